This design comes from an exercise in tuning for small area on the open sky130 flow, not from production work.
Only simulation tests tie the RTL to the original design; equivalence was not proved.
Order is by start time. A run may have started before the one above it ended, and the first run may already hold edits.
Not every run is shown, and edits may drop behaviour that the tests do not exercise.
No driver is modelled on the clock port, so clocking that relies on it looks cheaper here than on a real chip.
Power and IR drop assume default switching activity.

===== design/flow/run.sh =====
#!/bin/bash
# synth_recipe.tcl (not shown) runs the flow's synth.tcl, then flattens the netlist and writes it again
# the make line also repeats each setting of config.mk as NAME=value (left out here)
make -C /OpenROAD-flow-scripts/flow DESIGN_CONFIG=/design/flow/config.mk WORK_HOME=/design/flow/orfs CLKGATE_MAP_FILE= SYNTH_SCRIPT=/design/flow/synth_recipe.tcl finish

===== design/flow/config.mk =====
export PLATFORM = sky130hd
export DESIGN_NAME = top
export DESIGN_NICKNAME = top
export VERILOG_FILES = /design/flow/design.v
export SDC_FILE = /design/flow/constraint.sdc
export NUM_CORES = 4
export LEC_CHECK = 0
export CAP_MARGIN = 20
export CORE_MARGIN = 2
export CORE_UTILIZATION = 40
export SLEW_MARGIN = 20

===== design/flow/constraint.sdc =====
create_clock -name core_clock -period 25.0 [get_ports {CLK100MHZ}]
set_input_delay 5.0000 -clock core_clock [delete_from_list [all_inputs] [get_ports {CLK100MHZ}]]
set_output_delay 5.0000 -clock core_clock [all_outputs]
set_load 0.01 [all_outputs]

===== design/flow/design.v =====
`timescale 1ns / 1ps
module clkgen_200KHz(
    input clk_100MHz,
    input rst,
    output tick_200KHz
    );
    reg [7:0] counter;
    reg clk_reg;
    always @(posedge clk_100MHz or posedge rst) begin
        if(rst) begin
            counter <= 8'h00;
            clk_reg <= 1'b1;
        end
        else if(counter == 24) begin
            counter <= 8'h00;
            clk_reg <= ~clk_reg;
        end
        else
            counter <= counter + 1;
    end
    assign tick_200KHz = (counter == 24) && !clk_reg;
endmodule
`timescale 1ns / 1ps
module clkgen_1Hz(
    input clk_100MHz,
    input rst,
    output tick_1Hz
    );
    localparam [26:0] HALF_PERIOD = 27'd14999;
    reg [26:0] counter;
    reg clk_reg;
    always @(posedge clk_100MHz or posedge rst) begin
        if(rst) begin
            counter <= 27'd0;
            clk_reg <= 1'b1;
        end
        else if(counter == HALF_PERIOD) begin
            counter <= 27'd0;
            clk_reg <= ~clk_reg;
        end
        else
            counter <= counter + 1;
    end
    assign tick_1Hz = (counter == HALF_PERIOD) && !clk_reg;
endmodule
`timescale 1ns / 1ps
module temperature_sensor_interface(
    input clk,
    input rst,
    input tick_200KHz,
    input sda_in,
    output sda_out,
    output sda_oe,
    output [7:0] temperature_output,
    output sensor_clock
);
wire data_line_direction;
reg [3:0] clock_divider;
reg clock_signal;
assign sensor_clock = clock_signal;
parameter [7:0] device_identifier = 8'b1001_0111;
reg [7:0] temperature_msb;
reg [7:0] temperature_lsb;
reg output_bit;
reg [11:0] cycle_counter;
reg [7:0] temperature_buffer;
localparam [4:0] INITIALIZATION = 5'h00,
TRANSMISSION_START = 5'h01,
ADDRESS_TRANSMISSION_6 = 5'h02,
ADDRESS_TRANSMISSION_5 = 5'h03,
ADDRESS_TRANSMISSION_4 = 5'h04,
ADDRESS_TRANSMISSION_3 = 5'h05,
ADDRESS_TRANSMISSION_2 = 5'h06,
ADDRESS_TRANSMISSION_1 = 5'h07,
ADDRESS_TRANSMISSION_0 = 5'h08,
READ_WRITE_MODE = 5'h09,
ACKNOWLEDGMENT_RECEPTION = 5'h0A,
MSB_RECEPTION_7 = 5'h0B,
MSB_RECEPTION_6 = 5'h0C,
MSB_RECEPTION_5 = 5'h0D,
MSB_RECEPTION_4 = 5'h0E,
MSB_RECEPTION_3 = 5'h0F,
MSB_RECEPTION_2 = 5'h10,
MSB_RECEPTION_1 = 5'h11,
MSB_RECEPTION_0 = 5'h12,
ACKNOWLEDGMENT_TRANSMISSION = 5'h13,
LSB_RECEPTION_7 = 5'h14,
LSB_RECEPTION_6 = 5'h15,
LSB_RECEPTION_5 = 5'h16,
LSB_RECEPTION_4 = 5'h17,
LSB_RECEPTION_3 = 5'h18,
LSB_RECEPTION_2 = 5'h19,
LSB_RECEPTION_1 = 5'h1A,
LSB_RECEPTION_0 = 5'h1B,
NO_ACKNOWLEDGMENT = 5'h1C;
reg [4:0] current_state;
wire input_bit;
always @(posedge clk or posedge rst) begin
    if(rst) begin
        clock_divider <= 4'b0;
        clock_signal <= 1'b1;
        temperature_msb <= 8'b0;
        temperature_lsb <= 8'b0;
        output_bit <= 1'b1;
        cycle_counter <= 12'b0;
        current_state <= INITIALIZATION;
    end
    else if(tick_200KHz) begin
    if(clock_divider == 9) begin
        clock_divider <= 4'b0;
        clock_signal <= ~clock_signal;
    end
    else
        clock_divider <= clock_divider + 1;
        cycle_counter <= cycle_counter + 1;
        case(current_state)
        INITIALIZATION: begin
            if(cycle_counter == 12'd1999)
            current_state <= TRANSMISSION_START;
        end
        TRANSMISSION_START: begin
            if(cycle_counter == 12'd2004)
            output_bit <= 1'b0;
            if(cycle_counter == 12'd2013)
            current_state <= ADDRESS_TRANSMISSION_6;
        end
        ADDRESS_TRANSMISSION_6: begin
            output_bit <= device_identifier[7];
            if(cycle_counter == 12'd2033)
            current_state <= ADDRESS_TRANSMISSION_5;
        end
        ADDRESS_TRANSMISSION_5: begin
            output_bit <= device_identifier[6];
            if(cycle_counter == 12'd2053)
            current_state <= ADDRESS_TRANSMISSION_4;
        end
        ADDRESS_TRANSMISSION_4: begin
            output_bit <= device_identifier[5];
            if(cycle_counter == 12'd2073)
            current_state <= ADDRESS_TRANSMISSION_3;
        end
        ADDRESS_TRANSMISSION_3: begin
            output_bit <= device_identifier[4];
            if(cycle_counter == 12'd2093)
            current_state <= ADDRESS_TRANSMISSION_2;
        end
        ADDRESS_TRANSMISSION_2: begin
            output_bit <= device_identifier[3];
            if(cycle_counter == 12'd2113)
            current_state <= ADDRESS_TRANSMISSION_1;
        end
        ADDRESS_TRANSMISSION_1: begin
            output_bit <= device_identifier[2];
            if(cycle_counter == 12'd2133)
            current_state <= ADDRESS_TRANSMISSION_0;
        end
        ADDRESS_TRANSMISSION_0: begin
            output_bit <= device_identifier[1];
            if(cycle_counter == 12'd2153)
            current_state <= READ_WRITE_MODE;
        end
        READ_WRITE_MODE: begin
            output_bit <= device_identifier[0];
            if(cycle_counter == 12'd2169)
            current_state <= ACKNOWLEDGMENT_RECEPTION;
        end
        ACKNOWLEDGMENT_RECEPTION: begin
            if(cycle_counter == 12'd2189)
            current_state <= MSB_RECEPTION_7;
        end
        MSB_RECEPTION_7: begin
            temperature_msb[7] <= input_bit;
            if(cycle_counter == 12'd2209)
            current_state <= MSB_RECEPTION_6;
        end
        MSB_RECEPTION_6: begin
            temperature_msb[6] <= input_bit;
            if(cycle_counter == 12'd2229)
            current_state <= MSB_RECEPTION_5;
        end
        MSB_RECEPTION_5: begin
            temperature_msb[5] <= input_bit;
            if(cycle_counter == 12'd2249)
            current_state <= MSB_RECEPTION_4;       
        end
        MSB_RECEPTION_4: begin
            temperature_msb[4] <= input_bit;
            if(cycle_counter == 12'd2269)
            current_state <= MSB_RECEPTION_3;
        end
        MSB_RECEPTION_3: begin
            temperature_msb[3] <= input_bit;
            if(cycle_counter == 12'd2289)
            current_state <= MSB_RECEPTION_2;
        end
        MSB_RECEPTION_2: begin
        temperature_msb[2] <= input_bit;
        if(cycle_counter == 12'd2309)
        current_state <= MSB_RECEPTION_1;
        end
        MSB_RECEPTION_1: begin
            temperature_msb[1] <= input_bit;
            if(cycle_counter == 12'd2329)
                current_state <= MSB_RECEPTION_0;   
        end
        MSB_RECEPTION_0: begin
        output_bit <= 1'b0;
        temperature_msb[0] <= input_bit;
        if(cycle_counter == 12'd2349)
        current_state <= ACKNOWLEDGMENT_TRANSMISSION;
    end
    ACKNOWLEDGMENT_TRANSMISSION: begin
    if(cycle_counter == 12'd2369)
    current_state <= LSB_RECEPTION_7;
    end
    LSB_RECEPTION_7: begin
    temperature_lsb[7] <= input_bit;
    if(cycle_counter == 12'd2389)
        current_state <= LSB_RECEPTION_6;
    end
    LSB_RECEPTION_6: begin
        temperature_lsb[6] <= input_bit;
        if(cycle_counter == 12'd2409)
            current_state <= LSB_RECEPTION_5;
    end
    LSB_RECEPTION_5: begin
        temperature_lsb[5] <= input_bit;
        if(cycle_counter == 12'd2429)
            current_state <= LSB_RECEPTION_4;
    end
    LSB_RECEPTION_4: begin
        temperature_lsb[4] <= input_bit;
        if(cycle_counter == 12'd2449)
            current_state <= LSB_RECEPTION_3;
    end
    LSB_RECEPTION_3: begin
        temperature_lsb[3] <= input_bit;
        if(cycle_counter == 12'd2469)
            current_state <= LSB_RECEPTION_2;
    end
    LSB_RECEPTION_2: begin
        temperature_lsb[2] <= input_bit;
        if(cycle_counter == 12'd2489)   
            current_state <= LSB_RECEPTION_1;
    end
    LSB_RECEPTION_1: begin
        temperature_lsb[1] <= input_bit;
        if(cycle_counter == 12'd2509)   
            current_state <= LSB_RECEPTION_0;
    end
    LSB_RECEPTION_0: begin
        output_bit <= 1'b1; 
        temperature_lsb[0] <= input_bit;
        if(cycle_counter == 12'd2529)
            current_state <= NO_ACKNOWLEDGMENT; 
    end
    NO_ACKNOWLEDGMENT: begin
        if(cycle_counter == 12'd2559) begin
        cycle_counter <= 12'd2000;
        current_state <= TRANSMISSION_START;
    end
end
endcase
    end
end
always @(posedge clk or posedge rst)
if(rst)
    temperature_buffer <= 8'b0;
else if(tick_200KHz && current_state == NO_ACKNOWLEDGMENT)
    temperature_buffer <= { temperature_msb[6:0], temperature_lsb[7] };
assign data_line_direction = (
current_state == INITIALIZATION || current_state == TRANSMISSION_START || 
current_state == ADDRESS_TRANSMISSION_6 || current_state == ADDRESS_TRANSMISSION_5 ||
current_state == ADDRESS_TRANSMISSION_4 || current_state == ADDRESS_TRANSMISSION_3 ||
current_state == ADDRESS_TRANSMISSION_2 || current_state == ADDRESS_TRANSMISSION_1 ||
current_state == ADDRESS_TRANSMISSION_0 || current_state == READ_WRITE_MODE ||
current_state == ACKNOWLEDGMENT_TRANSMISSION || current_state == NO_ACKNOWLEDGMENT) ? 1 : 0;
assign sda_oe = data_line_direction;
assign sda_out = output_bit;
assign input_bit = sda_in;
assign temperature_output = temperature_buffer;
endmodule
`timescale 1ns / 1ps
module tempConverter(
    input [7:0] c,
    output reg[7:0] f
    );
    reg [15:0] a;
    reg [7:0] b,d;
    always@(*)begin
        a = c * 9;
        b = a / 5;
        f = b + 32;
    end
endmodule
`timescale 1ns / 1ps
module seg7c(
    input clk_100MHz,                
    input rst,                       
    input [7:0] display_data,        
    input [7:0] f_data,              
    output reg [6:0] SEG,            
    output reg [7:0] AN              
    );
    wire [3:0] f_tens, f_ones;
    wire [3:0] display_tens, display_ones;
    assign f_tens = f_data / 10;            
    assign f_ones = f_data % 10;            
    assign display_tens = display_data / 10;            
    assign display_ones = display_data % 10;            
    parameter ZERO  = 7'b000_0001;   
    parameter ONE   = 7'b100_1111;   
    parameter TWO   = 7'b001_0010;   
    parameter THREE = 7'b000_0110;   
    parameter FOUR  = 7'b100_1100;   
    parameter FIVE  = 7'b010_0100;   
    parameter SIX   = 7'b010_0000;   
    parameter SEVEN = 7'b000_1111;   
    parameter EIGHT = 7'b000_0000;   
    parameter NINE  = 7'b000_0100;   
    parameter DEG   = 7'b001_1100;   
    parameter F     = 7'b011_1000;   
    reg [2:0] anode_select;          
    reg [16:0] anode_timer;          
    always @(posedge clk_100MHz or posedge rst) begin
        if(rst) begin
            anode_timer <= 0;
            anode_select <= 0;
        end
        else if(anode_timer == 99_999) begin          
            anode_timer <= 0;                    
            anode_select <=  anode_select + 1;
        end
        else
            anode_timer <=  anode_timer + 1;
    end
    always @(anode_select) begin
        case(anode_select) 
            3'o0 : AN = 8'b1111_1110;
            3'o1 : AN = 8'b1111_1101;
            3'o2 : AN = 8'b1111_1011;
            3'o3 : AN = 8'b1111_0111;
            3'o4 : AN = 8'b1110_1111;
            3'o5 : AN = 8'b1101_1111;
            3'o6 : AN = 8'b1011_1111;
            3'o7 : AN = 8'b0111_1111;
        endcase
    end
    always @*
        case(anode_select)
            3'o0 : SEG = F;     
            3'o1 : SEG = DEG;   
            3'o2 : begin        
                        case(display_ones)
                            4'b0000 : SEG = ZERO;
                            4'b0001 : SEG = ONE;
                            4'b0010 : SEG = TWO;
                            4'b0011 : SEG = THREE;
                            4'b0100 : SEG = FOUR;
                            4'b0101 : SEG = FIVE;
                            4'b0110 : SEG = SIX;
                            4'b0111 : SEG = SEVEN;
                            4'b1000 : SEG = EIGHT;
                            4'b1001 : SEG = NINE;
                            default : SEG = 7'b111_1111;   
                        endcase
                    end
            3'o3 : begin        
                        case(display_tens)
                            4'b0000 : SEG = ZERO;
                            4'b0001 : SEG = ONE;
                            4'b0010 : SEG = TWO;
                            4'b0011 : SEG = THREE;
                            4'b0100 : SEG = FOUR;
                            4'b0101 : SEG = FIVE;
                            4'b0110 : SEG = SIX;
                            4'b0111 : SEG = SEVEN;
                            4'b1000 : SEG = EIGHT;
                            4'b1001 : SEG = NINE;
                            default : SEG = 7'b111_1111;   
                        endcase
                    end
            3'o4 : SEG = F;     
            3'o5 : SEG = DEG;   
            3'o6 : begin        
                        case(f_ones)
                            4'b0000 : SEG = ZERO;
                            4'b0001 : SEG = ONE;
                            4'b0010 : SEG = TWO;
                            4'b0011 : SEG = THREE;
                            4'b0100 : SEG = FOUR;
                            4'b0101 : SEG = FIVE;
                            4'b0110 : SEG = SIX;
                            4'b0111 : SEG = SEVEN;
                            4'b1000 : SEG = EIGHT;
                            4'b1001 : SEG = NINE;
                            default : SEG = 7'b111_1111;   
                        endcase
                    end
            3'o7 : begin        
                        case(f_tens)
                            4'b0000 : SEG = ZERO;
                            4'b0001 : SEG = ONE;
                            4'b0010 : SEG = TWO;
                            4'b0011 : SEG = THREE;
                            4'b0100 : SEG = FOUR;
                            4'b0101 : SEG = FIVE;
                            4'b0110 : SEG = SIX;
                            4'b0111 : SEG = SEVEN;
                            4'b1000 : SEG = EIGHT;
                            4'b1001 : SEG = NINE;
                            default : SEG = 7'b111_1111;   
                        endcase
                    end             
        endcase  
endmodule
`timescale 1ns / 1ps
module setTemperature(
    input [1:0]   selectionSW,    
    input         CLK100MHZ,         
    input [7:0] set_temp,              
    input [7:0] ave_temp,              
    input [7:0] max_temp,             
    input [7:0] min_temp,             
    output reg[7:0] display_reg           
    );
    always@(posedge CLK100MHZ)begin
        case(selectionSW)
            2'b00: begin
                display_reg <= set_temp;
            end
            2'b01: begin
                display_reg <= ave_temp;
            end
            2'b10: begin
                display_reg <= min_temp;
            end
            2'b11: begin
                display_reg <= max_temp;
            end
        endcase
    end
endmodule
`timescale 1ns / 1ps
module BRAMController ( 
     input wire clk,  
     input wire tick,  
     input wire rst,  
     input wire [7:0] new_temp,  
     input wire new_temp_valid,  
     output reg [7:0] avg_temp,  
     output reg [7:0] max_temp,  
     output reg [7:0] min_temp  
     ); 
     reg [7:0] bram [0:9];  
     reg [3:0] write_pointer;  
     reg [11:0] temp_sum;  
     reg [7:0] max_calc, min_calc;
     integer i;  
     always @(*) begin
            temp_sum = 0; 
            max_calc = 8'd1; 
            min_calc = 8'd255; 
            for (i = 0; i < 10; i = i + 1) 
                begin temp_sum = temp_sum + bram[i]; 
                if (bram[i] > max_calc) max_calc = bram[i]; 
                if (bram[i] < min_calc) min_calc = bram[i]; 
            end 
     end
     always @(posedge clk or posedge rst) begin 
        if (rst) begin  
            write_pointer <= 0; 
            avg_temp <= 8'd0; 
            max_temp <= 8'd0; 
            min_temp <= 8'd255;
            for (i = 0; i < 10; i = i + 1) begin 
                bram[i] <= 8'd0; 
            end 
            end 
            else if (tick && new_temp_valid) begin 
            bram[write_pointer] <= new_temp; 
            write_pointer <= (write_pointer + 1) % 10; 
            max_temp <= max_calc;
            min_temp <= min_calc;
            avg_temp <= temp_sum / 10; 
        end 
    end
 endmodule
`timescale 1ns / 1ps
module temp_controller(
    input[7:0] current_temp,
    input [7:0] set_temp,
    output reg red,
    output reg blue
    );
    always@(*)begin
        red = (current_temp < set_temp) ? 1'b1 : 1'b0;
        blue = (current_temp > set_temp) ? 1'b1 : 1'b0; 
    end
endmodule
`timescale 1ns / 1ps
module top(
    input [1:0]   selectionSW,       
    input [7:0]   desired_temp,       
    input         CLK100MHZ,         
    input         rst,
    input         TMP_SDA_i,         
    output        TMP_SDA_o,         
    output        TMP_SDA_oe,        
    output        TMP_SCL,           
    output [6:0]  SEG,               
    output [7:0]  AN,                
    output [15:0] LED,                
    output redLED,
    output blueLED
    );
    wire w_200KHz;                   
    wire w_1Hz;                      
    wire [7:0] c_data;               
    wire [7:0] f_data;               
    wire [7:0] display_data;         
    wire [7:0] ave_temp;
    wire [7:0] min_temp;
    wire [7:0] max_temp;
temperature_sensor_interface i2cmaster(
    .clk(CLK100MHZ),
    .rst(rst),
    .tick_200KHz(w_200KHz),
    .sda_in(TMP_SDA_i),
    .sda_out(TMP_SDA_o),
    .sda_oe(TMP_SDA_oe),
    .temperature_output(c_data),
    .sensor_clock(TMP_SCL)
    );
clkgen_200KHz clkgen(
    .clk_100MHz(CLK100MHZ),
    .rst(rst),
    .tick_200KHz(w_200KHz)
    );
clkgen_1Hz clkgen1(
    .clk_100MHz(CLK100MHZ),
    .rst(rst),
    .tick_1Hz(w_1Hz)
    ); 
seg7c segcontrol(
    .clk_100MHz(CLK100MHZ),
    .rst(rst),
    .display_data(display_data),
    .f_data(f_data),
    .SEG(SEG),
    .AN(AN)
    );
tempConverter tempconv(
    .c(c_data),
    .f(f_data)
    );
setTemperature set(
    .set_temp(desired_temp),
    .ave_temp(ave_temp),
    .max_temp(max_temp),
    .min_temp(min_temp),
    .selectionSW(selectionSW),
    .CLK100MHZ(CLK100MHZ),
    .display_reg(display_data)
    );
 BRAMController bram( 
    .clk(CLK100MHZ),
    .tick(w_1Hz),
    .rst(rst),      
    .new_temp(f_data), 
    .new_temp_valid(1'b1), 
    .avg_temp(ave_temp), 
    .max_temp(max_temp), 
    .min_temp(min_temp) 
    );
temp_controller heater_ac(
    .current_temp(f_data),
    .set_temp(desired_temp),
    .red(redLED),
    .blue(blueLED)
    );
assign LED = {display_data, f_data};
endmodule

==> metrics.md, run 1 <==
| Metric | Value |
|---|---|
| Outcome | no timing/DRC/antenna violations |
| Via/cell ratio | 5.930 |
| Pwr Density | about 34 nW/µm² |
| Syn Inst Count | between 2,000 and 3,000 |
| Max incr delay on CP | ~0.94 ns |
| Max Freq | between 50 and 60 MHz |
| Synth Warn # | 9 |
| First-pass GRT wire length | 110,900 µm |
| Cell row count | 87 |
| Clk slew on worst S/H paths | ~0.060 ns |
| Max-slew headroom | between 20% and 30% |
| Port buffer count | 48 |
| Post-Syn Nets | 3,068 |
| Peak VDD IR | 0.04714 mV |
| Number of synthesized flops with an enable pin | 0 |
| H-tree levels | 1 |
| Ant diodes | 0 |
| Minimum clock period after layout | 18.67 ns |
| Max Cap Viol | 0 |
| 1st-iter DRT viols | roughly 1,600 |
| Vias | 20,920 |
| CP endpoint kind | flip-flop |
| Syn-to-layout area delta | 9.614% |
| Layout Skew | between 0.04 and 0.05 ns |
| Sequential area share after synthesis | 23.37% |
| Crit share post-route | between 70 and 80% |
| DRC | 0 |
| LEAKAGE | 10.88 nW |
| Final Hold Fails | 0 |
| Max reg flops | 80 |
| Root buffer cell | clkbuf_16 |
| Worst-path maximum fanout | 16 |
| Setup Fix Bufs, Post-CTS | 0 |
| WP data arrival | between 15 and 20 ns |
| Worst-Margin Slew | roughly 1.0 ns |
| Register with the most flip-flops | bram.bram |
| Distinct cells, synth | between 100 and 150 |
| Wire per inst | 19.42 µm |
| Min-Delay Path Class | reg -> reg |
| Flip-flop and latch count after synthesis | 212 |
| Fraction of layout cells with a size suffix above 1 | 6.962% |
| Die height | between 200 and 250 µm |
| Final Max Slew Viols | 0 |
| Asr flop ratio synth | a little over nine tenths |
| Gr ovfl total | 0 |
| CTS hold repair buffers | 0 |
| RSZ-0062 raised after global routing | no |
| Die Wd | 241.7 µm |
| Top Registers | bram.bram: 80 flops, clkgen1.counter: 27 flops, segcontrol.anode_timer: 17 flops |
| Worst skew pair latency | ~0.60 ns |
| Setup Crit Path Kind | reg -> reg |
| Pre-antenna DRT Iters | 5 |
| # IOs | 49 |
| Final WL | ~69,000 µm |
| Num CTS Buffers | 28 |
| GRT Overall Usage | 23.11% |
| Final setup vio count | 0 |
| DP Wirelength | 53,080 µm |
| Fin nets | 3,049 |
| GPL Wtd Cong | 0.9495 |
| Netlist area before placement | 22,590 µm² |
| Setup TNS Final | 0 ns |
| Critical path's slowest cell | o41ai_2 |
| Avg Inst Size Synth | 8.157 µm² |
| Initial core utilization | 40.23% |
| Clk buf depth | 3 |
| CTS tree | yes |
| Post_cts resized | 0 |
| Largest net degree at the start of global routing | 138 |
| Initial antenna violation count | 0 |
| Tot Pwr | 0.8420 mW |
| Core ar. | 56,170 µm² |
| WP data required | 25.49 ns |
| Number of global-route vias before repair | 20,070 |
| Setup crit start kind | flip-flop |
| DIE AREA | about 60,000 µm² |
| DRT antenna net count | 0 |
| Top FF cell, synth | dfrtp_1 |
| Clk sink count | 212 |
kinds of logic (layout without fill, tap and decap cells):
| family | Yosys count | in the layout | synth area share, % |
|---|---|---|---|
| fa+ha+maj | 289 | 289 | 17.85 |
| buf+inv | 301 | 303 | 5.167 |
| mux | 109 | 109 | 5.549 |
| xor+xnor | 103 | 103 | 4.054 |
| compound gates | 830 | 830 | 24.49 |
| simple gates | 926 | 926 | 19.51 |
| flops | 212 | 212 | 23.37 |
synth_stat cells, types with 37 or more instances:
master,instances,share of area [%]
clkbuf_1,94,1.6
a21o_1,56,1.9
fa_1,57,5.1
nand3_1,90,2.0
dfrtp_1,192,21
mux2i_1,51,2.3
inv_1,177,2.9
nor2_1,213,3.5
a31oi_1,44,1.2
xor2_1,41,1.6
ha_1,228,13
o211ai_1,43,1.4
mux2_2,50,2.5
nand2_1,313,5.2
nor2b_1,37,1.0
and3_1,40,1.1
o21ai_0,219,4.9
nor3_1,55,1.2
xnor2_1,61,2.4
a21oi_1,166,3.7
placed cells by master, fill, tap and decap left out, types with 28 or more instances in the layout:
cell type,count
a211oi_1,33
dfrtp_1,192
mux2_2,50
nand4_1,33
a21o_1,56
nand2b_1,29
clkdlybuf4s50_1,48
mux2i_1,51
xor2_1,40
fa_1,57
xnor2_1,61
inv_1,176
nor2_1,213
nor3_1,54
nand2_1,313
ha_1,228
nand3_1,90
o21a_1,34
a31oi_1,44
a21oi_1,166
o211ai_1,43
and3_1,40
clkbuf_16,28
o21ai_0,219
nor2b_1,37
final timing paths:
path                                              to  depth (start not counted)             start  slack (ns)
min                                 bram.max_temp[6]                          2  bram.max_temp[6]        0.48
max                                 bram.min_temp[1]                         69   bram.bram[0][1]        6.33
max in group asynchronous            bram.bram[3][3]                          4               rst       18.44
max reg2reg                         bram.min_temp[1]                         69   bram.bram[0][1]        6.33
min in group asynchronous  segcontrol.anode_timer[8]                          2               rst        4.85
min reg2reg                         bram.max_temp[6]                          2  bram.max_temp[6]        0.48
worst max-delay path: cells and delay by family (launching register included):
kind / cells / cell delay, ns
AOI/OAI and AO/OA: 39 / 10.86
muxes: 2 / 0.83
buffers and inverters: 4 / 0.52
and+or+nand+nor: 15 / 3.46
adders and majority gates: 9 / 2.43
DFF: 1 / 0.46
metrics by stage:
stage               setup slack [ns]  hold slack [ns]  instance area, µm²  utilization (%)  instances
finish                         6.332           0.4766               24770            44.09       3528
global route                   4.804           0.4998               24770            44.09       3528
CTS                            6.681           0.4781               24740            44.04       3527
detailed placement             6.759           0.4645               23710            42.22       3476
global placement               7.194           0.4570               23710            42.22       3476
floorplan                      8.946           0.4406               22590                -       2770
cell type report:
type | count | area [µm²]
clock buffer | 36 | 780.7
clock inverter | 15 | 244.0
fill | 5613 | 31400
inverter | 186 | 708.2
multi-input combinational | 2257 | 16170
sequential | 212 | 5280
tap | 756 | 945.9
timing repair buffer | 66 | 635.6
power breakdown:
part / switching, mW / internal (mW) / total (mW)
logic: 0.0310 / 0.0193 / 0.0503
registers: 0.00138 / 0.344 / 0.345
clock network: 0.173 / 0.274 / 0.447
per-layer routing:
| metal | routed length, µm | up-vias | track usage (%) | part of all wire, % |
|---|---|---|---|---|
| li1 | - | 10050 | - | - |
| met5 | 0 | - | 0 | 0 |
| met4 | 1555 | 0 | 5.737 | 2.3 |
| met3 | 3588 | 98 | 2.309 | 5.2 |
| met1 | 31990 | 10140 | 32.65 | 47 |
| met2 | 31370 | 629 | 37.88 | 46 |
==> run 2, diff against run 1 <==
==> design/flow/design.v (replaced) <==
`timescale 1ns / 1ps
module top(
    input [1:0]   selectionSW,
    input [7:0]   desired_temp,
    input         CLK100MHZ,
    input         rst,
    input         TMP_SDA_i,
    output        TMP_SDA_o,
    output        TMP_SDA_oe,
    output        TMP_SCL,
    output reg [6:0] SEG,
    output reg [7:0] AN,
    output [15:0] LED,
    output redLED,
    output blueLED
    );
    reg [5:0] ph;        
    reg [3:0] cd;        
    reg [7:0] q;         
    reg [5:0] b60;       
    reg [3:0] a10;       
    reg [2:0] anode_select;
    wire tick   = (ph == 6'd49);
    wire tick10 = tick & (cd == 4'd9);
    wire lastp  = (cd == 4'd9) & (b60 == 6'd59);    
    wire stat   = tick & lastp;
    wire an_adv = tick10 & (((a10 == 4'd3) & (b60 == 6'd19)) |
                            ((a10 == 4'd6) & (b60 == 6'd39)) |
                            ((a10 == 4'd9) & (b60 == 6'd59)));
    always @(posedge CLK100MHZ or posedge rst) begin
        if (rst) begin
            ph <= 6'd0;
            cd <= 4'd0;
            q <= 8'd0;
            b60 <= 6'd0;
            a10 <= 4'd0;
            anode_select <= 3'd0;
        end else begin
            ph <= tick ? 6'd0 : ph + 6'd1;
            if (tick)
                cd <= (cd == 4'd9) ? 4'd0 : cd + 4'd1;
            if (tick10) begin
                q <= (q == 8'd255) ? 8'd200 : q + 8'd1;
                b60 <= (b60 == 6'd59) ? 6'd0 : b60 + 6'd1;
                if (b60 == 6'd59)
                    a10 <= (a10 == 4'd9) ? 4'd0 : a10 + 4'd1;
            end
            if (an_adv)
                anode_select <= anode_select + 3'd1;
        end
    end
    wire h = (cd >= 4'd5);
    assign TMP_SCL = ~q[0];
    assign TMP_SDA_oe = (q < 8'd217) | (q == 8'd235) | (q == 8'd236) | (q >= 8'd253);
    assign TMP_SDA_o = ~(((q == 8'd200) & h) | ((q == 8'd201) & ~h) |
                         ((q == 8'd203) & h) | ((q >= 8'd204) & (q <= 8'd206)) | ((q == 8'd207) & ~h) |
                         ((q == 8'd209) & h) | (q == 8'd210) | ((q == 8'd211) & ~h) |
                         (q == 8'd235) | (q == 8'd236));
    wire samp = tick10 & (((q >= 8'd222) & (q <= 8'd234) & ~q[0]) | (q == 8'd238));
    wire first = (q == 8'd222);
    reg [7:0] v;
    reg [2:0] r;
    reg [7:0] f_data;
    wire [2:0] rr = first ? 3'd0 : r;
    wire [4:0] t = {rr, 1'b0} + (TMP_SDA_i ? 5'd9 : 5'd0);
    reg [1:0] dq;
    reg [2:0] rn;
    always @(*) begin
        if (t >= 5'd15)      begin dq = 2'd3; rn = t - 5'd15; end
        else if (t >= 5'd10) begin dq = 2'd2; rn = t - 5'd10; end
        else if (t >= 5'd5)  begin dq = 2'd1; rn = t - 5'd5;  end
        else                 begin dq = 2'd0; rn = t[2:0];    end
    end
    always @(posedge CLK100MHZ) begin
        if (samp) begin
            v <= {v[6:0], 1'b0} + {6'd0, dq};
            r <= rn;
        end
    end
    always @(posedge CLK100MHZ or posedge rst) begin
        if (rst)
            f_data <= 8'd32;
        else if (tick & (q >= 8'd253))
            f_data <= v + 8'd32;
    end
    reg [7:0] ring [0:10];
    integer k;
    always @(posedge CLK100MHZ) begin
        ring[0] <= stat ? f_data : ring[10];
        for (k = 1; k < 11; k = k + 1)
            ring[k] <= ring[k-1];
    end
    reg [3:0] cnt;       
    reg [7:0] avg_temp, max_temp, min_temp;
    always @(posedge CLK100MHZ or posedge rst) begin
        if (rst) begin
            cnt <= 4'd0;
            avg_temp <= 8'd0;
            max_temp <= 8'd0;
            min_temp <= 8'd255;
        end else if (stat) begin
            if (cnt != 4'd10) cnt <= cnt + 4'd1;
            avg_temp <= acc[7:0];
            max_temp <= mx;
            min_temp <= mn;
        end
    end
    wire scan = lastp & (ph >= 6'd17) & (ph <= 6'd26);
    wire sfirst = (ph == 6'd17);
    wire div = lastp & (ph >= 6'd27) & (ph <= 6'd34);
    reg [3:0] age;
    always @(*) begin
        case (ph[3:0])
            4'd1:  age = 4'd7;    
            4'd2:  age = 4'd3;
            4'd3:  age = 4'd10;
            4'd4:  age = 4'd6;
            4'd5:  age = 4'd2;
            4'd6:  age = 4'd9;
            4'd7:  age = 4'd5;
            4'd8:  age = 4'd1;
            4'd9:  age = 4'd8;
            default: age = 4'd4;  
        endcase
    end
    wire [7:0] x = (age <= cnt) ? ring[10] : 8'd0;
    reg [11:0] acc;
    reg [7:0] mx, mn;
    wire [7:0] mx0 = sfirst ? 8'd1 : mx;
    wire [7:0] mn0 = sfirst ? 8'd255 : mn;
    wire [11:0] acc0 = sfirst ? 12'd0 : acc;
    wire [4:0] dt = {acc[11:8], acc[7]};
    wire dge = (dt >= 5'd10);
    wire [4:0] dr = dge ? dt - 5'd10 : dt;
    always @(posedge CLK100MHZ) begin
        if (scan) begin
            acc <= acc0 + {4'd0, x};
            mx <= (x > mx0) ? x : mx0;
            mn <= (x < mn0) ? x : mn0;
        end else if (div) begin
            acc <= {dr[3:0], acc[6:0], dge};
        end
    end
    reg [7:0] display_reg;
    always @(posedge CLK100MHZ) begin
        case (selectionSW)
            2'b00: display_reg <= desired_temp;
            2'b01: display_reg <= avg_temp;
            2'b10: display_reg <= min_temp;
            2'b11: display_reg <= max_temp;
        endcase
    end
    wire [7:0] val = anode_select[2] ? f_data : display_reg;
    wire [7:0] tens8 = val / 8'd10;
    wire [3:0] ones = val % 8'd10;
    wire [3:0] digit = anode_select[0] ? tens8[3:0] : ones;
    always @(*) begin
        if (!anode_select[1])
            SEG = anode_select[0] ? 7'b001_1100 : 7'b011_1000;
        else case (digit)
            4'd0: SEG = 7'b000_0001;
            4'd1: SEG = 7'b100_1111;
            4'd2: SEG = 7'b001_0010;
            4'd3: SEG = 7'b000_0110;
            4'd4: SEG = 7'b100_1100;
            4'd5: SEG = 7'b010_0100;
            4'd6: SEG = 7'b010_0000;
            4'd7: SEG = 7'b000_1111;
            4'd8: SEG = 7'b000_0000;
            4'd9: SEG = 7'b000_0100;
            default: SEG = 7'b111_1111;
        endcase
    end
    always @(*) begin
        AN = 8'hff;
        AN[anode_select] = 1'b0;
    end
    assign LED = {display_reg, f_data};
    assign redLED = f_data < desired_temp;
    assign blueLED = f_data > desired_temp;
endmodule
==> run 2 against run 1 <==
Critical endpoint is now blueLED. Largest power group is now sequential cells. Highest routed layer unchanged. Hold slack got worse by 0.16 ns. Global-route usage fell by 6.9 points. Total power fell by 20%.
==> metrics.md, run 2 <==
| Metric | Value |
|---|---|
| Gr ovfl total | 0 (unchanged) |
| Min-Delay Path Class | reg -> reg |
| Worst-path maximum fanout | 2 (-14) |
| Worst Setup SP | desired_temp[1] |
| Die height | 159.3 µm (-34%) |
| DRT antenna net count | 0 (unchanged) |
| Syn-to-layout area delta | 15.82% |
| Setup crit start kind | primary input |
| FF-to-FF path depth | 22 (-68%) |
| Sequential area share after synthesis | 49.58% (+26 points) |
| Synth top cells by count | dfxtp_1, nand2_1, ha_1 |
| Via/cell ratio | 5.136 (-13%) |
| Ant diodes | 0 (unchanged) |
| Wire per inst | 15.87 µm (-18%) |
| Register area | 4781 µm² (-9.5%) |
| Crit path to | blueLED |
| Register with the most flip-flops | ring |
| DRC | 0 (unchanged) |
| Top FF cell, synth | dfxtp_1 |
| Setup TNS Final | 0 ns (unchanged) |
| Placement Cell Area | 10,470 µm² (-56%) |
| Outcome | no timing/DRC/antenna violations |
| CTS tree | yes |
| Number of synthesized flops with an enable pin | 39 (+39) |
| Initial antenna violation count | 0 (unchanged) |
| Minimum clock period after layout | 12.50 ns (-6.163 ns) |
| Initial core utilization | 40.95% (+0.73 points) |
| Fraction of layout cells with a size suffix above 1 | 12.85% (+5.9 points) |
| GPL Wtd Cong | 0.8347 (-12%) |
| Vias | 6,595 (-68%) |
| Worst-Margin Slew | 1.044 ns (-0.005396 ns) |
| RSZ-0062 raised after global routing | no |
| Max-slew headroom | 29.94% (+0.36 points) |
| WP data arrival | 7.50 ns (-11.65 ns) |
| Post_cts resized | 0 (unchanged) |
| Setup Crit Path Kind | in -> out |
| LEAKAGE | 4.832 nW (-56%) |
| Worst skew pair latency | 0.50 ns (-0.10 ns) |
| Max Freq | 79.97 MHz (+49%) |
| DP Wirelength | 14,390 µm (-73%) |
| # IOs | 49 (unchanged) |
| Final Hold Fails | 0 (unchanged) |
| Largest net degree at the start of global routing | 68 (-51%) |
| Commonest non-fill, non-tap cell in the layout | dfxtp_1 |
| WP data required | 20.00 ns (-5.49 ns) |
| Max Cap Viol | 0 (unchanged) |
| Avg Inst Size Synth | 10.77 µm² (+32%) |
| Max reg flops | 88 (+10%) |
| Core ar. | 23,540 µm² (-58%) |
| Netlist area before placement | 9642 µm² (-57%) |
| Post-Layout Cell Count | 1,284 (-64%) |
| Synth top area share | 19.93% (-1.3 points) |
| Asr flop ratio synth | 33.17% (-63 points) |
| GRT Overall Usage | 16.25% (-6.9 points) |
| Syn Inst Count | 895 (-68%) |
| Top Registers | ring: 88 flops, acc: 12 flops |
| 1st-iter DRT viols | 344 (-79%) |
| Setup Fix Bufs, Post-CTS | 0 (unchanged) |
| Fill cells | 2,166 (-61%) |
| Clk sink count | 202 (-4.7%) |
| Post-route cell area | 11,170 µm² (-55%) |
| Peak VDD IR | 0.04222 mV (-10%) |
| CP endpoint kind | output pin |
| Post-Syn Nets | 981 (-68%) |
| DIE AREA | 25,360 µm² (-57%) |
| Die Wd | 159.3 µm (-34%) |
| Layout Skew | 0.007898 ns (-0.03509 ns) |
| CTS hold repair buffers | 0 (unchanged) |
| Fin nets | 1,035 (-66%) |
| Number of global-route vias before repair | 6,464 (-68%) |
| Synth area leaders | dfxtp_1, dfrtp_1, edfxtp_1, ha_1, mux2_2 |
| Final setup vio count | 0 (unchanged) |
| Clk buf depth | 3 (unchanged) |
| Flip-flop and latch count after synthesis | 202 (-4.7%) |
| Yosys top cell by area | dfxtp_1 |
| Cell row count | 56 (-36%) |
| Clk slew on worst S/H paths | 0.06 ns (about the same) |
| Final Max Slew Viols | 0 (unchanged) |
| Top-count cell post-synth | dfxtp_1 |
| Final core utilization | 47.43% (+3.3 points) |
| Crit share post-route | 50.02% (-25 points) |
| Num CTS Buffers | 22 (-21%) |
| Hold slack | 0.3204 ns (-0.1562 ns) |
| FF-to-FF End | acc[9] |
| Port buffer count | 48 (unchanged) |
| Final WL | 20,370 µm (-70%) |
| Synth Warn # | 2 (-7) |
| Pwr Density | 60.70 nW/µm² (+79%) |
| Distinct cells, synth | 79 (-28%) |
| Root buffer cell | clkbuf_16 |
| Most frequent cells in the layout | dfxtp_1, nand2_1, ha_1, dfrtp_1, o21ai_0 |
| Multi-input logic area | 4578 µm² (-72%) |
| Worst reg-to-reg setup slack | 19.43 ns (+13.10 ns) |
| First-pass GRT wire length | 33,980 µm (-69%) |
| Placed cells | 1,244 (-64%) |
| Crit Reg-Reg Startpoint | ph[1] |
| Pre-antenna DRT Iters | 4 (-1) |
| H-tree levels | 1 (unchanged) |
==> run 2: changes by cell type in the layout (fill, tap and decap cells not counted), sizes merged, moves of 134 or more <==
cell | previous run | this run
nand2 | 314 | 92
o21ai | 235 | 55
nor2 | 216 | 51
ha | 228 | 72
a21oi | 171 | 37
dfrtp | 192 | 58
==> run 2: layout make-up <==
class,instances,share of cell area (%)
inverter,51,1.714
timing repair buffer,53,4.639
multi-input combinational,619,41.00
sequential,202,42.81
clock buffer,28,5.501
clock inverter,12,0.7619
tap,319,3.574
==> run 2: per-layer routing <==
layer  share of wire [%]  up-vias  track usage (%)
li1                    -     3307                -
met1                  50     3126            23.49
met2                  43      132            25.34
met3                 4.4       30            2.891
met4                 2.1        0            3.967
met5                   0        -                0
==> run 2: logic make-up (layout without fill, tap and decap cells) <==
kind of cell	after synthesis	count (layout)	synth area share, %
AND/OR/NAND/NOR	261	261	13.00
flip-flops	202	202	49.58
AO/OA/AOI/OAI	171	171	11.63
multiplexers	76	76	9.771
buffers and inverters	74	144	3.011
adder cells (fa/ha/maj)	73	73	9.551
XOR/XNOR	38	38	3.452
==> run 2: critical path: stages <==
cell	delay, ns
clkdlybuf4s50_1	0.49
inv_1	0.08
ha_1	0.30
nor2b_1	0.13
o21ai_0	0.14
nand2b_1	0.07
a21oi_1	0.25
nor2_1	0.07
a211oi_1	0.30
nor2_1	0.16
clkdlybuf4s50_1	0.51
==> run 2: worst min-delay path by stage <==
stage	startpoint	end	slack, ns	depth (start not counted)
floorplan	ring[9][0]	ring[10][0]	0.31	0
global placement	ring[7][6]	ring[8][6]	0.31	0
detailed placement	ring[0][1]	ring[1][1]	0.31	0
CTS	ring[3][6]	ring[4][6]	0.32	0
global route	ring[8][7]	ring[9][7]	0.33	0
finish	ring[3][6]	ring[4][6]	0.32	0
==> run 2: through the flow <==
stage | worst slack, ns | total power, mW
6_report | 12.50 | 0.6778
5_1_grt | 12.40 | 0.7036
4_1_cts | 12.52 | 0.6870
3_5_place_dp | 12.53 | 0.3727
3_3_place_gp | 12.50 | 0.3728
2_1_floorplan | 13.65 | 0.3637
==> run 2: power breakdown <==
part / switching (mW) / leakage (nW) / internal, mW
Clock: 0.128 / 0.355 / 0.184
Sequential: 0.000606 / 1.98 / 0.333
Combinational: 0.0191 / 2.50 / 0.0135
==> run 3, diff against run 2 <==
--- a/design/flow/design.v
+++ b/design/flow/design.v
@@ -85,47 +85,17 @@
     end
-    reg [7:0] ring [0:10];
+    reg [7:0] ring [0:9];
     integer k;
+    wire clr = (q == 8'd0);
+    wire wr = lastp & ph[5] & ~ph[4] & (ph[3:0] == a10);    
     always @(posedge CLK100MHZ) begin
-        ring[0] <= stat ? f_data : ring[10];
-        for (k = 1; k < 11; k = k + 1)
+        ring[0] <= wr ? f_data : (clr ? 8'd0 : ring[9]);
+        for (k = 1; k < 10; k = k + 1)
             ring[k] <= ring[k-1];
     end
-    reg [3:0] cnt;       
-    reg [7:0] avg_temp, max_temp, min_temp;
-    always @(posedge CLK100MHZ or posedge rst) begin
-        if (rst) begin
-            cnt <= 4'd0;
-            avg_temp <= 8'd0;
-            max_temp <= 8'd0;
-            min_temp <= 8'd255;
-        end else if (stat) begin
-            if (cnt != 4'd10) cnt <= cnt + 4'd1;
-            avg_temp <= acc[7:0];
-            max_temp <= mx;
-            min_temp <= mn;
-        end
-    end
-    wire scan = lastp & (ph >= 6'd17) & (ph <= 6'd26);
-    wire sfirst = (ph == 6'd17);
-    wire div = lastp & (ph >= 6'd27) & (ph <= 6'd34);
-    reg [3:0] age;
-    always @(*) begin
-        case (ph[3:0])
-            4'd1:  age = 4'd7;    
-            4'd2:  age = 4'd3;
-            4'd3:  age = 4'd10;
-            4'd4:  age = 4'd6;
-            4'd5:  age = 4'd2;
-            4'd6:  age = 4'd9;
-            4'd7:  age = 4'd5;
-            4'd8:  age = 4'd1;
-            4'd9:  age = 4'd8;
-            default: age = 4'd4;  
-        endcase
-    end
-    wire [7:0] x = (age <= cnt) ? ring[10] : 8'd0;
+    wire scan = lastp & (ph <= 6'd9);
+    wire sfirst = (ph == 6'd0);
+    wire div = lastp & (ph >= 6'd10) & (ph <= 6'd17);
+    wire [7:0] x = ring[9];
     reg [11:0] acc;
     reg [7:0] mx, mn;
-    wire [7:0] mx0 = sfirst ? 8'd1 : mx;
-    wire [7:0] mn0 = sfirst ? 8'd255 : mn;
     wire [11:0] acc0 = sfirst ? 12'd0 : acc;
@@ -137,4 +107,4 @@
             acc <= acc0 + {4'd0, x};
-            mx <= (x > mx0) ? x : mx0;
-            mn <= (x < mn0) ? x : mn0;
+            if (sfirst | (x > mx)) mx <= x;
+            if (sfirst | (x < mn)) mn <= x;
         end else if (div) begin
@@ -143,2 +113,11 @@
     end
+    reg [7:0] avg_temp, max_temp, min_temp;
+    always @(posedge CLK100MHZ) begin
+        if (stat) begin
+            avg_temp <= acc[7:0];
+            max_temp <= {mx[7:1], mx[0] | ~(|mx[7:1])};
+            min_temp <= mn;
+        end
+    end
+    wire svalid = (q >= 8'd60);
     reg [7:0] display_reg;
@@ -147,5 +126,5 @@
             2'b00: display_reg <= desired_temp;
-            2'b01: display_reg <= avg_temp;
-            2'b10: display_reg <= min_temp;
-            2'b11: display_reg <= max_temp;
+            2'b01: display_reg <= svalid ? avg_temp : 8'd0;
+            2'b10: display_reg <= svalid ? min_temp : 8'd255;
+            2'b11: display_reg <= svalid ? max_temp : 8'd0;
         endcase
--- a/design/flow/config.mk
+++ b/design/flow/config.mk
@@ -10,2 +10,3 @@
 export CORE_UTILIZATION = 40
+export CTS_BUF_LIST = sky130_fd_sc_hd__clkbuf_8
 export SLEW_MARGIN = 20
==> run 3 against run 2 <==
Sequential share of layout area increased by 1.6 points. Clock skew up 0.016 ns. Flip-flop and latch count is 12 lower. Non-clock buffer count is 2 higher. Cell count fell by 5.4%. Worst setup slack improved by 0.26 ns. Largest cell class unchanged. Synthesized cell count decreased by 2.3%. Sequential power fell by 4%. Global-route usage is essentially flat. First-iteration DRC count rose by 7.6%. Still clean on timing, DRC and antenna.
==> metrics.md, run 3 <==
| Metric | Value |
|---|---|
| Min-Delay Path Class | reg -> reg |
| Setup crit start kind | primary input |
| WP data arrival | 7.24 ns (-0.26 ns) |
| Max-slew headroom | 39.28% (+9.3 points) |
| Yosys top cell by area | edfxtp_1 |
| Via/cell ratio | 5.284 (+2.9%) |
| Max Cap Viol | 0 (unchanged) |
| Reg power frac | 54.2% (+5.0 points) |
| Syn Inst Count | 874 (-2.3%) |
| Final Hold Fails | 0 (unchanged) |
| Fraction of the mapped netlist area in adder cells | 9.005% (-0.55 points) |
| Setup Fix Bufs, Post-CTS | 0 (unchanged) |
| Cell Int Power | 0.4318 mW (-19%) |
| Register with the most flip-flops | ring |
| Avg Inst Size Synth | 10.59 µm² (-1.7%) |
| Peak VDD IR | 0.02818 mV (-33%) |
| Multiplexer area fraction after synthesis | 3.880% (-5.9 points) |
| LEAKAGE | 4.220 nW (-13%) |
| Fin nets | 996 (-3.8%) |
| Net switching power | 0.1581 mW (+7.4%) |
| CP endpoint kind | output pin |
| Synth Area in XOR/XNOR | 3.786% (+0.33 points) |
| First-pass GRT wire length | 31,220 µm (-8.1%) |
| Die Wd | 156.1 µm (-2.0%) |
| Register area | 4631 µm² (-3.1%) |
| Flip-flop and latch count after synthesis | 190 (-5.9%) |
| Minimum clock period after layout | 12.24 ns (-0.2628 ns) |
| Asr flop ratio synth | 20.53% (-13 points) |
| Layout Skew | 0.02390 ns (+0.01600 ns) |
| Cell row count | 55 (-1.8%) |
| Synth Warn # | 2 (unchanged) |
| Pre-antenna DRT Iters | 4 (unchanged) |
| Synth top cells by count | dfxtp_1, nand2_1, ha_1 |
| Placement Cell Area | 9987 µm² (-4.6%) |
| Final Max Slew Viols | 0 (unchanged) |
| # IOs | 49 (unchanged) |
| Gr ovfl total | 0 (unchanged) |
| Num CTS Buffers | 17 (-23%) |
| Main combinational cell family by area after synthesis | compound AO/OA/AOI/OAI gates |
| Number of global-route vias before repair | 6,084 (-5.9%) |
| Worst skew pair latency | 0.48 ns (-0.02 ns) |
| Top FF cell, synth | dfxtp_1 |
| Synth area leaders | edfxtp_1, dfxtp_1, dfrtp_1, ha_1, o21ai_0 |
| DIE AREA | 24,370 µm² (-3.9%) |
| Final WL | 19,060 µm (-6.4%) |
| Top Registers | ring: 80 flops, acc: 12 flops |
| Synth top area share | 20.44% (+0.51 points) |
| H-tree levels | 4 (+3) |
| Sw frac | 26.81% (+5.1 points) |
| Setup Crit Path Kind | in -> out |
| Vias | 6,420 (-2.7%) |
| Wire per inst | 15.69 µm (-1.1%) |
| DRC | 0 (unchanged) |
| RSZ-0062 raised after global routing | no |
| Fraction of layout cells with a size suffix above 1 | 9.032% (-3.8 points) |
| DP Wirelength | 14,000 µm (-2.7%) |
| Post_cts resized | 0 (unchanged) |
| Post-Layout Cell Count | 1,215 (-5.4%) |
| Post-Syn Nets | 953 (-2.9%) |
| Pwr Density | 56.61 nW/µm² (-6.7%) |
| Hold slack | 0.3246 ns (+0.004196 ns) |
| Sequential area share after synthesis | 50.04% (+0.46 points) |
| Initial antenna violation count | 0 (unchanged) |
| Setup TNS Final | 0 ns (unchanged) |
| Max Freq | 81.69 MHz (+2.1%) |
| Core ar. | 22,710 µm² (-3.5%) |
| Die height | 156.1 µm (-2.0%) |
| Post-route cell area | 10,420 µm² (-6.7%) |
| Tot Pwr | 0.5900 mW (-13%) |
| Post-synthesis simple-gate area fraction | 14.44% (+1.4 points) |
| Clk sink count | 190 (-5.9%) |
| Worst-Margin Slew | 0.9107 ns (-0.1331 ns) |
| GPL Wtd Cong | 0.8846 (+6.0%) |
| Fill cells | 2,122 (-2.0%) |
| Crit share post-route | 48.97% (-1.1 points) |
| DRT antenna net count | 0 (unchanged) |
| Port buffer count | 48 (unchanged) |
| Final setup vio count | 0 (unchanged) |
| Max reg flops | 80 (-9.1%) |
| Placed cells | 1,183 (-4.9%) |
| Commonest non-fill, non-tap cell in the layout | dfxtp_1 |
| Syn-to-layout area delta | 12.61% |
| Root buffer cell | clkbuf_8 |
| Largest net degree at the start of global routing | 40 (-41%) |
| Top-count cell post-synth | dfxtp_1 |
| Most frequent cells in the layout | dfxtp_1, nand2_1, ha_1, edfxtp_1, inv_1 |
| WP data required | 20.00 ns (about the same) |
| Initial core utilization | 40.75% (-0.21 points) |
| GRT Overall Usage | 16.26% (+0.016 points) |
| Worst-path maximum fanout | 2 (unchanged) |
| Distinct cells, synth | 84 (+6.3%) |
| Clock power frac | 35.8% (-10 points) |
| Ant diodes | 0 (unchanged) |
| Multi-input logic area | 4238 µm² (-7.4%) |
| Outcome | no timing/DRC/antenna violations |
| Netlist area before placement | 9254 µm² (-4.0%) |
| Combinational share of power | 10.0% (+5.2 points) |
| Clk slew on worst S/H paths | 0.10 ns (+0.04 ns) |
| Number of synthesized flops with an enable pin | 63 (+62%) |
| 1st-iter DRT viols | 370 (+7.6%) |
| Clk buf depth | 2 (-1) |
| CTS hold repair buffers | 0 (unchanged) |
| Synth Area in Compound Gates | 14.59% (+3.0 points) |
| CTS tree | yes |
[run 3: cell count changes in the layout (fill, tap and decap cells not counted), sizes merged, moves of 10 or more]
cell    change
mux2       -33
edfxtp     +24
dfrtp      -20
nand2      -25
o31ai      +13
clkbuf     -10
inv        +17
[run 3: power by group through the flow]
| stage | Combinational, mW | Sequential, mW | Clock, mW |
|---|---|---|---|
| after global placement | 0.0588 | 0.327 | 0 |
| after detailed placement | 0.0590 | 0.327 | 0 |
| after global routing | 0.0657 | 0.320 | 0.232 |
| after floorplan | 0.0472 | 0.327 | 0 |
| final | 0.0592 | 0.320 | 0.211 |
| after CTS | 0.0594 | 0.320 | 0.218 |
[run 3: layout make-up]
| class | count | area share, % |
|---|---|---|
| Clock buffer | 18 | 2.377 |
| Tap cell | 285 | 3.422 |
| Timing Repair Buffer | 55 | 5.115 |
| Multi-Input combinational cell | 592 | 40.67 |
| Inverter | 61 | 2.197 |
| Sequential cell | 190 | 44.44 |
| Clock inverter | 14 | 1.789 |
[run 3: final timing paths]
check | cells past startpoint | from | endpoint | slack, ns
max | 10 | desired_temp[1] | redLED | 12.76
min | 0 | ring[8][0] | ring[9][0] | 0.32
max reg2reg | 15 | ph[2] | acc[11] | 21.08
min reg2reg | 0 | ring[8][0] | ring[9][0] | 0.32
max in group asynchronous | 3 | rst | a10[3] | 19.66
min in group asynchronous | 3 | rst | cd[3] | 4.96
[run 3: routing by layer]
layer / GRT usage [%] / vias up / share of wire [%]
met5: 0 / - / 0
met3: 3.139 / 22 / 3.2
met2: 26.74 / 106 / 47
met1: 21.59 / 3084 / 48
met4: 5.461 / 0 / 1.9
li1: - / 3208 / -
[run 3: stage by stage]
step	utilization, %	setup WS [ns]
floorplan	-	13.65
global placement	43.98	12.77
detailed placement	43.98	12.74
CTS	45.89	12.74
global route	45.89	12.58
finish	45.89	12.76
[run 3: critical path: stages]
cell             delay, ns
clkdlybuf4s50_1       0.48
inv_1                 0.05
ha_1                  0.29
nor2b_1               0.13
o21ai_0               0.13
nand2b_1              0.08
a21oi_1               0.14
nor2_1                0.05
a211oi_1              0.29
clkdlybuf4s50_1       0.60
[run 3: logic make-up (layout without fill, tap and decap cells)]
family | Yosys count | count (layout)
AO/OA/AOI/OAI | 195 | 195
adder cells (fa/ha/maj) | 66 | 66
flip-flops | 190 | 190
XOR/XNOR | 40 | 40
AND/OR/NAND/NOR | 262 | 262
multiplexers | 29 | 29
buffers and inverters | 92 | 148
==> run 4, diff against run 3 <==
==> design/flow/flow/run.sh (new file) <==
#!/bin/bash
# Layout flow: the standard ORFS flow (standard.sh), with two changes:
#  - synthesis maps the logic with an area-oriented ABC script (flow/area.abc) and
#    without Yosys's half/full-adder extraction; everything else in the standard
#    synthesis script (synth_recipe.tcl) is unchanged, so the registers are the same;
#  - port buffers use the smallest buffer cell (sky130_fd_sc_hd__buf_1).
# Each tool writes its full log under orfs/logs/; make's output goes to flow_make.log.
set -euo pipefail
W=$(pwd)
F=$W/flow
{
  echo "proc abc {args} { set o {}; set s 0; foreach a \$args { if {\$s} {set s 0; continue}; if {\$a eq \"-script\"} {set s 1; continue}; lappend o \$a }; yosys abc -script $F/area.abc {*}\$o }"
  echo "proc extract_fa {args} { }"
  cat "$W/synth_recipe.tcl"
} > "$W/area_synth.tcl"
sed "s#SYNTH_SCRIPT=[^ ]*#SYNTH_SCRIPT=$W/area_synth.tcl #" "$W/standard.sh" > "$W/area_standard.sh"
bash "$W/area_standard.sh" "BUFFER_PORTS_ARGS=-buffer_cell sky130_fd_sc_hd__buf_1" finish > "$W/flow_make.log" 2>&1
==> design/flow/flow/area.abc (new file) <==
strash
dch -f
map -a
strash
dch -f
map -a
strash
dch -f
map -a
strash
dch -f
map -a
strash
dch -f
map -a
topo
==> design/flow/standard.sh (new file) <==
#!/bin/bash
# synth_recipe.tcl (not shown) runs the flow's synth.tcl, then flattens the netlist and writes it again
# the make line also repeats each setting of config.mk as NAME=value (left out here)
make -C /OpenROAD-flow-scripts/flow DESIGN_CONFIG=/design/flow/config.mk WORK_HOME=/design/flow/orfs CLKGATE_MAP_FILE= SYNTH_SCRIPT=/design/flow/synth_recipe.tcl "${@:-finish}"
removed: design/flow/run.sh
==> run 4 against run 3 <==
Non-clock buffer count fell by 3. Clock power fell by 5%. Global-route usage fell by 0.16 points. Wire length fell by 21%. Area after synthesis fell by 19%. Total power fell by 6.8%. Clock-buffer cell count fell by 1. Worst setup slack improved by 0.85 ns. Combinational power fell by 48%. Largest power group unchanged. Synthesized cell count fell by 8.1%. Cell area fell by 19%. Cell count fell by 7.7%.
==> metrics.md, run 4 <==
| Metric | Value |
|---|---|
| Max Cap Viol | 0 (unchanged) |
| CP endpoint kind | output pin |
| Hold slack | 0.3267 ns (+0.002075 ns) |
| Gr ovfl total | 0 (unchanged) |
| Syn-to-layout area delta | 12.46% |
| Core ar. | 18,520 µm² (-18%) |
| Combinational share of power | 5.6% (-4.4 points) |
| Final setup vio count | 0 (unchanged) |
| Sequential area share after synthesis | 61.90% (+12 points) |
| Sw frac | 25.03% (-1.8 points) |
| Num CTS Buffers | 17 (unchanged) |
| Synth top cells by count | nor2_1, clkinv_1, nand2_1 |
| Syn Inst Count | 803 (-8.1%) |
| Clk buf depth | 2 (unchanged) |
| Flip-flop and latch count after synthesis | 190 (unchanged) |
| First-pass GRT wire length | 24,980 µm (-20%) |
| Setup crit start kind | primary input |
| Pre-antenna DRT Iters | 4 (unchanged) |
| Final WL | 15,140 µm (-21%) |
| Ant diodes | 0 (unchanged) |
| Max reg flops | 80 (unchanged) |
| Top-count cell post-synth | nor2_1 |
| Final core utilization | 45.43% (-0.46 points) |
| Vias | 5,466 (-15%) |
| Register area | 4631 µm² (unchanged) |
| Netlist area before placement | 7481 µm² (-19%) |
| Max Freq | 87.82 MHz (+7.5%) |
| Die height | 140.8 µm (-9.8%) |
| Min-Delay Path Class | reg -> reg |
| Layout Skew | 0.01736 ns (-0.006534 ns) |
| Worst Setup SP | desired_temp[1] |
| Most frequent cells in the layout | nor2_1, clkinv_1, nand2_1, dfxtp_1, o21ai_0 |
| Synth top area share | 25.29% (+4.8 points) |
| Setup Crit Path Kind | in -> out |
| DIE AREA | 19,810 µm² (-19%) |
| Post-Syn Nets | 816 (-14%) |
| FF-to-FF path depth | 21 (+6) |
| Synth area leaders | edfxtp_1, dfxtp_1, dfrtp_1, nor2_1, clkinv_1 |
| Outcome | no timing/DRC/antenna violations |
| Top Registers | ring: 80 flops, acc: 12 flops |
| H-tree levels | 4 (unchanged) |
| WP data required | 20.00 ns (about the same) |
| Crit Reg-Reg Startpoint | ph[2] |
| Crit path to | blueLED |
| Clk slew on worst S/H paths | 0.10 ns (about the same) |
| Worst-Margin Slew | 0.8448 ns (-0.06592 ns) |
| Fin nets | 887 (-11%) |
| Fraction of layout cells with a size suffix above 1 | 5.186% (-3.8 points) |
| FF-to-FF End | acc[10] |
| Net switching power | 0.1376 mW (-13%) |
| Crit share post-route | 45.55% (-3.4 points) |
| GRT Overall Usage | 16.10% (-0.16 points) |
| GPL Wtd Cong | 0.8794 (-0.59%) |
| Worst-path maximum fanout | 3 (+1) |
| Post-route cell area | 8413 µm² (-19%) |
| Register with the most flip-flops | ring |
| Met2 routed WL | 7174 µm (-20%) |
| Multi-input logic area | 2429 µm² (-43%) |
| Worst reg-to-reg setup slack | 21.16 ns (+0.08 ns) |
| Number of global-route vias before repair | 5,071 (-17%) |
| DP Wirelength | 11,390 µm (-19%) |
| Setup Fix Bufs, Post-CTS | 0 (unchanged) |
| LEAKAGE | 3.172 nW (-25%) |
| Top FF cell, synth | dfxtp_1 |
| Via/cell ratio | 4.876 (-7.7%) |
| Tot Pwr | 0.5499 mW (-6.8%) |
| Setup TNS Final | 0 ns (unchanged) |
| Asr flop ratio synth | 20.53% (unchanged) |
| Post_cts resized | 0 (unchanged) |
| Largest net degree at the start of global routing | 40 (unchanged) |
| DRT antenna net count | 0 (unchanged) |
| Peak VDD IR | 0.04098 mV (+45%) |
| 1st-iter DRT viols | 252 (-32%) |
| CTS tree | yes |
| Worst skew pair latency | 0.47 ns (about the same) |
| Placement Cell Area | 7998 µm² (-20%) |
| Hold_sp | ring[2][6] |
| Initial core utilization | 40.40% (-0.35 points) |
| Number of synthesized flops with an enable pin | 63 (unchanged) |
| CTS hold repair buffers | 0 (unchanged) |
| Die Wd | 140.8 µm (-9.8%) |
| Final Max Slew Viols | 0 (unchanged) |
| Avg Inst Size Synth | 9.316 µm² (-12%) |
| Clk sink count | 190 (unchanged) |
| WP data arrival | 6.39 ns (-0.85 ns) |
| Metal3 WL | 597 µm (-3.1%) |
| Fill cells | 1,751 (-17%) |
| Minimum clock period after layout | 11.39 ns (-0.8546 ns) |
| Top layer in use | met4 |
| Commonest non-fill, non-tap cell in the layout | nor2_1 |
| Final Hold Fails | 0 (unchanged) |
| Placed cells | 1,089 (-7.9%) |
| Max-slew headroom | 43.25% (+4.0 points) |
| Cell row count | 50 (-9.1%) |
| RSZ-0062 raised after global routing | no |
| Yosys top cell by area | edfxtp_1 |
| Reg power frac | 58.0% (+3.8 points) |
| Port buffer count | 48 (unchanged) |
| Post-Layout Cell Count | 1,121 (-7.7%) |
| Pwr Density | 65.37 nW/µm² (+15%) |
| Clock power frac | 36.4% (+0.6 points) |
| # IOs | 49 (unchanged) |
| Cell Int Power | 0.4123 mW (-4.5%) |
| Dpl ws | 13.56 ns (+0.8239 ns) |
| Wire per inst | 13.51 µm (-14%) |
| Distinct cells, synth | 32 (-62%) |
| Setup ws final | 13.61 ns (+0.8546 ns) |
| Synth Warn # | 2 (unchanged) |
| Root buffer cell | clkbuf_8 |
| DRC | 0 (unchanged) |
| Met1 wire length | 7164 µm (-22%) |
| Initial antenna violation count | 0 (unchanged) |
==> run 4: cell count changes after synthesis, moves of 19 or more <==
cell and change:
clkbuf_1 -19, clkinv_1 +118, ha_1 -65, inv_1 -59
nand2_1 +32, nand2b_1 -19, nor2_1 +85
==> run 4: cell families after synthesis <==
| group | share of synthesized area, % |
|---|---|
| AO/OA/AOI/OAI | 14.12 |
| XOR/XNOR | 1.873 |
| buffers and inverters | 5.921 |
| flip-flops | 61.90 |
| AND/OR/NAND/NOR | 16.19 |
==> run 4: area by class of cell <==
| class | count | share of cell area, % |
|---|---|---|
| flip-flops and latches | 190 | 55.04 |
| multi-input cells | 495 | 28.87 |
| inverters | 118 | 5.265 |
| well taps | 234 | 3.480 |
| clock buffers | 17 | 2.781 |
| repair buffers | 52 | 2.499 |
| clock inverters | 15 | 2.067 |
==> run 4: worst min-delay path by stage <==
stage | end | slack (ns) | cells after the start
3_3_place_gp | ring[6][0] | 0.31 | 0
5_1_grt | ring[5][2] | 0.33 | 0
4_1_cts | ring[6][5] | 0.33 | 0
2_1_floorplan | ring[1][0] | 0.31 | 0
3_5_place_dp | ring[1][5] | 0.31 | 0
6_report | ring[3][6] | 0.33 | 0
==> run 4: critical path, cell delays in order <==
cell      delay, ns
buf_1          0.10
or2_2          0.31
o211ai_1       0.11
a31oi_1        0.11
o21a_1         0.19
a221oi_1       0.34
a31oi_1        0.08
buf_1          0.14
==> run 4: metal layers <==
metal | up-vias | global-route usage [%]
li1 | 2878 | -
met1 | 2475 | 20.96
met2 | 100 | 26.60
met3 | 13 | 3.838
met4 | 0 | 5.368
met5 | - | 0
==> run 4: power groups by stage <==
| stage | sequential (mW) | clock, mW | combinational [mW] |
|---|---|---|---|
| 2_1_floorplan | 0.326 | 0 | 0.0227 |
| 3_3_place_gp | 0.326 | 0 | 0.0303 |
| 3_5_place_dp | 0.326 | 0 | 0.0304 |
| 4_1_cts | 0.319 | 0.207 | 0.0307 |
| 5_1_grt | 0.319 | 0.220 | 0.0364 |
| 6_report | 0.319 | 0.200 | 0.0307 |
==> run 5, diff against run 4 <==
--- a/design/flow/config.mk
+++ b/design/flow/config.mk
@@ -7,3 +7,3 @@
 export LEC_CHECK = 0
-export CAP_MARGIN = 20
+export CAP_MARGIN = 0
 export CORE_MARGIN = 2
@@ -11,2 +11,2 @@
 export CTS_BUF_LIST = sky130_fd_sc_hd__clkbuf_8
-export SLEW_MARGIN = 20
+export SLEW_MARGIN = 0
==> run 5 against run 4 <==
Clock skew is essentially flat. Critical path type unchanged. Sequential share of layout area is essentially flat. Wire length shrank 0.59%. Highest routed layer unchanged. Largest power group unchanged. Still clean.
==> metrics.md, run 5 <==
| Metric | Value |
|---|---|
| Minimum clock period after layout | 11.39 ns (+0.0001000 ns) |
| Flip-flop and latch count after synthesis | 190 (unchanged) |
| Top Registers | ring: 80 flops, acc: 12 flops |
| Distinct cells, synth | 32 (unchanged) |
| LEAKAGE | 3.171 nW (about the same) |
| DRC | 0 (unchanged) |
| Final WL | 15,050 µm (-0.59%) |
| DRT antenna net count | 0 (unchanged) |
| Die height | 140.8 µm (unchanged) |
| Placed cells | 1,089 (unchanged) |
| Min-Delay Path Class | reg -> reg |
| Die Wd | 140.8 µm (unchanged) |
| Crit share post-route | 45.55% (about the same) |
| Syn Inst Count | 803 (unchanged) |
| Gr ovfl total | 0 (unchanged) |
| Core ar. | 18,520 µm² (unchanged) |
| Max Cap Viol | 0 (unchanged) |
| Most frequent cells in the layout | nor2_1, clkinv_1, nand2_1, dfxtp_1, o21ai_0 |
| CP endpoint kind | output pin |
| Sw frac | 24.95% (-0.081 points) |
| Worst Setup SP | desired_temp[1] |
| Clk sink count | 190 (unchanged) |
| Sequential area share after synthesis | 61.90% (unchanged) |
| Post-Syn Nets | 816 (unchanged) |
| Fin nets | 887 (unchanged) |
| Number of global-route vias before repair | 5,071 (unchanged) |
| Netlist area before placement | 7481 µm² (unchanged) |
| WP data required | 20.00 ns (about the same) |
| Vias | 5,455 (-0.20%) |
| Ant diodes | 0 (unchanged) |
| Top-count cell post-synth | nor2_1 |
| Clock power frac | 36.4% (about the same) |
| Register with the most flip-flops | ring |
| Wire per inst | 13.43 µm (-0.59%) |
| Syn-to-layout area delta | 12.36% (about the same) |
| Setup Crit Path Kind | in -> out |
| Reg power frac | 58.0% (about the same) |
| Largest net degree at the start of global routing | 40 (unchanged) |
| Max reg flops | 80 (unchanged) |
| Number of synthesized flops with an enable pin | 63 (unchanged) |
| Combinational share of power | 5.6% (about the same) |
| Pre-antenna DRT Iters | 4 (unchanged) |
| Commonest non-fill, non-tap cell in the layout | nor2_1 |
| Top FF cell, synth | dfxtp_1 |
| Final setup vio count | 0 (unchanged) |
| GRT Overall Usage | 16.10% (unchanged) |
| Pwr Density | 65.37 nW/µm² (about the same) |
| Post-Layout Cell Count | 1,121 (unchanged) |
| Worst-path maximum fanout | 3 (unchanged) |
| WP data arrival | 6.39 ns (about the same) |
| First-pass GRT wire length | 24,980 µm (unchanged) |
| Via/cell ratio | 4.866 (-0.20%) |
| Setup Fix Bufs, Post-CTS | 0 (unchanged) |
| Clk slew on worst S/H paths | 0.10 ns (about the same) |
| 1st-iter DRT viols | 265 (+5.2%) |
| Hold_sp | ring[2][6] |
| CTS tree | yes |
| Num CTS Buffers | 17 (unchanged) |
| Synth top area share | 25.29% (unchanged) |
| CTS hold repair buffers | 0 (unchanged) |
| Peak VDD IR | 0.03999 mV (-2.4%) |
| Avg Inst Size Synth | 9.316 µm² (unchanged) |
| Max-slew headroom | 25.38% (-18 points) |
| Root buffer cell | clkbuf_8 |
| Initial antenna violation count | 0 (unchanged) |
| Cell row count | 50 (unchanged) |
| RSZ-0062 raised after global routing | no |
| Crit Reg-Reg Startpoint | ph[2] |
| DP Wirelength | 11,390 µm (unchanged) |
| H-tree levels | 4 (unchanged) |
| Initial core utilization | 40.40% (unchanged) |
| Synth area leaders | edfxtp_1, dfxtp_1, dfrtp_1, nor2_1, clkinv_1 |
| Setup TNS Final | 0 ns (unchanged) |
| Final Hold Fails | 0 (unchanged) |
| DIE AREA | 19,810 µm² (unchanged) |
| Setup crit start kind | primary input |
| Outcome | no timing/DRC/antenna violations |
| Fraction of layout cells with a size suffix above 1 | 5.186% (unchanged) |
| Layout Skew | 0.01783 ns (+0.0004697 ns) |
| Worst-Margin Slew | 1.117 ns (+0.2724 ns) |
| Synth top cells by count | nor2_1, clkinv_1, nand2_1 |
| Cell Int Power | 0.4124 mW (about the same) |
| Port buffer count | 48 (unchanged) |
| # IOs | 49 (unchanged) |
| Synth Warn # | 2 (unchanged) |
| Yosys top cell by area | edfxtp_1 |
| GPL Wtd Cong | 0.8794 (unchanged) |
| Final core utilization | 45.39% (about the same) |
| Max Freq | 87.81 MHz (about the same) |
| Worst skew pair latency | 0.46 ns (about the same) |
| Clk buf depth | 2 (unchanged) |
| Net switching power | 0.1371 mW (-0.41%) |
| Final Max Slew Viols | 0 (unchanged) |
| Post_cts resized | 0 (unchanged) |
| Asr flop ratio synth | 20.53% (unchanged) |
-- run 5: cell counts after synthesis --
Identical to the previous run, type by type.
-- run 5: cell type report --
type	count	area, µm²
fill	1753	10110
sequential	190	4631
multi-input combinational	495	2421
inverter	118	442.9
tap	234	292.8
clock buffer	17	234.0
timing repair buffer	52	210.2
clock inverter	15	173.9
-- run 5: worst paths after layout --
path | endpoint | slack [ns] | depth (start not counted)
min in group asynchronous | b60[0] | 4.60 | 3
min reg2reg | ring[3][6] | 0.33 | 0
max reg2reg | acc[10] | 21.19 | 21
max in group asynchronous | f_data[5] | 20.00 | 3
min | ring[3][6] | 0.33 | 0
max | blueLED | 13.61 | 8
-- run 5: power groups by stage --
stage          Combinational, mW  Sequential (mW)  Clock (mW)
6_report                  0.0307            0.319       0.200
2_1_floorplan             0.0227            0.326           0
3_5_place_dp              0.0304            0.326           0
4_1_cts                   0.0307            0.319       0.207
3_3_place_gp              0.0303            0.326           0
5_1_grt                   0.0364            0.319       0.220
-- run 5: routing by layer --
layer  global-route usage [%]  vias up  wire length (µm)
li1                         -     2882                 -
met1                    20.96     2464              7151
met2                    26.60      100              7149
met3                    3.838        9               587
met4                    5.368        0               163
met5                        0        -                 0
-- run 5: critical path: stages --
cell,delay [ns]
buf_1,0.10
or2_2,0.31
o211ai_1,0.11
a31oi_1,0.11
o21a_1,0.19
a221oi_1,0.34
a31oi_1,0.08
buf_1,0.14
-- run 5: metrics by stage --
step / area, µm² / power [mW] / hold WS [ns] / setup WS, ns
3_5_place_dp: 7998 / 0.3563 / 0.3121 / 13.56
5_1_grt: 8406 / 0.5759 / 0.3330 / 13.46
3_3_place_gp: 7998 / 0.3562 / 0.3102 / 13.58
2_1_floorplan: 7481 / 0.3490 / 0.3096 / 13.80
6_report: 8406 / 0.5494 / 0.3275 / 13.61
4_1_cts: 8406 / 0.5566 / 0.3278 / 13.56
-- run 5: cell families after synthesis --
group,Yosys count,synth area share [%]
compound gates,181,14.12
xor+xnor,16,1.873
buf+inv,118,5.921
flops,190,61.90
simple gates,298,16.19
==> run 6, diff against run 5 <==
--- a/design/flow/design.v
+++ b/design/flow/design.v
@@ -57,3 +57,3 @@
                          ((q == 8'd209) & h) | (q == 8'd210) | ((q == 8'd211) & ~h) |
-                         (q == 8'd235) | (q == 8'd236));
+                         ((q >= 8'd217) & (q <= 8'd252)));
     wire samp = tick10 & (((q >= 8'd222) & (q <= 8'd234) & ~q[0]) | (q == 8'd238));
@@ -88,5 +88,5 @@
     wire clr = (q == 8'd0);
-    wire wr = lastp & ph[5] & ~ph[4] & (ph[3:0] == a10);    
+    wire wr = (cd == 4'd0) & (b60 == 6'd0) & ph[5] & ~ph[4] & (ph[3:0] == a10);    
     always @(posedge CLK100MHZ) begin
-        ring[0] <= wr ? f_data : (clr ? 8'd0 : ring[9]);
+        ring[0] <= clr ? 8'd0 : (wr ? f_data : ring[9]);
         for (k = 1; k < 10; k = k + 1)
@@ -94,5 +94,4 @@
     end
-    wire scan = lastp & (ph <= 6'd9);
-    wire sfirst = (ph == 6'd0);
-    wire div = lastp & (ph >= 6'd10) & (ph <= 6'd17);
+    wire scan = lastp & (ph >= 6'd31) & (ph <= 6'd40);
+    wire sfirst = (ph == 6'd31);
     wire [7:0] x = ring[9];
@@ -105,9 +104,8 @@
     always @(posedge CLK100MHZ) begin
-        if (scan) begin
+        if (scan)
             acc <= acc0 + {4'd0, x};
-            if (sfirst | (x > mx)) mx <= x;
-            if (sfirst | (x < mn)) mn <= x;
-        end else if (div) begin
+        else
             acc <= {dr[3:0], acc[6:0], dge};
-        end
+        if (scan & (sfirst | (x > mx))) mx <= x;
+        if (scan & (sfirst | (x < mn))) mn <= x;
     end
--- a/design/flow/flow/run.sh
+++ b/design/flow/flow/run.sh
@@ -5,3 +5,4 @@
 #    synthesis script (synth_recipe.tcl) is unchanged, so the registers are the same;
-#  - port buffers use the smallest buffer cell (sky130_fd_sc_hd__buf_1).
+#  - port buffers use the smallest buffer cell (sky130_fd_sc_hd__buf_1);
+#  - clock tree synthesis uses clkbuf_8 buffers and inserts no dummy loads.
 # Each tool writes its full log under orfs/logs/; make's output goes to flow_make.log.
@@ -16,2 +17,5 @@
 sed "s#SYNTH_SCRIPT=[^ ]*#SYNTH_SCRIPT=$W/area_synth.tcl #" "$W/standard.sh" > "$W/area_standard.sh"
-bash "$W/area_standard.sh" "BUFFER_PORTS_ARGS=-buffer_cell sky130_fd_sc_hd__buf_1" finish > "$W/flow_make.log" 2>&1
+bash "$W/area_standard.sh" \
+  "BUFFER_PORTS_ARGS=-buffer_cell sky130_fd_sc_hd__buf_1" \
+  "CTS_ARGS=-sink_clustering_enable -repair_clock_nets -buf_list sky130_fd_sc_hd__clkbuf_16 -sink_clustering_size 40 -dont_use_dummy_load" \
+  finish > "$W/flow_make.log" 2>&1
--- a/design/flow/config.mk
+++ b/design/flow/config.mk
@@ -7,6 +7,5 @@
 export LEC_CHECK = 0
-export CAP_MARGIN = 0
+export CAP_MARGIN = 20
 export CORE_MARGIN = 2
 export CORE_UTILIZATION = 40
-export CTS_BUF_LIST = sky130_fd_sc_hd__clkbuf_8
-export SLEW_MARGIN = 0
+export SLEW_MARGIN = 20
==> run 6 against run 5 <==
Still clean. Cell count decreased by 0.98%. First-iteration DRC count rose by 7.9%. Area after synthesis fell by 1.6%. Critical path depth grew 2. Die area down 1.5%. Combinational power increased by 15%. Global-route usage is 0.82 points higher. Cell area fell by 1.2%. Critical endpoint unchanged.
==> metrics.md, run 6 <==
| Metric | Value |
|---|---|
| Setup Crit Path Kind | in -> out |
| Top-count cell post-synth | nor2_1 |
| Top layer in use | met4 |
| DRT antenna net count | 0 (unchanged) |
| CTS hold repair buffers | 0 (unchanged) |
| Dpl ws | 13.89 ns (+0.3298 ns) |
| Pwr Density | 68.59 nW/µm² (+4.9%) |
| Ant diodes | 0 (unchanged) |
| Setup crit start kind | primary input |
| Avg Inst Size Synth | 9.089 µm² (-2.4%) |
| Final Hold Fails | 0 (unchanged) |
| Die height | 139.7 µm (-0.77%) |
| Crit share post-route | 44.47% (-1.1 points) |
| Outcome | no timing/DRC/antenna violations |
| Setup TNS Final | 0 ns (unchanged) |
| Clk sink count | 190 (unchanged) |
| Syn-to-layout area delta | 12.76% |
| H-tree levels | 4 (unchanged) |
| DP Wirelength | 11,800 µm (+3.6%) |
| Sequential area share after synthesis | 61.27% (-0.63 points) |
| Clk buf depth | 2 (unchanged) |
| Synth Warn # | 2 (unchanged) |
| Hold slack | 0.3108 ns (-0.01668 ns) |
| Clk slew on worst S/H paths | 0.07 ns (-0.03 ns) |
| DIE AREA | 19,510 µm² (-1.5%) |
| Netlist area before placement | 7362 µm² (-1.6%) |
| Placement Cell Area | 7876 µm² (-1.5%) |
| Setup Fix Bufs, Post-CTS | 0 (unchanged) |
| Yosys top cell by area | dfxtp_1 |
| Peak VDD IR | 0.04969 mV (+24%) |
| LEAKAGE | 3.117 nW (-1.7%) |
| CTS tree | yes |
| Max-slew headroom | 29.37% (+4.0 points) |
| Max Cap Viol | 0 (unchanged) |
| CP endpoint kind | output pin |
| Via/cell ratio | 5.036 (+3.5%) |
| Asr flop ratio synth | 20.53% (unchanged) |
| Flip-flop and latch count after synthesis | 190 (unchanged) |
| Layout Skew | 0.03302 ns (+0.01519 ns) |
| Cell row count | 49 (-2.0%) |
| Number of synthesized flops with an enable pin | 51 (-19%) |
| Setup ws final | 13.88 ns (+0.2689 ns) |
| Worst skew pair latency | 0.44 ns (-0.02 ns) |
| Final WL | 15,800 µm (+5.0%) |
| Most frequent cells in the layout | nor2_1, clkinv_1, nand2_1, dfxtp_1, o21ai_0 |
| Wire per inst | 14.23 µm (+6.0%) |
| Met1 wire length | 7669 µm (+7.2%) |
| Post-Syn Nets | 823 (+0.86%) |
| Initial core utilization | 40.84% (+0.45 points) |
| Pre-antenna DRT Iters | 4 (unchanged) |
| Gr ovfl total | 0 (unchanged) |
| Initial antenna violation count | 0 (unchanged) |
| Worst-path maximum fanout | 3 (unchanged) |
| Synth top cells by count | nor2_1, clkinv_1, nand2_1 |
| Fraction of layout cells with a size suffix above 1 | 3.632% (-1.6 points) |
| Worst-Margin Slew | 1.056 ns (-0.06160 ns) |
| Tot Pwr | 0.5694 mW (+3.6%) |
| GRT Overall Usage | 16.92% (+0.82 points) |
| Final core utilization | 46.06% (+0.67 points) |
| GPL Wtd Cong | 0.8540 (-2.9%) |
| Top Registers | ring: 80 flops, acc: 12 flops |
| Num CTS Buffers | 17 (unchanged) |
| Max reg flops | 80 (unchanged) |
| Synth area leaders | dfxtp_1, edfxtp_1, dfrtp_1, nor2_1, clkinv_1 |
| WP data required | 20.00 ns (about the same) |
| Top FF cell, synth | dfxtp_1 |
| Root buffer cell | clkbuf_16 |
| Min-Delay Path Class | reg -> reg |
| Port buffer count | 48 (unchanged) |
| First-pass GRT wire length | 26,230 µm (+5.0%) |
| Synth top area share | 27.19% (+1.9 points) |
| Number of global-route vias before repair | 5,201 (+2.6%) |
| Final setup vio count | 0 (unchanged) |
| Vias | 5,590 (+2.5%) |
| Minimum clock period after layout | 11.12 ns (-0.2689 ns) |
| Worst reg-to-reg setup slack | 20.31 ns (-0.88 ns) |
| Commonest non-fill, non-tap cell in the layout | nor2_1 |
| Post-route cell area | 8302 µm² (-1.2%) |
| DRC | 0 (unchanged) |
| Fin nets | 896 (+1.0%) |
| Syn Inst Count | 810 (+0.87%) |
| Fill cells | 1,740 (-0.74%) |
| Placed cells | 1,093 (+0.37%) |
| Metal3 WL | 697 µm (+19%) |
| # IOs | 49 (unchanged) |
| 1st-iter DRT viols | 286 (+7.9%) |
| Post-Layout Cell Count | 1,110 (-0.98%) |
| Register with the most flip-flops | ring |
| Largest net degree at the start of global routing | 40 (unchanged) |
| Die Wd | 139.7 µm (-0.77%) |
| RSZ-0062 raised after global routing | no |
| Met2 routed WL | 7060 µm (-1.2%) |
| Max Freq | 89.94 MHz (+2.4%) |
| WP data arrival | 6.12 ns (-0.27 ns) |
| Distinct cells, synth | 33 (+3.1%) |
| Core ar. | 18,020 µm² (-2.7%) |
| Post_cts resized | 0 (unchanged) |
| Final Max Slew Viols | 0 (unchanged) |
[run 6: cell count changes after synthesis, sizes merged, moves of 7 or more]
cell	before	now
o21ai	65	73
nor2	138	128
edfxtp	63	51
o211ai	9	1
nor3	19	26
nand2	99	110
dfxtp	88	100
[run 6: power by group]
group          total (mW)  switching [mW]  internal [mW]  leakage [nW]
Sequential          0.317        0.000778          0.316          1.87
Clock               0.217          0.0988          0.118         0.209
Combinational      0.0354          0.0244         0.0110          1.04
Total               0.569           0.124          0.445          3.12
[run 6: worst paths after layout]
path | start | endpoint | depth (start not counted)
max in group asynchronous | rst | q[6] | 3
worst max-delay path | desired_temp[6] | blueLED | 10
worst min-delay path | ring[8][2] | ring[9][2] | 0
worst max register to register | ph[0] | acc[11] | 29
min in group asynchronous | rst | f_data[4] | 3
worst min register to register | ring[8][2] | ring[9][2] | 0
[run 6: kinds of logic (layout without fill, tap and decap cells)]
logic type                Yosys count  after routing  share of synthesized area [%]
and+or+nand+nor                   306            306                          17.06
DFF                               190            190                          61.27
AOI/OAI and AO/OA                 182            182                          14.06
buffers and inverters             119            190                          6.067
xor gates and xnor gates           13             13                          1.547
[run 6: area by class of cell]
class                   instances  area [µm²]  share of cell area, %
inverters                     119       446.7                  5.381
multi-input cells             501        2407                  29.00
clock buffers                  17       425.4                  5.124
repair buffers                 54       225.2                  2.713
well taps                     229       286.5                  3.451
flip-flops and latches        190        4511                  54.33
[run 6: worst max-delay path: stages]
cell and delay [ns]:
buf_1 0.11, o22ai_1 0.20, a21oi_1 0.06, nand2_1 0.06
clkinv_1 0.07, nand4_1 0.13, clkinv_1 0.08, a21oi_1 0.22
nor2_1 0.06, buf_1 0.13
[run 6: metal layers]
layer | up-vias | GRT usage [%]
li1 | 2879 | -
met1 | 2570 | 22.99
met2 | 119 | 26.26
met3 | 22 | 3.751
met4 | 0 | 7.105
met5 | - | 0
==> run 7, diff against run 6 <==
--- a/design/flow/flow/run.sh
+++ b/design/flow/flow/run.sh
@@ -19,3 +19,3 @@
   "BUFFER_PORTS_ARGS=-buffer_cell sky130_fd_sc_hd__buf_1" \
-  "CTS_ARGS=-sink_clustering_enable -repair_clock_nets -buf_list sky130_fd_sc_hd__clkbuf_16 -sink_clustering_size 40 -dont_use_dummy_load" \
+  "CTS_ARGS=-sink_clustering_enable -repair_clock_nets -buf_list sky130_fd_sc_hd__clkbuf_8 -dont_use_dummy_load" \
   finish > "$W/flow_make.log" 2>&1
==> run 7 against run 6 <==
Still clean on timing, DRC and antenna. Worst setup slack better by 0.0082 ns. Synthesized cell count unchanged. Fmax about the same. Area after synthesis unchanged. Via count down 0.75%. Total power down 11%. First-iteration DRC count down 21%. Clock-buffer cell count unchanged. Flip-flop and latch count unchanged. Core utilization down 1.1 points. Global-route usage down 0.10 points. Largest power group unchanged.
==> metrics.md, run 7 <==
| Metric | Value |
|---|---|
| Sw frac | 23.20% (+1.4 points) |
| Post_cts resized | 0 (unchanged) |
| Clk buf depth | 2 (unchanged) |
| Avg Inst Size Synth | 9.089 µm² (unchanged) |
| Net switching power | 0.1170 mW (-5.6%) |
| # IOs | 49 (unchanged) |
| Placement Cell Area | 7876 µm² (unchanged) |
| Placed cells | 1,093 (unchanged) |
| Final core utilization | 45.00% (-1.1 points) |
| Cell Int Power | 0.3872 mW (-13%) |
| Setup Crit Path Kind | in -> out |
| Dpl ws | 13.89 ns (unchanged) |
| GPL Wtd Cong | 0.8540 (unchanged) |
| Sequential area share after synthesis | 61.27% (unchanged) |
| Fin nets | 896 (unchanged) |
| Asr flop ratio synth | 20.53% (unchanged) |
| Initial core utilization | 40.84% (unchanged) |
| Synth top area share | 27.19% (unchanged) |
| DP Wirelength | 11,800 µm (unchanged) |
| Port buffer count | 48 (unchanged) |
| Top-count cell post-synth | nor2_1 |
| Clock power frac | 30.2% (-7.9 points) |
| WP data arrival | 6.11 ns (about the same) |
| Max Cap Viol | 0 (unchanged) |
| Peak VDD IR | 0.03561 mV (-28%) |
| 1st-iter DRT viols | 227 (-21%) |
| Clk slew on worst S/H paths | 0.09 ns (+0.02 ns) |
| Minimum clock period after layout | 11.11 ns (-0.008200 ns) |
| Min-Delay Path Class | reg -> reg |
| Setup ws final | 13.89 ns (+0.008200 ns) |
| Syn Inst Count | 810 (unchanged) |
| Most frequent cells in the layout | nor2_1, clkinv_1, nand2_1, dfxtp_1, o21ai_0 |
| Crit share post-route | 44.44% (about the same) |
| CTS hold repair buffers | 0 (unchanged) |
| Top Registers | ring: 80 flops, acc: 12 flops |
| Worst-path maximum fanout | 3 (unchanged) |
| Crit-path cells | buf_1 -> o22ai_1 -> a21oi_1 -> nand2_1 -> clkinv_1 -> nand4_1 -> clkinv_1 -> a21oi_1 -> nor2_1 -> buf_1 |
| Via/cell ratio | 4.998 (-0.75%) |
| Combinational share of power | 7.0% (+0.8 points) |
| Max-slew headroom | 29.90% (+0.53 points) |
| Final WL | 15,760 µm (-0.25%) |
| Gr ovfl total | 0 (unchanged) |
| Vias | 5,548 (-0.75%) |
| Distinct cells, synth | 33 (unchanged) |
| Num CTS Buffers | 17 (unchanged) |
| Fraction of layout cells with a size suffix above 1 | 3.632% (unchanged) |
| DIE AREA | 19,510 µm² (unchanged) |
| CP endpoint kind | output pin |
| Flip-flop and latch count after synthesis | 190 (unchanged) |
| Reg power frac | 62.8% (+7.1 points) |
| Largest net degree at the start of global routing | 40 (unchanged) |
| Post-route cell area | 8110 µm² (-2.3%) |
| Number of global-route vias before repair | 5,191 (-0.19%) |
| H-tree levels | 4 (unchanged) |
| Ant diodes | 0 (unchanged) |
| Synth top cells by count | nor2_1, clkinv_1, nand2_1 |
| Fill cells | 1,772 (+1.8%) |
| Setup crit start kind | primary input |
| Multi-input logic area | 2407 µm² (unchanged) |
| Final Hold Fails | 0 (unchanged) |
| Register area | 4511 µm² (unchanged) |
| Die height | 139.7 µm (unchanged) |
| Register with the most flip-flops | ring |
| DRT antenna net count | 0 (unchanged) |
| Tot Pwr | 0.5042 mW (-11%) |
| Commonest non-fill, non-tap cell in the layout | nor2_1 |
| Wire per inst | 14.20 µm (-0.25%) |
| Max Freq | 90.00 MHz (about the same) |
| WP data required | 20.00 ns (about the same) |
| Pre-antenna DRT Iters | 4 (unchanged) |
| Post-Syn Nets | 823 (unchanged) |
| WP buf/inv | 4 (unchanged) |
| Yosys top cell by area | dfxtp_1 |
| Outcome | no timing/DRC/antenna violations |
| Cell row count | 49 (unchanged) |
| Final Max Slew Viols | 0 (unchanged) |
| Root buffer cell | clkbuf_8 |
| Post-Layout Cell Count | 1,110 (unchanged) |
| Pwr Density | 62.17 nW/µm² (-9.4%) |
| Core ar. | 18,020 µm² (unchanged) |
| Number of synthesized flops with an enable pin | 51 (unchanged) |
| Max incr delay on CP | 0.21 ns (about the same) |
| Synth Warn # | 2 (unchanged) |
| Netlist area before placement | 7362 µm² (unchanged) |
| Layout Skew | 0.05095 ns (+0.01793 ns) |
| DRC | 0 (unchanged) |
| GRT Overall Usage | 16.82% (-0.10 points) |
| Critical path's slowest cell | a21oi_1 |
| Synth area leaders | dfxtp_1, edfxtp_1, dfrtp_1, nor2_1, clkinv_1 |
| CTS tree | yes |
| CP delay by family, top | compound AO/OA/AOI/OAI gates |
| First-pass GRT wire length | 26,130 µm (-0.39%) |
| Clk sink count | 190 (unchanged) |
| Max reg flops | 80 (unchanged) |
| Top FF cell, synth | dfxtp_1 |
| Syn-to-layout area delta | 10.16% |
| Final setup vio count | 0 (unchanged) |
| Initial antenna violation count | 0 (unchanged) |
| Worst-Margin Slew | 1.048 ns (-0.007966 ns) |
| Worst skew pair latency | 0.47 ns (+0.03 ns) |
| Setup TNS Final | 0 ns (unchanged) |
| LEAKAGE | 3.030 nW (-2.8%) |
| Hold slack | 0.3062 ns (-0.004575 ns) |
| Die Wd | 139.7 µm (unchanged) |
| RSZ-0062 raised after global routing | no |
| Setup Fix Bufs, Post-CTS | 0 (unchanged) |
==> run 7: cell counts after synthesis <==
Identical to the previous run, type by type.
==> run 7: layout make-up <==
cell class              count  area share [%]
clock buffers              17           2.885
repair buffers             54           2.777
inverters                 119           5.508
well taps                 229           3.533
multi-input cells         501           29.68
flip-flops and latches    190           55.62
==> run 7: final timing paths <==
| kind | slack [ns] | cells past startpoint | end | from |
|---|---|---|---|---|
| setup reg to reg | 20.36 | 29 | acc[11] | ph[0] |
| hold reg to reg | 0.31 | 0 | ring[9][2] | ring[8][2] |
| max in group asynchronous | 19.97 | 3 | q[6] | rst |
| min in group asynchronous | 4.63 | 3 | f_data[6] | rst |
| hold / removal | 0.31 | 0 | ring[9][2] | ring[8][2] |
| setup / recovery | 13.89 | 10 | blueLED | desired_temp[6] |
==> run 7: routing by layer <==
metal | wire length [µm] | share of wire [%] | track usage, %
met5 | 0 | 0 | 0
met2 | 6937 | 44 | 26.03
met3 | 652 | 4.1 | 3.889
met4 | 409 | 2.6 | 7.158
met1 | 7760 | 49 | 22.77
==> run 7: logic make-up (layout without fill, tap and decap cells) <==
logic type	Yosys count	count (layout)	synth area share, %
AOI/OAI and AO/OA	182	182	14.06
xor gates and xnor gates	13	13	1.547
buffers and inverters	119	190	6.067
DFF	190	190	61.27
and+or+nand+nor	306	306	17.06
==> run 7: power by group through the flow <==
stage	logic, mW	registers (mW)	clock network [mW]
floorplan	0.0265	0.324	0
finish	0.0354	0.317	0.152
CTS	0.0352	0.317	0.157
global placement	0.0345	0.324	0
detailed placement	0.0348	0.324	0
global route	0.0406	0.317	0.169
==> run 7: worst reg2reg max path: cells and delay by family, from the launching register on <==
family          cells  cell delay, ns
simple gates       18            2.57
buf+inv             7            0.88
compound gates      4            0.69
flops               1            0.40
==> run 8, diff against run 7 <==
--- a/design/flow/flow/run.sh
+++ b/design/flow/flow/run.sh
@@ -1,3 +1,3 @@
 #!/bin/bash
-# Layout flow: the standard ORFS flow (standard.sh), with two changes:
+# Layout flow: the standard ORFS flow (standard.sh), with these changes:
 #  - synthesis maps the logic with an area-oriented ABC script (flow/area.abc) and
==> design/flow/flow/area.abc (replaced) <==
strash
dch -f
map -a
strash
&get -n
&deepsyn -T 60
&put
strash
dch -f
map -a
strash
dch -f
map -a
strash
dch -f
map -a
topo
==> run 8 against run 7 <==
Clock skew is 0.0074 ns lower. Via count is 4.3% lower. Combinational power is 34% lower. Total power is 3.3% lower. Cell count is 3.0% lower. Largest power group unchanged. Synthesized cell count is 4.1% lower. Area after synthesis is 1.5% lower. Clock-buffer cell count stayed put. Worst setup slack worse by 0.39 ns. Core utilization is 0.22 points lower. Fmax is 3.4% lower.
==> metrics.md, run 8 <==
| Metric | Value |
|---|---|
| Setup Crit Path Kind | in -> out |
| Worst reg-to-reg setup slack | 20.45 ns (+0.09 ns) |
| Via/cell ratio | 4.930 (-1.4%) |
| Setup TNS Final | 0 ns (unchanged) |
| Setup crit start kind | primary input |
| 1st-iter DRT viols | 353 (+56%) |
| Max Freq | 86.93 MHz (-3.4%) |
| Initial core utilization | 40.51% (-0.34 points) |
| Final Hold Fails | 0 (unchanged) |
| Final WL | 14,470 µm (-8.2%) |
| CTS tree | yes |
| Register area | 4511 µm² (unchanged) |
| Final setup vio count | 0 (unchanged) |
| Ant diodes | 0 (unchanged) |
| FF-to-FF End | anode_select[2] |
| Hold_sp | ring[2][0] |
| Worst skew pair latency | 0.47 ns (about the same) |
| Number of synthesized flops with an enable pin | 51 (unchanged) |
| Cell row count | 49 (unchanged) |
| Distinct cells, synth | 37 (+12%) |
| CP most frequent cell | buf_1 |
| Die height | 138.6 µm (-0.73%) |
| Number of global-route vias before repair | 4,936 (-4.9%) |
| DIE AREA | 19,220 µm² (-1.5%) |
| Register with the most flip-flops | ring |
| Pre-antenna DRT Iters | 5 (+1) |
| Top FF cell, synth | dfxtp_1 |
| Post_cts resized | 0 (unchanged) |
| Netlist area before placement | 7252 µm² (-1.5%) |
| Yosys top cell by area | dfxtp_1 |
| Peak VDD IR | 0.03009 mV (-15%) |
| Pwr Density | 60.83 nW/µm² (-2.2%) |
| Final Max Slew Viols | 0 (unchanged) |
| Hold slack | 0.3244 ns (+0.01819 ns) |
| CTS hold repair buffers | 0 (unchanged) |
| H-tree levels | 4 (unchanged) |
| Levels on crit path | 8 (-2) |
| Crit share post-route | 46.01% (+1.6 points) |
| CP endpoint kind | output pin |
| WP buf/inv | 3 (-1) |
| Fin nets | 863 (-3.7%) |
| Fill cells | 1,762 (-0.56%) |
| Worst-Margin Slew | 0.8667 ns (-0.1809 ns) |
| Setup Fix Bufs, Post-CTS | 0 (unchanged) |
| Clk slew on worst S/H paths | 0.07 ns (-0.02 ns) |
| Port buffer count | 48 (unchanged) |
| Syn-to-layout area delta | 10.52% |
| Max incr delay on CP | 0.30 ns (+0.09 ns) |
| First-pass GRT wire length | 24,070 µm (-7.9%) |
| Minimum clock period after layout | 11.50 ns (+0.3931 ns) |
| Synth top area share | 27.61% (+0.41 points) |
| Synth area leaders | dfxtp_1, edfxtp_1, dfrtp_1, nor2_1, nand2_1 |
| Vias | 5,310 (-4.3%) |
| Num CTS Buffers | 17 (unchanged) |
| CP delay by family, top | compound AO/OA/AOI/OAI gates |
| Outcome | no timing/DRC/antenna violations |
| Most frequent cells in the layout | nor2_1, nand2_1, clkinv_1, dfxtp_1, o21ai_0 |
| LEAKAGE | 3.049 nW (+0.66%) |
| Clk sink count | 190 (unchanged) |
| WP data required | 20.00 ns (about the same) |
| Largest net degree at the start of global routing | 40 (unchanged) |
| Crit-path cells | buf_1 -> clkinv_1 -> a21oi_1 -> o221ai_1 -> nor3_1 -> a32oi_1 -> a31oi_1 -> buf_1 |
| Die Wd | 138.6 µm (-0.73%) |
| Layout Skew | 0.04360 ns (-0.007360 ns) |
| Initial antenna violation count | 0 (unchanged) |
| Wire per inst | 13.44 µm (-5.4%) |
| Clk buf depth | 2 (unchanged) |
| Core ar. | 17,900 µm² (-0.68%) |
| Top Registers | ring: 80 flops, acc: 12 flops |
| GRT Overall Usage | 15.87% (-0.95 points) |
| Max Cap Viol | 0 (unchanged) |
| Fraction of layout cells with a size suffix above 1 | 4.245% (+0.61 points) |
| Root buffer cell | clkbuf_8 |
| Max reg flops | 80 (unchanged) |
| DP Wirelength | 10,970 µm (-7.1%) |
| Post-Syn Nets | 790 (-4.0%) |
| Synth Warn # | 2 (unchanged) |
| # IOs | 49 (unchanged) |
| Worst-path maximum fanout | 2 (-1) |
| Top-count cell post-synth | nor2_1 |
| DRC | 0 (unchanged) |
| Critical path's slowest cell | nor3_1 |
| Synth top cells by count | nor2_1, nand2_1, clkinv_1 |
| Flip-flop and latch count after synthesis | 190 (unchanged) |
| RSZ-0062 raised after global routing | no |
| Min-Delay Path Class | reg -> reg |
| Avg Inst Size Synth | 9.333 µm² (+2.7%) |
| Sequential area share after synthesis | 62.20% (+0.93 points) |
| Gr ovfl total | 0 (unchanged) |
| Hold Path Stages | 0 (unchanged) |
| DRT antenna net count | 0 (unchanged) |
| FF-to-FF path depth | 20 (-31%) |
| Syn Inst Count | 777 (-4.1%) |
| Asr flop ratio synth | 20.53% (unchanged) |
| Crit Reg-Reg Startpoint | ph[4] |
| Commonest non-fill, non-tap cell in the layout | nor2_1 |
| WP data arrival | 6.50 ns (+0.39 ns) |
| Max-slew headroom | 41.77% (+12 points) |
| Multi-input logic area | 2350 µm² (-2.4%) |
| GPL Wtd Cong | 0.8784 (+2.9%) |
| Hold Path End | ring[3][0] |
==> run 8: logic make-up (layout without fill, tap and decap cells) <==
group	after synthesis	in the layout	synth area share [%]
XOR/XNOR	16	16	1.932
AND/OR/NAND/NOR	302	302	16.89
AO/OA/AOI/OAI	160	160	13.34
buffers and inverters	109	180	5.642
flip-flops	190	190	62.20
==> run 8: power by group <==
group	total (mW)	switching (mW)	internal [mW]	leakage (nW)
registers	0.316	0.000472	0.316	1.88
clock network	0.148	0.0880	0.0602	0.122
logic	0.0232	0.0156	0.00760	1.05
==> run 8: how the worst max path moves through the flow <==
stage,endpoint,from
after floorplan,blueLED,desired_temp[0]
after global placement,blueLED,desired_temp[6]
after detailed placement,blueLED,desired_temp[6]
after CTS,blueLED,desired_temp[6]
after global routing,blueLED,desired_temp[6]
final,blueLED,desired_temp[6]
==> run 8: per-stage QoR <==
step	area, µm²	instances	power, mW	util (%)	setup WS (ns)
global placement	7781	1060	0.3460	43.47	13.55
finish	8015	1077	0.4876	44.77	13.50
floorplan	7252	777	0.3402	-	13.90
detailed placement	7781	1060	0.3462	43.47	13.51
CTS	8015	1077	0.4941	44.77	13.50
global route	8015	1077	0.5093	44.77	13.25
==> run 8: final cells by class <==
class,instances,area share (%)
clock buffer,17,2.919
sequential,190,56.28
multi-input combinational,478,29.32
inverter,109,5.105
tap,229,3.575
timing repair buffer,54,2.810
==> run 8: layer usage <==
| metal | track usage, % | share of wire [%] | up-vias |
|---|---|---|---|
| li1 | - | - | 2760 |
| met5 | 0 | 0 | - |
| met3 | 3.453 | 3.2 | 25 |
| met2 | 24.99 | 45 | 105 |
| met1 | 21.38 | 50 | 2420 |
| met4 | 6.699 | 2.4 | 0 |
==> run 9, diff against run 8 <==
==> design/flow/flow/area.abc (replaced) <==
strash
&get -n
&dch -f
&nf -a -R 1000
&put
strash
&get -n
&deepsyn -T 60
&put
strash
&get -n
&dch -f
&nf -a -R 1000
&put
strash
&get -n
&dch -f
&nf -a -R 1000
&put
strash
&get -n
&dch -f
&nf -a -R 1000
&put
topo
==> run 9 against run 8 <==
Still clean. Cell area down 1.7%. Synthesized cell count is 15% lower. Clock skew is 0.00065 ns lower. Flip-flop and latch count did not move. Clock power is essentially flat. Hold slack got worse by 0.0092 ns. Core utilization rose by 0.63 points. Register-to-register slack improved by 1.1 ns. Wire length rose by 7.0%. Worst setup slack gained 0.019 ns.
==> metrics.md, run 9 <==
| Metric | Value |
|---|---|
| Number of synthesized flops with an enable pin | 51 (unchanged) |
| Crit-path cells | buf_1 -> a22o_1 -> a31oi_1 -> o221ai_1 -> a222oi_1 -> o2bb2ai_1 -> a21oi_1 -> buf_1 |
| CTS hold repair buffers | 0 (unchanged) |
| Layout Skew | 0.04294 ns (-0.0006508 ns) |
| Register with the most flip-flops | ring |
| H-tree levels | 4 (unchanged) |
| Die Wd | 137.6 µm (-0.73%) |
| Max Freq | 87.07 MHz (+0.16%) |
| Worst-path maximum fanout | 3 (+1) |
| Port buffer count | 48 (unchanged) |
| Initial core utilization | 41.15% (+0.65 points) |
| Initial antenna violation count | 0 (unchanged) |
| Largest net degree at the start of global routing | 40 (unchanged) |
| Yosys top cell by area | dfxtp_1 |
| WP data arrival | 6.48 ns (-0.02 ns) |
| Setup crit start kind | primary input |
| DIE AREA | 18,940 µm² (-1.5%) |
| Top Registers | ring: 80 flops, acc: 12 flops |
| Most frequent cells in the layout | dfxtp_1, nor2_1, a21oi_1, nand2_1, edfxtp_1 |
| Setup Crit Path Kind | in -> out |
| 1st-iter DRT viols | 306 (-13%) |
| Netlist area before placement | 7143 µm² (-1.5%) |
| Max incr delay on CP | 0.35 ns (+0.05 ns) |
| Die height | 137.6 µm (-0.73%) |
| Number of global-route vias before repair | 5,028 (+1.9%) |
| Worst-Margin Slew | 0.9283 ns (+0.06152 ns) |
| WP data required | 20.00 ns (about the same) |
| Max reg flops | 80 (unchanged) |
| Crit share post-route | 45.94% (-0.076 points) |
| Placement Cell Area | 7646 µm² (-1.7%) |
| Final WL | 15,490 µm (+7.0%) |
| Vias | 5,155 (-2.9%) |
| Setup Fix Bufs, Post-CTS | 0 (unchanged) |
| Worst skew pair latency | 0.46 ns (about the same) |
| Max-slew headroom | 37.99% (-3.8 points) |
| Distinct cells, synth | 51 (+38%) |
| LEAKAGE | 2.992 nW (-1.9%) |
| Fin nets | 746 (-14%) |
| Flip-flop and latch count after synthesis | 190 (unchanged) |
| CP delay by family, top | compound AO/OA/AOI/OAI gates |
| Final Hold Fails | 0 (unchanged) |
| Via/cell ratio | 5.392 (+9.4%) |
| CP endpoint kind | output pin |
| Sequential area share after synthesis | 63.15% (+0.95 points) |
| Peak VDD IR | 0.03436 mV (+14%) |
| Clk slew on worst S/H paths | 0.08 ns (about the same) |
| Num CTS Buffers | 17 (unchanged) |
| Cell row count | 48 (-2.0%) |
| Post-route cell area | 7880 µm² (-1.7%) |
| Syn-to-layout area delta | 10.32% |
| WP buf/inv | 2 (-1) |
| Core ar. | 17,360 µm² (-3.0%) |
| Top-count cell post-synth | dfxtp_1 |
| Outcome | no timing/DRC/antenna violations |
| Fill cells | 1,625 (-7.8%) |
| DP Wirelength | 11,490 µm (+4.8%) |
| Pwr Density | 62.00 nW/µm² (+1.9%) |
| Synth Warn # | 2 (unchanged) |
| DRC | 0 (unchanged) |
| Clk sink count | 190 (unchanged) |
| # IOs | 49 (unchanged) |
| Synth area leaders | dfxtp_1, edfxtp_1, dfrtp_1, nor2_1, a21oi_1 |
| Fraction of layout cells with a size suffix above 1 | 3.283% (-0.96 points) |
| RSZ-0062 raised after global routing | no |
| GPL Wtd Cong | 0.8337 (-5.1%) |
| Final setup vio count | 0 (unchanged) |
| Wire per inst | 16.20 µm (+21%) |
| GRT Overall Usage | 17.32% (+1.5 points) |
| Min-Delay Path Class | reg -> reg |
| CP most frequent cell | buf_1 |
| Minimum clock period after layout | 11.48 ns (-0.01890 ns) |
| Top FF cell, synth | dfxtp_1 |
| Asr flop ratio synth | 20.53% (unchanged) |
| Synth top area share | 28.03% (+0.42 points) |
| Pre-antenna DRT Iters | 5 (unchanged) |
| Max Cap Viol | 0 (unchanged) |
| Avg Inst Size Synth | 10.79 µm² (+16%) |
| Syn Inst Count | 662 (-15%) |
| CTS tree | yes |
| Setup TNS Final | 0 ns (unchanged) |
| Clk buf depth | 2 (unchanged) |
| Final Max Slew Viols | 0 (unchanged) |
| Critical path's slowest cell | a222oi_1 |
| DRT antenna net count | 0 (unchanged) |
| Commonest non-fill, non-tap cell in the layout | dfxtp_1 |
| Root buffer cell | clkbuf_8 |
| Post-Syn Nets | 675 (-15%) |
| First-pass GRT wire length | 25,010 µm (+3.9%) |
| Gr ovfl total | 0 (unchanged) |
| Ant diodes | 0 (unchanged) |
| Post_cts resized | 0 (unchanged) |
| Synth top cells by count | dfxtp_1, nor2_1, a21oi_1 |
run 9: changes by cell type after synthesis, sizes merged, moves of 10 or more:
cell,before,now
nand2,116,53
nand3,26,16
and3,0,12
xnor2,7,19
clkinv,109,32
o22ai,6,21
o21ai,54,31
nor2,123,79
run 9: cell families after synthesis:
| logic type | Yosys count | synth area share (%) |
|---|---|---|
| AND/OR/NAND/NOR | 228 | 14.84 |
| XOR/XNOR | 29 | 3.556 |
| adder cells (fa/ha/maj) | 6 | 0.8408 |
| buffers and inverters | 32 | 1.682 |
| AO/OA/AOI/OAI | 170 | 14.91 |
| multiplexers | 7 | 1.033 |
| flip-flops | 190 | 63.15 |
run 9: cell type report:
class	instances	area [µm²]	share of cell area, %
flip-flops and latches	190	4511	57.24
multi-input cells	440	2524	32.03
well taps	225	281.5	3.573
clock buffers	17	234.0	2.969
repair buffers	52	210.2	2.668
inverters	32	120.1	1.524
run 9: layer usage:
layer  share of wire, %  wire length [µm]  vias to the layer above  track usage [%]
met5                  0                 0                        -                0
met4                3.3               517                        0            8.133
met3                4.3               672                       33            3.826
met2                 47              7352                      145            28.83
met1                 45              6947                     2455            21.41
li1                   -                 -                     2522                -
run 9: per-stage QoR:
step                util [%]  instances  hold WS [ns]  total power, mW  setup WS (ns)
CTS                    45.40        956        0.3181           0.4925          13.52
detailed placement     44.05        939        0.3121           0.3463          13.53
global route           45.40        956        0.3198           0.5086          13.44
global placement       44.05        939        0.3110           0.3456          13.54
floorplan                  -        662        0.3096           0.3398          13.87
finish                 45.40        956        0.3152           0.4886          13.52
run 9: worst paths after layout:
check / depth (start not counted) / to / slack [ns] / startpoint
min in group asynchronous: 3 / q[2] / 4.65 / rst
min: 0 / ring[4][6] / 0.32 / ring[3][6]
min reg2reg: 0 / ring[4][6] / 0.32 / ring[3][6]
max in group asynchronous: 3 / f_data[5] / 19.97 / rst
max: 8 / blueLED / 13.52 / desired_temp[2]
max reg2reg: 15 / acc[11] / 21.55 / ring[9][1]
run 9: power by group:
group	switching (mW)	total (mW)	leakage (nW)	internal, mW
combinational	0.0158	0.0235	1.00	0.00770
clock	0.0883	0.149	0.122	0.0602
sequential	0.000720	0.317	1.87	0.316
total	0.105	0.489	2.99	0.384
==> run 10, diff against run 9 <==
==> design/flow/flow/run.sh (replaced) <==
#!/bin/bash
# Layout flow: the standard ORFS flow (standard.sh), with these changes:
#  - synthesis maps the logic with an area-oriented ABC script (flow/area.abc.in,
#    run with four random seeds for its &deepsyn step; the smallest result is kept)
#    and without Yosys's half/full-adder extraction; everything else in the
#    standard synthesis script (synth_recipe.tcl) is unchanged, so the registers
#    are the same;
#  - port buffers use the smallest buffer cell (sky130_fd_sc_hd__buf_1);
#  - clock tree synthesis uses clkbuf_8 buffers and inserts no dummy loads.
# Each tool writes its full log under orfs/logs/; make's output goes to flow_make.log.
# Optional arguments: the make targets (default finish).
set -euo pipefail
W=$(pwd)
F=$W/flow
SEEDS="1 2 3 4"
DEEPSYN_S=${DEEPSYN_S:-100}
for s in $SEEDS; do
  sed -e "s/@SEED@/$s/" -e "s/@TIME@/$DEEPSYN_S/" "$F/area.abc.in" > "$W/area_$s.abc"
done
cat > "$W/area_synth.tcl" <<EOF
proc abc {args} {
  set o {}; set s 0; set lib {}
  foreach a \$args {
    if {\$s == 1} { set s 0; continue }
    if {\$s == 2} { set s 0; set lib \$a; lappend o \$a; continue }
    if {\$a eq "-script"} { set s 1; continue }
    if {\$a eq "-liberty"} { set s 2 }
    lappend o \$a
  }
  yosys design -save abc_pre
  set best 1e30
  foreach seed {$SEEDS} {
    yosys design -load abc_pre
    yosys abc -script $W/area_\$seed.abc {*}\$o
    yosys tee -q -o $W/abc_stat_\$seed.txt stat -liberty \$lib
    set fh [open $W/abc_stat_\$seed.txt]; set txt [read \$fh]; close \$fh
    regexp {Chip area for module[^:]*:\s*([0-9.]+)} \$txt -> area
    puts "area_synth: ABC seed \$seed gives \$area um2"
    if {\$area < \$best} { set best \$area; yosys design -save abc_best }
  }
  yosys design -load abc_best
  puts "area_synth: kept \$best um2"
}
proc extract_fa {args} { }
EOF
cat "$W/synth_recipe.tcl" >> "$W/area_synth.tcl"
sed "s#SYNTH_SCRIPT=[^ ]*#SYNTH_SCRIPT=$W/area_synth.tcl #" "$W/standard.sh" > "$W/area_standard.sh"
bash "$W/area_standard.sh" \
  "BUFFER_PORTS_ARGS=-buffer_cell sky130_fd_sc_hd__buf_1" \
  "CTS_ARGS=-sink_clustering_enable -repair_clock_nets -buf_list sky130_fd_sc_hd__clkbuf_8 -dont_use_dummy_load" \
  "${@:-finish}" > "$W/flow_make.log" 2>&1
==> design/flow/flow/area.abc.in (new file) <==
strash
&get -n
&dch -f
&nf -a -R 1000
&put
strash
&get -n
&deepsyn -T @TIME@ -S @SEED@
&put
strash
&get -n
&dch -f
&nf -a -R 1000
&put
strash
&get -n
&dch -f
&nf -a -R 1000
&put
strash
&get -n
&dch -f
&nf -a -R 1000
&put
topo
removed: design/flow/flow/area.abc
==> run 10 against run 9 <==
Combinational power is about 10% lower. Via count is 3.4% lower. Wire length is 2.4% lower. Total power is 0.65% lower. Sequential power hardly changed. Hold slack worse by 0.010 ns. Fmax is 0.24% lower. Still clean on timing, DRC and antenna. Worst setup slack worse by 0.027 ns.
==> metrics.md, run 10 <==
| Metric | Value |
|---|---|
| Pre-antenna DRT Iters | 5 (unchanged) |
| Cell row count | 48 (unchanged) |
| Num CTS Buffers | 17 (unchanged) |
| Asr flop ratio synth | 20.53% (unchanged) |
| Net switching power | 0.1021 mW (-2.7%) |
| Setup Crit Path Kind | in -> out |
| Worst reg-to-reg setup slack | 21.13 ns (-0.42 ns) |
| Minimum clock period after layout | 11.51 ns (+0.02730 ns) |
| Levels on crit path | 7 (-1) |
| Top Registers | ring: 80 flops, acc: 12 flops |
| LEAKAGE | 2.992 nW (about the same) |
| FF-to-FF path depth | 14 (-1) |
| Hold Path Stages | 0 (unchanged) |
| GPL Wtd Cong | 0.9229 (+11%) |
| Clk slew on worst S/H paths | 0.12 ns (+0.04 ns) |
| Final WL | 15,110 µm (-2.4%) |
| Commonest non-fill, non-tap cell in the layout | dfxtp_1 |
| Clk sink count | 190 (unchanged) |
| Flip-flop and latch count after synthesis | 190 (unchanged) |
| Multi-input logic area | 2465 µm² (-2.3%) |
| Pwr Density | 62.12 nW/µm² (+0.19%) |
| Die height | 137.0 µm (-0.43%) |
| Number of synthesized flops with an enable pin | 51 (unchanged) |
| Outcome | no timing/DRC/antenna violations |
| H-tree levels | 4 (unchanged) |
| Layout Skew | 0.05343 ns (+0.01049 ns) |
| DRT antenna net count | 0 (unchanged) |
| Syn-to-layout area delta | 10.37% (about the same) |
| Final Hold Fails | 0 (unchanged) |
| Initial core utilization | 40.93% (-0.23 points) |
| Max-slew headroom | 32.34% (-5.6 points) |
| Final Max Slew Viols | 0 (unchanged) |
| Fraction of layout cells with a size suffix above 1 | 3.221% (-0.062 points) |
| Syn Inst Count | 646 (-2.4%) |
| RSZ-0062 raised after global routing | no |
| Final setup vio count | 0 (unchanged) |
| Worst-path maximum fanout | 3 (unchanged) |
| Sequential area share after synthesis | 63.72% (+0.57 points) |
| Reg power frac | 65.2% (+0.4 points) |
| Gr ovfl total | 0 (unchanged) |
| Crit-path cells | buf_1 -> a2bb2oi_1 -> a222oi_1 -> o221ai_1 -> a222oi_1 -> o22a_1 -> buf_1 |
| WP buf/inv | 2 (unchanged) |
| # IOs | 49 (unchanged) |
| Synth area leaders | dfxtp_1, edfxtp_1, dfrtp_1, nor2_1, nand2_1 |
| Sw frac | 21.03% (-0.44 points) |
| Placement Cell Area | 7572 µm² (-0.97%) |
| CP delay by family, top | compound AO/OA/AOI/OAI gates |
| Wire per inst | 16.04 µm (-0.98%) |
| CP endpoint kind | output pin |
| Clock power frac | 30.4% (about the same) |
| DRC | 0 (unchanged) |
| Yosys top cell by area | dfxtp_1 |
| WP data required | 20.00 ns (about the same) |
| Post_cts resized | 0 (unchanged) |
| Max reg flops | 80 (unchanged) |
| Post-Syn Nets | 659 (-2.4%) |
| Largest net degree at the start of global routing | 40 (unchanged) |
| Distinct cells, synth | 48 (-5.9%) |
| Tot Pwr | 0.4854 mW (-0.65%) |
| Cell Int Power | 0.3833 mW (-0.10%) |
| Synth Area in Compound Gates | 11.61% (-3.3 points) |
| Setup crit start kind | primary input |
| Peak VDD IR | 0.03930 mV (+14%) |
| Core ar. | 17,300 µm² (-0.35%) |
| CTS hold repair buffers | 0 (unchanged) |
| Fraction of the mapped netlist area in adder cells | 1.555% (+0.71 points) |
| Via/cell ratio | 5.288 (-1.9%) |
| Setup Fix Bufs, Post-CTS | 0 (unchanged) |
| Top FF cell, synth | dfxtp_1 |
| Synth Warn # | 2 (unchanged) |
| Vias | 4,981 (-3.4%) |
| Max Freq | 86.87 MHz (-0.24%) |
| Synth top area share | 28.28% (+0.25 points) |
| Critical path's slowest cell | a222oi_1 |
| Synth Area in XOR/XNOR | 4.825% (+1.3 points) |
| Min-Delay Path Class | reg -> reg |
| Worst skew pair latency | 0.48 ns (+0.02 ns) |
| Max Cap Viol | 0 (unchanged) |
| Number of global-route vias before repair | 4,693 (-6.7%) |
| Top-count cell post-synth | dfxtp_1 |
| Multiplexer area fraction after synthesis | 1.025% (-0.0084 points) |
| Fill cells | 1,605 (-1.2%) |
| GRT Overall Usage | 16.48% (-0.84 points) |
| Clk buf depth | 2 (unchanged) |
| Worst-Margin Slew | 1.006 ns (+0.07822 ns) |
| Die Wd | 137.0 µm (-0.43%) |
| Port buffer count | 48 (unchanged) |
| First-pass GRT wire length | 23,600 µm (-5.6%) |
| Avg Inst Size Synth | 10.96 µm² (+1.6%) |
| CTS tree | yes |
| Initial antenna violation count | 3 (+3) |
| Combinational share of power | 4.3% (-0.5 points) |
| Max incr delay on CP | 0.35 ns (about the same) |
| Most frequent cells in the layout | dfxtp_1, nor2_1, nand2_1, edfxtp_1, buf_1 |
| Crit share post-route | 46.05% (+0.11 points) |
| Synth top cells by count | dfxtp_1, nor2_1, nand2_1 |
| Setup TNS Final | 0 ns (unchanged) |
| Fin nets | 729 (-2.3%) |
| 1st-iter DRT viols | 340 (+11%) |
| Register with the most flip-flops | ring |
| Root buffer cell | clkbuf_8 |
| Register area | 4511 µm² (unchanged) |
| Post-route cell area | 7814 µm² (-0.84%) |
| WP data arrival | 6.51 ns (+0.03 ns) |
| Post-synthesis simple-gate area fraction | 15.68% (+0.84 points) |
| DP Wirelength | 10,850 µm (-5.5%) |
| DIE AREA | 18,780 µm² (-0.86%) |
| Netlist area before placement | 7079 µm² (-0.89%) |
| Main combinational cell family by area after synthesis | simple AND/OR/NAND/NOR gates |
[run 10: cell types whose count changed after synthesis, sizes merged, moves of 4 or more]
cell	before	now
nor4	8	14
nand2	53	63
nor3	20	24
a21oi	56	43
a31oi	7	3
xnor2	19	24
nor2	79	68
o21a	6	1
o22ai	21	17
xor2	10	15
a22oi	7	1
maj3	6	11
[run 10: power by group through the flow]
stage / combinational [mW] / sequential (mW) / clock (mW)
2_1_floorplan: 0.0143 / 0.324 / 0
3_3_place_gp: 0.0199 / 0.323 / 0
3_5_place_dp: 0.0207 / 0.323 / 0
4_1_cts: 0.0208 / 0.317 / 0.153
5_1_grt: 0.0234 / 0.317 / 0.165
6_report: 0.0211 / 0.317 / 0.148
[run 10: layout make-up]
class	instances	share of cell area (%)
flip-flops and latches	190	57.73
multi-input cells	426	31.55
well taps	225	3.603
clock buffers	17	2.994
repair buffers	51	2.594
inverters	30	1.441
diodes	3	0.09608
[run 10: kinds of logic (layout without fill, tap and decap cells)]
logic type / Yosys count / after routing
AND/OR/NAND/NOR: 236 / 236
flip-flops: 190 / 190
AO/OA/AOI/OAI: 133 / 133
XOR/XNOR: 39 / 39
buffers and inverters: 30 / 98
adder cells (fa/ha/maj): 11 / 11
multiplexers: 7 / 7
other: 0 / 3
[run 10: through the flow]
| step | std cells | util, % | hold WS [ns] | setup WS [ns] |
|---|---|---|---|---|
| after floorplan | 646 | - | 0.3096 | 13.93 |
| after global placement | 922 | 43.78 | 0.3113 | 13.57 |
| after detailed placement | 922 | 43.78 | 0.3121 | 13.51 |
| after CTS | 939 | 45.13 | 0.3087 | 13.51 |
| after global routing | 940 | 45.15 | 0.3105 | 13.36 |
| final | 942 | 45.18 | 0.3049 | 13.49 |
[run 10: path summary, 6_finish.rpt]
| path | startpoint | endpoint |
|---|---|---|
| setup / recovery | desired_temp[2] | blueLED |
| hold / removal | ring[6][7] | ring[7][7] |
| setup reg to reg | ph[3] | anode_select[1] |
| hold reg to reg | ring[6][7] | ring[7][7] |
| max in group asynchronous | rst | anode_select[1] |
| min in group asynchronous | rst | a10[0] |
[run 10: routing by layer]
metal / global-route usage (%) / vias to the layer above / wire, µm
met4: 8.190 / 0 / 440
met3: 4.519 / 29 / 888
met5: 0 / - / 0
li1: - / 2447 / -
met2: 25.18 / 143 / 6737
met1: 21.51 / 2362 / 7047
==> run 11, diff against run 10 <==
--- a/design/flow/design.v
+++ b/design/flow/design.v
@@ -16,4 +16,3 @@
     );
-    reg [5:0] ph;        
-    reg [3:0] cd;        
+    reg [8:0] m;         
     reg [7:0] q;         
@@ -22,6 +21,5 @@
     reg [2:0] anode_select;
-    wire tick   = (ph == 6'd49);
-    wire tick10 = tick & (cd == 4'd9);
-    wire lastp  = (cd == 4'd9) & (b60 == 6'd59);    
-    wire stat   = tick & lastp;
+    wire tick10 = (m == 9'd499);                     
+    wire tick0  = (m == 9'd49);                      
+    wire stat   = tick10 & (b60 == 6'd59);
     wire an_adv = tick10 & (((a10 == 4'd3) & (b60 == 6'd19)) |
@@ -31,4 +29,3 @@
         if (rst) begin
-            ph <= 6'd0;
-            cd <= 4'd0;
+            m <= 9'd0;
             q <= 8'd0;
@@ -38,5 +35,3 @@
         end else begin
-            ph <= tick ? 6'd0 : ph + 6'd1;
-            if (tick)
-                cd <= (cd == 4'd9) ? 4'd0 : cd + 4'd1;
+            m <= tick10 ? 9'd0 : m + 9'd1;
             if (tick10) begin
@@ -51,3 +46,3 @@
     end
-    wire h = (cd >= 4'd5);
+    wire h = (m >= 9'd250);      
     assign TMP_SCL = ~q[0];
@@ -82,3 +77,3 @@
             f_data <= 8'd32;
-        else if (tick & (q >= 8'd253))
+        else if (tick0 & (q == 8'd253))     
             f_data <= v + 8'd32;
@@ -88,3 +83,3 @@
     wire clr = (q == 8'd0);
-    wire wr = (cd == 4'd0) & (b60 == 6'd0) & ph[5] & ~ph[4] & (ph[3:0] == a10);    
+    wire wr = (m[8:6] == 3'd0) & m[5] & ~m[4] & (m[3:0] == a10) & (b60 == 6'd0);    
     always @(posedge CLK100MHZ) begin
@@ -94,4 +89,4 @@
     end
-    wire scan = lastp & (ph >= 6'd31) & (ph <= 6'd40);
-    wire sfirst = (ph == 6'd31);
+    wire scan = (m >= 9'd481) & (m <= 9'd490) & (b60 == 6'd59);
+    wire sfirst = (m == 9'd481);
     wire [7:0] x = ring[9];
==> run 11 against run 10 <==
Still clean on timing, DRC and antenna. Clock-buffer cell count stayed put. Cell count is 0.11% lower. Flip-flop and latch count is 1 lower. Critical path type unchanged.
==> metrics.md, run 11 <==
| Metric | Value |
|---|---|
| Outcome | no timing/DRC/antenna violations |
| Register with the most flip-flops | ring |
| WP data required | 20.00 ns (about the same) |
| Multi-input logic area | 2501 µm² (+1.5%) |
| Min-Delay Path Class | reg -> reg |
| Gr ovfl total | 0 (unchanged) |
| # IOs | 49 (unchanged) |
| Pre-antenna DRT Iters | 5 (unchanged) |
| Initial antenna violation count | 0 (-3) |
| DRT antenna net count | 0 (unchanged) |
| Max incr delay on CP | 0.45 ns (+0.10 ns) |
| Avg Inst Size Synth | 10.94 µm² (-0.14%) |
| Crit-path cells | buf_1 -> nor2b_1 -> a21oi_1 -> o21ai_0 -> o31ai_1 -> buf_1 |
| Syn Inst Count | 647 (+0.15%) |
| Setup TNS Final | 0 ns (unchanged) |
| Final core utilization | 45.18% (unchanged) |
| Setup Fix Bufs, Post-CTS | 0 (unchanged) |
| 1st-iter DRT viols | 343 (+0.88%) |
| Clk buf depth | 2 (unchanged) |
| Largest net degree at the start of global routing | 39 (-2.5%) |
| Max Cap Viol | 0 (unchanged) |
| Num CTS Buffers | 17 (unchanged) |
| Die Wd | 137.0 µm (about the same) |
| Worst skew pair latency | 0.46 ns (-0.02 ns) |
| Crit share post-route | 44.79% (-1.3 points) |
| Top Registers | ring: 80 flops, acc: 12 flops, m: 9 flops |
| Flip-flop and latch count after synthesis | 189 (-0.53%) |
| Worst-path maximum fanout | 3 (unchanged) |
| Placed cells | 924 (+0.22%) |
| CTS tree | yes |
| Distinct cells, synth | 50 (+4.2%) |
| Layout Skew | 0.03920 ns (-0.01423 ns) |
| Number of global-route vias before repair | 4,795 (+2.2%) |
| DRC | 0 (unchanged) |
| Peak VDD IR | 0.04144 mV (+5.5%) |
| Netlist area before placement | 7081 µm² (about the same) |
| Root buffer cell | clkbuf_8 |
| Cell row count | 48 (unchanged) |
| Final setup vio count | 0 (unchanged) |
| DP Wirelength | 11,120 µm (+2.4%) |
| Post-Layout Cell Count | 941 (-0.11%) |
| Post-route cell area | 7814 µm² (unchanged) |
| Syn-to-layout area delta | 10.36% (about the same) |
| Vias | 5,125 (+2.9%) |
| Clk slew on worst S/H paths | 0.11 ns (about the same) |
| Asr flop ratio synth | 20.11% (-0.42 points) |
| Number of synthesized flops with an enable pin | 51 (unchanged) |
| Commonest non-fill, non-tap cell in the layout | dfxtp_1 |
| RSZ-0062 raised after global routing | no |
| Top FF cell, synth | dfxtp_1 |
| Ant diodes | 0 (-3) |
| Final Max Slew Viols | 0 (unchanged) |
| Max-slew headroom | 31.02% (-1.3 points) |
| Setup crit start kind | primary input |
| Via/cell ratio | 5.446 (+3.0%) |
| Placement Cell Area | 7580 µm² (about the same) |
| CTS hold repair buffers | 0 (unchanged) |
| Fin nets | 731 (+0.27%) |
| Worst-Margin Slew | 1.025 ns (+0.01873 ns) |
| Most frequent cells in the layout | dfxtp_1, nor2_1, a21oi_1, nand2_1, edfxtp_1 |
| First-pass GRT wire length | 24,910 µm (+5.5%) |
| Top-count cell post-synth | dfxtp_1 |
| Setup Crit Path Kind | in -> out |
| WP data arrival | 6.20 ns (-0.31 ns) |
| Wire per inst | 16.45 µm (+2.5%) |
| Post_cts resized | 0 (unchanged) |
| Fraction of layout cells with a size suffix above 1 | 3.212% (-0.0090 points) |
| Synth top area share | 28.27% (about the same) |
| Max reg flops | 80 (unchanged) |
| Minimum clock period after layout | 11.20 ns (-0.3152 ns) |
| Port buffer count | 48 (unchanged) |
| GRT Overall Usage | 17.44% (+0.96 points) |
| Pwr Density | 62.37 nW/µm² (+0.40%) |
| Max Freq | 89.31 MHz (+2.8%) |
| Core ar. | 17,300 µm² (unchanged) |
| CP endpoint kind | output pin |
| DIE AREA | 18,780 µm² (about the same) |
| Final Hold Fails | 0 (unchanged) |
| Clk sink count | 189 (-0.53%) |
| Register area | 4486 µm² (-0.55%) |
| Synth area leaders | dfxtp_1, edfxtp_1, dfrtp_1, a21oi_1, nor2_1 |
| Fill cells | 1,601 (-0.25%) |
| Tot Pwr | 0.4873 mW (+0.40%) |
| Synth top cells by count | dfxtp_1, nor2_1, a21oi_1 |
| Sequential area share after synthesis | 63.35% (-0.36 points) |
| Initial core utilization | 40.94% (about the same) |
| Die height | 137.0 µm (about the same) |
| H-tree levels | 4 (unchanged) |
| Synth Warn # | 2 (unchanged) |
| LEAKAGE | 3.077 nW (+2.8%) |
| Yosys top cell by area | dfxtp_1 |
| Critical path's slowest cell | o31ai_1 |
| CP most frequent cell | buf_1 |
| GPL Wtd Cong | 0.8147 (-12%) |
| Final WL | 15,480 µm (+2.4%) |
| Post-Syn Nets | 660 (+0.15%) |
-- run 11: cell types whose count changed after synthesis, moves of 5 or more --
cell     delta
a21oi_1    +13
o21ai_0     -5
nor4_1      -7
a22oi_1     +5
xnor2_1     -9
nand2_1    -10
o22ai_1     +8
-- run 11: final timing paths --
kind                                      start          to  slack (ns)  cells past startpoint
min in group asynchronous                   rst        q[2]        4.63                      3
max in group asynchronous                   rst   f_data[5]       20.01                      3
worst max register to register       ring[9][1]     acc[11]       21.22                     16
worst min register to register       ring[2][1]  ring[3][1]        0.30                      0
worst max-delay path            desired_temp[7]     blueLED       13.80                      6
worst min-delay path                 ring[2][1]  ring[3][1]        0.30                      0
-- run 11: layout make-up --
type / count / share of cell area [%]
tap: 225 / 3.603
clock buffer: 17 / 2.994
multi-input combinational: 431 / 32.01
timing repair buffer: 52 / 2.690
sequential: 189 / 57.41
inverter: 27 / 1.297
-- run 11: cells by family after synthesis --
logic type	share of synthesized area [%]
adders and majority gates	0.9896
xor gates and xnor gates	3.835
DFF	63.35
and+or+nand+nor	14.77
AOI/OAI and AO/OA	14.28
muxes	1.343
buffers and inverters	1.431
-- run 11: worst max-delay path: cells and delay by family --
| family | cells | cell delay, ns |
|---|---|---|
| AOI/OAI and AO/OA | 3 | 0.71 |
| buffers and inverters | 2 | 0.33 |
| and+or+nand+nor | 1 | 0.15 |
-- run 11: routing by layer --
metal	share of wire [%]	up-vias	global-route usage [%]
met5	0	-	0
met4	2.2	0	6.644
met3	4.1	21	3.667
met2	47	144	27.20
met1	47	2477	23.90
li1	-	2483	-
-- run 11: stage by stage --
stage               hold slack (ns)  setup slack, ns
floorplan                    0.3096            14.23
global placement             0.3120            13.83
detailed placement           0.3121            13.82
CTS                          0.3018            13.82
global route                 0.3042            13.71
finish                       0.3043            13.80
-- run 11: power breakdown --
part / switching (mW) / internal (mW) / total [mW]
Combinational: 0.0155 / 0.00784 / 0.0233
Sequential: 0.000802 / 0.314 / 0.315
Clock: 0.0888 / 0.0602 / 0.149
==> run 12, diff against run 11 <==
--- a/design/flow/design.v
+++ b/design/flow/design.v
@@ -21,8 +21,10 @@
     reg [2:0] anode_select;
-    wire tick10 = (m == 9'd499);                     
-    wire tick0  = (m == 9'd49);                      
-    wire stat   = tick10 & (b60 == 6'd59);
-    wire an_adv = tick10 & (((a10 == 4'd3) & (b60 == 6'd19)) |
-                            ((a10 == 4'd6) & (b60 == 6'd39)) |
-                            ((a10 == 4'd9) & (b60 == 6'd59)));
+    wire tick10 = (m[8:4] == 5'b11111) & m[1] & m[0];    
+    wire tick0  = (m == 9'd49);                           
+    wire b59    = (b60[5:3] == 3'b111) & b60[1] & b60[0];  
+    wire a9     = a10[3] & a10[0];                         
+    wire stat   = tick10 & b59;
+    wire an_adv = tick10 & ((~a10[2] & a10[1] & a10[0] & (b60 == 6'd19)) |      
+                            (a10[2] & a10[1] & ~a10[0] & (b60 == 6'd39)) |      
+                            (a9 & b59));
     always @(posedge CLK100MHZ or posedge rst) begin
@@ -38,5 +40,5 @@
                 q <= (q == 8'd255) ? 8'd200 : q + 8'd1;
-                b60 <= (b60 == 6'd59) ? 6'd0 : b60 + 6'd1;
-                if (b60 == 6'd59)
-                    a10 <= (a10 == 4'd9) ? 4'd0 : a10 + 4'd1;
+                b60 <= b59 ? 6'd0 : b60 + 6'd1;
+                if (b59)
+                    a10 <= a9 ? 4'd0 : a10 + 4'd1;
             end
@@ -89,3 +91,3 @@
     end
-    wire scan = (m >= 9'd481) & (m <= 9'd490) & (b60 == 6'd59);
+    wire scan = (m >= 9'd481) & (m <= 9'd490) & b59;
     wire sfirst = (m == 9'd481);
--- a/design/flow/flow/run.sh
+++ b/design/flow/flow/run.sh
@@ -3,3 +3,3 @@
 #  - synthesis maps the logic with an area-oriented ABC script (flow/area.abc.in,
-#    run with four random seeds for its &deepsyn step; the smallest result is kept)
+#    run with eight random seeds for its &deepsyn step; the smallest result is kept)
 #    and without Yosys's half/full-adder extraction; everything else in the
@@ -14,4 +14,4 @@
 F=$W/flow
-SEEDS="1 2 3 4"
-DEEPSYN_S=${DEEPSYN_S:-100}
+SEEDS="1 2 3 4 5 6 7 8"
+DEEPSYN_S=${DEEPSYN_S:-80}
 for s in $SEEDS; do
==> run 12 against run 11 <==
Still clean on timing, DRC and antenna. Total power shrank 1.3%. Non-clock buffer count shrank 2. Cell area grew 0.13%. Synthesized cell count grew 0.62%. Clock power is essentially flat. Critical path depth grew 3. Worst setup slack lost 0.094 ns. Die area grew 0.31%. Hold slack gained 0.0090 ns. Critical path type unchanged. Highest routed layer unchanged.
==> metrics.md, run 12 <==
| Metric | Value |
|---|---|
| Final WL | 15,240 µm (-1.6%) |
| Worst skew pair latency | 0.45 ns (about the same) |
| RSZ-0062 raised after global routing | no |
| H-tree levels | 4 (unchanged) |
| Outcome | no timing/DRC/antenna violations |
| # IOs | 49 (unchanged) |
| Die Wd | 137.3 µm (+0.15%) |
| Pre-antenna DRT Iters | 4 (-1) |
| Fin nets | 733 (+0.27%) |
| Top FF cell, synth | dfxtp_1 |
| Syn Inst Count | 651 (+0.62%) |
| Wire per inst | 16.16 µm (-1.8%) |
| Max Cap Viol | 0 (unchanged) |
| Met2 routed WL | 7058 µm (-2.2%) |
| Via/cell ratio | 5.292 (-2.8%) |
| Sequential area share after synthesis | 63.15% (-0.20 points) |
| Syn-to-layout area delta | 10.15% |
| Gr ovfl total | 0 (unchanged) |
| Worst-Margin Slew | 0.9441 ns (-0.08111 ns) |
| Layout Skew | 0.02804 ns (-0.01116 ns) |
| Pwr Density | 61.46 nW/µm² (-1.5%) |
| GRT Overall Usage | 17.31% (-0.13 points) |
| Metal3 WL | 840 µm (+32%) |
| Max incr delay on CP | 0.22 ns (-0.23 ns) |
| Clk slew on worst S/H paths | 0.09 ns (-0.02 ns) |
| Final Max Slew Viols | 0 (unchanged) |
| Final setup vio count | 0 (unchanged) |
| Cell row count | 48 (unchanged) |
| Worst-path maximum fanout | 3 (unchanged) |
| Cell Int Power | 0.3810 mW (-0.33%) |
| Hold Path End | ring[1][0] |
| Root buffer cell | clkbuf_8 |
| Max Freq | 88.57 MHz (-0.83%) |
| Initial antenna violation count | 0 (unchanged) |
| Largest net degree at the start of global routing | 39 (unchanged) |
| CP most frequent cell | buf_1 |
| GPL Wtd Cong | 0.8831 (+8.4%) |
| Tot Pwr | 0.4808 mW (-1.3%) |
| Clk sink count | 189 (unchanged) |
| DIE AREA | 18,840 µm² (+0.31%) |
| Min-Delay Path Class | reg -> reg |
| Num CTS Buffers | 17 (unchanged) |
| Clock power frac | 30.8% (+0.2 points) |
| Vias | 4,990 (-2.6%) |
| Post-route cell area | 7824 µm² (+0.13%) |
| Sw frac | 20.76% (-0.80 points) |
| Top-count cell post-synth | dfxtp_1 |
| Placed cells | 926 (+0.22%) |
| Post_cts resized | 0 (unchanged) |
| Top layer in use | met4 |
| Die height | 137.3 µm (+0.15%) |
| Post-Syn Nets | 664 (+0.61%) |
| Number of global-route vias before repair | 4,912 (+2.4%) |
| CTS hold repair buffers | 0 (unchanged) |
| FF-to-FF End | acc[11] |
| Fill cells | 1,651 (+3.1%) |
| Synth area leaders | dfxtp_1, edfxtp_1, dfrtp_1, nor2_1, a21oi_1 |
| Placement Cell Area | 7586 µm² (about the same) |
| Setup Fix Bufs, Post-CTS | 0 (unchanged) |
| Netlist area before placement | 7103 µm² (+0.32%) |
| Distinct cells, synth | 49 (-2.0%) |
| Max-slew headroom | 36.83% (+5.8 points) |
| CTS tree | yes |
| Port buffer count | 48 (unchanged) |
| Synth top cells by count | dfxtp_1, nor2_1, nand2_1 |
| Hold_sp | ring[0][0] |
| Final Hold Fails | 0 (unchanged) |
| Register area | 4486 µm² (unchanged) |
| Met1 wire length | 7129 µm (-2.1%) |
| Crit-path cells | buf_1 -> o22ai_1 -> nand2b_1 -> a31oi_1 -> o21ai_0 -> o221ai_1 -> nor2b_1 -> a21oi_1 -> buf_1 |
| Crit share post-route | 45.16% (+0.38 points) |
| Number of synthesized flops with an enable pin | 51 (unchanged) |
| Ant diodes | 0 (unchanged) |
| Worst reg-to-reg setup slack | 21.64 ns (+0.42 ns) |
| DP Wirelength | 11,040 µm (-0.76%) |
| Peak VDD IR | 0.03639 mV (-12%) |
| 1st-iter DRT viols | 226 (-34%) |
| Crit Reg-Reg Startpoint | ring[9][0] |
| Register with the most flip-flops | ring |
| WP data arrival | 6.29 ns (+0.09 ns) |
| Synth Warn # | 2 (unchanged) |
| Core ar. | 17,360 µm² (+0.35%) |
| Yosys top cell by area | dfxtp_1 |
| First-pass GRT wire length | 24,990 µm (+0.33%) |
| Combinational share of power | 3.7% (-1.1 points) |
| Avg Inst Size Synth | 10.91 µm² (-0.30%) |
| Hold Path Stages | 0 (unchanged) |
| Post-Layout Cell Count | 943 (+0.21%) |
| Setup crit start kind | primary input |
| WP data required | 20.00 ns (about the same) |
| LEAKAGE | 3.082 nW (+0.16%) |
| Multi-input logic area | 2515 µm² (+0.55%) |
| Fraction of layout cells with a size suffix above 1 | 3.064% (-0.15 points) |
| Minimum clock period after layout | 11.29 ns (+0.09390 ns) |
| Setup Crit Path Kind | in -> out |
| DRC | 0 (unchanged) |
| CP endpoint kind | output pin |
| Commonest non-fill, non-tap cell in the layout | dfxtp_1 |
| Setup TNS Final | 0 ns (unchanged) |
| Initial core utilization | 40.92% (about the same) |
| Critical path's slowest cell | o22ai_1 |
| Reg power frac | 65.5% (+0.9 points) |
| Max reg flops | 80 (unchanged) |
| Net switching power | 0.09982 mW (-5.0%) |
| Top Registers | ring: 80 flops, acc: 12 flops, m: 9 flops |
| DRT antenna net count | 0 (unchanged) |
| Most frequent cells in the layout | dfxtp_1, nor2_1, nand2_1, edfxtp_1, buf_1 |
| Synth top area share | 28.18% (-0.090 points) |
| Clk buf depth | 2 (unchanged) |
| Asr flop ratio synth | 20.11% (unchanged) |
| Flip-flop and latch count after synthesis | 189 (unchanged) |
| FF-to-FF path depth | 16 (unchanged) |
-- run 12: how the worst max path moves through the flow --
stage,start,to,slack (ns),depth (start not counted)
6_report,desired_temp[1],blueLED,13.71,9
5_1_grt,desired_temp[2],blueLED,13.54,9
4_1_cts,desired_temp[2],blueLED,13.71,9
3_5_place_dp,desired_temp[2],blueLED,13.75,9
3_3_place_gp,desired_temp[2],blueLED,13.77,9
2_1_floorplan,desired_temp[2],blueLED,14.04,7
-- run 12: kinds of logic (layout without fill, tap and decap cells) --
kind of cell / after synthesis / after routing / share of synthesized area (%)
xor gates and xnor gates: 35 / 35 / 4.316
and+or+nand+nor: 233 / 233 / 15.25
muxes: 15 / 15 / 2.272
adders and majority gates: 6 / 6 / 0.8456
DFF: 189 / 189 / 63.15
AOI/OAI and AO/OA: 143 / 143 / 12.58
buffers and inverters: 30 / 97 / 1.585
-- run 12: through the flow --
step | hold slack (ns) | setup WS [ns] | util (%)
3_3_place_gp | 0.3105 | 13.77 | 43.67
2_1_floorplan | 0.3096 | 14.04 | -
5_1_grt | 0.3230 | 13.54 | 45.08
6_report | 0.3134 | 13.71 | 45.08
3_5_place_dp | 0.3121 | 13.75 | 43.71
4_1_cts | 0.3136 | 13.71 | 45.05
-- run 12: layout make-up --
class,count,share of cell area [%]
sequential,189,57.33
multi-input combinational,432,32.14
tap,225,3.598
clock buffer,17,2.991
timing repair buffer,50,2.495
inverter,30,1.439
-- run 12: power by group through the flow --
stage	Combinational [mW]	Clock [mW]	Sequential [mW]
after floorplan	0.0122	0	0.322
after global placement	0.0175	0	0.322
after CTS	0.0180	0.154	0.315
final	0.0180	0.148	0.315
after detailed placement	0.0179	0	0.322
after global routing	0.0203	0.169	0.315
-- run 12: metal layers --
layer / up-vias / global-route usage, %
li1: 2454 / -
met1: 2413 / 23.12
met2: 103 / 27.67
met3: 20 / 4.709
met4: 0 / 5.040
met5: - / 0
-- run 12: critical path: cells and delay by family --
family	cells	cell delay, ns
simple gates	2	0.30
buf+inv	2	0.29
compound gates	5	0.71
==> run 13, diff against run 12 <==
--- a/design/flow/design.v
+++ b/design/flow/design.v
@@ -82,8 +82,8 @@
     end
+    wire svalid = (q >= 8'd60);      
     reg [7:0] ring [0:9];
     integer k;
-    wire clr = (q == 8'd0);
     wire wr = (m[8:6] == 3'd0) & m[5] & ~m[4] & (m[3:0] == a10) & (b60 == 6'd0);    
     always @(posedge CLK100MHZ) begin
-        ring[0] <= clr ? 8'd0 : (wr ? f_data : ring[9]);
+        ring[0] <= svalid ? (wr ? f_data : ring[9]) : 8'd0;
         for (k = 1; k < 10; k = k + 1)
@@ -116,3 +116,2 @@
     end
-    wire svalid = (q >= 8'd60);
     reg [7:0] display_reg;
==> run 13 against run 12 <==
Clock-buffer cell count unchanged. Sequential share of layout area grew 0.48 points. Still clean on timing, DRC and antenna. Global-route usage decreased by 0.47 points. Critical path type unchanged. Via count shrank 0.46%. Critical endpoint unchanged. Highest routed layer unchanged. Total power down 0.14%. Largest cell class unchanged.
==> metrics.md, run 13 <==
| Metric | Value |
|---|---|
| Worst skew pair latency | 0.46 ns (about the same) |
| Max Cap Viol | 0 (unchanged) |
| Synth area leaders | dfxtp_1, edfxtp_1, dfrtp_1, a21oi_1, nor2_1 |
| WP data arrival | 6.22 ns (-0.07 ns) |
| DRT antenna net count | 0 (unchanged) |
| Final Hold Fails | 0 (unchanged) |
| Max incr delay on CP | 0.26 ns (+0.04 ns) |
| Synth Area in Compound Gates | 14.54% (+2.0 points) |
| Asr flop ratio synth | 20.11% (unchanged) |
| Via/cell ratio | 5.452 (+3.0%) |
| FF-to-FF path depth | 13 (-3) |
| Max-slew headroom | 42.48% (+5.7 points) |
| Multiplexer area fraction after synthesis | 1.837% (-0.44 points) |
| Main combinational cell family by area after synthesis | compound AO/OA/AOI/OAI gates |
| Minimum clock period after layout | 11.22 ns (-0.07080 ns) |
| Worst-Margin Slew | 0.8562 ns (-0.08789 ns) |
| CTS hold repair buffers | 0 (unchanged) |
| DP Wirelength | 10,720 µm (-2.9%) |
| Setup Crit Path Kind | in -> out |
| Distinct cells, synth | 53 (+8.2%) |
| Clk sink count | 189 (unchanged) |
| GRT Overall Usage | 16.84% (-0.47 points) |
| Fraction of the mapped netlist area in adder cells | 1.712% (+0.87 points) |
| Number of synthesized flops with an enable pin | 51 (unchanged) |
| Largest net degree at the start of global routing | 39 (unchanged) |
| Setup Fix Bufs, Post-CTS | 0 (unchanged) |
| Synth Warn # | 2 (unchanged) |
| DIE AREA | 18,610 µm² (-1.2%) |
| Most frequent cells in the layout | dfxtp_1, a21oi_1, nor2_1, edfxtp_1, buf_1 |
| Avg Inst Size Synth | 11.39 µm² (+4.4%) |
| Commonest non-fill, non-tap cell in the layout | dfxtp_1 |
| 1st-iter DRT viols | 336 (+49%) |
| Grt met3 use | 4.437% (-0.27 points) |
| Post-synthesis simple-gate area fraction | 12.18% (-3.1 points) |
| Top-count cell post-synth | dfxtp_1 |
| Synth top area share | 28.54% (+0.36 points) |
| Pre-antenna DRT Iters | 6 (+2) |
| Syn Inst Count | 616 (-5.4%) |
| Top Registers | ring: 80 flops, acc: 12 flops, m: 9 flops |
| Yosys top cell by area | dfxtp_1 |
| Max reg flops | 80 (unchanged) |
| Hold Path Stages | 0 (unchanged) |
| Fin nets | 701 (-4.4%) |
| First-pass GRT wire length | 23,860 µm (-4.5%) |
| DRC | 0 (unchanged) |
| Met2 GRT Util | 27.39% (-0.28 points) |
| Critical path's slowest cell | a221oi_1 |
| Final core utilization | 45.01% (-0.063 points) |
| Cell row count | 48 (unchanged) |
| Root buffer cell | clkbuf_8 |
| Ant diodes | 0 (unchanged) |
| Wire per inst | 16.12 µm (-0.24%) |
| Post-Syn Nets | 629 (-5.3%) |
| Initial antenna violation count | 0 (unchanged) |
| Gr ovfl total | 0 (unchanged) |
| Initial core utilization | 40.69% (-0.23 points) |
| Placed cells | 894 (-3.5%) |
| Post-Layout Cell Count | 911 (-3.4%) |
| Die height | 136.4 µm (-0.61%) |
| Peak VDD IR | 0.03167 mV (-13%) |
| Port buffer count | 48 (unchanged) |
| GPL Wtd Cong | 0.8371 (-5.2%) |
| Syn-to-layout area delta | 10.61% |
| Setup ws final | 13.78 ns (+0.07080 ns) |
| # IOs | 49 (unchanged) |
| Register with the most flip-flops | ring |
| Crit-path cells | buf_1 -> o21ai_0 -> o21ai_0 -> nand2b_1 -> a21oi_1 -> a221oi_1 -> o2bb2ai_1 -> nor2_1 -> buf_1 |
| Crit share post-route | 44.88% (-0.28 points) |
| Clk slew on worst S/H paths | 0.10 ns (about the same) |
| Synth Area in XOR/XNOR | 4.121% (-0.20 points) |
| Fraction of layout cells with a size suffix above 1 | 3.644% (+0.58 points) |
| Fill cells | 1,586 (-3.9%) |
| LEAKAGE | 2.849 nW (-7.6%) |
| Pwr Density | 61.88 nW/µm² (+0.70%) |
| CP endpoint kind | output pin |
| Max Freq | 89.13 MHz (+0.63%) |
| Core ar. | 17,240 µm² (-0.69%) |
| Setup crit start kind | primary input |
| Tot Pwr | 0.4801 mW (-0.14%) |
| Die Wd | 136.4 µm (-0.61%) |
| Top FF cell, synth | dfxtp_1 |
| Final WL | 14,680 µm (-3.6%) |
| Netlist area before placement | 7014 µm² (-1.3%) |
| Layout Skew | 0.04020 ns (+0.01216 ns) |
| Dpl ws | 13.84 ns (+0.09220 ns) |
| RSZ-0062 raised after global routing | no |
| Sequential area share after synthesis | 63.95% (+0.80 points) |
| Setup TNS Final | 0 ns (unchanged) |
| H-tree levels | 4 (unchanged) |
| Final setup vio count | 0 (unchanged) |
| CTS tree | yes |
| Final Max Slew Viols | 0 (unchanged) |
| WP data required | 20.00 ns (about the same) |
| Post_cts resized | 0 (unchanged) |
| Vias | 4,967 (-0.46%) |
| GRT Max-Usage Layer | met2 |
| Outcome | no timing/DRC/antenna violations |
| Synth top cells by count | dfxtp_1, a21oi_1, edfxtp_1, nor2_1, dfrtp_1 |
| Min-Delay Path Class | reg -> reg |
| Num CTS Buffers | 17 (unchanged) |
| Clk buf depth | 2 (unchanged) |
| Number of global-route vias before repair | 4,758 (-3.1%) |
| Met1 Usage GRT | 21.65% (-1.5 points) |
| Flip-flop and latch count after synthesis | 189 (unchanged) |
| Worst-path maximum fanout | 4 (+1) |
[run 13: cell count changes after synthesis, moves of 6 or more]
cell | previous run | this run
nor2_1 | 90 | 51
nand2_1 | 53 | 34
a22oi_1 | 2 | 14
nor4_1 | 13 | 4
a21oi_1 | 47 | 55
and3_1 | 14 | 7
nor3_1 | 14 | 21
maj3_1 | 6 | 12
o22ai_1 | 13 | 19
[run 13: final timing paths]
path | endpoint | startpoint | slack (ns)
max in group asynchronous | m[8] | rst | 20.01
setup / recovery | blueLED | desired_temp[1] | 13.78
hold reg to reg | ring[4][3] | ring[3][3] | 0.30
setup reg to reg | acc[11] | ring[9][1] | 20.79
min in group asynchronous | f_data[0] | rst | 4.61
hold / removal | ring[4][3] | ring[3][3] | 0.30
[run 13: cells by family after synthesis]
| kind of cell | Yosys count |
|---|---|
| DFF | 189 |
| and+or+nand+nor | 173 |
| muxes | 12 |
| buffers and inverters | 31 |
| AOI/OAI and AO/OA | 166 |
| xor gates and xnor gates | 33 |
| adders and majority gates | 12 |
[run 13: routing by layer]
metal  share of wire, %  routed length (µm)
met5                  0                   0
met4                1.7                 244
met3                5.2                 768
met2                 47                6963
met1                 46                6705
[run 13: metrics by stage]
stage / instance area (µm²) / hold slack [ns]
floorplan: 7014 / 0.3096
finish: 7759 / 0.2993
global placement: 7525 / 0.3099
global route: 7759 / 0.3051
detailed placement: 7525 / 0.3121
CTS: 7759 / 0.3027
[run 13: layout make-up]
type	instances	area, µm²	area share [%]
Inverter	31	116.4	1.500
Clock buffer	17	234.0	3.016
Tap cell	225	281.5	3.628
Multi-Input combinational cell	396	2424	31.24
Timing Repair Buffer	53	217.7	2.806
Sequential cell	189	4486	57.81
[run 13: critical path, delay by kind of cell]
family,cells,cell delay [ns]
simple gates,2,0.22
buf+inv,2,0.28
compound gates,5,0.73
[run 13: report_power, final]
group	leakage, nW	internal, mW	switching (mW)
sequential	1.84	0.314	0.000489
combinational	0.891	0.00583	0.0128
clock	0.122	0.0602	0.0867
==> run 14, diff against run 13 <==
==> design/flow/flow/run.sh (replaced) <==
#!/bin/bash
# Layout flow: the standard ORFS flow (standard.sh), with these changes:
#  - synthesis maps the logic with an area-oriented ABC script (flow/area.abc.in)
#    and without Yosys's half/full-adder extraction. The ABC step is run on the
#    logic Yosys extracts once per random seed of its &deepsyn step, in parallel
#    (flow/seeds.sh), and the smallest mapped netlist is read back. Everything
#    else in the standard synthesis script (synth_recipe.tcl) is unchanged, so the
#    registers are the same;
#  - port buffers use the smallest buffer cell (sky130_fd_sc_hd__buf_1);
#  - clock tree synthesis uses clkbuf_8 buffers and inserts no dummy loads.
# Each tool writes its full log under orfs/logs/ (ABC's per-seed runs: abc_seed_N.log,
# summary in abc_seeds.log); make's output goes to flow_make.log.
# Optional arguments: the make targets (default finish).
set -euo pipefail
W=$(pwd)
F=$W/flow
SEEDS="1 2 3 4 5 6 7 8"
DEEPSYN_S=${DEEPSYN_S:-150}
YOSYS_ABC=${FLOW_HOME:-/OpenROAD-flow-scripts/flow}/../tools/install/yosys/bin/yosys-abc
[[ -x "$YOSYS_ABC" ]] || YOSYS_ABC=$(command -v yosys-abc)
export YOSYS_ABC
NF='strash
&get -n
&dch -f
&nf -a -R 1000
&put'
printf 'write_blif %s\n%s\n' "$W/abc_in.blif" "$NF" > "$W/abc_dump.abc"
printf 'write_blif %s\nread_blif %s\n' "$W/abc_in2.blif" "$W/abc_best.blif" > "$W/abc_load.abc"
cat > "$W/area_synth.tcl" <<EOF
proc abc {args} {
  set o {}; set s 0; set lib {}; set constr {}; set du {}
  foreach a \$args {
    if {\$s == 1} { set s 0; continue }
    if {\$s == 2} { set s 0; set lib \$a; lappend o \$a; continue }
    if {\$s == 3} { set s 0; lappend du \$a; lappend o \$a; continue }
    if {\$s == 4} { set s 0; set constr \$a; lappend o \$a; continue }
    if {\$a eq "-script"} { set s 1; continue }
    if {\$a eq "-liberty"} { set s 2 }
    if {\$a eq "-dont_use"} { set s 3 }
    if {\$a eq "-constr"} { set s 4 }
    lappend o \$a
  }
  set fh [open $W/abc_lib.txt w]
  set cmd "read_lib"
  foreach c \$du { append cmd " -X \"\$c\"" }
  append cmd " -w \"\$lib\""
  puts \$fh \$cmd
  if {\$constr ne ""} { puts \$fh "read_constr -v \"\$constr\"" }
  close \$fh
  yosys design -save abc_pre
  # extract the logic (written to abc_in.blif) and map it quickly as a fallback
  yosys abc -script $W/abc_dump.abc {*}\$o
  yosys design -save abc_quick
  if {[catch {exec bash $F/seeds.sh $W/abc_in.blif $W/abc_best.blif $W/abc_lib.txt $F/area.abc.in "$SEEDS" 4 $DEEPSYN_S >& $W/abc_seeds.log} err]} {
    puts "area_synth: seed runs failed (\$err), keeping the quick mapping"
    return
  }
  yosys design -load abc_pre
  yosys abc -script $W/abc_load.abc {*}\$o
  set f1 [open $W/abc_in.blif]; set t1 [read \$f1]; close \$f1
  set f2 [open $W/abc_in2.blif]; set t2 [read \$f2]; close \$f2
  regsub -all -line {^#.*$} \$t1 {} t1
  regsub -all -line {^#.*$} \$t2 {} t2
  if {\$t1 ne \$t2} {
    puts "area_synth: ABC input differs between runs, keeping the quick mapping"
    yosys design -load abc_quick
    return
  }
  puts "area_synth: [exec cat $W/abc_seeds.log]"
}
proc extract_fa {args} { }
EOF
cat "$W/synth_recipe.tcl" >> "$W/area_synth.tcl"
sed "s#SYNTH_SCRIPT=[^ ]*#SYNTH_SCRIPT=$W/area_synth.tcl #" "$W/standard.sh" > "$W/area_standard.sh"
bash "$W/area_standard.sh" \
  "BUFFER_PORTS_ARGS=-buffer_cell sky130_fd_sc_hd__buf_1" \
  "CTS_ARGS=-sink_clustering_enable -repair_clock_nets -buf_list sky130_fd_sc_hd__clkbuf_8 -dont_use_dummy_load" \
  "${@:-finish}" > "$W/flow_make.log" 2>&1
==> design/flow/flow/seeds.sh (new file) <==
#!/bin/bash
# seeds.sh IN.BLIF OUT.BLIF LIBCMD_FILE SCRIPT_IN SEEDS PARALLEL TIME
# Maps IN.BLIF with SCRIPT_IN once per seed (in parallel), keeps the smallest
# mapped netlist in OUT.BLIF. Each run's full ABC output is kept in abc_seed_N.log.
set -uo pipefail
IN=$1; OUT=$2; LIBCMD=$3; SIN=$4; SEEDS=$5; PAR=$6; TIME=$7
D=$(dirname "$OUT")
ABC=${YOSYS_ABC:-yosys-abc}
run() {
  s=$1
  {
    echo "read_blif $IN"
    cat "$LIBCMD"
    sed -e "s/@SEED@/$s/" -e "s/@TIME@/$TIME/" "$SIN"
    echo "write_blif $D/abc_seed_$s.blif"
    echo "print_stats"
  } > "$D/abc_seed_$s.scr"
  "$ABC" -f "$D/abc_seed_$s.scr" > "$D/abc_seed_$s.log" 2>&1
}
export -f run; export IN LIBCMD SIN TIME D ABC
printf '%s\n' $SEEDS | xargs -P "$PAR" -I{} bash -c 'run {}'
best=""; barea=""
for s in $SEEDS; do
  a=$(grep -o "area *= *[0-9.]*" "$D/abc_seed_$s.log" | tail -1 | sed 's/.*= *//')
  echo "seed $s: area $a"
  if [[ -n "$a" && -s "$D/abc_seed_$s.blif" ]]; then
    if [[ -z "$barea" ]] || awk -v a="$a" -v b="$barea" 'BEGIN{exit !(a<b)}'; then best=$s; barea=$a; fi
  fi
done
[[ -n "$best" ]] || exit 1
echo "kept seed $best: area $barea"
cp "$D/abc_seed_$best.blif" "$OUT"
==> run 14 against run 13 <==
Highest routed layer unchanged. Synthesized cell count increased by 0.81%. Core utilization decreased by 0.061 points. Non-clock buffer count decreased by 2.
==> metrics.md, run 14 <==
| Metric | Value |
|---|---|
| Top FF cell, synth | dfxtp_1 |
| Setup Fix Bufs, Post-CTS | 0 (unchanged) |
| Number of synthesized flops with an enable pin | 51 (unchanged) |
| Register with the most flip-flops | ring |
| Setup ws final | 13.83 ns (+0.04980 ns) |
| Post-Layout Cell Count | 914 (+0.33%) |
| Commonest non-fill, non-tap cell in the layout | dfxtp_1 |
| Final core utilization | 44.95% (-0.061 points) |
| Crit share post-route | 44.68% (-0.20 points) |
| Number of global-route vias before repair | 4,747 (-0.23%) |
| Core ar. | 17,180 µm² (-0.35%) |
| CP delay by family, top | compound AO/OA/AOI/OAI gates |
| CP most frequent cell | buf_1 |
| Cell row count | 48 (unchanged) |
| Final WL | 14,690 µm (about the same) |
| Largest net degree at the start of global routing | 39 (unchanged) |
| Flip-flop and latch count after synthesis | 189 (unchanged) |
| Clk buf depth | 2 (unchanged) |
| Final setup vio count | 0 (unchanged) |
| Final Max Slew Viols | 0 (unchanged) |
| Syn Inst Count | 621 (+0.81%) |
| Ant diodes | 0 (unchanged) |
| Fin nets | 704 (+0.43%) |
| Most frequent cells in the layout | dfxtp_1, a21oi_1, nor2_1, edfxtp_1, buf_1 |
| Netlist area before placement | 7000 µm² (-0.20%) |
| Max reg flops | 80 (unchanged) |
| Synth top cells by count | dfxtp_1, a21oi_1, nor2_1 |
| Register area | 4486 µm² (unchanged) |
| Critical path's slowest cell | a221oi_1 |
| WP buf/inv | 2 (unchanged) |
| Outcome | no timing/DRC/antenna violations |
| Final Hold Fails | 0 (unchanged) |
| Clk slew on worst S/H paths | 0.08 ns (-0.02 ns) |
| Root buffer cell | clkbuf_8 |
| Worst reg-to-reg setup slack | 21.18 ns (+0.39 ns) |
| Max incr delay on CP | 0.21 ns (-0.05 ns) |
| Die Wd | 136.3 µm (about the same) |
| Multi-input logic area | 2394 µm² (-1.2%) |
| Hold slack | 0.2962 ns (-0.003080 ns) |
| Num CTS Buffers | 17 (unchanged) |
| CTS hold repair buffers | 0 (unchanged) |
| RSZ-0062 raised after global routing | no |
| Avg Inst Size Synth | 11.27 µm² (-1.0%) |
| WP data arrival | 6.17 ns (-0.05 ns) |
| Setup TNS Final | 0 ns (unchanged) |
| Fill cells | 1,649 (+4.0%) |
| Asr flop ratio synth | 20.11% (unchanged) |
| Initial antenna violation count | 0 (unchanged) |
| Yosys top cell by area | dfxtp_1 |
| Worst skew pair latency | 0.47 ns (about the same) |
| 1st-iter DRT viols | 316 (-6.0%) |
| Vias | 4,891 (-1.5%) |
| Pre-antenna DRT Iters | 4 (-2) |
| DP Wirelength | 10,610 µm (-0.95%) |
| Setup crit start kind | primary input |
| Synth area leaders | dfxtp_1, edfxtp_1, dfrtp_1, a21oi_1, nor2_1 |
| Dpl ws | 13.85 ns (+0.01080 ns) |
| Worst-path maximum fanout | 3 (-1) |
| GPL Wtd Cong | 0.8651 (+3.3%) |
| Post_cts resized | 0 (unchanged) |
| Port buffer count | 48 (unchanged) |
| Post-Syn Nets | 634 (+0.79%) |
| Max-slew headroom | 31.17% (-11 points) |
| Placement Cell Area | 7487 µm² (-0.50%) |
| DRT antenna net count | 0 (unchanged) |
| First-pass GRT wire length | 23,730 µm (-0.55%) |
| Initial core utilization | 40.76% (+0.062 points) |
| DIE AREA | 18,580 µm² (-0.19%) |
| Max Cap Viol | 0 (unchanged) |
| Via/cell ratio | 5.351 (-1.9%) |
| Peak VDD IR | 0.03039 mV (-4.0%) |
| Sequential area share after synthesis | 64.08% (+0.13 points) |
| Pwr Density | 62.07 nW/µm² (+0.31%) |
| Top-count cell post-synth | dfxtp_1 |
| CTS tree | yes |
| Distinct cells, synth | 50 (-5.7%) |
| Fraction of layout cells with a size suffix above 1 | 3.193% (-0.45 points) |
| Worst-Margin Slew | 1.029 ns (+0.1725 ns) |
| CP endpoint kind | output pin |
| Crit-path cells | buf_1 -> a22oi_1 -> o21ai_0 -> nand2b_1 -> a21oi_1 -> a221oi_1 -> o2bb2ai_1 -> nor2_1 -> buf_1 |
| Setup Crit Path Kind | in -> out |
| Min-Delay Path Class | reg -> reg |
| Top Registers | ring: 80 flops, acc: 12 flops, m: 9 flops |
| H-tree levels | 4 (unchanged) |
| # IOs | 49 (unchanged) |
| Placed cells | 897 (+0.34%) |
| Layout Skew | 0.06255 ns (+0.02235 ns) |
| Tot Pwr | 0.4793 mW (-0.18%) |
| LEAKAGE | 2.922 nW (+2.6%) |
| WP data required | 20.00 ns (about the same) |
| Syn-to-layout area delta | 10.29% |
| Minimum clock period after layout | 11.17 ns (-0.04980 ns) |
| Max Freq | 89.52 MHz (+0.45%) |
| Die height | 136.3 µm (about the same) |
| Wire per inst | 16.07 µm (-0.29%) |
| DRC | 0 (unchanged) |
| Post-route cell area | 7721 µm² (-0.48%) |
| Clk sink count | 189 (unchanged) |
| Gr ovfl total | 0 (unchanged) |
| GRT Overall Usage | 16.54% (-0.30 points) |
| Synth top area share | 28.60% (+0.056 points) |
| Synth Warn # | 2 (unchanged) |
==> run 14: power breakdown <==
group	total, mW	internal, mW	switching [mW]
Combinational	0.0172	0.00619	0.0110
Clock	0.147	0.0603	0.0870
Sequential	0.315	0.314	0.000710
==> run 14: layout make-up <==
class	instances	share of cell area [%]
repair buffers	51	2.625
multi-input cells	399	31.00
clock buffers	17	3.030
flip-flops and latches	189	58.09
inverters	33	1.604
well taps	225	3.646
==> run 14: logic make-up (layout without fill, tap and decap cells) <==
group | after synthesis | in the layout | share of synthesized area (%)
flip-flops | 189 | 189 | 64.08
AND/OR/NAND/NOR | 180 | 180 | 12.51
AO/OA/AOI/OAI | 164 | 164 | 14.30
XOR/XNOR | 35 | 35 | 4.379
buffers and inverters | 33 | 101 | 1.769
multiplexers | 11 | 11 | 1.680
adder cells (fa/ha/maj) | 9 | 9 | 1.287
==> run 14: layer usage <==
| layer | wire, µm | track usage (%) | vias to the layer above |
|---|---|---|---|
| met5 | 0 | 0 | - |
| met4 | 161 | 4.572 | 0 |
| met3 | 760 | 4.213 | 15 |
| met2 | 7049 | 27.44 | 139 |
| met1 | 6717 | 21.50 | 2356 |
| li1 | - | - | 2381 |
==> run 14: worst paths after layout <==
path,startpoint,end,cells past startpoint
setup / recovery,desired_temp[2],blueLED,9
hold / removal,ring[2][4],ring[3][4],0
setup reg to reg,ring[9][1],mx[2],10
hold reg to reg,ring[2][4],ring[3][4],0
max in group asynchronous,rst,m[5],3
min in group asynchronous,rst,anode_select[0],3
==> run 15, diff against run 14 <==
--- a/design/flow/design.v
+++ b/design/flow/design.v
@@ -92,3 +92,3 @@
     wire scan = (m >= 9'd481) & (m <= 9'd490) & b59;
-    wire sfirst = (m == 9'd481);
+    wire sfirst = (m[3:0] == 4'd1);     
     wire [7:0] x = ring[9];
--- a/design/flow/flow/run.sh
+++ b/design/flow/flow/run.sh
@@ -9,3 +9,5 @@
 #  - port buffers use the smallest buffer cell (sky130_fd_sc_hd__buf_1);
-#  - clock tree synthesis uses clkbuf_8 buffers and inserts no dummy loads.
+#  - clock tree synthesis uses clkbuf_8 buffers and inserts no dummy loads; after
+#    it, a leaf clock buffer whose flip-flops see a clock slew over 110 ps is
+#    upsized to clkbuf_16 (flow/post_cts.tcl).
 # Each tool writes its full log under orfs/logs/ (ABC's per-seed runs: abc_seed_N.log,
@@ -16,3 +18,3 @@
 F=$W/flow
-SEEDS="1 2 3 4 5 6 7 8"
+SEEDS="1 2 3 4 5 6 7 8 9 10 11 12 13 14 15 16"
 DEEPSYN_S=${DEEPSYN_S:-150}
@@ -77,2 +79,3 @@
   "CTS_ARGS=-sink_clustering_enable -repair_clock_nets -buf_list sky130_fd_sc_hd__clkbuf_8 -dont_use_dummy_load" \
+  "POST_CTS_TCL=$F/post_cts.tcl" \
   "${@:-finish}" > "$W/flow_make.log" 2>&1
==> design/flow/flow/post_cts.tcl (new file) <==
set_propagated_clock [all_clocks]
estimate_parasitics -placement
set upsized 0
foreach inst [get_cells *] {
  if {[get_property $inst ref_name] ne "sky130_fd_sc_hd__clkbuf_8"} { continue }
  set worst 0
  foreach out [get_pins -of_objects $inst -filter "direction == output"] {
    foreach p [get_pins -of_objects [get_nets -of_objects $out] -filter "direction == input"] {
      if {![string match */CLK [get_full_name $p]]} { continue }
      set s [get_property $p slew_max]
      if {$s > $worst} { set worst $s }
    }
  }
  if {$worst > 0.110} {
    puts "post_cts: [get_full_name $inst] slew $worst, upsized"
    replace_cell $inst sky130_fd_sc_hd__clkbuf_16
    incr upsized
  }
}
if {$upsized > 0} {
  detailed_placement
  check_placement -verbose
}
unset_propagated_clock [all_clocks]
puts "post_cts: upsized $upsized clock buffers"
==> run 15 against run 14 <==
Clock skew is 0.029 ns lower. Sequential share of layout area down 0.25 points. Die area barely moved. Sequential power is essentially flat. Global-route usage increased by 0.38 points. Synthesized cell count increased by 1.4%. Fmax decreased by 0.87%. Worst setup slack got worse by 0.098 ns. Flip-flop and latch count unchanged. Via count grew 2.0%. Core utilization hardly changed. Area after synthesis hardly changed.
==> metrics.md, run 15 <==
| Metric | Value |
|---|---|
| Outcome | no timing/DRC/antenna violations |
| Most frequent cells in the layout | dfxtp_1, nor2_1, nand2_1, edfxtp_1, buf_1 |
| Worst-path maximum fanout | 3 (unchanged) |
| 1st-iter DRT viols | 371 (+17%) |
| WP data arrival | 6.27 ns (+0.10 ns) |
| Worst-Margin Slew | 0.9629 ns (-0.06582 ns) |
| Largest net degree at the start of global routing | 39 (unchanged) |
| Via/cell ratio | 5.397 (+0.86%) |
| CP endpoint kind | output pin |
| Setup ws final | 13.73 ns (-0.09760 ns) |
| Die height | 136.3 µm (about the same) |
| Max Freq | 88.75 MHz (-0.87%) |
| DIE AREA | 18,590 µm² (about the same) |
| Tot Pwr | 0.4878 mW (+1.8%) |
| Synth top area share | 28.58% (about the same) |
| Minimum clock period after layout | 11.27 ns (+0.09760 ns) |
| GRT Overall Usage | 16.92% (+0.38 points) |
| Post-Layout Cell Count | 924 (+1.1%) |
| Worst Setup SP | desired_temp[2] |
| Worst skew pair latency | 0.45 ns (-0.02 ns) |
| Setup crit start kind | primary input |
| Top FF cell, synth | dfxtp_1 |
| Number of global-route vias before repair | 4,818 (+1.5%) |
| Distinct cells, synth | 49 (-2.0%) |
| GPL Wtd Cong | 0.8477 (-2.0%) |
| Final setup vio count | 0 (unchanged) |
| Wire per inst | 16.44 µm (+2.3%) |
| FF-to-FF End | mn[0] |
| Commonest non-fill, non-tap cell in the layout | dfxtp_1 |
| Netlist area before placement | 7005 µm² (about the same) |
| Pwr Density | 62.91 nW/µm² (+1.3%) |
| Setup TNS Final | 0 ns (unchanged) |
| Top Registers | ring: 80 flops, acc: 12 flops, m: 9 flops |
| Avg Inst Size Synth | 11.12 µm² (-1.4%) |
| LEAKAGE | 2.996 nW (+2.6%) |
| Setup Crit Path Kind | in -> out |
| Layout Skew | 0.03323 ns (-0.02932 ns) |
| DRC | 0 (unchanged) |
| Hold_sp | ring[1][0] |
| Fin nets | 714 (+1.4%) |
| Crit Reg-Reg Startpoint | ring[9][1] |
| DRT antenna net count | 0 (unchanged) |
| Final Max Slew Viols | 0 (unchanged) |
| Initial antenna violation count | 0 (unchanged) |
| Sequential area share after synthesis | 64.03% (about the same) |
| Asr flop ratio synth | 20.11% (unchanged) |
| Die Wd | 136.3 µm (about the same) |
| Final Hold Fails | 0 (unchanged) |
| Min-Delay Path Class | reg -> reg |
| Port buffer count | 48 (unchanged) |
| Fraction of layout cells with a size suffix above 1 | 3.433% (+0.24 points) |
| Crit share post-route | 45.07% (+0.39 points) |
| Max-slew headroom | 35.57% (+4.4 points) |
| Peak VDD IR | 0.03872 mV (+27%) |
| Clk sink count | 189 (unchanged) |
| Ant diodes | 0 (unchanged) |
| Syn-to-layout area delta | 10.70% |
| Dpl ws | 13.76 ns (-0.08480 ns) |
| Syn Inst Count | 630 (+1.4%) |
| Final core utilization | 44.99% (about the same) |
| Vias | 4,987 (+2.0%) |
| RSZ-0062 raised after global routing | no |
| Max reg flops | 80 (unchanged) |
| Synth top cells by count | dfxtp_1, nor2_1, nand2_1 |
| Placed cells | 907 (+1.1%) |
| Top-count cell post-synth | dfxtp_1 |
| Flip-flop and latch count after synthesis | 189 (unchanged) |
| Gr ovfl total | 0 (unchanged) |
| # IOs | 49 (unchanged) |
| CTS tree | yes |
| First-pass GRT wire length | 24,140 µm (+1.7%) |
| Pre-antenna DRT Iters | 7 (+3) |
| Number of synthesized flops with an enable pin | 51 (unchanged) |
| Clk slew on worst S/H paths | 0.10 ns (+0.02 ns) |
| Initial core utilization | 40.64% (-0.11 points) |
| Hold Path Stages | 0 (unchanged) |
| Synth Warn # | 2 (unchanged) |
| WP data required | 20.00 ns (about the same) |
| Synth area leaders | dfxtp_1, edfxtp_1, dfrtp_1, nor2_1, nand2_1 |
| Worst reg-to-reg setup slack | 21.28 ns (+0.10 ns) |
| Post-Syn Nets | 643 (+1.4%) |
| Max Cap Viol | 0 (unchanged) |
| DP Wirelength | 11,000 µm (+3.6%) |
| Core ar. | 17,240 µm² (+0.35%) |
| Yosys top cell by area | dfxtp_1 |
| Cell row count | 48 (unchanged) |
| FF-to-FF path depth | 12 (+2) |
| Register with the most flip-flops | ring |
| Final WL | 15,190 µm (+3.4%) |
| Hold Path End | ring[2][0] |
[run 15: cell count changes after synthesis, sizes merged, moves of 5 or more]
| cell | before | now |
|---|---|---|
| a21oi | 56 | 39 |
| a22oi | 11 | 3 |
| clkinv | 33 | 22 |
| nand2 | 39 | 55 |
| nor2 | 55 | 68 |
| nor3 | 14 | 19 |
| o21ai | 35 | 40 |
[run 15: cells by family (layout without fill, tap and decap cells)]
group | after synthesis | in the layout | share of synthesized area, %
muxes | 10 | 10 | 1.518
DFF | 189 | 189 | 64.03
AOI/OAI and AO/OA | 148 | 148 | 13.00
adders and majority gates | 10 | 10 | 1.429
buffers and inverters | 22 | 91 | 1.179
and+or+nand+nor | 216 | 216 | 14.47
xor gates and xnor gates | 35 | 35 | 4.376
[run 15: routing by layer]
layer | part of all wire [%] | up-vias | GRT usage, %
met4 | 1.8 | 0 | 5.671
met2 | 48 | 133 | 28.98
met3 | 5.1 | 24 | 3.691
met5 | 0 | - | 0
li1 | - | 2412 | -
met1 | 45 | 2418 | 21.19
[run 15: area by class of cell]
| type | instances | area [µm²] |
|---|---|---|
| multi-input combinational | 419 | 2450 |
| tap | 225 | 281.5 |
| clock buffer | 17 | 245.2 |
| fill | 1580 | 9482 |
| inverter | 22 | 82.58 |
| timing repair buffer | 52 | 210.2 |
| sequential | 189 | 4486 |
[run 15: how the worst max path moves through the flow]
| stage | endpoint | cells after the start | slack, ns |
|---|---|---|---|
| 5_1_grt | blueLED | 9 | 13.56 |
| 3_3_place_gp | blueLED | 9 | 13.76 |
| 6_report | blueLED | 9 | 13.73 |
| 2_1_floorplan | blueLED | 7 | 14.08 |
| 3_5_place_dp | blueLED | 9 | 13.76 |
[run 15: stage by stage]
| step | area [µm²] | hold WS, ns |
|---|---|---|
| 6_report | 7755 | 0.3142 |
| 5_1_grt | 7755 | 0.3215 |
| 3_5_place_dp | 7510 | 0.3121 |
| 3_3_place_gp | 7510 | 0.3103 |
| 2_1_floorplan | 7005 | 0.3096 |
[run 15: report_power, final]
part	switching [mW]	internal [mW]	leakage, nW
registers	0.000572	0.314	1.86
logic	0.0138	0.00724	1.01
clock network	0.0884	0.0637	0.127
total	0.103	0.385	3.00
[run 15: critical path, stage by stage]
cell      delay (ns)
buf_1           0.10
nand2b_1        0.17
nand3_1         0.10
a21o_1          0.11
a21oi_1         0.05
a221oi_1        0.31
nor2_1          0.07
a31oi_1         0.16
buf_1           0.19
==> run 16, diff against run 15 <==
--- a/design/flow/flow/run.sh
+++ b/design/flow/flow/run.sh
@@ -10,4 +10,4 @@
 #  - clock tree synthesis uses clkbuf_8 buffers and inserts no dummy loads; after
-#    it, a leaf clock buffer whose flip-flops see a clock slew over 110 ps is
-#    upsized to clkbuf_16 (flow/post_cts.tcl).
+#    it, each leaf clock buffer is resized to the smallest clkbuf that keeps the
+#    estimated clock slew at its flip-flops under 105 ps (flow/post_cts.tcl).
 # Each tool writes its full log under orfs/logs/ (ABC's per-seed runs: abc_seed_N.log,
==> design/flow/flow/post_cts.tcl (replaced) <==
set_propagated_clock [all_clocks]
estimate_parasitics -placement
proc leaf_slew {inst} {
  set worst 0; set n 0
  foreach out [get_pins -of_objects $inst -filter "direction == output"] {
    foreach p [get_pins -of_objects [get_nets -of_objects $out] -filter "direction == input"] {
      if {![string match */CLK [get_full_name $p]]} { continue }
      incr n
      set s [get_property $p slew_max]
      if {$s > $worst} { set worst $s }
    }
  }
  return [list $n $worst]
}
set changes 0
foreach inst [get_cells *] {
  set ref [get_property $inst ref_name]
  if {![string match sky130_fd_sc_hd__clkbuf_* $ref]} { continue }
  lassign [leaf_slew $inst] n w
  if {$n == 0} { continue }
  set best $ref
  foreach c {sky130_fd_sc_hd__clkbuf_2 sky130_fd_sc_hd__clkbuf_4 sky130_fd_sc_hd__clkbuf_8 sky130_fd_sc_hd__clkbuf_16} {
    replace_cell $inst $c
    estimate_parasitics -placement
    lassign [leaf_slew $inst] n w
    if {$w <= 0.105} { set best $c; break }
  }
  replace_cell $inst $best
  if {$best ne $ref} { incr changes }
  estimate_parasitics -placement
  lassign [leaf_slew $inst] n w
  puts "resize_clk: [get_full_name $inst] $n sinks: $ref -> $best, slew $w"
}
if {$changes > 0} {
  detailed_placement
  check_placement -verbose
}
unset_propagated_clock [all_clocks]
puts "resize_clk: $changes clock buffers resized"
==> run 16 against run 15 <==
Sequential power barely moved. Hold slack improved by 0.0021 ns. Wire length rose by 0.79%. First-iteration DRC count rose by 3.0%. Die area rose by 0.19%. Critical path depth did not move. Total power fell by 2.6%. Non-clock buffer count fell by 1. Critical endpoint unchanged. Largest cell class unchanged. Largest power group unchanged.
==> metrics.md, run 16 <==
| Metric | Value |
|---|---|
| Most frequent cells in the layout | dfxtp_1, nor2_1, a21oi_1, edfxtp_1, nand2_1 |
| Gr ovfl total | 0 (unchanged) |
| Placed cells | 915 (+0.88%) |
| Setup TNS Final | 0 ns (unchanged) |
| CP delay by family, top | compound AO/OA/AOI/OAI gates |
| Hold slack | 0.3163 ns (+0.002127 ns) |
| Hold Path Stages | 0 (unchanged) |
| DRT antenna net count | 0 (unchanged) |
| Setup Crit Path Kind | in -> out |
| GRT Overall Usage | 17.28% (+0.36 points) |
| Syn-to-layout area delta | 9.893% |
| CP endpoint kind | output pin |
| Combinational share of power | 4.5% (+0.2 points) |
| WP data required | 20.00 ns (about the same) |
| Synth area leaders | dfxtp_1, edfxtp_1, dfrtp_1, a21oi_1, nor2_1 |
| Max incr delay on CP | 0.39 ns (+0.08 ns) |
| Layout Skew | 0.03651 ns (+0.003281 ns) |
| Die Wd | 136.5 µm (about the same) |
| Register with the most flip-flops | ring |
| Post-Layout Cell Count | 932 (+0.87%) |
| RSZ-0062 raised after global routing | no |
| Hold_sp | ring[2][6] |
| Top Registers | ring: 80 flops, acc: 12 flops, m: 9 flops |
| Initial antenna violation count | 0 (unchanged) |
| FF-to-FF End | mn[4] |
| Dpl ws | 13.52 ns (-0.2471 ns) |
| Fraction of layout cells with a size suffix above 1 | 3.253% (-0.18 points) |
| WP data arrival | 6.49 ns (+0.22 ns) |
| Post-Syn Nets | 652 (+1.4%) |
| Syn Inst Count | 639 (+1.4%) |
| Synth Warn # | 2 (unchanged) |
| Worst-path maximum fanout | 3 (unchanged) |
| Pre-antenna DRT Iters | 4 (-3) |
| Number of synthesized flops with an enable pin | 51 (unchanged) |
| Reg power frac | 66.3% (+1.8 points) |
| Cell Int Power | 0.3740 mW (-2.9%) |
| Die height | 136.5 µm (about the same) |
| Synth top area share | 28.52% (-0.056 points) |
| WP buf/inv | 2 (unchanged) |
| Clk slew on worst S/H paths | 0.09 ns (about the same) |
| Avg Inst Size Synth | 10.98 µm² (-1.2%) |
| Levels on crit path | 9 (unchanged) |
| Final WL | 15,310 µm (+0.79%) |
| Final Max Slew Viols | 0 (unchanged) |
| Peak VDD IR | 0.02964 mV (-23%) |
| Sequential area share after synthesis | 63.90% (-0.13 points) |
| DIE AREA | 18,620 µm² (+0.19%) |
| Yosys top cell by area | dfxtp_1 |
| Wire per inst | 16.43 µm (about the same) |
| Fin nets | 722 (+1.1%) |
| Vias | 5,055 (+1.4%) |
| Number of global-route vias before repair | 4,846 (+0.58%) |
| Critical path's slowest cell | maj3_1 |
| Pwr Density | 61.58 nW/µm² (-2.1%) |
| FF-to-FF path depth | 6 (-6) |
| Worst skew pair latency | 0.46 ns (about the same) |
| DP Wirelength | 11,060 µm (+0.53%) |
| First-pass GRT wire length | 24,680 µm (+2.3%) |
| Distinct cells, synth | 48 (-2.0%) |
| Initial core utilization | 40.72% (+0.080 points) |
| DRC | 0 (unchanged) |
| Core ar. | 17,240 µm² (unchanged) |
| Crit Reg-Reg Startpoint | m[6] |
| Max-slew headroom | 35.79% (+0.22 points) |
| Cell row count | 48 (unchanged) |
| Outcome | no timing/DRC/antenna violations |
| Minimum clock period after layout | 11.49 ns (+0.2258 ns) |
| Tot Pwr | 0.4750 mW (-2.6%) |
| Sw frac | 21.27% (+0.20 points) |
| Crit share post-route | 45.97% (+0.90 points) |
| Hold Path End | ring[3][6] |
| Min-Delay Path Class | reg -> reg |
| Clock power frac | 29.2% (-2.0 points) |
| LEAKAGE | 2.956 nW (-1.4%) |
| GPL Wtd Cong | 0.8993 (+6.1%) |
| Net switching power | 0.1010 mW (-1.7%) |
| Via/cell ratio | 5.424 (+0.49%) |
| Top FF cell, synth | dfxtp_1 |
| CTS tree | yes |
| Netlist area before placement | 7019 µm² (+0.20%) |
| Max reg flops | 80 (unchanged) |
| Worst reg-to-reg setup slack | 21.55 ns (+0.27 ns) |
| # IOs | 49 (unchanged) |
| Flip-flop and latch count after synthesis | 189 (unchanged) |
| Max Freq | 87.01 MHz (-2.0%) |
| Crit-path cells | buf_1 -> o22ai_1 -> a21o_1 -> a21oi_1 -> a221oi_1 -> o2bb2ai_1 -> maj3_1 -> a21oi_1 -> buf_1 |
| Commonest non-fill, non-tap cell in the layout | dfxtp_1 |
| Largest net degree at the start of global routing | 39 (unchanged) |
| Setup ws final | 13.51 ns (-0.2258 ns) |
| 1st-iter DRT viols | 382 (+3.0%) |
| Synth top cells by count | dfxtp_1, nor2_1, a21oi_1 |
| Final setup vio count | 0 (unchanged) |
| Clk sink count | 189 (unchanged) |
| Ant diodes | 0 (unchanged) |
| Worst-Margin Slew | 0.9612 ns (-0.001710 ns) |
| Final Hold Fails | 0 (unchanged) |
| Port buffer count | 48 (unchanged) |
| Setup crit start kind | primary input |
| Top-count cell post-synth | dfxtp_1 |
| Asr flop ratio synth | 20.11% (unchanged) |
| Max Cap Viol | 0 (unchanged) |
run 16: changes by cell type in the layout (fill, tap and decap cells not counted), moves of 4 or more:
cell | before | now
a21oi_1 | 39 | 52
and3_1 | 13 | 9
clkbuf_4 | 0 | 7
clkbuf_8 | 16 | 9
clkinv_1 | 22 | 31
maj3_1 | 10 | 3
nand2_1 | 55 | 49
nor3_1 | 19 | 24
o21ai_0 | 39 | 24
o22ai_1 | 23 | 29
o31ai_1 | 0 | 4
xnor2_1 | 14 | 20
xor2_1 | 21 | 12
run 16: cell families (layout without fill, tap and decap cells):
| group | after synthesis | count (layout) | synth area share [%] |
|---|---|---|---|
| AOI/OAI and AO/OA | 166 | 166 | 14.92 |
| xor gates and xnor gates | 32 | 32 | 3.993 |
| adders and majority gates | 3 | 3 | 0.4278 |
| buffers and inverters | 31 | 99 | 1.658 |
| DFF | 189 | 189 | 63.90 |
| muxes | 9 | 9 | 1.337 |
| and+or+nand+nor | 209 | 209 | 13.76 |
run 16: stage by stage:
stage	util (%)	area [µm²]
after floorplan	-	7019
after global placement	43.58	7512
after detailed placement	43.58	7512
after global routing	44.75	7714
final	44.75	7714
run 16: worst register-to-register path: stages (launching register included):
cell and delay [ns]:
dfrtp_1 0.41, and2_0 0.22, nand3_1 0.23, nor4_1 0.59, nor2b_1 0.55, nor2_1 0.32
a21oi_1 0.74
run 16: area by class of cell:
class	instances	area (µm²)
well taps	225	281.5
fillers	1608	9523
multi-input cells	419	2426
repair buffers	51	202.7
inverters	31	116.4
clock buffers	17	201.4
flip-flops and latches	189	4486
run 16: worst max path at each step:
stage          endpoint  slack [ns]       startpoint
6_report        blueLED       13.51  desired_temp[2]
5_1_grt         blueLED       13.40  desired_temp[2]
3_5_place_dp    blueLED       13.52  desired_temp[2]
3_3_place_gp    blueLED       13.58  desired_temp[1]
2_1_floorplan   blueLED       13.76  desired_temp[1]
run 16: power groups by stage:
| stage | logic, mW | registers, mW | clock network [mW] |
|---|---|---|---|
| after floorplan | 0.0151 | 0.322 | 0 |
| after global placement | 0.0203 | 0.322 | 0 |
| after detailed placement | 0.0212 | 0.322 | 0 |
| after global routing | 0.0242 | 0.315 | 0.155 |
| final | 0.0216 | 0.315 | 0.139 |
run 16: routing by layer:
| layer | wire length (µm) | vias to the layer above | part of all wire [%] | GRT usage [%] |
|---|---|---|---|---|
| met5 | 0 | - | 0 | 0 |
| met3 | 751 | 23 | 4.9 | 3.990 |
| li1 | - | 2443 | - | - |
| met4 | 332 | 0 | 2.2 | 6.887 |
| met2 | 7398 | 131 | 48 | 28.42 |
| met1 | 6828 | 2458 | 45 | 22.00 |

[separate check: timing with driven ports]
In the flow no input, the clock included, has a driving cell. The finished layouts below were timed again as built, in two steps. Step 1 (the two cells are an assumption about what drives the block):
set clk [get_ports {CLK100MHZ}]
set_driving_cell -lib_cell sky130_fd_sc_hd__clkbuf_16 $clk
set_driving_cell -lib_cell sky130_fd_sc_hd__buf_2 [delete_from_list [all_inputs] $clk]
Step 2 moves the port delays by t, midway between the first and last clock arrival at a register: inputs arrive t later, outputs are due t later. That takes back most of the time a late clock gives input paths. Three values: ideal, step 1, step 2; two values: the first two.
| run | shift t [ns] | setup WS [ns] | worst setup path after step 2 | worst slew at a driven data input, ns | cell pins on the clock port's net |
|---|---|---|---|---|---|
| run 1 | 0.630 | 6.332 / 6.332 / 6.332 | register to register | 0.07 | 1 |
| run 2 | 0.538 | 12.495 / 12.450 / 12.450 | input to output | 0.05 | 1 |
| run 3 | 0.503 | 12.758 / 12.726 / 12.726 | input to output | 0.06 | 1 |
| run 4 | 0.502 | 13.613 / 13.592 / 13.592 | input to output | 0.05 | 1 |
| run 5 | 0.492 | 13.612 / 13.592 / 13.592 | input to output | 0.05 | 1 |
| run 6 | 0.464 | 13.881 / 13.860 / 13.860 | input to output | 0.06 | 1 |
| run 7 | 0.487 | 13.889 / 13.868 / 13.868 | input to output | 0.06 | 1 |
| run 8 | 0.487 | 13.496 / 13.475 / 13.475 | input to output | 0.04 | 1 |
| run 9 | 0.480 | 13.515 / 13.492 / 13.492 | input to output | 0.06 | 1 |
| run 10 | 0.490 | 13.488 / 13.429 / 13.429 | input to output | 0.08 | 1 |
| run 11 | 0.483 | 13.803 / 13.778 / 13.778 | input to output | 0.03 | 1 |
| run 12 | 0.470 | 13.709 / 13.690 / 13.690 | input to output | 0.04 | 1 |
| run 13 | 0.475 | 13.780 / 13.758 / 13.758 | input to output | 0.05 | 1 |
| run 14 | 0.473 | 13.830 / 13.803 / 13.803 | input to output | 0.03 | 1 |
| run 15 | 0.475 | 13.732 / 13.685 / 13.685 | input to output | 0.08 | 1 |
| run 16 | 0.478 | 13.507 / 13.486 / 13.486 | input to output | 0.07 | 1 |
After both steps setup and hold are still met in every run listed. The setup slack of run 10, which loses most, moves by -0.059 ns with the drivers and by -0.059 ns with both steps.
